From an optimization exercise on the open Yosys and OpenROAD flow, aimed at small area; shortcuts taken in it are not production practice. In this exercise RTL edits were held to simulation tests only and were not proved equivalent to the original. The runs stand in the order in which they began. Some may have run side by side, so a run need not build on the results above it, and the first need not be the original design. Not every run is shown, and edits may drop behaviour that the tests do not exercise. The flow treats the clock pin as an ideal source. Dropping or thinning the clock tree relies on that and would not hold on a real chip. No activity file was given, so power comes from the tool's default toggle rates.

[flow/config.mk]
export PLATFORM = sky130hd
export DESIGN_NAME = LM35INO
export DESIGN_NICKNAME = LM35INO
export VERILOG_FILES = /design/flow/design.v
export SDC_FILE = /design/flow/constraint.sdc
export NUM_CORES = 4
export LEC_CHECK = 0
export CAP_MARGIN = 20
export CORE_MARGIN = 2
export CORE_UTILIZATION = 40
export SLEW_MARGIN = 20
[flow/constraint.sdc]
create_clock -name core_clock -period 20.0 [get_ports {clk}]
set_input_delay 4.0000 -clock core_clock [delete_from_list [all_inputs] [get_ports {clk}]]
set_output_delay 4.0000 -clock core_clock [all_outputs]
set_load 0.01 [all_outputs]
[flow/design.v]
module LM35INO(
	input clk,
	input rst,
	input ack,
	input [9:0] db,
	output reg [7:0] sseg,
	output reg[5:0] en
);
reg clk_input;
integer clk_input_cnt;
reg clk_sseg;
integer clk_sseg_cnt;
reg [9:0] data;
reg [1:0] sseg_flg;
function [7:0] mem;
	input [3:0] d;
	case(d)
		4'd0: mem = 8'b11000000;
		4'd1: mem = 8'b11111001;
		4'd2: mem = 8'b10100100;
		4'd3: mem = 8'b10110000;
		4'd4: mem = 8'b10011001;
		4'd5: mem = 8'b10010010;
		4'd6: mem = 8'b10000010;
		4'd7: mem = 8'b11111000;
		4'd8: mem = 8'b10000000;
		4'd9: mem = 8'b10010000;
		default: mem = 8'b11111111;
	endcase
endfunction
wire input_tick = (clk_input_cnt >= 25500) && !clk_input;
wire sseg_tick  = (clk_sseg_cnt >= 60000) && !clk_sseg;
always @(posedge clk)
begin
  if(rst)
	begin
	clk_input_cnt <= 0;
	clk_input <= 1'b0;
	end
  else if(clk_input_cnt >= 25500)
	begin
	clk_input_cnt <= 0;
	clk_input <= ~clk_input;
	end
  else
	clk_input_cnt <= clk_input_cnt + 1;
end
always @(posedge clk)
begin
  if(rst)
	begin
	clk_sseg_cnt <= 0;
	clk_sseg <= 1'b0;
	end
  else if(clk_sseg_cnt >= 60000)
	begin
	clk_sseg_cnt <= 0;
	clk_sseg <= ~clk_sseg;
	end
  else
	clk_sseg_cnt <= clk_sseg_cnt + 1;
end
always @(posedge clk)
begin
	if(rst)
		data <= 10'd0;
	else if(input_tick && ack == 1)
		begin
			data <= db;
		end
end
always @(posedge clk)
begin
	if(rst)
		begin
			sseg <= 8'b11000000;
			en <= 6'b111111;
			sseg_flg <= 2'b00;
		end
	else if(sseg_tick)
		begin
			case(sseg_flg)
				0: begin sseg <= mem((data % 10)); en <= 6'b111110; end
				1: begin sseg <= mem(((data / 10) % 10)) & 8'b01111111; en <= 6'b111101; end
				2: begin sseg <= mem(((data / 100) % 10)); en <= 6'b111011; end
				default: ;
			endcase
			if(sseg_flg + 2'b01 == 2'b11)
				sseg_flg <= 2'b00;
			else
				sseg_flg <= sseg_flg + 2'b01;
		end
end
endmodule
[flow/run.sh]
#!/bin/bash
# synth_recipe.tcl (not shown) runs the flow's synth.tcl, then flattens the netlist and writes it again
# the make line also repeats each setting of config.mk as NAME=value (left out here)
make -C /OpenROAD-flow-scripts/flow DESIGN_CONFIG=/design/flow/config.mk WORK_HOME=/design/flow/orfs CLKGATE_MAP_FILE= SYNTH_SCRIPT=/design/flow/synth_recipe.tcl finish
==> results of run 1 <==
==> layer usage <==
layer  vias to the layer above  global-route usage (%)  share of wire [%]  wire length (um)
li1                       3643                       -                  -                 -
met1                      3260                    25.3                 48              8880
met2                       195                    30.1                 45              8240
met3                        35                    2.86                5.1               944
met4                         0                    6.26                2.0               370
met5                         -                       0                  0                 0
==> synthesized netlist by cell type (16+ instances only) <==
master	n
nand3_1	45
o21ai_0	53
and2_1	16
inv_1	37
ha_1	37
clkbuf_1	30
and3_1	16
xor2_1	36
a21oi_1	79
nand4_1	16
nor3_1	19
dfxtp_1	88
mux2i_1	22
nand2_1	84
xnor2_1	39
nor2_1	163
==> cell type report <==
cell class / count / share of cell area (%)
Clock buffer: 11 / 3.08
Clock inverter: 3 / 0.518
Inverter: 47 / 2.15
Multi-Input combinational cell: 847 / 65.9
Sequential cell: 88 / 21.5
Tap cell: 234 / 3.57
Timing Repair Buffer: 29 / 3.35
==> path summary, 6_finish.rpt <==
kind	slack, ns	cells after the start	to
setup / recovery	10.78	36	sseg[3]$_SDFFE_PP0P_
hold reg to reg	0.47	1	en[2]$_SDFFE_PP1P_
hold / removal	0.47	1	en[2]$_SDFFE_PP1P_
setup reg to reg	10.78	36	sseg[3]$_SDFFE_PP0P_
==> worst max-delay path, delay by kind of cell, from the launching register on <==
kind	cells	cell delay [ns]
AOI/OAI and AO/OA	15	3.86
and+or+nand+nor	9	1.78
muxes	2	0.38
buffers and inverters	5	0.72
DFF	1	0.76
adders and majority gates	3	0.87
xor gates and xnor gates	2	0.76
==> flip-flops by register name (all words and copies together) (netlist names) <==
register       flops
clk_input          1
clk_input_cnt     32
clk_sseg           1
clk_sseg_cnt      32
data              10
en                 3
sseg               7
sseg_flg           2
==> per-stage QoR <==
stage / instances / instance area [um2] / setup slack [ns] / hold WS, ns
2_1_floorplan: 1037 / 7620 / 12.60 / 0.442
3_3_place_gp: 1245 / 7920 / 11.08 / 0.454
3_5_place_dp: 1245 / 7920 / 10.88 / 0.456
4_1_cts: 1259 / 8210 / 10.84 / 0.471
5_1_grt: 1259 / 8210 / 9.81 / 0.492
6_report: 1259 / 8210 / 10.78 / 0.468
==> cell families after synthesis <==
| family | synth area share [%] |
|---|---|
| AOI/OAI and AO/OA | 24.1 |
| xor gates and xnor gates | 9.06 |
| adders and majority gates | 6.35 |
| buffers and inverters | 5.97 |
| DFF | 23.1 |
| muxes | 3.72 |
| other | 0.0493 |
| and+or+nand+nor | 27.7 |
==> run notes, run 1 <==
----------------------------------------------------
[STA]
  Final critical delay including setup and external delays ... 9.22 ns
  Transition time at the pin with the least slew margin ... 1.06 ns
  Max Fclk ... 108 MHz
  RSZ-0062 raised after global routing ... no
  Final clock period utilization by the worst path ... 46.1%
  Fin. Hold Viols ... 0
  Max Transition Viols Final ... 0
  Fin Clk Skew ... 0.00412 ns
  Final count of negative-setup-slack endpoints ... 0
  Slew margin rel. ... 28.7%
  Final-layout setup total negative slack ... 0 ns

[Placement]
  Number of port buffers ... 23
  Placed wire-length estimate after detailed placement ... 13400 um
  Placer congestion estimate ... 0.901

[Die]
  Count of pins on the block boundary ... 27
  Rows ... 50
  Die boundary width ... 142 um
  Die area ... 20100 um2
  Die height ... 142 um
  Initial Util ... 40.7%
  Core Region ... 18700 um2

[Final layout]
  Number of inserted filler cells in the final layout ... 1893
  Share of the core filled with cells ... 43.9%
  Multi-input gate area in the final layout ... 5410 um2
  Fraction of final layout cells sized beyond drive strength 1 ... 6.73%
  Most common cell after layout, fill and taps aside ... nor2_1
  Sequential cell area in the final layout ... 1760 um2
  # diodes ... 0
  Commonest cells after routing, fill and taps aside ... nor2_1, dfxtp_1, nand2_1
  Final net count ... 1072
  Area added between synthesis and finish ... 7.87%

[Route]
  DRT Wirelength ... 18400 um
  Number of violations reported at the end of detailed-routing iteration 0 ... 598
  Remaining antenna violation count ... 0
  Routed vias ... 7133
  Detailed Routing Iterations Pass 1 ... 5
  Vias/cell ... 5.67
  Routed wire per std cell ... 14.6 um
  Remaining design rule violation count ... 0

[Setup path]
  Crit path launch type ... flop
  Required time of the critical path ... 20.28 ns
  Largest driver fanout on the critical path ... 23
  Reg2reg start ... data[7]$_SDFFE_PP0P_
  Slowest CP cell ... a32oi_2
  Critical Path Sink Type ... flop
  Arr. time, crit path ... 9.50 ns
  Start-to-end type of the worst setup path ... reg -> reg
  Largest stage delay, worst path ... 0.79 ns
  Worst setup path startpoint ... data[7]$_SDFFE_PP0P_

[Clock tree]
  Clock tree from TritonCTS ... built
  Cell at the root of the clock tree ... clkbuf_16
  Maximum clock insertion buffer count ... 2
  Num Clock Sinks ... 88
  Post-CTS Hold Buffers ... 0
  Level count of the clock H-tree ... 3
  Count of instances resized after the clock tree is built ... 0
  Setup Fix Bufs, Post-CTS ... 0
  Worst-skew pair later-pin latency ... 0.33 ns
  CTS buffer count ... 9
  Clk slew on worst S/H paths ... 0.06 ns

[Synthesis]
  Distinct cells, synth ... 96
  Gate Count Post-Synth ... 1035
  Summed instance area of the synthesized netlist ... 7610 um2
  Ys Warns ... 1
  Synth Register Bits ... 88
  Post-synthesis sequential area ratio ... 23.1%
  Synth area leader ... dfxtp_1
  Mean cell area of the mapped netlist ... 7.35 um2
  Number of synthesized flops with an enable pin ... 0
  Area contributors post-synth ... dfxtp_1, nor2_1, ha_1, a21oi_1, xnor2_1
  Dominant synthesized flop cell ... dfxtp_1
  Proportion of netlist area held by the largest area contributor ... 23.1%
  Post-synthesis async set-or-reset flop share ... 0%

[GRT]
  Maximum number of pins on one net before global-route repair ... 33
  Total grt overflow ... 0
  Wire length of the first global-routing pass ... 31500 um
  Antenna violations before repair ... 0
  Combined global-route utilization of all metal layers ... 18.6%
  Number of global-route vias before repair ... 6594

[Min path]
  Worst min-delay path startpoint ... en[2]$_SDFFE_PP1P_
  Tightest Hold Check Type ... reg -> reg

[Outcome]
  Status ... finished clean

[Flow run]
  Number of max-cap violations ... 0

----------------------------------------------------
Power of run 1 is not shown: the default activity estimate is doubtful for this run.
==> inputs of run 2 (changes only) <==
==> flow/design.v (replaced) <==
module LM35INO(
	input clk,
	input rst,
	input ack,
	input [9:0] db,
	output [7:0] sseg,
	output [5:0] en
);
reg [14:0] ca;
reg ta;
wire ca_end = (ca & 15'd11007) == 15'd10922;
wire ca_clr = rst | ca_end;
always @(posedge clk) begin
	ca <= ca_clr ? 15'd630 : {~ca[13:0], ca[14] ^ ca[0]};
	ta <= ~rst & (ta ^ ca_end);
end
wire input_tick = ca_end & ~ta;
reg [15:0] cb;
reg tb;
wire cb_end = (cb & 16'd22527) == 16'd746;
wire cb_clr = rst | cb_end;
always @(posedge clk) begin
	cb <= cb_clr ? 16'd48720 : {~cb[14:0], ~(cb[15] ^ cb[6])};
	tb <= ~rst & (tb ^ cb_end);
end
wire sseg_tick = cb_end & ~tb;
reg [9:0] data;
always @(posedge clk)
	if (rst) data <= 10'd0;
	else if (input_tick & ack) data <= db;
function [3:0] st5;
	input [2:0] r;
	input b;
	reg [3:0] v;
	begin
		v = {r, b};
		st5[3] = (v >= 4'd5);
		st5[2:0] = (v >= 4'd5) ? v - 4'd5 : v;
	end
endfunction
reg [2:0] r1, r2;
reg [6:0] q1;
reg [3:0] q2, t;
integer i;
always @* begin
	r1 = {1'b0, data[9], data[8]};
	for (i = 7; i >= 1; i = i - 1) begin
		t = st5(r1, data[i]);
		q1[i-1] = t[3];
		r1 = t[2:0];
	end
	r2 = {1'b0, q1[6], q1[5]};
	q2[3:2] = 2'b00;
	for (i = 4; i >= 1; i = i - 1) begin
		t = st5(r2, q1[i]);
		q2[i-1] = t[3];
		r2 = t[2:0];
	end
end
wire [3:0] ones = {r1, data[0]};
wire [3:0] tens = {r2, q1[0]};
wire [3:0] hund = (q2 == 4'd10) ? 4'd0 : q2;
reg [1:0] pos;
reg [3:0] digit;
wire [1:0] pos_nx = (pos == 2'd3) ? 2'd1 : pos + 2'd1;
always @(posedge clk) begin
	if (rst) begin
		pos <= 2'd0;
		digit <= 4'd0;
	end else if (sseg_tick) begin
		pos <= pos_nx;
		digit <= (pos_nx == 2'd1) ? ones : (pos_nx == 2'd2) ? tens : hund;
	end
end
wire [15:0] seg_t0 = 16'b1111110000010010;
wire [15:0] seg_t1 = 16'b1111110001100000;
wire [15:0] seg_t2 = 16'b1111110000000100;
wire [15:0] seg_t3 = 16'b1111110010010010;
wire [15:0] seg_t4 = 16'b1111111010111010;
wire [15:0] seg_t5 = 16'b1111110010001110;
wire [15:0] seg_t6 = 16'b1111110010000011;
wire [6:0] seg_d = {seg_t6[digit], seg_t5[digit], seg_t4[digit], seg_t3[digit], seg_t2[digit], seg_t1[digit], seg_t0[digit]};
assign en = {3'b111, pos != 2'd3, pos != 2'd2, pos != 2'd1};
assign sseg = {pos != 2'd2, seg_d};
endmodule
--- a/flow/config.mk
+++ b/flow/config.mk
@@ -7,2 +7,3 @@
 export LEC_CHECK = 0
+export ABC_AREA = 1
 export CAP_MARGIN = 20
==> run 2 against run 1 <==
Against the previous run:
- utilization up 2.7 points
- worst hold slack worse by 0.087 ns
- count of clock-buffer cells in the layout down 5
- critical path depth up 15
- register-to-register slack better by 2.4 ns
==> run notes, run 2 <==
----------------------------------------------------
[Power and ir drop]
  Net load switching power ... 39.1 uW
  Leakage ... 0.00160 uW
  Proportion of power drawn by combinational gates ... 4.1%
  Clock network power share ... 36.2%
  Power per cell area ... 51.4 nW/um2
  Sequential Power Share ... 59.7%
  Internal cell power ... 134 uW
  Worst vdd rail ir drop ... 51.5 uV
  Switching Share ... 22.6%

[Synthesis]
  Proportion of netlist area held by the largest area contributor ... 33.3% (+10 points)
  Number of synthesized flops with an enable pin ... 0 (unchanged)
  Mean cell area of the mapped netlist ... 7.54 um2 (+2.6%)
  Synth area leader ... dfxtp_1
  Post-synthesis sequential area ratio ... 33.3% (+10 points)
  Synth Register Bits ... 49 (-44%)
  Gate Count Post-Synth ... 391 (-62%)
  Distinct cells, synth ... 34 (-65%)
  Most frequently used cell type in the post-synthesis netlist ... nand2_1
  Ys Warns ... 1 (unchanged)
  Dominant synthesized flop cell ... dfxtp_1
  Summed instance area of the synthesized netlist ... 2950 um2 (-61%)
  Area contributors post-synth ... dfxtp_1, ha_1, nand2_1, inv_1, nand3_1
  Leading post-synthesis cells by instance count ... nand2_1, inv_1, dfxtp_1
  Post-synthesis async set-or-reset flop share ... 0% (unchanged)

[STA]
  Fin Clk Skew ... 0.00655 ns (+0.00243 ns)
  Transition time at the pin with the least slew margin ... 0.520 ns (-0.540 ns)
  Final-layout setup total negative slack ... 0 ns (unchanged)
  Final critical delay including setup and external delays ... 6.80 ns (-2.43 ns)
  RSZ-0062 raised after global routing ... no
  Fin. Hold Viols ... 0 (unchanged)
  Max Fclk ... 147 MHz (+36%)
  Max Transition Viols Final ... 0 (unchanged)
  Final clock period utilization by the worst path ... 34.0% (-12 points)
  Slew margin rel. ... 65.2% (+37 points)
  Final count of negative-setup-slack endpoints ... 0 (unchanged)

[Setup path]
  Number of buffer and inverter instances along the worst setup path ... 11 (+6)
  Setup slack, reg-to-reg ... 13.20 ns (+2.43 ns)
  Start-to-end type of the worst setup path ... reg -> reg
  Slowest CP cell ... dfxtp_1
  Crit path launch type ... flop
  Worst reg2reg endpoint ... digit[2]$_SDFFE_PP0P_
  Path depth of the worst reg2reg path ... 51 (+42%)
  Largest stage delay, worst path ... 0.34 ns (-0.45 ns)
  Required time of the critical path ... 20.24 ns (-0.04 ns)
  Critical Path Sink Type ... flop
  Top delay family on crit path ... simple AND/OR/NAND/NOR gates
  Largest driver fanout on the critical path ... 6 (-74%)
  Arr. time, crit path ... 7.03 ns (-2.47 ns)
  Reg2reg start ... data[8]$_SDFFE_PP0P_

[Route]
  Vias/cell ... 4.61 (-19%)
  Number of violations reported at the end of detailed-routing iteration 0 ... 92 (-85%)
  Remaining design rule violation count ... 0 (unchanged)
  Routed wire per std cell ... 10.3 um (-30%)
  DRT Wirelength ... 5270 um (-71%)
  Routed vias ... 2369 (-67%)
  Remaining antenna violation count ... 0 (unchanged)
  Detailed Routing Iterations Pass 1 ... 4 (-1)

[GRT]
  Antenna violations before repair ... 0 (unchanged)
  Maximum number of pins on one net before global-route repair ... 20 (-39%)
  Combined global-route utilization of all metal layers ... 13.9% (-4.6 points)
  Wire length of the first global-routing pass ... 9660 um (-69%)
  Total grt overflow ... 0 (unchanged)
  Number of global-route vias before repair ... 2289 (-65%)

[Final layout]
  Fraction of final layout cells sized beyond drive strength 1 ... 13.0% (+6.3 points)
  Number of inserted filler cells in the final layout ... 745 (-61%)
  Reg with most FFs ... cb
  Post-route design area ... 3360 um2 (-59%)
  Most common cell after layout, fill and taps aside ... nand2_1
  Final net count ... 460 (-57%)
  # diodes ... 0 (unchanged)
  Commonest cells after routing, fill and taps aside ... nand2_1, inv_1, dfxtp_1
  Flip-flop count of the largest register after layout ... 16
  Area added between synthesis and finish ... 13.9%
  Final cell count without fillers ... 514 (-59%)
  Top Registers ... cb (16), ca (15), data (10)

[Die]
  Die area ... 8080 um2 (-60%)
  Initial Util ... 40.9% (+0.19 points)
  Count of pins on the block boundary ... 27 (unchanged)
  Rows ... 31 (-38%)
  Die boundary width ... 89.9 um (-37%)
  Core Region ... 7210 um2 (-61%)
  Die height ... 89.9 um (-37%)

[Clock tree]
  Count of instances resized after the clock tree is built ... 0 (unchanged)
  Level count of the clock H-tree ... 2 (-1)
  Cell at the root of the clock tree ... clkbuf_8
  Clock tree from TritonCTS ... built
  Maximum clock insertion buffer count ... 2 (unchanged)
  Post-CTS Hold Buffers ... 0 (unchanged)
  Setup Fix Bufs, Post-CTS ... 0 (unchanged)
  CTS buffer count ... 5 (-4)
  Worst-skew pair later-pin latency ... 0.30 ns (-0.03 ns)
  Num Clock Sinks ... 49 (-44%)
  Clk slew on worst S/H paths ... 0.09 ns (+0.03 ns)

[Placement]
  Placed Cells incl. Taps ... 506 (-59%)
  Placed wire-length estimate after detailed placement ... 4210 um (-69%)
  Number of port buffers ... 23 (unchanged)
  Area after DPL ... 3260 um2 (-59%)
  Placer congestion estimate ... 0.798 (-11%)

[Min path]
  Tightest Hold Check Type ... reg -> reg
  Worst min-delay path startpoint ... cb[11]$_SDFF_PP1_
  Worst-case hold path end point ... cb[12]$_SDFF_PP1_
  Cells on Worst Hold Path ... 1 (unchanged)

[Outcome]
  Status ... finished clean

[Flow run]
  Number of max-cap violations ... 0 (unchanged)

----------------------------------------------------
-- run 2: layer usage --
layer	part of all wire, %	wire length [um]	GRT usage (%)
met1	52	2750	18.9
met2	44	2320	22.7
met3	2.7	140	2.51
met4	1.2	62	4.23
met5	0	0	0
-- run 2: final cells by class --
cell class	count	area (um2)	share of cell area, %
timing repair buffer	23	230	6.86
inverter	53	199	5.92
multi-input combinational	282	1720	51.3
clock inverter	2	17.5	0.522
sequential	49	981	29.2
tap	99	124	3.69
clock buffer	6	82.6	2.46
-- run 2: how the worst max path moves through the flow --
| stage | start | to | slack, ns | cells after the start |
|---|---|---|---|---|
| finish | data[8]$_SDFFE_PP0P_ | digit[2]$_SDFFE_PP0P_ | 13.20 | 51 |
| CTS | data[8]$_SDFFE_PP0P_ | digit[2]$_SDFFE_PP0P_ | 13.18 | 51 |
| global route | data[8]$_SDFFE_PP0P_ | digit[1]$_SDFFE_PP0P_ | 12.51 | 51 |
| detailed placement | data[8]$_SDFFE_PP0P_ | digit[2]$_SDFFE_PP0P_ | 13.20 | 51 |
| floorplan | data[8]$_SDFFE_PP0P_ | digit[2]$_SDFFE_PP0P_ | 13.88 | 51 |
| global placement | data[8]$_SDFFE_PP0P_ | digit[2]$_SDFFE_PP0P_ | 13.39 | 51 |
-- run 2: logic make-up (layout without fill, tap and decap cells) --
group	count (synthesis)	count (layout)	synth area share (%)
compound gates	52	52	9.93
buf+inv	62	84	8.53
flops	49	49	33.3
other cells	1	3	0.127
simple gates	189	189	32.7
fa+ha+maj	33	33	14.0
xor+xnor	5	5	1.49
-- run 2: power by group through the flow --
stage,combinational (uW),clock (uW),sequential (uW)
3_5_place_dp,7.21,0,105
2_1_floorplan,4.33,0,105
3_3_place_gp,7.06,0,105
6_report,7.11,62.5,103
5_1_grt,8.14,69.3,104
4_1_cts,7.22,65.1,103
-- run 2: stage by stage --
| step | utilization (%) | hold slack, ns | setup WS [ns] | power (uW) |
|---|---|---|---|---|
| after detailed placement | 45.2 | 0.363 | 13.20 | 113 |
| after global routing | 46.5 | 0.405 | 12.51 | 181 |
| final | 46.5 | 0.381 | 13.20 | 173 |
| after floorplan | - | 0.352 | 13.88 | 109 |
| after global placement | 45.2 | 0.355 | 13.39 | 112 |
| after CTS | 46.5 | 0.386 | 13.18 | 175 |
==> inputs of run 3 (changes only) <==
--- a/flow/config.mk
+++ b/flow/config.mk
@@ -7,3 +7,2 @@
 export LEC_CHECK = 0
-export ABC_AREA = 1
 export CAP_MARGIN = 20
==> run 3 against run 2 <==
Against the previous run:
- die area rose by 13%
- design area rose by 11%
- highest routed layer unchanged
- still clean on timing, DRC and antenna
- clock power fell by 8.6%
- total power fell by 3.4%
- setup slack got worse by 1.6 ns
- synthesized cell count rose by 1.5%
- first-iteration DRC count rose by 34%
- register-to-register slack got worse by 1.6 ns
- largest power group unchanged
- sequential power barely moved
- non-clock buffer count rose by 1
- combinational power fell by 5.1%
- worst hold slack got worse by 0.010 ns
==> run notes, run 3 <==
----------------------------------------------------
[GRT]
  GR met3 Demand/Resource ... 2.53% (+0.015 points)
  Combined global-route utilization of all metal layers ... 15.6% (+1.7 points)
  Wire length of the first global-routing pass ... 11500 um (+19%)
  Global Route met1 Usage ... 21.0% (+2.1 points)
  Total grt overflow ... 0 (unchanged)
  Antenna violations before repair ... 0 (unchanged)
  Global-route track usage on met2 ... 25.9% (+3.2 points)
  Maximum number of pins on one net before global-route repair ... 34 (+70%)
  Number of global-route vias before repair ... 2548 (+11%)
  Global-route layer with the greatest usage ... met2

[Final layout]
  Area added between synthesis and finish ... 10.8%
  Fraction of final layout cells sized beyond drive strength 1 ... 9.93% (-3.1 points)
  Multi-input gate area in the final layout ... 2170 um2 (+26%)
  Sequential cell area in the final layout ... 981 um2 (unchanged)
  Most common cell after layout, fill and taps aside ... nand2_1
  Reg with most FFs ... cb
  Flip-flop count of the largest register after layout ... 16 (unchanged)
  Top Registers ... cb (16), ca (15), data (10)
  Commonest cells after routing, fill and taps aside ... nand2_1, dfxtp_1, nor2_1
  # diodes ... 0 (unchanged)
  Number of inserted filler cells in the final layout ... 817 (+9.7%)
  Final net count ... 458 (-0.43%)
  Share of the core filled with cells ... 45.4% (-1.1 points)

[Clock tree]
  Level count of the clock H-tree ... 2 (unchanged)
  CTS buffer count ... 5 (unchanged)
  Num Clock Sinks ... 49 (unchanged)
  Count of instances resized after the clock tree is built ... 0 (unchanged)
  Clock tree from TritonCTS ... built
  Worst-skew pair later-pin latency ... 0.30 ns (about the same)
  Post-CTS Hold Buffers ... 0 (unchanged)
  Clk slew on worst S/H paths ... 0.09 ns (about the same)
  Setup Fix Bufs, Post-CTS ... 0 (unchanged)
  Maximum clock insertion buffer count ... 2 (unchanged)
  Cell at the root of the clock tree ... clkbuf_8

[Die]
  Core Region ... 8180 um2 (+13%)
  Count of pins on the block boundary ... 27 (unchanged)
  Initial Util ... 41.0% (+0.14 points)
  Die height ... 95.6 um (+6.3%)
  Die area ... 9130 um2 (+13%)
  Die boundary width ... 95.6 um (+6.3%)
  Rows ... 33 (+6.5%)

[STA]
  Final clock period utilization by the worst path ... 42.1% (+8.1 points)
  Fin Clk Skew ... 0.00599 ns (-0.000561 ns)
  Final critical delay including setup and external delays ... 8.42 ns (+1.63 ns)
  Max Fclk ... 119 MHz (-19%)
  Final-layout setup total negative slack ... 0 ns (unchanged)
  Final count of negative-setup-slack endpoints ... 0 (unchanged)
  Slew margin rel. ... 56.2% (-9.1 points)
  Max Transition Viols Final ... 0 (unchanged)
  Fin. Hold Viols ... 0 (unchanged)
  RSZ-0062 raised after global routing ... no
  Transition time at the pin with the least slew margin ... 0.653 ns (+0.133 ns)

[Setup path]
  Number of buffer and inverter instances along the worst setup path ... 3 (-8)
  Start-to-end type of the worst setup path ... reg -> reg
  Most frequent cell on the critical path ... ha_1
  Largest stage delay, worst path ... 0.47 ns (+0.13 ns)
  Critical Path Sink Type ... flop
  Required time of the critical path ... 20.19 ns (-0.05 ns)
  Path depth of the worst reg2reg path ... 40 (-22%)
  Worst reg2reg endpoint ... digit[1]$_SDFFE_PP0P_
  Slowest CP cell ... dfxtp_1
  Top delay family on crit path ... compound AO/OA/AOI/OAI gates
  Crit path launch type ... flop
  Reg2reg start ... data[7]$_SDFFE_PP0P_
  Arr. time, crit path ... 8.62 ns (+1.59 ns)
  Setup slack, reg-to-reg ... 11.58 ns (-1.63 ns)
  Largest driver fanout on the critical path ... 8 (+2)

[Synthesis]
  Summed instance area of the synthesized netlist ... 3350 um2 (+14%)
  Proportion of netlist area held by the largest area contributor ... 29.3% (-4.0 points)
  Area contributors post-synth ... dfxtp_1, ha_1, nand2_1, nor2_1, inv_1
  Synth area leader ... dfxtp_1
  Distinct cells, synth ... 79 (+130%)
  Leading post-synthesis cells by instance count ... nand2_1, dfxtp_1, nor2_1
  Number of synthesized flops with an enable pin ... 0 (unchanged)
  Gate Count Post-Synth ... 397 (+1.5%)
  Synth Register Bits ... 49 (unchanged)
  Mean cell area of the mapped netlist ... 8.45 um2 (+12%)
  Post-synthesis async set-or-reset flop share ... 0% (unchanged)
  Post-synthesis sequential area ratio ... 29.3% (-4.0 points)
  Most frequently used cell type in the post-synthesis netlist ... nand2_1
  Dominant synthesized flop cell ... dfxtp_1
  Ys Warns ... 1 (unchanged)

[Route]
  Routed vias ... 2666 (+13%)
  Routed wire per std cell ... 12.5 um (+21%)
  Vias/cell ... 5.15 (+12%)
  DRT Wirelength ... 6450 um (+22%)
  Remaining antenna violation count ... 0 (unchanged)
  Remaining design rule violation count ... 0 (unchanged)
  Detailed Routing Iterations Pass 1 ... 4 (unchanged)
  Number of violations reported at the end of detailed-routing iteration 0 ... 123 (+34%)

[Min path]
  Tightest Hold Check Type ... reg -> reg
  Worst min-delay path startpoint ... cb[11]$_SDFF_PP1_
  Worst-case hold path end point ... cb[12]$_SDFF_PP1_
  Cells on Worst Hold Path ... 1 (unchanged)

[Placement]
  Number of port buffers ... 23 (unchanged)
  Placed wire-length estimate after detailed placement ... 5090 um (+21%)
  Placer congestion estimate ... 0.876 (+9.8%)

[Outcome]
  Status ... finished clean

[Power and ir drop]
  Worst vdd rail ir drop ... 52.6 uV (+2.3%)
  Leakage ... 0.00138 uW (-14%)
  Power per cell area ... 44.9 nW/um2 (-13%)

[Flow run]
  Number of max-cap violations ... 0 (unchanged)

----------------------------------------------------
[run 3: changes by cell type in the layout (fill, tap and decap cells not counted), sizes merged, moves of 5 or more]
| cell | previous run | this run |
|---|---|---|
| inv | 53 | 28 |
| o211ai | 0 | 7 |
| nand2 | 97 | 50 |
| a211oi | 0 | 5 |
| nor2 | 38 | 48 |
| nand3 | 39 | 6 |
| nor2b | 0 | 10 |
| and2 | 0 | 5 |
| nand2b | 0 | 11 |
[run 3: routing by layer]
metal  share of wire, %  vias up
met1                 52     1215
li1                   -     1405
met5                  0        -
met4                1.1        0
met2                 44       40
met3                3.1        6
[run 3: area by class of cell]
cell class | instances | share of cell area (%)
Clock inverter | 2 | 0.404
Timing Repair Buffer | 24 | 6.40
Inverter | 28 | 2.83
Multi-Input combinational cell | 304 | 58.5
Sequential cell | 49 | 26.4
Tap cell | 105 | 3.54
Clock buffer | 6 | 1.95
[run 3: power breakdown]
part           switching (uW)  leakage [uW]  total [uW]  internal (uW)
registers                1.85      0.000403         103            101
clock network            32.4     0.0000374        57.1           24.7
logic                    2.99      0.000943        6.75           3.76
[run 3: logic make-up after synthesis]
family	synth area share (%)
XOR/XNOR	2.91
adder cells (fa/ha/maj)	12.3
AND/OR/NAND/NOR	24.5
other	0.112
flip-flops	29.3
AO/OA/AOI/OAI	22.4
buffers and inverters	6.19
multiplexers	2.35
[run 3: metrics by stage]
stage,instances,hold WS [ns],power [uW],cell area (um2),worst slack [ns]
global placement,510,0.348,112,3630,12.09
floorplan,399,0.343,109,3360,12.49
CTS,518,0.377,169,3710,11.59
finish,518,0.371,167,3710,11.58
global route,518,0.393,174,3710,10.73
detailed placement,510,0.356,112,3630,11.68
[run 3: worst max path at each step]
stage | from | to | slack (ns) | cells after the start
after floorplan | data[9]$_SDFFE_PP0P_ | digit[1]$_SDFFE_PP0P_ | 12.49 | 42
after global placement | data[7]$_SDFFE_PP0P_ | digit[1]$_SDFFE_PP0P_ | 12.09 | 40
after detailed placement | data[9]$_SDFFE_PP0P_ | digit[1]$_SDFFE_PP0P_ | 11.68 | 39
after CTS | data[9]$_SDFFE_PP0P_ | digit[1]$_SDFFE_PP0P_ | 11.59 | 39
after global routing | data[7]$_SDFFE_PP0P_ | digit[1]$_SDFFE_PP0P_ | 10.73 | 40
final | data[7]$_SDFFE_PP0P_ | digit[1]$_SDFFE_PP0P_ | 11.58 | 40
==> inputs of run 4 (changes only) <==
--- a/flow/design.v
+++ b/flow/design.v
@@ -31,10 +31,43 @@
 function [3:0] st5;
-	input [2:0] r;
+	input [2:0] c;
 	input b;
-	reg [3:0] v;
-	begin
-		v = {r, b};
-		st5[3] = (v >= 4'd5);
-		st5[2:0] = (v >= 4'd5) ? v - 4'd5 : v;
-	end
+	case ({c, b})
+		4'b0000: st5 = 4'b0000;
+		4'b0001: st5 = 4'b0001;
+		4'b0010: st5 = 4'b0010;
+		4'b0011: st5 = 4'b0011;
+		4'b0100: st5 = 4'b0100;
+		4'b0101: st5 = 4'b1000;
+		4'b0110: st5 = 4'b1001;
+		4'b0111: st5 = 4'b1010;
+		4'b1000: st5 = 4'b1011;
+		4'b1001: st5 = 4'b1100;
+		default: st5 = 4'b0000;
+	endcase
+endfunction
+function [2:0] c2;
+	input [1:0] v;
+	case (v)
+		2'd0: c2 = 3'b000;
+		2'd1: c2 = 3'b001;
+		2'd2: c2 = 3'b010;
+		2'd3: c2 = 3'b011;
+	endcase
+endfunction
+function [3:0] hc;
+	input [3:0] q;
+	case (q)
+		4'd0: hc = 4'b0000;
+		4'd1: hc = 4'b0001;
+		4'd2: hc = 4'b0010;
+		4'd3: hc = 4'b0011;
+		4'd4: hc = 4'b0100;
+		4'd5: hc = 4'b0101;
+		4'd6: hc = 4'b0110;
+		4'd7: hc = 4'b0111;
+		4'd8: hc = 4'b1000;
+		4'd9: hc = 4'b1001;
+		4'd10: hc = 4'b0000;
+		default: hc = 4'b0000;
+	endcase
 endfunction
@@ -45,3 +78,3 @@
 always @* begin
-	r1 = {1'b0, data[9], data[8]};
+	r1 = c2({data[9], data[8]});
 	for (i = 7; i >= 1; i = i - 1) begin
@@ -51,3 +84,3 @@
 	end
-	r2 = {1'b0, q1[6], q1[5]};
+	r2 = c2({q1[6], q1[5]});
 	q2[3:2] = 2'b00;
@@ -61,6 +94,12 @@
 wire [3:0] tens = {r2, q1[0]};
-wire [3:0] hund = (q2 == 4'd10) ? 4'd0 : q2;
+wire [3:0] hund = hc(q2);
 reg [1:0] pos;
 reg [3:0] digit;
-wire [1:0] pos_nx = (pos == 2'd3) ? 2'd1 : pos + 2'd1;
+reg [1:0] pos_nx;
+always @* case (pos)
+	2'd0: pos_nx = 2'd1;
+	2'd1: pos_nx = 2'd2;
+	2'd2: pos_nx = 2'd3;
+	default: pos_nx = 2'd1;
+endcase
 always @(posedge clk) begin
@@ -68,3 +107,3 @@
 		pos <= 2'd0;
-		digit <= 4'd0;
+		digit <= 4'b0000;
 	end else if (sseg_tick) begin
@@ -74,9 +113,9 @@
 end
-wire [15:0] seg_t0 = 16'b1111110000010010;
-wire [15:0] seg_t1 = 16'b1111110001100000;
-wire [15:0] seg_t2 = 16'b1111110000000100;
-wire [15:0] seg_t3 = 16'b1111110010010010;
-wire [15:0] seg_t4 = 16'b1111111010111010;
-wire [15:0] seg_t5 = 16'b1111110010001110;
-wire [15:0] seg_t6 = 16'b1111110010000011;
+wire [15:0] seg_t6 = 16'b0000000010000011;
+wire [15:0] seg_t5 = 16'b0000000010001110;
+wire [15:0] seg_t4 = 16'b0000001010111010;
+wire [15:0] seg_t3 = 16'b0000000010010010;
+wire [15:0] seg_t2 = 16'b0000000000000100;
+wire [15:0] seg_t1 = 16'b0000000001100000;
+wire [15:0] seg_t0 = 16'b0000000000010010;
 wire [6:0] seg_d = {seg_t6[digit], seg_t5[digit], seg_t4[digit], seg_t3[digit], seg_t2[digit], seg_t1[digit], seg_t0[digit]};
==> flow/flow/run.sh (new file) <==
#!/bin/bash
# The standard layout (standard.sh) with three changes:
#  - synthesis is synth_recipe.tcl unchanged except that ABC maps the logic with
#    flow/abc.script (area-oriented, no buffering or upsizing);
#  - the port buffers are the smallest buffer cell;
#  - CTS adds no dummy clock loads.
set -euo pipefail
W=$(pwd)
sed 's#log_cmd abc {\*}\$abc_args#log_cmd abc {*}[lreplace $abc_args 1 1 '"$W"'/flow/abc.script]#' \
    "$FLOW_HOME/scripts/synth.tcl" > my_synth_body.tcl
grep -q "flow/abc.script" my_synth_body.tcl
sed "s#source \$::env(SCRIPTS_DIR)/synth.tcl#source $W/my_synth_body.tcl#" synth_recipe.tcl > my_synth.tcl
grep -q "my_synth_body.tcl" my_synth.tcl
sed "s#SYNTH_SCRIPT=[^ ]*#SYNTH_SCRIPT=$W/my_synth.tcl#" standard.sh > my_standard.sh
grep -q "my_synth.tcl" my_standard.sh
export BUFFER_PORTS_ARGS="-buffer_cell sky130_fd_sc_hd__buf_1"
export CTS_ARGS="-sink_clustering_enable -repair_clock_nets -dont_use_dummy_load -buf_list {sky130_fd_sc_hd__clkbuf_4 sky130_fd_sc_hd__clkbuf_8}"
bash my_standard.sh > standard.log 2>&1
==> flow/flow/abc.script (new file) <==
strash
&get -n
&deepsyn -T 60
&put
dch
map -a
topo
stime -c
==> flow/standard.sh (new file) <==
#!/bin/bash
# synth_recipe.tcl (not shown) runs the flow's synth.tcl, then flattens the netlist and writes it again
# the make line also repeats each setting of config.mk as NAME=value (left out here)
make -C /OpenROAD-flow-scripts/flow DESIGN_CONFIG=/design/flow/config.mk WORK_HOME=/design/flow/orfs CLKGATE_MAP_FILE= SYNTH_SCRIPT=/design/flow/synth_recipe.tcl "${@:-finish}"
--- a/flow/config.mk
+++ b/flow/config.mk
@@ -7,2 +7,3 @@
 export LEC_CHECK = 0
+export ABC_AREA = 1
 export CAP_MARGIN = 20
removed: flow/run.sh
==> run 4 against run 3 <==
Against the previous run:
- final cell count decreased by 19%
- highest routed layer unchanged
- critical path depth decreased by 36
- largest cell class unchanged
- utilization increased by 0.13 points
==> run notes, run 4 <==
----------------------------------------------------
[STA]
  Final clock period utilization by the worst path ... 27.6% (-15 points)
  Max Transition Viols Final ... 0 (unchanged)
  RSZ-0062 raised after global routing ... no
  Fin Clk Skew ... 0.0197 ns (+0.0137 ns)
  Final-layout setup total negative slack ... 0 ns (unchanged)
  Transition time at the pin with the least slew margin ... 0.515 ns (-0.138 ns)
  Final count of negative-setup-slack endpoints ... 0 (unchanged)
  Final critical delay including setup and external delays ... 5.51 ns (-2.91 ns)
  Slew margin rel. ... 65.6% (+9.4 points)
  Max Fclk ... 181 MHz (+53%)
  Fin. Hold Viols ... 0 (unchanged)

[Clock tree]
  Setup Fix Bufs, Post-CTS ... 0 (unchanged)
  CTS buffer count ... 5 (unchanged)
  Clock tree from TritonCTS ... built
  Maximum clock insertion buffer count ... 2 (unchanged)
  Post-CTS Hold Buffers ... 0 (unchanged)
  Clk slew on worst S/H paths ... 0.09 ns (about the same)
  Cell at the root of the clock tree ... clkbuf_8
  Level count of the clock H-tree ... 2 (unchanged)
  Worst-skew pair later-pin latency ... 0.30 ns (about the same)
  Num Clock Sinks ... 49 (unchanged)
  Count of instances resized after the clock tree is built ... 0 (unchanged)

[Route]
  Detailed Routing Iterations Pass 1 ... 4 (unchanged)
  Number of violations reported at the end of detailed-routing iteration 0 ... 84 (-32%)
  Routed vias ... 2034 (-24%)
  Routed wire per std cell ... 10.4 um (-17%)
  Vias/cell ... 4.84 (-5.9%)
  DRT Wirelength ... 4370 um (-32%)
  Remaining antenna violation count ... 0 (unchanged)
  Remaining design rule violation count ... 0 (unchanged)

[Synthesis]
  Mean cell area of the mapped netlist ... 7.15 um2 (-15%)
  Ys Warns ... 1 (unchanged)
  Post-synthesis share of cell area spent on xor and xnor gates ... 0.379% (-2.5 points)
  Dominant synthesized flop cell ... dfxtp_1
  Distinct cells, synth ... 29 (-63%)
  Area contributors post-synth ... dfxtp_1, clkinv_1, nor2_1, nand2_1, ha_1
  Synth Area in Compound Gates ... 14.1% (-8.2 points)
  Summed instance area of the synthesized netlist ... 2310 um2 (-31%)
  Most frequently used cell type in the post-synthesis netlist ... clkinv_1
  Main combinational cell family by area after synthesis ... simple AND/OR/NAND/NOR gates
  Post-synthesis simple-gate area fraction ... 24.5% (+0.062 points)
  Leading post-synthesis cells by instance count ... clkinv_1, nor2_1, nand2_1
  Synthesized-area fraction occupied by adder cells ... 5.96% (-6.4 points)
  Post-synthesis sequential area ratio ... 42.5% (+13 points)
  Synth area leader ... dfxtp_1
  Mux share of post-synthesis cell area ... 0% (-2.4 points)
  Gate Count Post-Synth ... 323 (-19%)
  Number of synthesized flops with an enable pin ... 0 (unchanged)
  Synth Register Bits ... 49 (unchanged)
  Post-synthesis async set-or-reset flop share ... 0% (unchanged)
  Proportion of netlist area held by the largest area contributor ... 42.5% (+13 points)

[Final layout]
  Fraction of final layout cells sized beyond drive strength 1 ... 2.59% (-7.3 points)
  Final net count ... 374 (-18%)
  Commonest cells after routing, fill and taps aside ... clkinv_1, nor2_1, nand2_1
  Area added between synthesis and finish ... 9.32%
  Most common cell after layout, fill and taps aside ... clkinv_1
  # diodes ... 0 (unchanged)
  Share of the core filled with cells ... 45.6% (+0.13 points)
  Flip-flop count of the largest register after layout ... 16 (unchanged)
  Top Registers ... cb (16), ca (15), data (10)
  Reg with most FFs ... cb

[Die]
  Die boundary width ... 80.0 um (-16%)
  Rows ... 27 (-18%)
  Count of pins on the block boundary ... 27 (unchanged)
  Die height ... 80.0 um (-16%)
  Die area ... 6400 um2 (-30%)
  Initial Util ... 41.7% (+0.67 points)
  Core Region ... 5540 um2 (-32%)

[Power and ir drop]
  Power per cell area ... 63.5 nW/um2 (+41%)
  Sequential Power Share ... 64.1% (+2.3 points)
  Internal cell power ... 126 uW (-3.0%)
  Leakage ... 0.000969 uW (-30%)
  Worst vdd rail ir drop ... 46.8 uV (-11%)
  Clock network power share ... 32.2% (-2.0 points)
  Switching Share ... 21.5% (-0.76 points)
  Proportion of power drawn by combinational gates ... 3.7% (-0.3 points)
  Net load switching power ... 34.6 uW (-7.2%)

[Setup path]
  Largest driver fanout on the critical path ... 5 (-3)
  Critical Path Sink Type ... output port
  Critical path, cell by cell ... clkinv_1 -> ha_1 -> o21ai_0 -> buf_1
  Required time of the critical path ... 16.00 ns (-4.19 ns)
  Largest stage delay, worst path ... 0.37 ns (-0.10 ns)
  Arr. time, crit path ... 1.51 ns (-7.11 ns)
  Start-to-end type of the worst setup path ... reg -> out
  Slowest CP cell ... dfxtp_1
  Crit path launch type ... flop

[Flow run]
  Number of max-cap violations ... 0 (unchanged)

[GRT]
  Wire length of the first global-routing pass ... 7610 um (-34%)
  Maximum number of pins on one net before global-route repair ... 18 (-47%)
  Total grt overflow ... 0 (unchanged)
  Number of global-route vias before repair ... 1839 (-28%)
  Antenna violations before repair ... 0 (unchanged)
  Combined global-route utilization of all metal layers ... 15.1% (-0.52 points)

[Outcome]
  Status ... finished clean

[Placement]
  Placed wire-length estimate after detailed placement ... 3440 um (-32%)
  Number of port buffers ... 23 (unchanged)
  Placer congestion estimate ... 0.893 (+2.0%)

[Min path]
  Tightest Hold Check Type ... reg -> reg

----------------------------------------------------
[run 4: final timing paths]
check,startpoint,to,slack (ns),depth (start not counted)
max,digit[0]$_SDFFE_PP0P_,sseg[3],14.49,4
min,cb[11]$_SDFF_PP1_,cb[12]$_SDFF_PP1_,0.36,1
max reg2reg,data[8]$_SDFFE_PP0P_,digit[2]$_SDFFE_PP0P_,16.28,25
min reg2reg,cb[11]$_SDFF_PP1_,cb[12]$_SDFF_PP1_,0.36,1
[run 4: layer usage]
| layer | track usage, % | wire length, um | vias up |
|---|---|---|---|
| met3 | 2.38 | 155 | 7 |
| met5 | 0 | 0 | - |
| met1 | 19.3 | 2130 | 911 |
| li1 | - | - | 1079 |
| met2 | 24.8 | 2010 | 37 |
| met4 | 7.12 | 76 | 0 |
[run 4: power groups by stage]
| stage | combinational [uW] | sequential (uW) | clock, uW |
|---|---|---|---|
| after CTS | 5.99 | 103 | 53.5 |
| after global placement | 5.81 | 105 | 0 |
| after floorplan | 4.38 | 105 | 0 |
| after global routing | 6.93 | 103 | 57.3 |
| after detailed placement | 5.99 | 105 | 0 |
| final | 5.86 | 103 | 51.7 |
[run 4: kinds of logic after synthesis]
| kind of cell | Yosys count |
|---|---|
| buffers and inverters | 71 |
| other | 1 |
| xor gates and xnor gates | 1 |
| DFF | 49 |
| adders and majority gates | 11 |
| AOI/OAI and AO/OA | 54 |
| and+or+nand+nor | 136 |
[run 4: critical path: cells and delay by family, from the launching register on]
family                   cells  cell delay (ns)
AO/OA/AOI/OAI                1             0.17
adder cells (fa/ha/maj)      1             0.35
buffers and inverters        2             0.34
flip-flops                   1             0.37
[run 4: final cells by class]
type | instances | area (um2)
inverter | 66 | 248
sequential | 49 | 981
fill | 590 | 3020
tap | 72 | 90.1
multi-input combinational | 205 | 1050
timing repair buffer | 23 | 86.3
clock buffer | 5 | 68.8
[run 4: metrics by stage]
step | setup WS (ns) | instances | total power [uW] | cell area, um2 | hold WS (ns)
2_1_floorplan | 14.91 | 325 | 109 | 2320 | 0.352
3_3_place_gp | 14.71 | 415 | 111 | 2460 | 0.354
3_5_place_dp | 14.61 | 415 | 111 | 2460 | 0.371
4_1_cts | 14.47 | 420 | 162 | 2520 | 0.356
5_1_grt | 14.39 | 420 | 168 | 2520 | 0.388
6_report | 14.49 | 420 | 160 | 2520 | 0.360
==> inputs of run 5 (changes only) <==
--- a/flow/flow/run.sh
+++ b/flow/flow/run.sh
@@ -16,3 +16,3 @@
 export BUFFER_PORTS_ARGS="-buffer_cell sky130_fd_sc_hd__buf_1"
-export CTS_ARGS="-sink_clustering_enable -repair_clock_nets -dont_use_dummy_load -buf_list {sky130_fd_sc_hd__clkbuf_4 sky130_fd_sc_hd__clkbuf_8}"
+export CTS_ARGS="-sink_clustering_enable -repair_clock_nets -dont_use_dummy_load"
 bash my_standard.sh > standard.log 2>&1
==> run 5 against run 4 <==
Against the previous run:
- still clean on timing, DRC and antenna
- die area did not move
- design area unchanged
- wire length unchanged
- utilization is the same
- first-iteration DRC count stayed put
- global-route usage unchanged
- count of clock-buffer cells in the layout unchanged
- final cell count is the same
- sequential power about the same
- largest power group unchanged
- clock skew unchanged
==> run notes, run 5 <==
----------------------------------------------------
[Placement]
  Number of port buffers ... 23 (unchanged)
  Setup WS pre-CTS ... 14.61 ns (unchanged)
  Placer congestion estimate ... 0.893 (unchanged)
  Placed wire-length estimate after detailed placement ... 3440 um (unchanged)

[Setup path]
  Worst reg2reg endpoint ... digit[2]$_SDFFE_PP0P_
  Crit path launch type ... flop
  Start-to-end type of the worst setup path ... reg -> out
  Reg2reg start ... data[8]$_SDFFE_PP0P_
  Logic depth of the worst setup path including buffers ... 4 (unchanged)
  Largest stage delay, worst path ... 0.37 ns (about the same)
  Number of buffer and inverter instances along the worst setup path ... 2 (unchanged)
  Slowest CP cell ... dfxtp_1
  Worst setup path startpoint ... digit[0]$_SDFFE_PP0P_
  Path depth of the worst reg2reg path ... 25 (unchanged)
  Largest driver fanout on the critical path ... 5 (unchanged)
  Endpoint of the most critical setup path ... sseg[3]
  Critical path, cell by cell ... clkinv_1 -> ha_1 -> o21ai_0 -> buf_1
  Top delay family on crit path ... flip-flops
  Setup slack, reg-to-reg ... 16.28 ns (about the same)
  Required time of the critical path ... 16.00 ns (about the same)
  Arr. time, crit path ... 1.51 ns (about the same)
  Critical Path Sink Type ... output port

[Power and ir drop]
  Leakage ... 0.000969 uW (unchanged)
  Worst vdd rail ir drop ... 46.8 uV (unchanged)
  Power per cell area ... 63.5 nW/um2 (unchanged)

[GRT]
  Global-route layer with the greatest usage ... met2
  Antenna violations before repair ... 0 (unchanged)
  Global-route track usage on met2 ... 24.8% (unchanged)
  GR met3 Demand/Resource ... 2.38% (unchanged)
  Number of global-route vias before repair ... 1839 (unchanged)
  Combined global-route utilization of all metal layers ... 15.1% (unchanged)
  Total grt overflow ... 0 (unchanged)
  Wire length of the first global-routing pass ... 7610 um (unchanged)
  Global Route met1 Usage ... 19.3% (unchanged)
  Maximum number of pins on one net before global-route repair ... 18 (unchanged)

[Die]
  Core Region ... 5540 um2 (unchanged)
  Die height ... 80.0 um (unchanged)
  Rows ... 27 (unchanged)
  Count of pins on the block boundary ... 27 (unchanged)
  Die boundary width ... 80.0 um (unchanged)
  Initial Util ... 41.7% (unchanged)
  Die area ... 6400 um2 (unchanged)

[Synthesis]
  Proportion of netlist area held by the largest area contributor ... 42.5% (unchanged)
  Area contributors post-synth ... dfxtp_1, clkinv_1, nor2_1, nand2_1, ha_1
  Number of synthesized flops with an enable pin ... 0 (unchanged)
  Post-synthesis simple-gate area fraction ... 24.5% (unchanged)
  Leading post-synthesis cells by instance count ... clkinv_1, nor2_1, nand2_1
  Ys Warns ... 1 (unchanged)
  Summed instance area of the synthesized netlist ... 2310 um2 (unchanged)
  Post-synthesis async set-or-reset flop share ... 0% (unchanged)
  Synth Register Bits ... 49 (unchanged)
  Synth area leader ... dfxtp_1
  Gate Count Post-Synth ... 323 (unchanged)
  Distinct cells, synth ... 29 (unchanged)
  Post-synthesis share of cell area spent on xor and xnor gates ... 0.379% (unchanged)
  Mean cell area of the mapped netlist ... 7.15 um2 (unchanged)
  Synthesized-area fraction occupied by adder cells ... 5.96% (unchanged)
  Main combinational cell family by area after synthesis ... simple AND/OR/NAND/NOR gates
  Mux share of post-synthesis cell area ... 0% (unchanged)
  Dominant synthesized flop cell ... dfxtp_1
  Most frequently used cell type in the post-synthesis netlist ... clkinv_1
  Post-synthesis sequential area ratio ... 42.5% (unchanged)
  Synth Area in Compound Gates ... 14.1% (unchanged)

[Min path]
  Tightest Hold Check Type ... reg -> reg

[STA]
  Max Fclk ... 181 MHz (unchanged)
  Crit path setup slack, layout ... 14.49 ns (unchanged)
  Max Transition Viols Final ... 0 (unchanged)
  RSZ-0062 raised after global routing ... no
  Transition time at the pin with the least slew margin ... 0.515 ns (unchanged)
  Final critical delay including setup and external delays ... 5.51 ns (unchanged)
  Final count of negative-setup-slack endpoints ... 0 (unchanged)
  Fin Clk Skew ... 0.0197 ns (unchanged)
  Final clock period utilization by the worst path ... 27.6% (unchanged)
  Fin. Hold Viols ... 0 (unchanged)
  Slew margin rel. ... 65.6% (unchanged)
  Final-layout setup total negative slack ... 0 ns (unchanged)

[Final layout]
  Most common cell after layout, fill and taps aside ... clkinv_1
  Flip-flop count of the largest register after layout ... 16 (unchanged)
  Area added between synthesis and finish ... 9.32% (unchanged)
  Fraction of final layout cells sized beyond drive strength 1 ... 2.59% (unchanged)
  Commonest cells after routing, fill and taps aside ... clkinv_1, nor2_1, nand2_1
  Top Registers ... cb (16), ca (15), data (10)
  Reg with most FFs ... cb
  # diodes ... 0 (unchanged)
  Final net count ... 374 (unchanged)

[Clock tree]
  Level count of the clock H-tree ... 2 (unchanged)
  Num Clock Sinks ... 49 (unchanged)
  Clk slew on worst S/H paths ... 0.09 ns (about the same)
  Setup Fix Bufs, Post-CTS ... 0 (unchanged)
  Cell at the root of the clock tree ... clkbuf_8
  Maximum clock insertion buffer count ... 2 (unchanged)
  Count of instances resized after the clock tree is built ... 0 (unchanged)
  Worst-skew pair later-pin latency ... 0.30 ns (about the same)
  Clock tree from TritonCTS ... built
  Post-CTS Hold Buffers ... 0 (unchanged)
  CTS buffer count ... 5 (unchanged)

[Route]
  Detailed Routing Iterations Pass 1 ... 4 (unchanged)
  Remaining antenna violation count ... 0 (unchanged)
  Vias/cell ... 4.84 (unchanged)
  Number of violations reported at the end of detailed-routing iteration 0 ... 84 (unchanged)
  Routed wire per std cell ... 10.4 um (unchanged)
  Remaining design rule violation count ... 0 (unchanged)
  Routed vias ... 2034 (unchanged)
  DRT Wirelength ... 4370 um (unchanged)

[Outcome]
  Status ... finished clean

[Flow run]
  Number of max-cap violations ... 0 (unchanged)

----------------------------------------------------
==> run 5: how the worst min path moves through the flow <==
stage,start,endpoint,slack [ns],cells after the start
after global placement,ca[8]$_SDFF_PP0_,ca[9]$_SDFF_PP1_,0.35,1
final,cb[11]$_SDFF_PP1_,cb[12]$_SDFF_PP1_,0.36,1
after floorplan,ca[8]$_SDFF_PP0_,ca[9]$_SDFF_PP1_,0.35,1
after CTS,cb[11]$_SDFF_PP1_,cb[12]$_SDFF_PP1_,0.36,1
after detailed placement,cb[11]$_SDFF_PP1_,cb[12]$_SDFF_PP1_,0.37,1
after global routing,cb[11]$_SDFF_PP1_,cb[12]$_SDFF_PP1_,0.39,1
==> run 5: logic make-up (layout without fill, tap and decap cells) <==
| logic type | Yosys count | after routing |
|---|---|---|
| XOR/XNOR | 1 | 1 |
| flip-flops | 49 | 49 |
| AO/OA/AOI/OAI | 54 | 54 |
| other | 1 | 3 |
| buffers and inverters | 71 | 94 |
| AND/OR/NAND/NOR | 136 | 136 |
| adder cells (fa/ha/maj) | 11 | 11 |
==> run 5: stage by stage <==
step	util, %	instances	hold slack [ns]	total power [uW]	area [um2]
final	45.6	420	0.360	160	2520
after global routing	45.6	420	0.388	168	2520
after CTS	45.6	420	0.356	162	2520
after detailed placement	44.3	415	0.371	111	2460
after global placement	44.3	415	0.354	111	2460
after floorplan	-	325	0.352	109	2320
==> run 5: where the power goes <==
group | internal, uW | switching, uW | total, uW
sequential | 101 | 1.71 | 103
clock | 22.6 | 29.1 | 51.7
combinational | 2.08 | 3.77 | 5.86
==> run 5: layout make-up <==
cell class,count,area (um2)
Timing Repair Buffer,23,86.3
Inverter,66,248
Multi-Input combinational cell,205,1050
Sequential cell,49,981
Clock buffer,5,68.8
Tap cell,72,90.1
Fill cell,590,3020
==> run 5: per-layer routing <==
| layer | up-vias | part of all wire (%) |
|---|---|---|
| met5 | - | 0 |
| met4 | 0 | 1.7 |
| met3 | 7 | 3.6 |
| met2 | 37 | 46 |
| met1 | 911 | 49 |
| li1 | 1079 | - |
==> inputs of run 6 (changes only) <==
--- a/flow/flow/run.sh
+++ b/flow/flow/run.sh
@@ -16,3 +16,3 @@
 export BUFFER_PORTS_ARGS="-buffer_cell sky130_fd_sc_hd__buf_1"
-export CTS_ARGS="-sink_clustering_enable -repair_clock_nets -dont_use_dummy_load"
+export CTS_ARGS="-sink_clustering_enable -sink_clustering_size 50 -sink_clustering_max_diameter 400 -repair_clock_nets -dont_use_dummy_load -buf_list {sky130_fd_sc_hd__clkbuf_8 sky130_fd_sc_hd__clkbuf_16}"
 bash my_standard.sh > standard.log 2>&1
==> run 6 against run 5 <==
Against the previous run:
- utilization unchanged
- count of clock-buffer cells in the layout unchanged
- non-clock buffer count unchanged
- largest power group unchanged
- highest routed layer unchanged
- still clean
- clock power about the same
- area after synthesis unchanged
- combinational power about the same
- register-to-register slack about the same
- first-iteration DRC count unchanged
==> run notes, run 6 <==
----------------------------------------------------
[GRT]
  Combined global-route utilization of all metal layers ... 15.1% (unchanged)
  Total grt overflow ... 0 (unchanged)
  Wire length of the first global-routing pass ... 7610 um (unchanged)
  Maximum number of pins on one net before global-route repair ... 18 (unchanged)
  Antenna violations before repair ... 0 (unchanged)
  Number of global-route vias before repair ... 1839 (unchanged)

[Outcome]
  Status ... finished clean

[Placement]
  Area after DPL ... 2460 um2 (unchanged)
  Placed wire-length estimate after detailed placement ... 3440 um (unchanged)
  Placed Cells incl. Taps ... 415 (unchanged)
  Number of port buffers ... 23 (unchanged)
  Setup WS pre-CTS ... 14.61 ns (unchanged)
  Placer congestion estimate ... 0.893 (unchanged)

[Setup path]
  Slowest CP cell ... dfxtp_1
  Path depth of the worst reg2reg path ... 25 (unchanged)
  Reg2reg start ... data[8]$_SDFFE_PP0P_
  Crit path launch type ... flop
  Number of buffer and inverter instances along the worst setup path ... 2 (unchanged)
  Start-to-end type of the worst setup path ... reg -> out
  Top delay family on crit path ... flip-flops
  Critical Path Sink Type ... output port
  Largest stage delay, worst path ... 0.37 ns (about the same)
  Setup slack, reg-to-reg ... 16.28 ns (about the same)
  Critical path, cell by cell ... clkinv_1 -> ha_1 -> o21ai_0 -> buf_1
  Arr. time, crit path ... 1.51 ns (about the same)
  Required time of the critical path ... 16.00 ns (about the same)
  Worst reg2reg endpoint ... digit[2]$_SDFFE_PP0P_
  Largest driver fanout on the critical path ... 5 (unchanged)

[Power and ir drop]
  Leakage ... 0.000969 uW (unchanged)
  Power, Total ... 160 uW (unchanged)
  Power per cell area ... 63.5 nW/um2 (unchanged)
  Worst vdd rail ir drop ... 46.8 uV (unchanged)

[Final layout]
  Most common cell after layout, fill and taps aside ... clkinv_1
  Reg with most FFs ... cb
  Top Registers ... cb (16), ca (15), data (10)
  Final net count ... 374 (unchanged)
  # diodes ... 0 (unchanged)
  Post-route design area ... 2520 um2 (unchanged)
  Fraction of final layout cells sized beyond drive strength 1 ... 2.59% (unchanged)
  Area added between synthesis and finish ... 9.32% (unchanged)
  Final cell count without fillers ... 420 (unchanged)
  Flip-flop count of the largest register after layout ... 16 (unchanged)
  Commonest cells after routing, fill and taps aside ... clkinv_1, nor2_1, nand2_1

[Clock tree]
  Clk slew on worst S/H paths ... 0.09 ns (about the same)
  CTS buffer count ... 5 (unchanged)
  Num Clock Sinks ... 49 (unchanged)
  Cell at the root of the clock tree ... clkbuf_8
  Setup Fix Bufs, Post-CTS ... 0 (unchanged)
  Maximum clock insertion buffer count ... 2 (unchanged)
  Worst-skew pair later-pin latency ... 0.30 ns (about the same)
  Clock tree from TritonCTS ... built
  Count of instances resized after the clock tree is built ... 0 (unchanged)
  Level count of the clock H-tree ... 2 (unchanged)
  Post-CTS Hold Buffers ... 0 (unchanged)

[Synthesis]
  Most frequently used cell type in the post-synthesis netlist ... clkinv_1
  Leading post-synthesis cells by instance count ... clkinv_1, nor2_1, nand2_1
  Summed instance area of the synthesized netlist ... 2310 um2 (unchanged)
  Proportion of netlist area held by the largest area contributor ... 42.5% (unchanged)
  Mean cell area of the mapped netlist ... 7.15 um2 (unchanged)
  Synth area leader ... dfxtp_1
  Gate Count Post-Synth ... 323 (unchanged)
  Post-synthesis async set-or-reset flop share ... 0% (unchanged)
  Dominant synthesized flop cell ... dfxtp_1
  Number of synthesized flops with an enable pin ... 0 (unchanged)
  Ys Warns ... 1 (unchanged)
  Area contributors post-synth ... dfxtp_1, clkinv_1, nor2_1, nand2_1, ha_1
  Distinct cells, synth ... 29 (unchanged)
  Post-synthesis sequential area ratio ... 42.5% (unchanged)
  Synth Register Bits ... 49 (unchanged)

[STA]
  Final count of negative-setup-slack endpoints ... 0 (unchanged)
  Final-layout setup total negative slack ... 0 ns (unchanged)
  Final clock period utilization by the worst path ... 27.6% (unchanged)
  Transition time at the pin with the least slew margin ... 0.515 ns (unchanged)
  Max Transition Viols Final ... 0 (unchanged)
  Final critical delay including setup and external delays ... 5.51 ns (unchanged)
  Crit path setup slack, layout ... 14.49 ns (unchanged)
  Slew margin rel. ... 65.6% (unchanged)
  Max Fclk ... 181 MHz (unchanged)
  Fin. Hold Viols ... 0 (unchanged)
  RSZ-0062 raised after global routing ... no
  Fin Clk Skew ... 0.0197 ns (unchanged)

[Die]
  Core Region ... 5540 um2 (unchanged)
  Initial Util ... 41.7% (unchanged)
  Die boundary width ... 80.0 um (unchanged)
  Rows ... 27 (unchanged)
  Die area ... 6400 um2 (unchanged)
  Count of pins on the block boundary ... 27 (unchanged)
  Die height ... 80.0 um (unchanged)

[Min path]
  Worst-case hold path end point ... cb[12]$_SDFF_PP1_
  Tightest Hold Check Type ... reg -> reg
  Cells on Worst Hold Path ... 1 (unchanged)
  Worst min-delay path startpoint ... cb[11]$_SDFF_PP1_

[Route]
  Detailed Routing Iterations Pass 1 ... 4 (unchanged)
  Vias/cell ... 4.84 (unchanged)
  Remaining antenna violation count ... 0 (unchanged)
  Remaining design rule violation count ... 0 (unchanged)
  Routed wire per std cell ... 10.4 um (unchanged)
  Routed vias ... 2034 (unchanged)
  Number of violations reported at the end of detailed-routing iteration 0 ... 84 (unchanged)
  DRT Wirelength ... 4370 um (unchanged)

[Flow run]
  Number of max-cap violations ... 0 (unchanged)

----------------------------------------------------
==> run 6: final cells by class <==
| cell class | instances | area (um2) |
|---|---|---|
| flip-flops and latches | 49 | 981 |
| clock buffers | 5 | 68.8 |
| multi-input cells | 205 | 1050 |
| well taps | 72 | 90.1 |
| fillers | 590 | 3020 |
| inverters | 66 | 248 |
| repair buffers | 23 | 86.3 |
==> run 6: metrics by stage <==
step	hold WS [ns]	utilization [%]
after floorplan	0.352	-
after global placement	0.354	44.3
after CTS	0.356	45.6
after detailed placement	0.371	44.3
after global routing	0.388	45.6
final	0.360	45.6
==> run 6: kinds of logic after synthesis <==
kind of cell | synth area share (%)
AO/OA/AOI/OAI | 14.1
XOR/XNOR | 0.379
adder cells (fa/ha/maj) | 5.96
buffers and inverters | 12.4
flip-flops | 42.5
other | 0.162
AND/OR/NAND/NOR | 24.5
==> run 6: how the worst max path moves through the flow <==
stage | from | endpoint | slack [ns] | cells past startpoint
2_1_floorplan | digit[0]$_SDFFE_PP0P_ | sseg[3] | 14.91 | 3
3_3_place_gp | rst | digit[2]$_SDFFE_PP0P_ | 14.71 | 10
3_5_place_dp | rst | digit[2]$_SDFFE_PP0P_ | 14.61 | 10
4_1_cts | digit[0]$_SDFFE_PP0P_ | sseg[3] | 14.47 | 4
5_1_grt | digit[0]$_SDFFE_PP0P_ | sseg[3] | 14.39 | 4
6_report | digit[0]$_SDFFE_PP0P_ | sseg[3] | 14.49 | 4
==> run 6: metal layers <==
layer	GRT usage [%]	wire length, um	up-vias
li1	-	-	1079
met1	19.3	2130	911
met2	24.8	2010	37
met3	2.38	155	7
met4	7.12	76	0
met5	0	0	-
==> run 6: where the power goes <==
group          internal (uW)  total, uW  switching (uW)
Clock                   22.6       51.7            29.1
Combinational           2.08       5.86            3.77
Sequential               101        103            1.71
Total                    126        160            34.6
==> inputs of run 7 (changes only) <==
==> flow/design.v (replaced) <==
module LM35INO(
	input clk,
	input rst,
	input ack,
	input [9:0] db,
	output [7:0] sseg,
	output [5:0] en
);
reg [14:0] ca;
reg ta;
wire ca_end = (ca & 15'd11007) == 15'd10922;
wire ca_clr = rst | ca_end;
always @(posedge clk) begin
	ca <= ca_clr ? 15'd630 : {~ca[13:0], ca[14] ^ ca[0]};
	ta <= ~rst & (ta ^ ca_end);
end
wire input_tick = ca_end & ~ta;
reg [15:0] cb;
reg tb;
wire cb_end = (cb & 16'd22527) == 16'd746;
wire cb_clr = rst | cb_end;
always @(posedge clk) begin
	cb <= cb_clr ? 16'd48720 : {~cb[14:0], ~(cb[15] ^ cb[6])};
	tb <= ~rst & (tb ^ cb_end);
end
wire sseg_tick = cb_end & ~tb;
reg [9:0] data;
always @(posedge clk)
	if (rst) data <= 10'd0;
	else if (input_tick & ack) data <= db;
function [3:0] st5;
	input [2:0] r;
	input b;
	reg [3:0] v;
	begin
		v = {r, b};
		st5[3] = (v >= 4'd5);
		st5[2:0] = (v >= 4'd5) ? v - 4'd5 : v;
	end
endfunction
reg [2:0] r1, r2;
reg [6:0] q1;
reg [3:0] q2, t;
integer i;
always @* begin
	r1 = {1'b0, data[9], data[8]};
	for (i = 7; i >= 1; i = i - 1) begin
		t = st5(r1, data[i]);
		q1[i-1] = t[3];
		r1 = t[2:0];
	end
	r2 = {1'b0, q1[6], q1[5]};
	q2[3:2] = 2'b00;
	for (i = 4; i >= 1; i = i - 1) begin
		t = st5(r2, q1[i]);
		q2[i-1] = t[3];
		r2 = t[2:0];
	end
end
wire [3:0] ones = {r1, data[0]};
wire [3:0] tens = {r2, q1[0]};
wire [3:0] hund = (q2 == 4'd10) ? 4'd0 : q2;
reg [1:0] pos;
reg [3:0] digit;
wire [1:0] pos_nx = (pos == 2'd3) ? 2'd1 : pos + 2'd1;
always @(posedge clk) begin
	if (rst) begin
		pos <= 2'd0;
		digit <= 4'd0;
	end else if (sseg_tick) begin
		pos <= pos_nx;
		digit <= (pos_nx == 2'd1) ? ones : (pos_nx == 2'd2) ? tens : hund;
	end
end
wire [15:0] seg_t0 = 16'b1111110000010010;
wire [15:0] seg_t1 = 16'b1111110001100000;
wire [15:0] seg_t2 = 16'b1111110000000100;
wire [15:0] seg_t3 = 16'b1111110010010010;
wire [15:0] seg_t4 = 16'b1111111010111010;
wire [15:0] seg_t5 = 16'b1111110010001110;
wire [15:0] seg_t6 = 16'b1111110010000011;
wire [6:0] seg_d = {seg_t6[digit], seg_t5[digit], seg_t4[digit], seg_t3[digit], seg_t2[digit], seg_t1[digit], seg_t0[digit]};
assign en = {3'b111, pos != 2'd3, pos != 2'd2, pos != 2'd1};
assign sseg = {pos != 2'd2, seg_d};
endmodule
==> flow/flow/run.sh (replaced) <==
#!/bin/bash
# The standard layout (standard.sh) with these changes:
#  - synthesis is synth_recipe.tcl unchanged except that ABC maps the logic with
#    flow/abc.script (area-oriented, no buffering or upsizing) and Yosys does not
#    extract half/full adders before ABC (ADDER_MAP_FILE empty);
#  - the port buffers are the smallest buffer cell;
#  - CTS uses clkbuf_4 and adds no dummy clock loads.
# Each tool's output goes to the ORFS logs; make's own output to standard.log.
set -euo pipefail
W=$(pwd)
sed 's#log_cmd abc {\*}\$abc_args#log_cmd abc {*}[lreplace $abc_args 1 1 '"$W"'/flow/abc.script]#' \
    "$FLOW_HOME/scripts/synth.tcl" > my_synth_body.tcl
grep -q "flow/abc.script" my_synth_body.tcl
sed "s#source \$::env(SCRIPTS_DIR)/synth.tcl#source $W/my_synth_body.tcl#" synth_recipe.tcl > my_synth.tcl
grep -q "my_synth_body.tcl" my_synth.tcl
sed -e "s#SYNTH_SCRIPT=[^ ]*#SYNTH_SCRIPT=$W/my_synth.tcl#" \
    -e "s#CLKGATE_MAP_FILE= #CLKGATE_MAP_FILE= ADDER_MAP_FILE= #" standard.sh > my_standard.sh
grep -q "my_synth.tcl" my_standard.sh
grep -q "ADDER_MAP_FILE= " my_standard.sh
export BUFFER_PORTS_ARGS="-buffer_cell sky130_fd_sc_hd__buf_1"
export CTS_ARGS="-sink_clustering_enable -repair_clock_nets -dont_use_dummy_load -buf_list {sky130_fd_sc_hd__clkbuf_4 sky130_fd_sc_hd__clkbuf_8}"
bash my_standard.sh > standard.log 2>&1
==> flow/flow/abc.script (replaced) <==
strash
&get -n
&deepsyn -T 60
&put
dch
amap
topo
stime -c
==> run 7 against run 6 <==
Against the previous run:
- largest power group unchanged
- count of clock-buffer cells in the layout unchanged
- design area fell by 9.6%
- combinational power down 17%
- via count shrank 11%
- area after synthesis down 10%
- final cell count decreased by 13%
- non-clock buffer count did not move
- register-to-register slack worse by 2.0 ns
==> run notes, run 7 <==
----------------------------------------------------
[Flow run]
  Number of max-cap violations ... 0 (unchanged)

[Setup path]
  Slowest CP cell ... dfxtp_1
  Start-to-end type of the worst setup path ... reg -> reg
  Critical Path Sink Type ... flop
  Largest stage delay, worst path ... 0.34 ns (-0.03 ns)
  Setup slack, reg-to-reg ... 14.29 ns (-1.99 ns)
  Crit path launch type ... flop
  Largest driver fanout on the critical path ... 6 (+1)
  Most frequent cell on the critical path ... nor2_1
  Arr. time, crit path ... 5.87 ns (+4.36 ns)
  Required time of the critical path ... 20.16 ns (+4.16 ns)

[Synthesis]
  Synth area leader ... dfxtp_1
  Dominant synthesized flop cell ... dfxtp_1
  Ys Warns ... 1 (unchanged)
  Most frequently used cell type in the post-synthesis netlist ... nor2_1
  Mean cell area of the mapped netlist ... 7.70 um2 (+7.7%)
  Gate Count Post-Synth ... 269 (-17%)
  Synth Register Bits ... 49 (unchanged)
  Number of synthesized flops with an enable pin ... 0 (unchanged)
  Post-synthesis sequential area ratio ... 47.4% (+4.9 points)
  Post-synthesis async set-or-reset flop share ... 0% (unchanged)
  Proportion of netlist area held by the largest area contributor ... 47.4% (+4.9 points)
  Leading post-synthesis cells by instance count ... nor2_1, dfxtp_1, clkinv_1
  Area contributors post-synth ... dfxtp_1, nor2_1, o221a_1, clkinv_1, nand2_1
  Summed instance area of the synthesized netlist ... 2070 um2 (-10%)
  Distinct cells, synth ... 28 (-3.4%)

[Die]
  Count of pins on the block boundary ... 27 (unchanged)
  Initial Util ... 41.1% (-0.62 points)
  Rows ... 26 (-3.7%)
  Die area ... 5770 um2 (-9.8%)
  Die height ... 76.0 um (-5.1%)
  Core Region ... 5040 um2 (-9.0%)
  Die boundary width ... 76.0 um (-5.1%)

[Placement]
  Placer congestion estimate ... 0.804 (-10%)
  Number of port buffers ... 23 (unchanged)
  Placed Cells incl. Taps ... 359 (-13%)
  Placed wire-length estimate after detailed placement ... 3120 um (-9.2%)

[STA]
  Final count of negative-setup-slack endpoints ... 0 (unchanged)
  Hold slack final ... 0.363 ns (+0.00227 ns)
  Final-layout setup total negative slack ... 0 ns (unchanged)
  Max Fclk ... 175 MHz (-3.5%)
  Fin Clk Skew ... 0.0171 ns (-0.00253 ns)
  Transition time at the pin with the least slew margin ... 0.636 ns (+0.122 ns)
  Final critical delay including setup and external delays ... 5.71 ns (+0.200 ns)
  Slew margin rel. ... 57.6% (-8.0 points)
  RSZ-0062 raised after global routing ... no
  Fin. Hold Viols ... 0 (unchanged)
  Final clock period utilization by the worst path ... 28.6% (+1.0 points)
  Max Transition Viols Final ... 0 (unchanged)

[Final layout]
  Most common cell after layout, fill and taps aside ... nor2_1
  # diodes ... 0 (unchanged)
  Commonest cells after routing, fill and taps aside ... nor2_1, dfxtp_1, clkinv_1
  Top Registers ... cb (16), ca (15), data (10)
  Final cell count without fillers ... 364 (-13%)
  Area added between synthesis and finish ... 10.3%
  Flip-flop count of the largest register after layout ... 16 (unchanged)
  Final net count ... 309 (-17%)
  Reg with most FFs ... cb
  Fraction of final layout cells sized beyond drive strength 1 ... 1.70% (-0.89 points)

[Route]
  Met2 wire length ... 1850 um (-7.6%)
  Length of routed met3 wiring ... 111 um (-28%)
  Detailed-routing wirelength on met1 ... 1970 um (-7.4%)
  Remaining antenna violation count ... 0 (unchanged)
  Routed wire per std cell ... 10.9 um (+4.9%)
  Routed vias ... 1808 (-11%)
  DRT Wirelength ... 3970 um (-9.0%)
  Remaining design rule violation count ... 0 (unchanged)
  Number of violations reported at the end of detailed-routing iteration 0 ... 76 (-9.5%)
  Vias/cell ... 4.97 (+2.6%)
  Top Metal Used ... met4
  Detailed Routing Iterations Pass 1 ... 4 (unchanged)

[Clock tree]
  Count of instances resized after the clock tree is built ... 0 (unchanged)
  Worst-skew pair later-pin latency ... 0.29 ns (about the same)
  Level count of the clock H-tree ... 2 (unchanged)
  CTS buffer count ... 5 (unchanged)
  Post-CTS Hold Buffers ... 0 (unchanged)
  Clk slew on worst S/H paths ... 0.09 ns (about the same)
  Cell at the root of the clock tree ... clkbuf_8
  Setup Fix Bufs, Post-CTS ... 0 (unchanged)
  Clock tree from TritonCTS ... built
  Num Clock Sinks ... 49 (unchanged)
  Maximum clock insertion buffer count ... 2 (unchanged)

[Power and ir drop]
  Leakage ... 0.000835 uW (-14%)
  Power per cell area ... 69.1 nW/um2 (+8.8%)
  Worst vdd rail ir drop ... 42.7 uV (-8.9%)

[GRT]
  Wire length of the first global-routing pass ... 7230 um (-5.0%)
  Number of global-route vias before repair ... 1766 (-4.0%)
  Total grt overflow ... 0 (unchanged)
  Maximum number of pins on one net before global-route repair ... 16 (-2)
  Antenna violations before repair ... 0 (unchanged)
  Combined global-route utilization of all metal layers ... 14.8% (-0.34 points)

[Outcome]
  Status ... finished clean

[Min path]
  Tightest Hold Check Type ... reg -> reg

----------------------------------------------------
[run 7: changes by cell type in the layout (fill, tap and decap cells not counted), sizes merged, moves of 3 or more]
| cell | before | now |
|---|---|---|
| nor3 | 5 | 2 |
| a31oi | 1 | 8 |
| nand2 | 52 | 27 |
| nand4 | 4 | 0 |
| nand3 | 11 | 3 |
| nor2 | 56 | 75 |
| o22ai | 13 | 3 |
| ha | 11 | 0 |
| a211oi | 0 | 7 |
| nor2b | 0 | 3 |
| o221a | 1 | 10 |
| o221ai | 3 | 0 |
| clkinv | 66 | 29 |
[run 7: layout make-up]
cell class / count / area [um2]
inverters: 29 / 109
flip-flops and latches: 49 / 981
multi-input cells: 188 / 951
clock buffers: 5 / 68.8
well taps: 70 / 87.6
repair buffers: 23 / 86.3
fillers: 504 / 2760
[run 7: routing by layer]
layer  up-vias  track usage, %
met2        23            26.0
met3         4            2.74
li1        967               -
met5         -               0
met4         0            4.18
met1       814            18.5
[run 7: worst max-delay path: cells and delay by family, from the launching register on]
family,cells,cell delay [ns]
AOI/OAI and AO/OA,13,2.33
DFF,1,0.34
buffers and inverters,1,0.09
and+or+nand+nor,19,2.80
[run 7: kinds of logic after synthesis]
family / count (synthesis) / synth area share, %
and+or+nand+nor: 121 / 24.4
AOI/OAI and AO/OA: 64 / 21.0
DFF: 49 / 47.4
buffers and inverters: 34 / 7.07
other: 1 / 0.181
[run 7: worst paths after layout]
check                           to  depth (start not counted)            startpoint
max reg2reg  digit[1]$_SDFFE_PP0P_                         33  data[9]$_SDFFE_PP0P_
max          digit[1]$_SDFFE_PP0P_                         33  data[9]$_SDFFE_PP0P_
min reg2reg      cb[12]$_SDFF_PP1_                          1     cb[11]$_SDFF_PP1_
min              cb[12]$_SDFF_PP1_                          1     cb[11]$_SDFF_PP1_
[run 7: power by group]
part           internal, uW  leakage, uW  switching [uW]  total, uW
Sequential              101     0.000403            1.72        103
Clock                  22.6    0.0000359            27.5       50.1
Combinational          1.73     0.000396            3.14       4.87
Total                   125     0.000835            32.4        158
[run 7: stage by stage]
stage / setup slack [ns] / util [%] / power, uW / area, um2
floorplan: 14.91 / - / 108 / 2080
global placement: 14.45 / 43.9 / 110 / 2210
detailed placement: 14.34 / 43.9 / 110 / 2210
CTS: 14.29 / 45.3 / 161 / 2280
global route: 13.49 / 45.3 / 165 / 2280
finish: 14.29 / 45.3 / 158 / 2280
==> inputs of run 8 (changes only) <==
--- a/flow/flow/run.sh
+++ b/flow/flow/run.sh
@@ -6,3 +6,3 @@
 #  - the port buffers are the smallest buffer cell;
-#  - CTS uses clkbuf_4 and adds no dummy clock loads.
+#  - CTS uses clkbuf_4 or clkbuf_8 and adds no dummy clock loads.
 # Each tool's output goes to the ORFS logs; make's own output to standard.log.
==> run 8 against run 7 <==
Against the previous run:
- non-clock buffer count is the same
- sequential power is essentially flat
- setup slack is the same
- worst hold slack is the same
- largest power group unchanged
- critical path depth is the same
- area after synthesis is the same
- design area is the same
- critical endpoint unchanged
- still clean on timing, DRC and antenna
==> run notes, run 8 <==
----------------------------------------------------
[STA]
  RSZ-0062 raised after global routing ... no
  Transition time at the pin with the least slew margin ... 0.636 ns (unchanged)
  Slew margin rel. ... 57.6% (unchanged)
  Crit path setup slack, layout ... 14.29 ns (unchanged)
  Fin Clk Skew ... 0.0171 ns (unchanged)
  Fin. Hold Viols ... 0 (unchanged)
  Final-layout setup total negative slack ... 0 ns (unchanged)
  Final clock period utilization by the worst path ... 28.6% (unchanged)
  Max Transition Viols Final ... 0 (unchanged)
  Final critical delay including setup and external delays ... 5.71 ns (unchanged)
  Max Fclk ... 175 MHz (unchanged)
  Final count of negative-setup-slack endpoints ... 0 (unchanged)

[Final layout]
  # diodes ... 0 (unchanged)
  Commonest cells after routing, fill and taps aside ... nor2_1, dfxtp_1, clkinv_1
  Flip-flop count of the largest register after layout ... 16 (unchanged)
  Top Registers ... cb (16), ca (15), data (10)
  Area added between synthesis and finish ... 10.3% (unchanged)
  Final cell count without fillers ... 364 (unchanged)
  Reg with most FFs ... cb
  Most common cell after layout, fill and taps aside ... nor2_1
  Fraction of final layout cells sized beyond drive strength 1 ... 1.70% (unchanged)
  Share of the core filled with cells ... 45.3% (unchanged)
  Final net count ... 309 (unchanged)

[Route]
  Routed vias ... 1808 (unchanged)
  Number of violations reported at the end of detailed-routing iteration 0 ... 76 (unchanged)
  Remaining design rule violation count ... 0 (unchanged)
  Vias/cell ... 4.97 (unchanged)
  DRT Wirelength ... 3970 um (unchanged)
  Remaining antenna violation count ... 0 (unchanged)
  Detailed Routing Iterations Pass 1 ... 4 (unchanged)
  Routed wire per std cell ... 10.9 um (unchanged)

[Clock tree]
  Post-CTS Hold Buffers ... 0 (unchanged)
  CTS buffer count ... 5 (unchanged)
  Level count of the clock H-tree ... 2 (unchanged)
  Maximum clock insertion buffer count ... 2 (unchanged)
  Worst-skew pair later-pin latency ... 0.29 ns (about the same)
  Count of instances resized after the clock tree is built ... 0 (unchanged)
  Cell at the root of the clock tree ... clkbuf_8
  Clk slew on worst S/H paths ... 0.09 ns (about the same)
  Num Clock Sinks ... 49 (unchanged)
  Setup Fix Bufs, Post-CTS ... 0 (unchanged)
  Clock tree from TritonCTS ... built

[Power and ir drop]
  Power, Total ... 158 uW (unchanged)
  Leakage ... 0.000835 uW (unchanged)
  Worst vdd rail ir drop ... 42.7 uV (unchanged)
  Power per cell area ... 69.1 nW/um2 (unchanged)

[GRT]
  Wire length of the first global-routing pass ... 7230 um (unchanged)
  Total grt overflow ... 0 (unchanged)
  Maximum number of pins on one net before global-route repair ... 16 (unchanged)
  Number of global-route vias before repair ... 1766 (unchanged)
  Combined global-route utilization of all metal layers ... 14.8% (unchanged)
  Antenna violations before repair ... 0 (unchanged)

[Synthesis]
  Synth area leader ... dfxtp_1
  Proportion of netlist area held by the largest area contributor ... 47.4% (unchanged)
  Post-synthesis sequential area ratio ... 47.4% (unchanged)
  Number of synthesized flops with an enable pin ... 0 (unchanged)
  Leading post-synthesis cells by instance count ... nor2_1, dfxtp_1, clkinv_1
  Post-synthesis simple-gate area fraction ... 24.4% (unchanged)
  Area contributors post-synth ... dfxtp_1, nor2_1, o221a_1, clkinv_1, nand2_1
  Ys Warns ... 1 (unchanged)
  Dominant synthesized flop cell ... dfxtp_1
  Gate Count Post-Synth ... 269 (unchanged)
  Synthesized-area fraction occupied by adder cells ... 0% (unchanged)
  Synth Register Bits ... 49 (unchanged)
  Main combinational cell family by area after synthesis ... simple AND/OR/NAND/NOR gates
  Most frequently used cell type in the post-synthesis netlist ... nor2_1
  Distinct cells, synth ... 28 (unchanged)
  Post-synthesis share of cell area spent on xor and xnor gates ... 0% (unchanged)
  Summed instance area of the synthesized netlist ... 2070 um2 (unchanged)
  Mux share of post-synthesis cell area ... 0% (unchanged)
  Synth Area in Compound Gates ... 21.0% (unchanged)
  Mean cell area of the mapped netlist ... 7.70 um2 (unchanged)
  Post-synthesis async set-or-reset flop share ... 0% (unchanged)

[Min path]
  Worst-case hold path end point ... cb[12]$_SDFF_PP1_
  Tightest Hold Check Type ... reg -> reg
  Worst min-delay path startpoint ... cb[11]$_SDFF_PP1_
  Cells on Worst Hold Path ... 1 (unchanged)

[Setup path]
  Arr. time, crit path ... 5.87 ns (about the same)
  Most frequent cell on the critical path ... nor2_1
  Largest driver fanout on the critical path ... 6 (unchanged)
  Slowest CP cell ... dfxtp_1
  Reg2reg start ... data[9]$_SDFFE_PP0P_
  Largest stage delay, worst path ... 0.34 ns (about the same)
  Setup slack, reg-to-reg ... 14.29 ns (about the same)
  Critical Path Sink Type ... flop
  Path depth of the worst reg2reg path ... 33 (unchanged)
  Start-to-end type of the worst setup path ... reg -> reg
  Crit path launch type ... flop
  Required time of the critical path ... 20.16 ns (about the same)
  Worst reg2reg endpoint ... digit[1]$_SDFFE_PP0P_

[Placement]
  Placer congestion estimate ... 0.804 (unchanged)
  Placed Cells incl. Taps ... 359 (unchanged)
  Placed wire-length estimate after detailed placement ... 3120 um (unchanged)
  Number of port buffers ... 23 (unchanged)
  Setup WS pre-CTS ... 14.34 ns (unchanged)

[Die]
  Die height ... 76.0 um (unchanged)
  Die boundary width ... 76.0 um (unchanged)
  Die area ... 5770 um2 (unchanged)
  Initial Util ... 41.1% (unchanged)
  Rows ... 26 (unchanged)
  Count of pins on the block boundary ... 27 (unchanged)
  Core Region ... 5040 um2 (unchanged)

[Outcome]
  Status ... finished clean

[Flow run]
  Number of max-cap violations ... 0 (unchanged)

----------------------------------------------------
## run 8: cell counts in the layout (fill, tap and decap cells not counted)
No cell type changed its count.
## run 8: layer usage
metal | vias up | GRT usage, % | wire length [um]
li1 | 967 | - | -
met5 | - | 0 | 0
met3 | 4 | 2.74 | 111
met2 | 23 | 26.0 | 1850
met4 | 0 | 4.18 | 36
met1 | 814 | 18.5 | 1970
## run 8: area by class of cell
type	instances	area (um2)
Fill cell	504	2760
Tap cell	70	87.6
Sequential cell	49	981
Inverter	29	109
Clock buffer	5	68.8
Multi-Input combinational cell	188	951
Timing Repair Buffer	23	86.3
## run 8: worst max-delay path by stage
stage,slack [ns],to,cells after the start,start
detailed placement,14.34,digit[1]$_SDFFE_PP0P_,33,data[9]$_SDFFE_PP0P_
global route,13.49,digit[1]$_SDFFE_PP0P_,33,data[9]$_SDFFE_PP0P_
floorplan,14.91,sseg[4],4,digit[1]$_SDFFE_PP0P_
global placement,14.45,digit[1]$_SDFFE_PP0P_,33,data[9]$_SDFFE_PP0P_
CTS,14.29,digit[1]$_SDFFE_PP0P_,33,data[9]$_SDFFE_PP0P_
finish,14.29,digit[1]$_SDFFE_PP0P_,33,data[9]$_SDFFE_PP0P_
## run 8: cells by family (layout without fill, tap and decap cells)
logic type,Yosys count,after routing
buf+inv,34,57
other cells,1,3
compound gates,64,64
simple gates,121,121
flops,49,49
## run 8: per-stage QoR
stage               cell area [um2]  hold slack [ns]
detailed placement             2210            0.360
global route                   2280            0.386
floorplan                      2080            0.343
finish                         2280            0.363
global placement               2210            0.353
CTS                            2280            0.369
## run 8: where the power goes
part	internal, uW	switching, uW	leakage (uW)
logic	1.73	3.14	0.000396
registers	101	1.72	0.000403
clock network	22.6	27.5	0.0000359
## run 8: worst max-delay path, delay by kind of cell (launching register included)
family          cells  cell delay (ns)
simple gates       19             2.80
compound gates     13             2.33
flops               1             0.34
buf+inv             1             0.09
==> inputs of run 9 (changes only) <==
--- a/flow/flow/run.sh
+++ b/flow/flow/run.sh
@@ -6,3 +6,4 @@
 #  - the port buffers are the smallest buffer cell;
-#  - CTS uses clkbuf_4 or clkbuf_8 and adds no dummy clock loads.
+#  - CTS uses clkbuf_4 and adds no dummy clock loads; flow/cts_post.tcl then makes
+#    any clock buffer driving more than 12 flip-flops a clkbuf_8.
 # Each tool's output goes to the ORFS logs; make's own output to standard.log.
@@ -20,3 +21,4 @@
 export BUFFER_PORTS_ARGS="-buffer_cell sky130_fd_sc_hd__buf_1"
-export CTS_ARGS="-sink_clustering_enable -repair_clock_nets -dont_use_dummy_load -buf_list {sky130_fd_sc_hd__clkbuf_4 sky130_fd_sc_hd__clkbuf_8}"
+export CTS_ARGS="-sink_clustering_enable -repair_clock_nets -dont_use_dummy_load -buf_list {sky130_fd_sc_hd__clkbuf_4}"
+export POST_CTS_TCL="$W/flow/cts_post.tcl"
 bash my_standard.sh > standard.log 2>&1
==> flow/flow/cts_post.tcl (new file) <==
# Run by ORFS at the end of its CTS step (POST_CTS_TCL): a clock buffer that drives
# more than 12 flip-flops is made a clkbuf_8, so that clock-pin slews stay low;
# the cells are then legalized again.
estimate_parasitics -placement
foreach inst [get_cells clkbuf_*] {
  set out [get_pins -of_objects $inst -filter "direction==output"]
  set n [llength [get_pins -of_objects [get_nets -of_objects $out] -filter "direction==input"]]
  if { $n > 12 } {
    puts "cts_post: [get_full_name $inst] drives $n pins, now sky130_fd_sc_hd__clkbuf_8"
    replace_cell $inst sky130_fd_sc_hd__clkbuf_8
  }
}
detailed_placement
check_placement -verbose
estimate_parasitics -placement
==> run 9 against run 8 <==
Against the previous run:
- count of clock-buffer cells in the layout did not move
- sequential cell count stayed put
- clock power is 19% lower
- setup slack better by 0.040 ns
- synthesized cell count is the same
- worst hold slack improved by 0.0055 ns
- still clean on timing, DRC and antenna
- largest power group unchanged
- highest routed layer unchanged
==> run notes, run 9 <==
----------------------------------------------------
[Route]
  Vias/cell ... 4.95 (-0.28%)
  DRT Wirelength ... 3960 um (-0.23%)
  Detailed-routing wirelength on met1 ... 1950 um (-0.76%)
  Length of routed met3 wiring ... 97 um (-13%)
  Met2 wire length ... 1890 um (+1.8%)
  Remaining design rule violation count ... 0 (unchanged)
  Number of violations reported at the end of detailed-routing iteration 0 ... 70 (-7.9%)
  Routed wire per std cell ... 10.9 um (-0.23%)
  Top Metal Used ... met4
  Detailed Routing Iterations Pass 1 ... 4 (unchanged)
  Remaining antenna violation count ... 0 (unchanged)
  Routed vias ... 1803 (-0.28%)

[Final layout]
  # diodes ... 0 (unchanged)
  Fraction of final layout cells sized beyond drive strength 1 ... 1.70% (unchanged)
  Most common cell after layout, fill and taps aside ... nor2_1
  Flip-flop count of the largest register after layout ... 16 (unchanged)
  Final net count ... 309 (unchanged)
  Post-route design area ... 2260 um2 (-1.1%)
  Area added between synthesis and finish ... 9.06%
  Top Registers ... cb (16), ca (15), data (10)
  Reg with most FFs ... cb
  Commonest cells after routing, fill and taps aside ... nor2_1, dfxtp_1, clkinv_1

[Setup path]
  Largest stage delay, worst path ... 0.34 ns (about the same)
  Largest driver fanout on the critical path ... 6 (unchanged)
  Arr. time, crit path ... 5.89 ns (+0.02 ns)
  Critical Path Sink Type ... flop
  Start-to-end type of the worst setup path ... reg -> reg
  Slowest CP cell ... dfxtp_1
  Top delay family on crit path ... simple AND/OR/NAND/NOR gates
  Most frequent cell on the critical path ... nor2_1
  Number of buffer and inverter instances along the worst setup path ... 1 (unchanged)
  Required time of the critical path ... 20.22 ns (+0.06 ns)
  Crit path launch type ... flop

[Die]
  Core Region ... 5040 um2 (unchanged)
  Die height ... 76.0 um (unchanged)
  Die area ... 5770 um2 (unchanged)
  Rows ... 26 (unchanged)
  Initial Util ... 41.1% (unchanged)
  Die boundary width ... 76.0 um (unchanged)
  Count of pins on the block boundary ... 27 (unchanged)

[Synthesis]
  Distinct cells, synth ... 28 (unchanged)
  Ys Warns ... 1 (unchanged)
  Proportion of netlist area held by the largest area contributor ... 47.4% (unchanged)
  Summed instance area of the synthesized netlist ... 2070 um2 (unchanged)
  Most frequently used cell type in the post-synthesis netlist ... nor2_1
  Number of synthesized flops with an enable pin ... 0 (unchanged)
  Mean cell area of the mapped netlist ... 7.70 um2 (unchanged)
  Synth area leader ... dfxtp_1
  Dominant synthesized flop cell ... dfxtp_1
  Synth Register Bits ... 49 (unchanged)
  Post-synthesis async set-or-reset flop share ... 0% (unchanged)
  Area contributors post-synth ... dfxtp_1, nor2_1, o221a_1, clkinv_1, nand2_1
  Post-synthesis sequential area ratio ... 47.4% (unchanged)
  Gate Count Post-Synth ... 269 (unchanged)
  Leading post-synthesis cells by instance count ... nor2_1, dfxtp_1, clkinv_1

[Placement]
  Placer congestion estimate ... 0.804 (unchanged)
  Number of port buffers ... 23 (unchanged)
  Area after DPL ... 2210 um2 (unchanged)
  Placed wire-length estimate after detailed placement ... 3120 um (unchanged)

[Min path]
  Tightest Hold Check Type ... reg -> reg

[GRT]
  Antenna violations before repair ... 0 (unchanged)
  Maximum number of pins on one net before global-route repair ... 16 (unchanged)
  Number of global-route vias before repair ... 1763 (-0.17%)
  Wire length of the first global-routing pass ... 7230 um (unchanged)
  Combined global-route utilization of all metal layers ... 14.8% (+0.051 points)
  Total grt overflow ... 0 (unchanged)

[Power and ir drop]
  Clock network power share ... 27.4% (-4.3 points)
  Switching Share ... 21.2% (+0.70 points)
  Leakage ... 0.000825 uW (-1.2%)
  Proportion of power drawn by combinational gates ... 3.3% (+0.2 points)
  Power per cell area ... 65.7 nW/um2 (-5.0%)
  Internal cell power ... 117 uW (-6.8%)
  Worst vdd rail ir drop ... 39.4 uV (-7.7%)
  Sequential Power Share ... 69.4% (+4.2 points)
  Net load switching power ... 31.5 uW (-2.8%)

[Flow run]
  Number of max-cap violations ... 0 (unchanged)

[STA]
  Fin. Hold Viols ... 0 (unchanged)
  Slew margin rel. ... 58.2% (+0.59 points)
  Final-layout setup total negative slack ... 0 ns (unchanged)
  Fin Clk Skew ... 0.0274 ns (+0.0102 ns)
  RSZ-0062 raised after global routing ... no
  Max Transition Viols Final ... 0 (unchanged)
  Final count of negative-setup-slack endpoints ... 0 (unchanged)
  Transition time at the pin with the least slew margin ... 0.628 ns (-0.00886 ns)
  Final critical delay including setup and external delays ... 5.67 ns (-0.0396 ns)
  Max Fclk ... 176 MHz (+0.70%)
  Final clock period utilization by the worst path ... 28.4% (-0.20 points)

[Clock tree]
  Num Clock Sinks ... 49 (unchanged)
  Worst-skew pair later-pin latency ... 0.34 ns (+0.05 ns)
  Clock tree from TritonCTS ... built
  Clk slew on worst S/H paths ... 0.12 ns (+0.03 ns)

[Outcome]
  Status ... finished clean

----------------------------------------------------
## run 9: layout make-up
type	count	area [um2]
inverter	29	109
timing repair buffer	23	86.3
fill	503	2780
multi-input combinational	188	951
clock buffer	5	43.8
tap	70	87.6
sequential	49	981
## run 9: kinds of logic after synthesis
family / synth area share [%]
AO/OA/AOI/OAI: 21.0
flip-flops: 47.4
other: 0.181
AND/OR/NAND/NOR: 24.4
buffers and inverters: 7.07
## run 9: metrics by stage
step                      setup slack, ns  instances  hold WS [ns]  utilization, %  total power [uW]
final                               14.33        364         0.368            44.8               148
after floorplan                     14.91        271         0.343               -               108
after detailed placement            14.34        359         0.360            43.9               110
after global routing                13.54        364         0.396            44.8               156
after global placement              14.45        359         0.353            43.9               110
## run 9: power groups by stage
stage          logic, uW  registers (uW)  clock network (uW)
2_1_floorplan       3.33             105                   0
3_3_place_gp        4.85             105                   0
3_5_place_dp        5.01             105                   0
5_1_grt             5.73             103                46.5
6_report            4.86             103                40.6
## run 9: routing by layer
layer	up-vias	global-route usage, %
met5	-	0
met2	17	26.0
met1	811	18.4
met3	2	2.74
li1	973	-
met4	0	4.73
## run 9: worst paths after layout
check	cells past startpoint	from	slack, ns	endpoint
setup / recovery	33	data[9]$_SDFFE_PP0P_	14.33	digit[1]$_SDFFE_PP0P_
hold / removal	1	cb[11]$_SDFF_PP1_	0.37	cb[12]$_SDFF_PP1_
setup reg to reg	33	data[9]$_SDFFE_PP0P_	14.33	digit[1]$_SDFFE_PP0P_
hold reg to reg	1	cb[11]$_SDFF_PP1_	0.37	cb[12]$_SDFF_PP1_
## run 9: worst reg2reg max path: cells and delay by family (launching register included)
kind	cells	cell delay [ns]
simple gates	19	2.81
buf+inv	1	0.09
flops	1	0.34
compound gates	13	2.33
==> inputs of run 10 (changes only) <==
--- a/flow/design.v
+++ b/flow/design.v
@@ -74,9 +74,9 @@
 end
-wire [15:0] seg_t0 = 16'b1111110000010010;
-wire [15:0] seg_t1 = 16'b1111110001100000;
-wire [15:0] seg_t2 = 16'b1111110000000100;
-wire [15:0] seg_t3 = 16'b1111110010010010;
-wire [15:0] seg_t4 = 16'b1111111010111010;
-wire [15:0] seg_t5 = 16'b1111110010001110;
-wire [15:0] seg_t6 = 16'b1111110010000011;
+wire [15:0] seg_t0 = 16'b0000000000010010;
+wire [15:0] seg_t1 = 16'b0110000001100000;
+wire [15:0] seg_t2 = 16'b0000010000000100;
+wire [15:0] seg_t3 = 16'b0000000010010010;
+wire [15:0] seg_t4 = 16'b1011111010111010;
+wire [15:0] seg_t5 = 16'b0000000010001110;
+wire [15:0] seg_t6 = 16'b0000000010000011;
 wire [6:0] seg_d = {seg_t6[digit], seg_t5[digit], seg_t4[digit], seg_t3[digit], seg_t2[digit], seg_t1[digit], seg_t0[digit]};
--- a/flow/flow/run.sh
+++ b/flow/flow/run.sh
@@ -3,4 +3,5 @@
 #  - synthesis is synth_recipe.tcl unchanged except that ABC maps the logic with
-#    flow/abc.script (area-oriented, no buffering or upsizing) and Yosys does not
-#    extract half/full adders before ABC (ADDER_MAP_FILE empty);
+#    flow/abc_best.tcl (area-oriented scripts, no buffering or upsizing, best of
+#    three seeds) and Yosys does not extract half/full adders before ABC
+#    (ADDER_MAP_FILE empty);
 #  - the port buffers are the smallest buffer cell;
@@ -11,5 +12,6 @@
 W=$(pwd)
-sed 's#log_cmd abc {\*}\$abc_args#log_cmd abc {*}[lreplace $abc_args 1 1 '"$W"'/flow/abc.script]#' \
+export FLOW_FLOWDIR="$W/flow"
+sed 's#log_cmd abc {\*}\$abc_args#source '"$W"'/flow/abc_best.tcl#' \
     "$FLOW_HOME/scripts/synth.tcl" > my_synth_body.tcl
-grep -q "flow/abc.script" my_synth_body.tcl
+grep -q "flow/abc_best.tcl" my_synth_body.tcl
 sed "s#source \$::env(SCRIPTS_DIR)/synth.tcl#source $W/my_synth_body.tcl#" synth_recipe.tcl > my_synth.tcl
==> flow/flow/abc_best.tcl (new file) <==
# Sourced by the synthesis in place of its single ABC call: maps the logic with each
# flow/abc_s*.script (the same area script with different random seeds for &deepsyn)
# and keeps the result with the smallest cell area.
set my_best ""
design -save my_pre_abc
foreach my_script [lsort [glob $::env(FLOW_FLOWDIR)/abc_s*.script]] {
  design -load my_pre_abc
  log_cmd abc {*}[lreplace $abc_args 1 1 $my_script]
  set my_stat [tee -q -s result.string stat {*}$lib_args]
  if { ![regexp {Chip area for module[^:]*:\s*([0-9.eE+]+)} $my_stat -> my_area] } {
    error "no area for $my_script"
  }
  puts "abc_best: $my_script gives area $my_area"
  if { $my_best eq "" || $my_area < $my_best } {
    set my_best $my_area
    design -save my_best_abc
  }
}
design -load my_best_abc
puts "abc_best: kept area $my_best"
==> flow/flow/abc_s0.script (new file) <==
strash
&get -n
&deepsyn -T 60 -S 0
&put
dch
amap
topo
stime -c
==> flow/flow/abc_s1.script (new file) <==
strash
&get -n
&deepsyn -T 60 -S 1
&put
dch
amap
topo
stime -c
==> flow/flow/abc_s2.script (new file) <==
strash
&get -n
&deepsyn -T 60 -S 2
&put
dch
amap
topo
stime -c
removed: flow/flow/abc.script
==> run 10 against run 9 <==
Against the previous run:
- still clean
- setup slack worse by 0.11 ns
- sequential power about the same
- global-route usage about the same
- clock power up 6.4%
- count of clock-buffer cells in the layout unchanged
- sequential cell count unchanged
- critical endpoint unchanged
- largest cell class unchanged
==> run notes, run 10 <==
----------------------------------------------------
[Synthesis]
  Post-synthesis simple-gate area fraction ... 23.3% (-1.0 points)
  Number of synthesized flops with an enable pin ... 0 (unchanged)
  Most frequently used cell type in the post-synthesis netlist ... nor2_1
  Gate Count Post-Synth ... 263 (-2.2%)
  Dominant synthesized flop cell ... dfxtp_1
  Summed instance area of the synthesized netlist ... 2050 um2 (-0.97%)
  Post-synthesis share of cell area spent on xor and xnor gates ... 0% (unchanged)
  Synth Area in Compound Gates ... 21.5% (+0.51 points)
  Proportion of netlist area held by the largest area contributor ... 47.8% (+0.46 points)
  Main combinational cell family by area after synthesis ... simple AND/OR/NAND/NOR gates
  Area contributors post-synth ... dfxtp_1, nor2_1, o221a_1, clkinv_1, a21oi_1
  Distinct cells, synth ... 30 (+7.1%)
  Post-synthesis sequential area ratio ... 47.8% (+0.46 points)
  Synth area leader ... dfxtp_1
  Mux share of post-synthesis cell area ... 0% (unchanged)
  Mean cell area of the mapped netlist ... 7.80 um2 (+1.3%)
  Synthesized-area fraction occupied by adder cells ... 0% (unchanged)
  Ys Warns ... 1 (unchanged)
  Synth Register Bits ... 49 (unchanged)
  Post-synthesis async set-or-reset flop share ... 0% (unchanged)
  Leading post-synthesis cells by instance count ... nor2_1, dfxtp_1, clkinv_1

[Power and ir drop]
  Worst vdd rail ir drop ... 52.9 uV (+34%)
  Sequential Power Share ... 68.2% (-1.2 points)
  Internal cell power ... 119 uW (+1.8%)
  Switching Share ... 21.2% (-0.051 points)
  Net load switching power ... 31.9 uW (+1.5%)
  Leakage ... 0.000830 uW (+0.66%)
  Power per cell area ... 67.2 nW/um2 (+2.4%)
  Proportion of power drawn by combinational gates ... 3.3% (about the same)
  Power, Total ... 151 uW (+1.7%)
  Clock network power share ... 28.6% (+1.2 points)

[Die]
  Die area ... 5720 um2 (-0.92%)
  Count of pins on the block boundary ... 27 (unchanged)
  Die boundary width ... 75.6 um (-0.46%)
  Core Region ... 5040 um2 (unchanged)
  Die height ... 75.6 um (-0.46%)
  Rows ... 26 (unchanged)
  Initial Util ... 40.7% (-0.40 points)

[GRT]
  Maximum number of pins on one net before global-route repair ... 16 (unchanged)
  Total grt overflow ... 0 (unchanged)
  Wire length of the first global-routing pass ... 6420 um (-11%)
  Antenna violations before repair ... 0 (unchanged)
  Combined global-route utilization of all metal layers ... 14.8% (about the same)
  Number of global-route vias before repair ... 1508 (-14%)

[Placement]
  Placer congestion estimate ... 0.792 (-1.6%)
  Setup WS pre-CTS ... 14.34 ns (-0.00270 ns)
  Number of port buffers ... 23 (unchanged)
  Area after DPL ... 2190 um2 (-0.90%)
  Placed wire-length estimate after detailed placement ... 2970 um (-4.8%)

[STA]
  Final-layout setup total negative slack ... 0 ns (unchanged)
  Max Transition Viols Final ... 0 (unchanged)
  RSZ-0062 raised after global routing ... no
  Transition time at the pin with the least slew margin ... 0.572 ns (-0.0560 ns)
  Max Fclk ... 173 MHz (-1.9%)
  Crit path setup slack, layout ... 14.22 ns (-0.111 ns)
  Final clock period utilization by the worst path ... 28.9% (+0.56 points)
  Slew margin rel. ... 61.5% (+3.4 points)
  Final count of negative-setup-slack endpoints ... 0 (unchanged)
  Fin. Hold Viols ... 0 (unchanged)
  Final critical delay including setup and external delays ... 5.78 ns (+0.111 ns)
  Fin Clk Skew ... 0.0299 ns (+0.00254 ns)

[Route]
  Routed wire per std cell ... 10.6 um (-3.0%)
  Remaining design rule violation count ... 0 (unchanged)
  Detailed Routing Iterations Pass 1 ... 4 (unchanged)
  Vias/cell ... 4.97 (+0.44%)
  Remaining antenna violation count ... 0 (unchanged)
  DRT Wirelength ... 3780 um (-4.6%)
  Routed vias ... 1781 (-1.2%)
  Number of violations reported at the end of detailed-routing iteration 0 ... 70 (unchanged)

[Final layout]
  Fraction of final layout cells sized beyond drive strength 1 ... 1.74% (+0.035 points)
  Area added between synthesis and finish ... 9.46%
  Reg with most FFs ... cb
  Number of inserted filler cells in the final layout ... 523 (+4.0%)
  Post-route design area ... 2240 um2 (-0.61%)
  Top Registers ... cb (16), ca (15), data (10)
  Flip-flop count of the largest register after layout ... 16 (unchanged)
  # diodes ... 0 (unchanged)
  Most common cell after layout, fill and taps aside ... nor2_1
  Final net count ... 303 (-1.9%)
  Commonest cells after routing, fill and taps aside ... nor2_1, dfxtp_1, clkinv_1

[Setup path]
  Required time of the critical path ... 20.21 ns (about the same)
  Largest driver fanout on the critical path ... 7 (+1)
  Number of buffer and inverter instances along the worst setup path ... 1 (unchanged)
  Arr. time, crit path ... 5.99 ns (+0.10 ns)
  Start-to-end type of the worst setup path ... reg -> reg
  Largest stage delay, worst path ... 0.37 ns (+0.03 ns)
  Top delay family on crit path ... simple AND/OR/NAND/NOR gates
  Slowest CP cell ... dfxtp_1
  Most frequent cell on the critical path ... nor2_1
  Critical Path Sink Type ... flop
  Crit path launch type ... flop

[Min path]
  Tightest Hold Check Type ... reg -> reg

[Outcome]
  Status ... finished clean

[Clock tree]
  Worst-skew pair later-pin latency ... 0.35 ns (about the same)
  Num Clock Sinks ... 49 (unchanged)
  Clk slew on worst S/H paths ... 0.11 ns (about the same)
  Clock tree from TritonCTS ... built

[Flow run]
  Number of max-cap violations ... 0 (unchanged)

----------------------------------------------------
==> run 10: power by group through the flow <==
stage	clock network (uW)	logic, uW	registers, uW
after floorplan	0	3.45	105
after global placement	0	4.88	105
after detailed placement	0	5.05	105
after global routing	48.0	5.79	103
final	43.2	4.91	103
==> run 10: area by class of cell <==
class	count	area (um2)	share of cell area, %
sequential	49	981	43.7
multi-input combinational	182	931	41.5
clock buffer	5	50.0	2.23
inverter	29	109	4.85
timing repair buffer	23	86.3	3.85
tap	70	87.6	3.90
==> run 10: final timing paths <==
| check | to | startpoint | cells after the start | slack (ns) |
|---|---|---|---|---|
| hold / removal | ca[9]$_SDFF_PP1_ | ca[8]$_SDFF_PP0_ | 1 | 0.38 |
| hold reg to reg | ca[9]$_SDFF_PP1_ | ca[8]$_SDFF_PP0_ | 1 | 0.38 |
| setup / recovery | digit[1]$_SDFFE_PP0P_ | data[9]$_SDFFE_PP0P_ | 33 | 14.22 |
| setup reg to reg | digit[1]$_SDFFE_PP0P_ | data[9]$_SDFFE_PP0P_ | 33 | 14.22 |
==> run 10: cell families after synthesis <==
family          after synthesis
flops                        49
buf+inv                      34
simple gates                116
other cells                   1
compound gates               63
==> run 10: stage by stage <==
| stage | hold slack (ns) | utilization (%) | instances |
|---|---|---|---|
| floorplan | 0.343 | - | 265 |
| finish | 0.376 | 44.5 | 358 |
| detailed placement | 0.348 | 43.5 | 353 |
| global placement | 0.346 | 43.5 | 353 |
| global route | 0.393 | 44.5 | 358 |
==> run 10: layer usage <==
layer  up-vias  part of all wire [%]  global-route usage [%]
li1        956                     -                       -
met1       798                    50                    19.8
met2        22                    45                    23.3
met3         5                   2.9                    3.57
met4         0                   1.8                    5.85
met5         -                     0                       0
==> run 10: worst reg2reg max path, delay by kind of cell (launching register included) <==
kind,cells,cell delay (ns)
compound gates,13,2.35
flops,1,0.37
buf+inv,1,0.10
simple gates,19,2.84
==> inputs of run 11 (changes only) <==
--- a/flow/design.v
+++ b/flow/design.v
@@ -9,3 +9,3 @@
 reg [14:0] ca;
-reg ta;
+reg ta_n;
 wire ca_end = (ca & 15'd11007) == 15'd10922;
@@ -14,7 +14,7 @@
 	ca <= ca_clr ? 15'd630 : {~ca[13:0], ca[14] ^ ca[0]};
-	ta <= ~rst & (ta ^ ca_end);
+	ta_n <= rst | (ta_n ^ ca_end);
 end
-wire input_tick = ca_end & ~ta;
+wire input_tick = ca_end & ta_n;
 reg [15:0] cb;
-reg tb;
+reg tb_n;
 wire cb_end = (cb & 16'd22527) == 16'd746;
@@ -23,5 +23,5 @@
 	cb <= cb_clr ? 16'd48720 : {~cb[14:0], ~(cb[15] ^ cb[6])};
-	tb <= ~rst & (tb ^ cb_end);
+	tb_n <= rst | (tb_n ^ cb_end);
 end
-wire sseg_tick = cb_end & ~tb;
+wire sseg_tick = cb_end & tb_n;
 reg [9:0] data;
--- a/flow/flow/run.sh
+++ b/flow/flow/run.sh
@@ -4,3 +4,3 @@
 #    flow/abc_best.tcl (area-oriented scripts, no buffering or upsizing, best of
-#    three seeds) and Yosys does not extract half/full adders before ABC
+#    six seeds) and Yosys does not extract half/full adders before ABC
 #    (ADDER_MAP_FILE empty);
==> flow/flow/abc_s3.script (new file) <==
strash
&get -n
&deepsyn -T 60 -S 3
&put
dch
amap
topo
stime -c
==> flow/flow/abc_s4.script (new file) <==
strash
&get -n
&deepsyn -T 60 -S 4
&put
dch
amap
topo
stime -c
==> flow/flow/abc_s5.script (new file) <==
strash
&get -n
&deepsyn -T 60 -S 5
&put
dch
amap
topo
stime -c
==> run 11 against run 10 <==
Against the previous run:
- via count is 0.73% higher
- count of clock-buffer cells in the layout unchanged
- wire length rose by 5.1%
- non-clock buffer count unchanged
- register-to-register slack gained 0.11 ns
- critical path type is now reg -> out
- critical endpoint is now sseg[3]
==> run notes, run 11 <==
----------------------------------------------------
[Setup path]
  Path depth of the worst reg2reg path ... 35 (+6.1%)
  Crit path launch type ... flop
  Worst reg2reg endpoint ... digit[2]$_SDFFE_PP0P_
  Largest driver fanout on the critical path ... 5 (-2)
  Slowest CP cell ... dfxtp_1
  Required time of the critical path ... 16.00 ns (-4.21 ns)
  Arr. time, crit path ... 1.77 ns (-4.22 ns)
  Largest stage delay, worst path ... 0.37 ns (about the same)
  Reg2reg start ... data[9]$_SDFFE_PP0P_
  Critical path, cell by cell ... clkinv_1 -> nor2_1 -> nor2_1 -> a21oi_1 -> and3_1 -> o21bai_1 -> buf_1
  Number of buffer and inverter instances along the worst setup path ... 2 (+1)
  Start-to-end type of the worst setup path ... reg -> out
  Critical Path Sink Type ... output port
  Top delay family on crit path ... simple AND/OR/NAND/NOR gates
  Most frequent cell on the critical path ... nor2_1
  Setup slack, reg-to-reg ... 14.33 ns (+0.11 ns)

[Synthesis]
  Post-synthesis sequential area ratio ... 48.1% (+0.26 points)
  Main combinational cell family by area after synthesis ... simple AND/OR/NAND/NOR gates
  Synth Register Bits ... 49 (unchanged)
  Synth Area in Compound Gates ... 20.4% (-1.2 points)
  Area contributors post-synth ... dfxtp_1, nor2_1, nand2_1, clkinv_1, a32o_1
  Post-synthesis share of cell area spent on xor and xnor gates ... 0% (unchanged)
  Post-synthesis simple-gate area fraction ... 24.4% (+1.0 points)
  Synthesized-area fraction occupied by adder cells ... 0% (unchanged)
  Mux share of post-synthesis cell area ... 0% (unchanged)
  Summed instance area of the synthesized netlist ... 2040 um2 (-0.55%)
  Synth area leader ... dfxtp_1
  Proportion of netlist area held by the largest area contributor ... 48.1% (+0.26 points)
  Post-synthesis async set-or-reset flop share ... 0% (unchanged)
  Most frequently used cell type in the post-synthesis netlist ... nor2_1
  Number of synthesized flops with an enable pin ... 0 (unchanged)
  Mean cell area of the mapped netlist ... 7.75 um2 (-0.55%)
  Dominant synthesized flop cell ... dfxtp_1
  Ys Warns ... 1 (unchanged)
  Distinct cells, synth ... 33 (+10%)
  Leading post-synthesis cells by instance count ... nor2_1, dfxtp_1, nand2_1
  Gate Count Post-Synth ... 263 (unchanged)

[Final layout]
  Final net count ... 303 (unchanged)
  Most common cell after layout, fill and taps aside ... nor2_1
  Number of inserted filler cells in the final layout ... 505 (-3.4%)
  # diodes ... 0 (unchanged)
  Fraction of final layout cells sized beyond drive strength 1 ... 1.74% (unchanged)
  Reg with most FFs ... cb
  Flip-flop count of the largest register after layout ... 16 (unchanged)
  Share of the core filled with cells ... 46.3% (+1.8 points)
  Commonest cells after routing, fill and taps aside ... nor2_1, dfxtp_1, nand2_1
  Top Registers ... cb (16), ca (15), data (10)
  Area added between synthesis and finish ... 9.33%

[Min path]
  Cells on Worst Hold Path ... 1 (unchanged)
  Tightest Hold Check Type ... reg -> reg
  Worst min-delay path startpoint ... cb[11]$_SDFF_PP1_
  Worst-case hold path end point ... cb[12]$_SDFF_PP1_

[Power and ir drop]
  Leakage ... 0.000838 uW (+0.93%)
  Power per cell area ... 67.9 nW/um2 (+1.0%)
  Worst vdd rail ir drop ... 55.0 uV (+3.9%)

[Route]
  Detailed Routing Iterations Pass 1 ... 4 (unchanged)
  Number of violations reported at the end of detailed-routing iteration 0 ... 93 (+33%)
  Routed wire per std cell ... 11.2 um (+6.0%)
  Remaining antenna violation count ... 0 (unchanged)
  DRT Wirelength ... 3970 um (+5.1%)
  Remaining design rule violation count ... 0 (unchanged)
  Vias/cell ... 5.05 (+1.6%)
  Routed vias ... 1794 (+0.73%)

[STA]
  Final clock period utilization by the worst path ... 28.8% (-0.078 points)
  Fin Clk Skew ... 0.0293 ns (-0.000600 ns)
  Hold slack final ... 0.372 ns (-0.00375 ns)
  Final-layout setup total negative slack ... 0 ns (unchanged)
  Max Fclk ... 173 MHz (+0.27%)
  Fin. Hold Viols ... 0 (unchanged)
  Transition time at the pin with the least slew margin ... 0.642 ns (+0.0703 ns)
  RSZ-0062 raised after global routing ... no
  Final count of negative-setup-slack endpoints ... 0 (unchanged)
  Slew margin rel. ... 57.1% (-4.5 points)
  Final critical delay including setup and external delays ... 5.77 ns (-0.0156 ns)
  Max Transition Viols Final ... 0 (unchanged)

[GRT]
  Maximum number of pins on one net before global-route repair ... 16 (unchanged)
  Number of global-route vias before repair ... 1584 (+5.0%)
  Antenna violations before repair ... 0 (unchanged)
  Combined global-route utilization of all metal layers ... 15.6% (+0.72 points)
  Wire length of the first global-routing pass ... 6710 um (+4.4%)
  Total grt overflow ... 0 (unchanged)

[Clock tree]
  Clk slew on worst S/H paths ... 0.11 ns (about the same)
  Worst-skew pair later-pin latency ... 0.36 ns (about the same)
  Clock tree from TritonCTS ... built
  Num Clock Sinks ... 49 (unchanged)

[Die]
  Die boundary width ... 75.4 um (-0.26%)
  Die height ... 75.4 um (-0.26%)
  Initial Util ... 42.3% (+1.7 points)
  Count of pins on the block boundary ... 27 (unchanged)
  Core Region ... 4820 um2 (-4.5%)
  Rows ... 25 (-3.8%)
  Die area ... 5690 um2 (-0.52%)

[Outcome]
  Status ... finished clean

[Placement]
  Number of port buffers ... 23 (unchanged)
  Placed wire-length estimate after detailed placement ... 3070 um (+3.4%)
  Placer congestion estimate ... 0.807 (+1.9%)

[Flow run]
  Number of max-cap violations ... 0 (unchanged)

----------------------------------------------------
run 11: cell count changes after synthesis, sizes merged, moves of 5 or more:
cell | before | now
o221a | 10 | 0
nand2 | 24 | 29
nor2 | 76 | 68
a32o | 0 | 10
o21ai | 7 | 18
a21oi | 20 | 12
run 11: worst max-delay path by stage:
stage	start	endpoint	slack (ns)	depth (start not counted)
global placement	data[9]$_SDFFE_PP0P_	digit[2]$_SDFFE_PP0P_	14.51	35
global route	data[9]$_SDFFE_PP0P_	digit[2]$_SDFFE_PP0P_	13.57	35
detailed placement	data[9]$_SDFFE_PP0P_	digit[2]$_SDFFE_PP0P_	14.41	35
finish	digit[2]$_SDFFE_PP0P_	sseg[3]	14.23	7
floorplan	digit[2]$_SDFFE_PP0P_	sseg[3]	14.81	6
run 11: kinds of logic (layout without fill, tap and decap cells):
family          Yosys count  count (layout)
flops                    49              49
simple gates            118             118
other cells               1               3
buf+inv                  33              56
compound gates           62              62
run 11: routing by layer:
metal	track usage [%]	up-vias	part of all wire, %
met5	0	-	0
met4	7.21	0	2.4
met3	4.37	9	5.0
met2	25.0	41	43
met1	19.3	800	49
li1	-	944	-
run 11: power by group:
group	total [uW]	switching [uW]	internal, uW
clock network	43.4	27.3	16.0
logic	5.15	3.44	1.71
registers	103	1.74	101
run 11: layout make-up:
cell class / instances / area [um2] / area share, %
Clock buffer: 5 / 50.0 / 2.24
Inverter: 28 / 105 / 4.71
Sequential cell: 49 / 981 / 44.0
Multi-Input combinational cell: 183 / 923 / 41.4
Timing Repair Buffer: 23 / 86.3 / 3.87
Tap cell: 67 / 83.8 / 3.76
run 11: metrics by stage:
stage | instance area [um2] | power [uW] | setup WS (ns) | cells
3_3_place_gp | 2180 | 110 | 14.51 | 350
3_5_place_dp | 2180 | 110 | 14.41 | 350
5_1_grt | 2230 | 159 | 13.57 | 355
2_1_floorplan | 2050 | 108 | 14.81 | 265
6_report | 2230 | 151 | 14.23 | 355
==> inputs of run 12 (changes only) <==
--- a/flow/flow/run.sh
+++ b/flow/flow/run.sh
@@ -25,2 +25,3 @@
 export POST_CTS_TCL="$W/flow/cts_post.tcl"
+export SKIP_REPAIR_TIE_FANOUT=1
 bash my_standard.sh > standard.log 2>&1
==> run 12 against run 11 <==
Against the previous run:
- utilization shrank 0.16 points
- sequential share of layout area grew 0.15 points
- die area is the same
- still clean
- non-clock buffer count is the same
- largest cell class unchanged
- area after synthesis is the same
- synthesized cell count is the same
- final cell count shrank 0.56%
- global-route usage is essentially flat
- combinational power is essentially flat
- critical path depth is the same
- critical endpoint unchanged
==> run notes, run 12 <==
----------------------------------------------------
[Outcome]
  Status ... finished clean

[Setup path]
  Largest driver fanout on the critical path ... 5 (unchanged)
  Critical path, cell by cell ... clkinv_1 -> nor2_1 -> nor2_1 -> a21oi_1 -> and3_1 -> o21bai_1 -> buf_1
  Largest stage delay, worst path ... 0.37 ns (about the same)
  Top delay family on crit path ... simple AND/OR/NAND/NOR gates
  Path depth of the worst reg2reg path ... 35 (unchanged)
  Setup slack, reg-to-reg ... 14.37 ns (+0.04 ns)
  Arr. time, crit path ... 1.75 ns (-0.02 ns)
  Slowest CP cell ... dfxtp_1
  Crit path launch type ... flop
  Critical Path Sink Type ... output port
  Start-to-end type of the worst setup path ... reg -> out
  Required time of the critical path ... 16.00 ns (about the same)
  Most frequent cell on the critical path ... nor2_1
  Number of buffer and inverter instances along the worst setup path ... 2 (unchanged)
  Worst reg2reg endpoint ... digit[2]$_SDFFE_PP0P_
  Reg2reg start ... data[9]$_SDFFE_PP0P_

[GRT]
  Number of global-route vias before repair ... 1538 (-2.9%)
  Wire length of the first global-routing pass ... 6710 um (unchanged)
  Maximum number of pins on one net before global-route repair ... 16 (unchanged)
  Total grt overflow ... 0 (unchanged)
  Antenna violations before repair ... 0 (unchanged)
  Combined global-route utilization of all metal layers ... 15.5% (about the same)

[Final layout]
  Commonest cells after routing, fill and taps aside ... nor2_1, dfxtp_1, nand2_1
  Top Registers ... cb (16), ca (15), data (10)
  Flip-flop count of the largest register after layout ... 16 (unchanged)
  Most common cell after layout, fill and taps aside ... nor2_1
  Reg with most FFs ... cb
  Number of inserted filler cells in the final layout ... 518 (+2.6%)
  Area added between synthesis and finish ... 8.96%
  # diodes ... 0 (unchanged)
  Sequential cell area in the final layout ... 981 um2 (unchanged)
  Fraction of final layout cells sized beyond drive strength 1 ... 1.75% (+0.012 points)
  Final net count ... 301 (-0.66%)
  Multi-input gate area in the final layout ... 916 um2 (-0.81%)

[Die]
  Die height ... 75.4 um (unchanged)
  Count of pins on the block boundary ... 27 (unchanged)
  Initial Util ... 42.3% (unchanged)
  Core Region ... 4820 um2 (unchanged)
  Die area ... 5690 um2 (unchanged)
  Die boundary width ... 75.4 um (unchanged)
  Rows ... 25 (unchanged)

[Clock tree]
  Clk slew on worst S/H paths ... 0.10 ns (about the same)
  Worst-skew pair later-pin latency ... 0.35 ns (about the same)
  Num Clock Sinks ... 49 (unchanged)
  Clock tree from TritonCTS ... built

[Route]
  Routed vias ... 1744 (-2.8%)
  Remaining antenna violation count ... 0 (unchanged)
  DRT Wirelength ... 3910 um (-1.6%)
  Remaining design rule violation count ... 0 (unchanged)
  Length of routed met3 wiring ... 113 um (-43%)
  Met2 wire length ... 1680 um (-2.4%)
  Vias/cell ... 4.94 (-2.2%)
  Detailed-routing wirelength on met1 ... 2060 um (+5.2%)
  Top Metal Used ... met4
  Number of violations reported at the end of detailed-routing iteration 0 ... 112 (+20%)
  Routed wire per std cell ... 11.1 um (-1.1%)
  Detailed Routing Iterations Pass 1 ... 4 (unchanged)

[Synthesis]
  Synth area leader ... dfxtp_1
  Leading post-synthesis cells by instance count ... nor2_1, dfxtp_1, nand2_1
  Proportion of netlist area held by the largest area contributor ... 48.1% (unchanged)
  Summed instance area of the synthesized netlist ... 2040 um2 (unchanged)
  Mean cell area of the mapped netlist ... 7.75 um2 (unchanged)
  Ys Warns ... 1 (unchanged)
  Post-synthesis sequential area ratio ... 48.1% (unchanged)
  Dominant synthesized flop cell ... dfxtp_1
  Number of synthesized flops with an enable pin ... 0 (unchanged)
  Distinct cells, synth ... 33 (unchanged)
  Gate Count Post-Synth ... 263 (unchanged)
  Post-synthesis async set-or-reset flop share ... 0% (unchanged)
  Area contributors post-synth ... dfxtp_1, nor2_1, nand2_1, clkinv_1, a32o_1
  Synth Register Bits ... 49 (unchanged)
  Most frequently used cell type in the post-synthesis netlist ... nor2_1

[STA]
  Final clock period utilization by the worst path ... 28.7% (-0.081 points)
  Transition time at the pin with the least slew margin ... 0.613 ns (-0.0286 ns)
  Final-layout setup total negative slack ... 0 ns (unchanged)
  Max Transition Viols Final ... 0 (unchanged)
  Final count of negative-setup-slack endpoints ... 0 (unchanged)
  Slew margin rel. ... 59.0% (+1.9 points)
  Final critical delay including setup and external delays ... 5.75 ns (-0.0162 ns)
  Fin Clk Skew ... 0.0357 ns (+0.00641 ns)
  Hold slack final ... 0.374 ns (+0.00226 ns)
  Fin. Hold Viols ... 0 (unchanged)
  Max Fclk ... 174 MHz (+0.28%)
  RSZ-0062 raised after global routing ... no

[Min path]
  Worst-case hold path end point ... ca[9]$_SDFF_PP1_
  Worst min-delay path startpoint ... ca[8]$_SDFF_PP0_
  Tightest Hold Check Type ... reg -> reg
  Cells on Worst Hold Path ... 1 (unchanged)

[Power and ir drop]
  Power, Total ... 151 uW (-0.24%)
  Power per cell area ... 68.0 nW/um2 (about the same)
  Worst vdd rail ir drop ... 62.4 uV (+14%)
  Leakage ... 0.000832 uW (-0.77%)

[Flow run]
  Number of max-cap violations ... 0 (unchanged)

[Placement]
  Placed wire-length estimate after detailed placement ... 3010 um (-2.0%)
  Number of port buffers ... 23 (unchanged)
  Placer congestion estimate ... 0.832 (+3.2%)

----------------------------------------------------
[run 12: area by class of cell]
type                            count  area share, %
Clock buffer                        5           2.25
Inverter                           28           4.73
Multi-Input combinational cell    181           41.2
Sequential cell                    49           44.1
Tap cell                           67           3.77
Timing Repair Buffer               23           3.89
[run 12: through the flow]
stage	utilization (%)	cells	instance area, um2	setup slack, ns
2_1_floorplan	-	263	2040	14.81
3_3_place_gp	45.1	348	2170	14.54
3_5_place_dp	45.1	348	2170	14.49
5_1_grt	46.1	353	2220	13.47
6_report	46.1	353	2220	14.25
[run 12: cells by family after synthesis]
kind of cell           Yosys count  synth area share, %
AND/OR/NAND/NOR                118                 24.4
AO/OA/AOI/OAI                   62                 20.4
flip-flops                      49                 48.1
buffers and inverters           33                 6.99
other                            1                0.184
[run 12: worst max-delay path by stage]
stage | from | end | slack (ns) | cells after the start
after detailed placement | data[9]$_SDFFE_PP0P_ | digit[2]$_SDFFE_PP0P_ | 14.49 | 35
after global routing | data[9]$_SDFFE_PP0P_ | digit[2]$_SDFFE_PP0P_ | 13.47 | 35
after global placement | rst | tb_n$_DFF_P_ | 14.54 | 5
final | digit[2]$_SDFFE_PP0P_ | sseg[3] | 14.25 | 7
after floorplan | digit[2]$_SDFFE_PP0P_ | sseg[3] | 14.81 | 6
[run 12: layer usage]
metal,vias up,GRT usage [%]
met1,761,21.0
met4,0,6.04
met3,6,3.97
li1,951,-
met5,-,0
met2,26,24.0
[run 12: power breakdown]
part	switching, uW	internal, uW
logic	3.45	1.71
registers	1.72	101
clock network	26.9	16.1
==> inputs of run 13 (changes only) <==
--- a/flow/flow/run.sh
+++ b/flow/flow/run.sh
@@ -9,2 +9,3 @@
 #    any clock buffer driving more than 12 flip-flops a clkbuf_8.
+#  - the constant outputs share one tie cell (SKIP_REPAIR_TIE_FANOUT).
 # Each tool's output goes to the ORFS logs; make's own output to standard.log.
==> run 13 against run 12 <==
Against the previous run:
- final cell count is the same
- still clean on timing, DRC and antenna
- total power stayed put
- highest routed layer unchanged
- die area is the same
==> run notes, run 13 <==
----------------------------------------------------
[Final layout]
  # diodes ... 0 (unchanged)
  Flip-flop count of the largest register after layout ... 16 (unchanged)
  Final cell count without fillers ... 353 (unchanged)
  Commonest cells after routing, fill and taps aside ... nor2_1, dfxtp_1, nand2_1
  Fraction of final layout cells sized beyond drive strength 1 ... 1.75% (unchanged)
  Reg with most FFs ... cb
  Area added between synthesis and finish ... 8.96% (unchanged)
  Most common cell after layout, fill and taps aside ... nor2_1
  Final net count ... 301 (unchanged)
  Top Registers ... cb (16), ca (15), data (10)

[Synthesis]
  Post-synthesis async set-or-reset flop share ... 0% (unchanged)
  Area contributors post-synth ... dfxtp_1, nor2_1, nand2_1, clkinv_1, a32o_1
  Number of synthesized flops with an enable pin ... 0 (unchanged)
  Dominant synthesized flop cell ... dfxtp_1
  Synth area leader ... dfxtp_1
  Mean cell area of the mapped netlist ... 7.75 um2 (unchanged)
  Ys Warns ... 1 (unchanged)
  Post-synthesis sequential area ratio ... 48.1% (unchanged)
  Distinct cells, synth ... 33 (unchanged)
  Proportion of netlist area held by the largest area contributor ... 48.1% (unchanged)
  Most frequently used cell type in the post-synthesis netlist ... nor2_1
  Synth Register Bits ... 49 (unchanged)
  Gate Count Post-Synth ... 263 (unchanged)
  Leading post-synthesis cells by instance count ... nor2_1, dfxtp_1, nand2_1
  Summed instance area of the synthesized netlist ... 2040 um2 (unchanged)

[Die]
  Initial Util ... 42.3% (unchanged)
  Die area ... 5690 um2 (unchanged)
  Die boundary width ... 75.4 um (unchanged)
  Rows ... 25 (unchanged)
  Count of pins on the block boundary ... 27 (unchanged)
  Core Region ... 4820 um2 (unchanged)
  Die height ... 75.4 um (unchanged)

[Route]
  Vias/cell ... 4.94 (unchanged)
  Detailed Routing Iterations Pass 1 ... 4 (unchanged)
  Routed vias ... 1744 (unchanged)
  Remaining design rule violation count ... 0 (unchanged)
  Routed wire per std cell ... 11.1 um (unchanged)
  Number of violations reported at the end of detailed-routing iteration 0 ... 112 (unchanged)
  DRT Wirelength ... 3910 um (unchanged)
  Remaining antenna violation count ... 0 (unchanged)

[GRT]
  Combined global-route utilization of all metal layers ... 15.5% (unchanged)
  Antenna violations before repair ... 0 (unchanged)
  Maximum number of pins on one net before global-route repair ... 16 (unchanged)
  Number of global-route vias before repair ... 1538 (unchanged)
  Total grt overflow ... 0 (unchanged)
  Wire length of the first global-routing pass ... 6710 um (unchanged)

[Setup path]
  Top delay family on crit path ... simple AND/OR/NAND/NOR gates
  Arr. time, crit path ... 1.75 ns (about the same)
  Slowest CP cell ... dfxtp_1
  Crit path launch type ... flop
  Start-to-end type of the worst setup path ... reg -> out
  Critical Path Sink Type ... output port
  Setup slack, reg-to-reg ... 14.37 ns (about the same)
  Largest stage delay, worst path ... 0.37 ns (about the same)
  Number of buffer and inverter instances along the worst setup path ... 2 (unchanged)
  Required time of the critical path ... 16.00 ns (about the same)
  Most frequent cell on the critical path ... nor2_1
  Critical path, cell by cell ... clkinv_1 -> nor2_1 -> nor2_1 -> a21oi_1 -> and3_1 -> o21bai_1 -> buf_1
  Largest driver fanout on the critical path ... 5 (unchanged)

[Power and ir drop]
  Power per cell area ... 68.0 nW/um2 (unchanged)
  Worst vdd rail ir drop ... 62.4 uV (unchanged)
  Leakage ... 0.000832 uW (unchanged)

[STA]
  Final-layout setup total negative slack ... 0 ns (unchanged)
  Hold slack final ... 0.374 ns (unchanged)
  Fin. Hold Viols ... 0 (unchanged)
  Max Transition Viols Final ... 0 (unchanged)
  Crit path setup slack, layout ... 14.25 ns (unchanged)
  Slew margin rel. ... 59.0% (unchanged)
  Final clock period utilization by the worst path ... 28.7% (unchanged)
  Transition time at the pin with the least slew margin ... 0.613 ns (unchanged)
  Final critical delay including setup and external delays ... 5.75 ns (unchanged)
  Fin Clk Skew ... 0.0357 ns (unchanged)
  Max Fclk ... 174 MHz (unchanged)
  RSZ-0062 raised after global routing ... no
  Final count of negative-setup-slack endpoints ... 0 (unchanged)

[Placement]
  Setup WS pre-CTS ... 14.49 ns (unchanged)
  Placer congestion estimate ... 0.832 (unchanged)
  Placed wire-length estimate after detailed placement ... 3010 um (unchanged)
  Placed Cells incl. Taps ... 348 (unchanged)
  Number of port buffers ... 23 (unchanged)

[Clock tree]
  Num Clock Sinks ... 49 (unchanged)
  Clk slew on worst S/H paths ... 0.10 ns (about the same)
  Worst-skew pair later-pin latency ... 0.35 ns (about the same)
  Clock tree from TritonCTS ... built

[Flow run]
  Number of max-cap violations ... 0 (unchanged)

[Outcome]
  Status ... finished clean

[Min path]
  Tightest Hold Check Type ... reg -> reg

----------------------------------------------------
## run 13: cell counts in the layout (fill, tap and decap cells not counted)
Identical to the previous run, type by type.
## run 13: metal layers
layer | wire (um) | track usage (%)
met1 | 2060 | 21.0
met2 | 1680 | 24.0
met3 | 113 | 3.97
met4 | 58 | 6.04
met5 | 0 | 0
## run 13: metrics by stage
stage / area (um2) / utilization [%] / total power (uW)
after floorplan: 2040 / - / 108
after detailed placement: 2170 / 45.1 / 110
final: 2220 / 46.1 / 151
after global placement: 2170 / 45.1 / 110
after global routing: 2220 / 46.1 / 159
## run 13: path summary, 6_finish.rpt
kind,cells past startpoint,to,from
hold / removal,1,ca[9]$_SDFF_PP1_,ca[8]$_SDFF_PP0_
setup reg to reg,35,digit[2]$_SDFFE_PP0P_,data[9]$_SDFFE_PP0P_
hold reg to reg,1,ca[9]$_SDFF_PP1_,ca[8]$_SDFF_PP0_
setup / recovery,7,sseg[3],digit[2]$_SDFFE_PP0P_
## run 13: cells by family after synthesis
group	share of synthesized area [%]
AOI/OAI and AO/OA	20.4
DFF	48.1
buffers and inverters	6.99
other	0.184
and+or+nand+nor	24.4
## run 13: cell type report
| type | instances | area, um2 |
|---|---|---|
| Multi-Input combinational cell | 181 | 916 |
| Tap cell | 67 | 83.8 |
| Timing Repair Buffer | 23 | 86.3 |
| Inverter | 28 | 105 |
| Clock buffer | 5 | 50.0 |
| Fill cell | 518 | 2590 |
| Sequential cell | 49 | 981 |
## run 13: power breakdown
| part | total, uW | internal [uW] | switching [uW] |
|---|---|---|---|
| Combinational | 5.17 | 1.71 | 3.45 |
| Sequential | 103 | 101 | 1.72 |
| Clock | 43.0 | 16.1 | 26.9 |
==> inputs of run 14 (changes only) <==
--- a/flow/flow/run.sh
+++ b/flow/flow/run.sh
@@ -8,3 +8,4 @@
 #  - CTS uses clkbuf_4 and adds no dummy clock loads; flow/cts_post.tcl then makes
-#    any clock buffer driving more than 12 flip-flops a clkbuf_8.
+#    any clock buffer driving more than 12 flip-flops a clkbuf_8 and removes the
+#    root clock buffer, so the clock port drives the 4 leaf buffers;
 #  - the constant outputs share one tie cell (SKIP_REPAIR_TIE_FANOUT).
--- a/flow/flow/cts_post.tcl
+++ b/flow/flow/cts_post.tcl
@@ -1,4 +1,4 @@
-# Run by ORFS at the end of its CTS step (POST_CTS_TCL): a clock buffer that drives
-# more than 12 flip-flops is made a clkbuf_8, so that clock-pin slews stay low;
-# the cells are then legalized again.
+# Run by ORFS at the end of its CTS step (POST_CTS_TCL).
+# 1. A clock buffer that drives more than 12 flip-flops is made a clkbuf_8, so that
+#    clock-pin slews stay low.
 estimate_parasitics -placement
@@ -12,2 +12,25 @@
 }
+set root [get_cells -quiet clkbuf_0_clk]
+if { [llength $root] == 1 } {
+  set rin [get_pins -of_objects $root -filter "direction==input"]
+  set rout [get_pins -of_objects $root -filter "direction==output"]
+  set innet [get_nets -of_objects $rin]
+  set outnet [get_nets -of_objects $rout]
+  set sinks [get_pins -of_objects $outnet -filter "direction==input"]
+  set all_bufs 1
+  foreach s $sinks {
+    if { ![string match "*clkbuf*" [get_property [get_cells -of_objects $s] ref_name]] } { set all_bufs 0 }
+  }
+  if { [get_full_name $innet] eq "clk" && [llength $sinks] <= 4 && $all_bufs } {
+    puts "cts_post: removing root buffer, clock port drives [llength $sinks] buffers"
+    foreach s $sinks {
+      disconnect_pin $outnet $s
+      connect_pin $innet $s
+    }
+    disconnect_pin $innet $rin
+    disconnect_pin $outnet $rout
+    delete_instance $root
+    delete_net $outnet
+  }
+}
 detailed_placement
==> run 14 against run 13 <==
Against the previous run:
- final cell count down 0.28%
- sequential power barely moved
- clock power decreased by 14%
- count of clock-buffer cells in the layout down 1
- fmax grew 2.0%
- non-clock buffer count unchanged
==> run notes, run 14 <==
----------------------------------------------------
[STA]
  Fin Clk Skew ... 0.0356 ns (-0.000100 ns)
  Final-layout setup total negative slack ... 0 ns (unchanged)
  Final count of negative-setup-slack endpoints ... 0 (unchanged)
  Transition time at the pin with the least slew margin ... 0.627 ns (+0.0141 ns)
  RSZ-0062 raised after global routing ... no
  Slew margin rel. ... 58.0% (-0.94 points)
  Fin. Hold Viols ... 0 (unchanged)
  Max Transition Viols Final ... 0 (unchanged)
  Hold slack final ... 0.374 ns (+0.000114 ns)
  Final critical delay including setup and external delays ... 5.64 ns (-0.113 ns)
  Max Fclk ... 177 MHz (+2.0%)
  Final clock period utilization by the worst path ... 28.2% (-0.56 points)

[Route]
  Routed wire per std cell ... 11.0 um (-0.31%)
  Detailed Routing Iterations Pass 1 ... 4 (unchanged)
  Routed vias ... 1744 (unchanged)
  Remaining design rule violation count ... 0 (unchanged)
  Vias/cell ... 4.95 (+0.28%)
  Number of violations reported at the end of detailed-routing iteration 0 ... 94 (-16%)
  Remaining antenna violation count ... 0 (unchanged)
  DRT Wirelength ... 3890 um (-0.59%)

[Flow run]
  Number of max-cap violations ... 0 (unchanged)

[Setup path]
  Largest stage delay, worst path ... 0.38 ns (about the same)
  Required time of the critical path ... 20.08 ns (+4.08 ns)
  Arr. time, crit path ... 5.72 ns (+3.97 ns)
  Most frequent cell on the critical path ... nor2_1
  Setup slack, reg-to-reg ... 14.36 ns (about the same)
  Largest driver fanout on the critical path ... 5 (unchanged)
  Crit path launch type ... flop
  Slowest CP cell ... dfxtp_1
  Start-to-end type of the worst setup path ... reg -> reg
  Critical Path Sink Type ... flop

[Synthesis]
  Most frequently used cell type in the post-synthesis netlist ... nor2_1
  Number of synthesized flops with an enable pin ... 0 (unchanged)
  Post-synthesis async set-or-reset flop share ... 0% (unchanged)
  Post-synthesis sequential area ratio ... 48.1% (unchanged)
  Distinct cells, synth ... 33 (unchanged)
  Leading post-synthesis cells by instance count ... nor2_1, dfxtp_1, nand2_1
  Area contributors post-synth ... dfxtp_1, nor2_1, nand2_1, clkinv_1, a32o_1
  Synth area leader ... dfxtp_1
  Dominant synthesized flop cell ... dfxtp_1
  Proportion of netlist area held by the largest area contributor ... 48.1% (unchanged)
  Synth Register Bits ... 49 (unchanged)
  Mean cell area of the mapped netlist ... 7.75 um2 (unchanged)
  Ys Warns ... 1 (unchanged)
  Summed instance area of the synthesized netlist ... 2040 um2 (unchanged)
  Gate Count Post-Synth ... 263 (unchanged)

[Placement]
  Placed Cells incl. Taps ... 348 (unchanged)
  Placed wire-length estimate after detailed placement ... 3010 um (unchanged)
  Placer congestion estimate ... 0.832 (unchanged)
  Number of port buffers ... 23 (unchanged)

[Final layout]
  Reg with most FFs ... cb
  Top Registers ... cb (16), ca (15), data (10)
  Fraction of final layout cells sized beyond drive strength 1 ... 1.40% (-0.34 points)
  Commonest cells after routing, fill and taps aside ... nor2_1, dfxtp_1, nand2_1
  Flip-flop count of the largest register after layout ... 16 (unchanged)
  # diodes ... 0 (unchanged)
  Most common cell after layout, fill and taps aside ... nor2_1
  Area added between synthesis and finish ... 8.59%
  Final cell count without fillers ... 352 (-0.28%)
  Final net count ... 300 (-0.33%)

[Clock tree]
  Num Clock Sinks ... 49 (unchanged)
  Worst-skew pair later-pin latency ... 0.18 ns (-0.17 ns)
  Clk slew on worst S/H paths ... 0.12 ns (+0.02 ns)

[Power and ir drop]
  Worst vdd rail ir drop ... 62.8 uV (+0.58%)
  Power per cell area ... 65.5 nW/um2 (-3.7%)
  Leakage ... 0.000827 uW (-0.55%)

[GRT]
  Antenna violations before repair ... 0 (unchanged)
  Combined global-route utilization of all metal layers ... 15.2% (-0.33 points)
  Number of global-route vias before repair ... 1530 (-0.52%)
  Wire length of the first global-routing pass ... 6660 um (-0.72%)
  Maximum number of pins on one net before global-route repair ... 16 (unchanged)
  Total grt overflow ... 0 (unchanged)

[Die]
  Die area ... 5690 um2 (unchanged)
  Core Region ... 4820 um2 (unchanged)
  Rows ... 25 (unchanged)
  Die boundary width ... 75.4 um (unchanged)
  Die height ... 75.4 um (unchanged)
  Count of pins on the block boundary ... 27 (unchanged)
  Initial Util ... 42.3% (unchanged)

[Min path]
  Tightest Hold Check Type ... reg -> reg

[Outcome]
  Status ... finished clean

----------------------------------------------------
-- run 14: cell families (layout without fill, tap and decap cells) --
logic type	after synthesis	in the layout	synth area share [%]
compound gates	62	62	20.4
buf+inv	33	55	6.99
flops	49	49	48.1
other cells	1	1	0.184
simple gates	118	118	24.4
-- run 14: worst paths after layout --
kind,from,endpoint,depth (start not counted)
setup / recovery,data[9]$_SDFFE_PP0P_,digit[2]$_SDFFE_PP0P_,35
hold / removal,ca[8]$_SDFF_PP0_,ca[9]$_SDFF_PP1_,1
setup reg to reg,data[9]$_SDFFE_PP0P_,digit[2]$_SDFFE_PP0P_,35
hold reg to reg,ca[8]$_SDFF_PP0_,ca[9]$_SDFF_PP1_,1
-- run 14: area by class of cell --
cell class | instances | area, um2
Sequential cell | 49 | 981
Inverter | 28 | 105
Tap cell | 67 | 83.8
Timing Repair Buffer | 23 | 86.3
Fill cell | 518 | 2600
Multi-Input combinational cell | 181 | 916
Clock buffer | 4 | 42.5
-- run 14: worst max-delay path, delay by kind of cell, from the launching register on --
| family | cells | cell delay [ns] |
|---|---|---|
| AOI/OAI and AO/OA | 10 | 1.97 |
| DFF | 1 | 0.38 |
| buffers and inverters | 5 | 0.57 |
| and+or+nand+nor | 20 | 2.61 |
-- run 14: per-layer routing --
metal / track usage [%] / routed length (um)
met1: 21.0 / 2040
met2: 24.0 / 1640
met3: 3.17 / 140
met4: 4.87 / 61
met5: 0 / 0
-- run 14: per-stage QoR --
step	util, %	instance area [um2]	setup WS (ns)	total power (uW)
6_report	46.0	2210	14.36	145
2_1_floorplan	-	2040	14.81	108
5_1_grt	46.0	2210	13.47	151
3_3_place_gp	45.1	2170	14.54	110
3_5_place_dp	45.1	2170	14.49	110
-- run 14: power breakdown --
part	internal [uW]	switching, uW	total (uW)
combinational	1.71	3.46	5.17
sequential	101	1.72	103
clock	14.0	23.0	37.0
total	117	28.2	145
==> inputs of run 15 (changes only) <==
--- a/flow/flow/run.sh
+++ b/flow/flow/run.sh
@@ -4,3 +4,3 @@
 #    flow/abc_best.tcl (area-oriented scripts, no buffering or upsizing, best of
-#    six seeds) and Yosys does not extract half/full adders before ABC
+#    ten seeds) and Yosys does not extract half/full adders before ABC
 #    (ADDER_MAP_FILE empty);
==> flow/flow/abc_s6.script (new file) <==
strash
&get -n
&deepsyn -T 60 -S 6
&put
dch
amap
topo
stime -c
==> flow/flow/abc_s7.script (new file) <==
strash
&get -n
&deepsyn -T 60 -S 7
&put
dch
amap
topo
stime -c
==> flow/flow/abc_s8.script (new file) <==
strash
&get -n
&deepsyn -T 60 -S 8
&put
dch
amap
topo
stime -c
==> flow/flow/abc_s9.script (new file) <==
strash
&get -n
&deepsyn -T 60 -S 9
&put
dch
amap
topo
stime -c
==> run 15 against run 14 <==
Against the previous run:
- total power is the same
- sequential power is essentially flat
- global-route usage is the same
- clock skew is the same
- combinational power is essentially flat
- register-to-register slack is essentially flat
- fmax is the same
- area after synthesis is the same
- via count is the same
==> run notes, run 15 <==
----------------------------------------------------
[Outcome]
  Status ... finished clean

[Final layout]
  Sequential cell area in the final layout ... 981 um2 (unchanged)
  Commonest cells after routing, fill and taps aside ... nor2_1, dfxtp_1, nand2_1
  Multi-input gate area in the final layout ... 916 um2 (unchanged)
  Most common cell after layout, fill and taps aside ... nor2_1
  Final net count ... 300 (unchanged)
  Area added between synthesis and finish ... 8.59% (unchanged)
  Post-route design area ... 2210 um2 (unchanged)
  Reg with most FFs ... cb
  # diodes ... 0 (unchanged)
  Flip-flop count of the largest register after layout ... 16 (unchanged)
  Fraction of final layout cells sized beyond drive strength 1 ... 1.40% (unchanged)
  Top Registers ... cb (16), ca (15), data (10)
  Number of inserted filler cells in the final layout ... 518 (unchanged)

[Power and ir drop]
  Clock network power share ... 25.5% (about the same)
  Net load switching power ... 28.2 uW (unchanged)
  Worst vdd rail ir drop ... 62.8 uV (unchanged)
  Sequential Power Share ... 70.9% (about the same)
  Power per cell area ... 65.5 nW/um2 (unchanged)
  Internal cell power ... 117 uW (unchanged)
  Proportion of power drawn by combinational gates ... 3.6% (about the same)
  Switching Share ... 19.4% (unchanged)
  Leakage ... 0.000827 uW (unchanged)

[Setup path]
  Slowest CP cell ... dfxtp_1
  Setup slack, reg-to-reg ... 14.36 ns (about the same)
  Start-to-end type of the worst setup path ... reg -> reg
  Most frequent cell on the critical path ... nor2_1
  Required time of the critical path ... 20.08 ns (about the same)
  Largest stage delay, worst path ... 0.38 ns (about the same)
  Arr. time, crit path ... 5.72 ns (about the same)
  Crit path launch type ... flop
  Largest driver fanout on the critical path ... 5 (unchanged)
  Critical Path Sink Type ... flop

[Placement]
  Area after DPL ... 2170 um2 (unchanged)
  Placer congestion estimate ... 0.832 (unchanged)
  Placed wire-length estimate after detailed placement ... 3010 um (unchanged)
  Number of port buffers ... 23 (unchanged)

[STA]
  Max Transition Viols Final ... 0 (unchanged)
  Final count of negative-setup-slack endpoints ... 0 (unchanged)
  Final clock period utilization by the worst path ... 28.2% (unchanged)
  Final-layout setup total negative slack ... 0 ns (unchanged)
  Final critical delay including setup and external delays ... 5.64 ns (unchanged)
  Slew margin rel. ... 58.0% (unchanged)
  Max Fclk ... 177 MHz (unchanged)
  RSZ-0062 raised after global routing ... no
  Fin Clk Skew ... 0.0356 ns (unchanged)
  Transition time at the pin with the least slew margin ... 0.627 ns (unchanged)
  Fin. Hold Viols ... 0 (unchanged)

[Synthesis]
  Summed instance area of the synthesized netlist ... 2040 um2 (unchanged)
  Mux share of post-synthesis cell area ... 0% (unchanged)
  Dominant synthesized flop cell ... dfxtp_1
  Number of synthesized flops with an enable pin ... 0 (unchanged)
  Post-synthesis share of cell area spent on xor and xnor gates ... 0% (unchanged)
  Distinct cells, synth ... 33 (unchanged)
  Proportion of netlist area held by the largest area contributor ... 48.1% (unchanged)
  Mean cell area of the mapped netlist ... 7.75 um2 (unchanged)
  Synth Area in Compound Gates ... 20.4% (unchanged)
  Synthesized-area fraction occupied by adder cells ... 0% (unchanged)
  Synth area leader ... dfxtp_1
  Leading post-synthesis cells by instance count ... nor2_1, dfxtp_1, nand2_1
  Ys Warns ... 1 (unchanged)
  Area contributors post-synth ... dfxtp_1, nor2_1, nand2_1, clkinv_1, a32o_1
  Post-synthesis simple-gate area fraction ... 24.4% (unchanged)
  Synth Register Bits ... 49 (unchanged)
  Post-synthesis async set-or-reset flop share ... 0% (unchanged)
  Main combinational cell family by area after synthesis ... simple AND/OR/NAND/NOR gates
  Most frequently used cell type in the post-synthesis netlist ... nor2_1
  Gate Count Post-Synth ... 263 (unchanged)
  Post-synthesis sequential area ratio ... 48.1% (unchanged)

[GRT]
  Total grt overflow ... 0 (unchanged)
  Wire length of the first global-routing pass ... 6660 um (unchanged)
  Number of global-route vias before repair ... 1530 (unchanged)
  Combined global-route utilization of all metal layers ... 15.2% (unchanged)
  Maximum number of pins on one net before global-route repair ... 16 (unchanged)
  Antenna violations before repair ... 0 (unchanged)

[Die]
  Die height ... 75.4 um (unchanged)
  Die boundary width ... 75.4 um (unchanged)
  Core Region ... 4820 um2 (unchanged)
  Count of pins on the block boundary ... 27 (unchanged)
  Die area ... 5690 um2 (unchanged)
  Rows ... 25 (unchanged)
  Initial Util ... 42.3% (unchanged)

[Route]
  Number of violations reported at the end of detailed-routing iteration 0 ... 94 (unchanged)
  Detailed Routing Iterations Pass 1 ... 4 (unchanged)
  Remaining design rule violation count ... 0 (unchanged)
  Remaining antenna violation count ... 0 (unchanged)
  DRT Wirelength ... 3890 um (unchanged)
  Routed wire per std cell ... 11.0 um (unchanged)
  Routed vias ... 1744 (unchanged)
  Vias/cell ... 4.95 (unchanged)

[Clock tree]
  Clk slew on worst S/H paths ... 0.12 ns (about the same)
  Num Clock Sinks ... 49 (unchanged)
  Worst-skew pair later-pin latency ... 0.18 ns (about the same)

[Min path]
  Tightest Hold Check Type ... reg -> reg

[Flow run]
  Number of max-cap violations ... 0 (unchanged)

----------------------------------------------------
run 15: cell counts after synthesis:
Identical to the previous run, type by type.
run 15: area by class of cell:
| type | instances | area share (%) |
|---|---|---|
| flip-flops and latches | 49 | 44.3 |
| multi-input cells | 181 | 41.4 |
| inverters | 28 | 4.75 |
| repair buffers | 23 | 3.90 |
| well taps | 67 | 3.79 |
| clock buffers | 4 | 1.92 |
run 15: cells by family after synthesis:
family,Yosys count
and+or+nand+nor,118
AOI/OAI and AO/OA,62
DFF,49
buffers and inverters,33
other,1
run 15: worst paths after layout:
path         cells after the start               endpoint                 start
max                             35  digit[2]$_SDFFE_PP0P_  data[9]$_SDFFE_PP0P_
min                              1       ca[9]$_SDFF_PP1_      ca[8]$_SDFF_PP0_
max reg2reg                     35  digit[2]$_SDFFE_PP0P_  data[9]$_SDFFE_PP0P_
min reg2reg                      1       ca[9]$_SDFF_PP1_      ca[8]$_SDFF_PP0_
run 15: per-stage QoR:
| stage | std cells | total power (uW) | hold slack, ns | utilization (%) | setup slack, ns |
|---|---|---|---|---|---|
| detailed placement | 348 | 110 | 0.358 | 45.1 | 14.49 |
| finish | 352 | 145 | 0.374 | 46.0 | 14.36 |
| global route | 352 | 151 | 0.389 | 46.0 | 13.47 |
| global placement | 348 | 110 | 0.347 | 45.1 | 14.54 |
| floorplan | 263 | 108 | 0.343 | - | 14.81 |
run 15: routing by layer:
layer  part of all wire [%]  track usage (%)  up-vias
li1                       -                -      950
met1                     53             21.0      757
met2                     42             24.0       32
met3                    3.6             3.17        5
met4                    1.6             4.87        0
met5                      0                0        -
run 15: power groups by stage:
stage	registers, uW	logic, uW	clock network, uW
after floorplan	105	3.61	0
after global placement	105	5.24	0
after detailed placement	105	5.29	0
after global routing	103	5.99	41.8
final	103	5.17	37.0
run 15: worst max-delay path: cells and delay by family (launching register included):
| family | cells | cell delay, ns |
|---|---|---|
| AO/OA/AOI/OAI | 10 | 1.97 |
| buffers and inverters | 5 | 0.57 |
| AND/OR/NAND/NOR | 20 | 2.61 |
| flip-flops | 1 | 0.38 |
==> inputs of run 16 (changes only) <==
--- a/flow/design.v
+++ b/flow/design.v
@@ -64,3 +64,3 @@
 reg [3:0] digit;
-wire [1:0] pos_nx = (pos == 2'd3) ? 2'd1 : pos + 2'd1;
+wire [1:0] pos_nx = (pos == 2'd1) ? 2'd3 : (pos == 2'd3) ? 2'd2 : 2'd1;
 always @(posedge clk) begin
@@ -71,3 +71,3 @@
 		pos <= pos_nx;
-		digit <= (pos_nx == 2'd1) ? ones : (pos_nx == 2'd2) ? tens : hund;
+		digit <= (pos_nx == 2'd1) ? ones : (pos_nx == 2'd3) ? tens : hund;
 	end
@@ -82,4 +82,4 @@
 wire [6:0] seg_d = {seg_t6[digit], seg_t5[digit], seg_t4[digit], seg_t3[digit], seg_t2[digit], seg_t1[digit], seg_t0[digit]};
-assign en = {3'b111, pos != 2'd3, pos != 2'd2, pos != 2'd1};
-assign sseg = {pos != 2'd2, seg_d};
+assign en = {3'b111, pos != 2'd2, pos != 2'd3, pos != 2'd1};
+assign sseg = {pos != 2'd3, seg_d};
 endmodule
--- a/flow/flow/run.sh
+++ b/flow/flow/run.sh
@@ -4,3 +4,3 @@
 #    flow/abc_best.tcl (area-oriented scripts, no buffering or upsizing, best of
-#    ten seeds) and Yosys does not extract half/full adders before ABC
+#    six seeds) and Yosys does not extract half/full adders before ABC
 #    (ADDER_MAP_FILE empty);
removed: flow/flow/abc_s6.script
removed: flow/flow/abc_s7.script
removed: flow/flow/abc_s8.script
removed: flow/flow/abc_s9.script
==> run 16 against run 15 <==
Against the previous run:
- design area decreased by 0.51%
- sequential share of layout area increased by 0.23 points
- sequential cell count unchanged
- clock skew decreased by 0.011 ns
- combinational power decreased by 7.0%
- wire length decreased by 1.7%
- sequential power about the same
- total power about the same
- critical endpoint is now sseg[1]
- via count decreased by 3.5%
- setup slack improved by 0.091 ns
==> run notes, run 16 <==
----------------------------------------------------
[Outcome]
  Status ... finished clean

[STA]
  Final-layout setup total negative slack ... 0 ns (unchanged)
  Max Transition Viols Final ... 0 (unchanged)
  RSZ-0062 raised after global routing ... no
  Hold slack final ... 0.368 ns (-0.00611 ns)
  Transition time at the pin with the least slew margin ... 0.800 ns (+0.173 ns)
  Final critical delay including setup and external delays ... 5.55 ns (-0.0910 ns)
  Slew margin rel. ... 46.0% (-12 points)
  Fin. Hold Viols ... 0 (unchanged)
  Final clock period utilization by the worst path ... 27.7% (-0.45 points)
  Fin Clk Skew ... 0.0245 ns (-0.0112 ns)
  Final count of negative-setup-slack endpoints ... 0 (unchanged)
  Max Fclk ... 180 MHz (+1.6%)

[Route]
  Detailed Routing Iterations Pass 1 ... 4 (unchanged)
  Number of violations reported at the end of detailed-routing iteration 0 ... 38 (-60%)
  Remaining design rule violation count ... 0 (unchanged)
  DRT Wirelength ... 3820 um (-1.7%)
  Vias/cell ... 4.95 (about the same)
  Remaining antenna violation count ... 0 (unchanged)
  Routed vias ... 1683 (-3.5%)
  Routed wire per std cell ... 11.2 um (+1.8%)

[Die]
  Die boundary width ... 75.1 um (-0.44%)
  Core Region ... 4790 um2 (-0.65%)
  Rows ... 25 (unchanged)
  Initial Util ... 42.2% (-0.12 points)
  Die area ... 5640 um2 (-0.87%)
  Count of pins on the block boundary ... 27 (unchanged)
  Die height ... 75.1 um (-0.44%)

[Synthesis]
  Post-synthesis sequential area ratio ... 48.5% (+0.45 points)
  Dominant synthesized flop cell ... dfxtp_1
  Distinct cells, synth ... 33 (unchanged)
  Synth area leader ... dfxtp_1
  Leading post-synthesis cells by instance count ... nor2_1, dfxtp_1, nand2_1
  Most frequently used cell type in the post-synthesis netlist ... nor2_1
  Area contributors post-synth ... dfxtp_1, nor2_1, o221a_1, nand2_1, clkinv_1
  Proportion of netlist area held by the largest area contributor ... 48.5% (+0.45 points)
  Ys Warns ... 1 (unchanged)
  Summed instance area of the synthesized netlist ... 2020 um2 (-0.92%)
  Synth Register Bits ... 49 (unchanged)
  Gate Count Post-Synth ... 250 (-4.9%)
  Number of synthesized flops with an enable pin ... 0 (unchanged)
  Mean cell area of the mapped netlist ... 8.08 um2 (+4.2%)
  Post-synthesis async set-or-reset flop share ... 0% (unchanged)

[Setup path]
  Path depth of the worst reg2reg path ... 31 (-11%)
  Required time of the critical path ... 16.00 ns (-4.08 ns)
  Crit path launch type ... flop
  Start-to-end type of the worst setup path ... reg -> out
  Worst setup path startpoint ... digit[2]$_SDFFE_PP0P_
  Slowest CP cell ... dfxtp_1
  Arr. time, crit path ... 1.55 ns (-4.17 ns)
  Worst reg2reg endpoint ... digit[2]$_SDFFE_PP0P_
  Critical Path Sink Type ... output port
  Largest stage delay, worst path ... 0.44 ns (+0.06 ns)
  Largest driver fanout on the critical path ... 5 (unchanged)
  Setup slack, reg-to-reg ... 14.89 ns (+0.53 ns)
  Critical path, cell by cell ... clkinv_1 -> a32oi_1 -> nor2_1 -> a21oi_1 -> nor2b_1 -> buf_1
  Endpoint of the most critical setup path ... sseg[1]
  Reg2reg start ... data[8]$_SDFFE_PP0P_

[Clock tree]
  Num Clock Sinks ... 49 (unchanged)
  Worst-skew pair later-pin latency ... 0.17 ns (about the same)
  Clk slew on worst S/H paths ... 0.10 ns (-0.02 ns)

[GRT]
  Antenna violations before repair ... 0 (unchanged)
  Total grt overflow ... 0 (unchanged)
  Number of global-route vias before repair ... 1517 (-0.85%)
  Combined global-route utilization of all metal layers ... 14.6% (-0.56 points)
  Wire length of the first global-routing pass ... 6490 um (-2.6%)
  Maximum number of pins on one net before global-route repair ... 16 (unchanged)

[Flow run]
  Number of max-cap violations ... 0 (unchanged)

[Placement]
  Placed wire-length estimate after detailed placement ... 2970 um (-1.4%)
  Number of port buffers ... 23 (unchanged)
  Placed Cells incl. Taps ... 336 (-3.4%)
  Placer congestion estimate ... 0.788 (-5.4%)

[Power and ir drop]
  Worst vdd rail ir drop ... 65.7 uV (+4.6%)
  Proportion of power drawn by combinational gates ... 3.3% (-0.3 points)
  Net load switching power ... 28.1 uW (-0.37%)
  Leakage ... 0.000806 uW (-2.5%)
  Clock network power share ... 25.7% (+0.2 points)
  Switching Share ... 19.4% (-0.060 points)
  Power per cell area ... 65.8 nW/um2 (+0.45%)
  Internal cell power ... 117 uW (about the same)
  Sequential Power Share ... 71.0% (about the same)

[Final layout]
  Most common cell after layout, fill and taps aside ... nor2_1
  Commonest cells after routing, fill and taps aside ... nor2_1, dfxtp_1, nand2_1
  Flip-flop count of the largest register after layout ... 16 (unchanged)
  Top Registers ... cb (16), ca (15), data (10)
  # diodes ... 0 (unchanged)
  Final net count ... 288 (-4.0%)
  Fraction of final layout cells sized beyond drive strength 1 ... 1.47% (+0.062 points)
  Share of the core filled with cells ... 46.0% (+0.065 points)
  Area added between synthesis and finish ... 9.04%
  Final cell count without fillers ... 340 (-3.4%)
  Reg with most FFs ... cb

[Min path]
  Tightest Hold Check Type ... reg -> reg

----------------------------------------------------
## run 16: changes by cell type in the layout (fill, tap and decap cells not counted), moves of 2 or more
cell,change
nand2_1,-3
a32o_1,-10
o21ai_0,-3
clkinv_1,-3
and3_1,-2
nor2_1,-7
o221a_1,+11
a221oi_1,+2
nand3_1,-2
## run 16: cell type report
class	count	area, um2
multi-input combinational	172	916
sequential	49	981
tap	67	83.8
timing repair buffer	23	86.3
inverter	25	93.8
clock buffer	4	42.5
fill	482	2580
## run 16: per-layer routing
layer  vias up  global-route usage, %  wire length (um)
li1        917                      -                 -
met1       751                   20.0              1960
met2        12                   24.6              1760
met3         3                   1.61                76
met4         0                   4.17                31
met5         -                      0                 0
## run 16: kinds of logic after synthesis
group | Yosys count | share of synthesized area [%]
and+or+nand+nor | 106 | 22.0
AOI/OAI and AO/OA | 64 | 22.7
DFF | 49 | 48.5
buffers and inverters | 29 | 6.13
xor gates and xnor gates | 1 | 0.434
other | 1 | 0.186
## run 16: worst max-delay path: cells and delay by family, from the launching register on
kind            cells  cell delay (ns)
compound gates      2             0.42
buf+inv             2             0.29
flops               1             0.44
simple gates        2             0.24
## run 16: stage by stage
step	power, uW	setup slack, ns	area (um2)
after floorplan	108	14.87	2020
after global placement	110	14.67	2160
after detailed placement	110	14.67	2160
after global routing	151	14.15	2200
final	145	14.45	2200
## run 16: worst min path at each step
| stage | to | cells after the start | slack [ns] | startpoint |
|---|---|---|---|---|
| after floorplan | ca[9]$_SDFF_PP1_ | 1 | 0.34 | ca[8]$_SDFF_PP0_ |
| after global placement | ca[9]$_SDFF_PP1_ | 1 | 0.35 | ca[8]$_SDFF_PP0_ |
| after detailed placement | ca[9]$_SDFF_PP1_ | 1 | 0.35 | ca[8]$_SDFF_PP0_ |
| after global routing | ca[9]$_SDFF_PP1_ | 1 | 0.39 | ca[8]$_SDFF_PP0_ |
| final | ca[9]$_SDFF_PP1_ | 1 | 0.37 | ca[8]$_SDFF_PP0_ |
## run 16: power by group through the flow
stage / Clock [uW] / Combinational (uW) / Sequential (uW)
final: 37.2 / 4.81 / 103
after floorplan: 0 / 3.39 / 105
after detailed placement: 0 / 4.86 / 105
after global placement: 0 / 4.86 / 105
after global routing: 41.8 / 5.71 / 103

-- re-timing with driven ports --
The results above use ideal ports. As a check the final layouts listed here were re-extracted and re-timed, cells and wires unchanged. Step 1 assumes that a clkbuf_16 drives the clock port and a buf_2 every other input. Step 2 also shifts input and output timing later by t, the mid clock arrival at the registers, as if the neighbouring blocks saw the same clock. a / b / c = ideal / step 1 / step 2; a / b = the first two.
run	shift t [ns]	slack for setup (ns)	worst register clock-pin slew, ns	worst slew at a driven data input, ns	cell pins on the clock port's net
run 1	0.366	10.779 / 10.779 / 10.779	0.06 / 0.06	0.03	1
run 2	0.326	13.204 / 13.204 / 13.204	0.09 / 0.09	0.03	1
run 3	0.324	11.576 / 11.576 / 11.576	0.09 / 0.09	0.03	1
run 4	0.320	14.490 / 14.463 / 14.623	0.09 / 0.09	0.03	1
run 5	0.320	14.490 / 14.463 / 14.623	0.09 / 0.09	0.03	1
run 6	0.320	14.490 / 14.463 / 14.623	0.09 / 0.09	0.03	1
run 7	0.308	14.290 / 14.290 / 14.290	0.09 / 0.09	0.03	1
run 8	0.308	14.290 / 14.290 / 14.290	0.09 / 0.09	0.03	1
run 9	0.350	14.330 / 14.330 / 14.330	0.12 / 0.12	0.03	1
run 10	0.359	14.218 / 14.218 / 14.218	0.11 / 0.11	0.04	1
run 11	0.365	14.234 / 14.212 / 14.333	0.11 / 0.11	0.03	1
run 12	0.358	14.250 / 14.227 / 14.366	0.12 / 0.12	0.03	1
run 13	0.358	14.250 / 14.227 / 14.366	0.12 / 0.12	0.03	1
run 14	0.203	14.363 / 14.363 / 14.363	0.12 / 0.12	0.03	4
run 15	0.203	14.363 / 14.363 / 14.363	0.12 / 0.12	0.03	4
run 16	0.196	14.454 / 14.411 / 14.607	0.11 / 0.11	0.04	4
After both steps every run listed still meets setup and hold.
